Background: an optimization exercise with open tools, aiming at small area, a short achievable clock period and few clock cycles per item. Do not read the settings as production practice.
At most, simulation tests tie the RTL to the original design; equivalence was not proved.
The runs stand in the order in which they began. Some may have run side by side, so a run need not build on the results above it, and the first need not be the original design.
Some runs may be left out. An edit can pass the tests and still lose a function that they never use.
The RTL of runs 2, 21 and 23 was laid out without a check of its function.

## flow/config.mk

```make
export PLATFORM = sky130hd
export DESIGN_NAME = haze_removal
export DESIGN_NICKNAME = haze_removal
export VERILOG_FILES = /design/flow/design.v
export SDC_FILE = /design/flow/constraint.sdc
export NUM_CORES = 4
export LEC_CHECK = 0
export CAP_MARGIN = 20
export CORE_MARGIN = 2
export CORE_UTILIZATION = 40
export SLEW_MARGIN = 20
```

## flow/constraint.sdc

```tcl
create_clock -name core_clock -period 40.0 [get_ports {clock}]
set_input_delay 8.0000 -clock core_clock [delete_from_list [all_inputs] [get_ports {clock}]]
set_output_delay 8.0000 -clock core_clock [all_outputs]
set_load 0.01 [all_outputs]
```

## flow/design.v

```verilog
`timescale 1ns / 1ps
module MIN9(clock,Enable, pixel_1, pixel_2, pixel_3, pixel_4,x, pixel_6, pixel_7, pixel_8, pixel_9, dataout) ;
input clock;
input Enable;
input [7:0] pixel_1, pixel_2, pixel_3, pixel_4, x, pixel_6, pixel_7, pixel_8, pixel_9;
output [7:0] dataout ;
reg [7:0] pixel_values[1:9];
integer i;
reg [3:0] ADDR, temp;  
always @(posedge clock) begin
if (Enable) begin
pixel_values[1] <= pixel_1;
pixel_values[2] <= pixel_2;
pixel_values[3] <= pixel_3;
pixel_values[4] <= pixel_4;
pixel_values[5] <= x;
pixel_values[6] <= pixel_6;
pixel_values[7] <= pixel_7;
pixel_values[8] <= pixel_8;
pixel_values[9] <= pixel_9;
end
end
always @(*) begin
temp = 1;
for (i = 1; i < 9; i=i+1) begin
if (pixel_values[i] > pixel_values[i+1] )
ADDR = i+1;   
else
ADDR = i;
if (pixel_values[temp] >  pixel_values[ADDR])
temp = ADDR;
end
end
assign dataout = pixel_values[temp];
endmodule 
`timescale 1ns / 1ps
module MIN3(clock,Enable, a, b, c, dataout) ;
input clock;
input Enable;
input [7:0] a, b, c;
output [7:0] dataout ;
reg [7:0] values[1:3];
integer i;
reg [3:0] ADDR, temp;  
always @(posedge clock) begin
if (Enable) begin
values[1] <= a;
values[2] <= b;
values[3] <= c;
end
end
always @(*) begin
temp = 1;
for (i = 1; i < 3; i=i+1) begin
if (values[i] > values[i+1] )
ADDR = i+1;  
else
ADDR = i;
if (values[temp] >  values[ADDR])
temp = ADDR;
end
end
assign dataout = values[temp];
endmodule 
`timescale 1ns / 1ps
module MAX3(clock,Enable, a, b, c, dataout) ;
input clock;
input Enable;
input [7:0] a, b, c;
output [7:0] dataout ;
reg [7:0] values[1:3];
integer i;
reg [3:0] ADDR, temp;  
always @(posedge clock) begin
if (Enable) begin
values[1] <= a;
values[2] <= b;
values[3] <= c;
end
end
always @(*) begin
temp = 1;
for (i = 1; i < 3; i=i+1) begin
if (values[i] < values[i+1] )
ADDR = i+1;  
else
ADDR = i;
if (values[temp] <  values[ADDR])
temp = ADDR;
end
end
assign dataout = values[temp];
endmodule 
`timescale 1ns / 1ps
module alight_est( clock, reset, Enable, valid, start, r1, r2, r3, r4, r5, r6, r7, r8, r9, A );
input clock;
input reset;    
input Enable;   
input valid;    
input start;    
input [7:0] r1, r2, r3, r4, r5, r6, r7, r8, r9;
output [7:0] A;
wire [7:0] min;
reg [7:0] temp, A;
MIN9 channel_min (clock, Enable, r1, r2, r3, r4, r5, r6, r7, r8, r9, min);
always @(posedge clock)
begin
    if (reset)
        A <= 8'd180;
    else if (valid)
    begin
        if (start)
            temp = 8'd180;
        else
            temp = A;
        if(min > temp)
            A <= min;
        else A <= temp;
    end
end
endmodule
`timescale 1ns / 1ps
module transmission_estimation(clock, Enable, r1, r2, r3, r4, r5, r6, r7, r8, r9,
g1, g2, g3, g4, g5, g6, g7, g8, g9, b1, b2, b3, b4, b5, b6, b7, b8, b9, t);
input clock;
input Enable;
input [7:0] r1, r2, r3, r4, r5, r6, r7, r8, r9;
input [7:0] g1, g2, g3, g4, g5, g6, g7, g8, g9; 
input [7:0] b1, b2, b3, b4, b5, b6, b7, b8, b9;
output [7:0] t ;
wire [7:0] r_min;
wire [7:0] g_min;
wire [7:0] b_min; 
wire [7:0] BC; 
wire [7:0] DC;
wire [7:0] DC_neg;
wire [7:0] three_BC;
reg [7:0] BC_d;  
MIN9 r_min9 (clock, Enable, r1, r2, r3, r4, r5, r6, r7, r8, r9, r_min);
MIN9 g_min9 (clock, Enable, g1, g2, g3, g4, g5, g6, g7, g8, g9, g_min);
MIN9 b_min9 (clock, Enable, b1, b2, b3, b4, b5, b6, b7, b8, b9, b_min);
MAX3 max3_x (clock, Enable, r5, g5, b5, BC);
MIN3 min3 (clock, Enable, r_min, g_min, b_min, DC);
always @(posedge clock)
begin
BC_d <= BC;
end
assign DC_neg = ~DC;
assign three_BC = BC_d + {BC_d[6:0],1'b0};
assign t = (DC_neg > three_BC) ? DC_neg : three_BC;
endmodule
`timescale 1ns / 1ps
module scene_recovery( Ar, R, t, Jr );
input [7:0] Ar, R, t;
output [7:0] Jr;
reg Jr_flag;
reg [15:0] Jr_temp;
reg [7:0] Jr;
always @(*)
begin
    if(R > Ar)
    Jr_flag = 1'b1;
    else Jr_flag = 1'b0;
end
always @(*)
begin
    if(R > Ar)
    Jr_temp = ((R-Ar)<<8)/t;
    else Jr_temp = ((Ar-R)<<8)/t;
end
always @(*)
begin
if(Jr_flag == 0)
    begin
    if(Jr_temp > Ar)
        Jr = 8'b0;
    else Jr = Ar - Jr_temp;
    end
else
    begin
    if(Jr_temp + Ar > 255)
        Jr = 8'd255;
    else Jr = Jr_temp + Ar;
    end
end
endmodule
`timescale 1ns / 1ps
module haze_removal( clock, reset, in_valid, frame_start, win_r, win_g, win_b,
                     out_valid, Jr, Jg, Jb );
input clock;
input reset;         
input in_valid;      
input frame_start;   
input [71:0] win_r, win_g, win_b;
output reg out_valid;
output reg [7:0] Jr, Jg, Jb;
wire [7:0] r1 = win_r[7:0],   r2 = win_r[15:8],  r3 = win_r[23:16],
           r4 = win_r[31:24], r5 = win_r[39:32], r6 = win_r[47:40],
           r7 = win_r[55:48], r8 = win_r[63:56], r9 = win_r[71:64];
wire [7:0] g1 = win_g[7:0],   g2 = win_g[15:8],  g3 = win_g[23:16],
           g4 = win_g[31:24], g5 = win_g[39:32], g6 = win_g[47:40],
           g7 = win_g[55:48], g8 = win_g[63:56], g9 = win_g[71:64];
wire [7:0] b1 = win_b[7:0],   b2 = win_b[15:8],  b3 = win_b[23:16],
           b4 = win_b[31:24], b5 = win_b[39:32], b6 = win_b[47:40],
           b7 = win_b[55:48], b8 = win_b[63:56], b9 = win_b[71:64];
reg valid_d1, valid_d2, start_d1;
always @(posedge clock)
begin
    if (reset)
    begin
        valid_d1 <= 1'b0;
        valid_d2 <= 1'b0;
        out_valid <= 1'b0;
    end
    else
    begin
        valid_d1 <= in_valid;
        valid_d2 <= valid_d1;
        out_valid <= valid_d2;
    end
    start_d1 <= frame_start;
end
reg [7:0] R_d1, G_d1, B_d1, R_d2, G_d2, B_d2;
always @(posedge clock)
begin
    R_d1 <= r5; G_d1 <= g5; B_d1 <= b5;
    R_d2 <= R_d1; G_d2 <= G_d1; B_d2 <= B_d1;
end
wire [7:0] t;
transmission_estimation trans_est (clock, 1'b1, r1, r2, r3, r4, r5, r6, r7, r8, r9,
    g1, g2, g3, g4, g5, g6, g7, g8, g9, b1, b2, b3, b4, b5, b6, b7, b8, b9, t);
wire [7:0] Ar, Ag, Ab;
alight_est alight_red   (clock, reset, in_valid, valid_d1, start_d1, r1, r2, r3, r4, r5, r6, r7, r8, r9, Ar);
alight_est alight_green (clock, reset, in_valid, valid_d1, start_d1, g1, g2, g3, g4, g5, g6, g7, g8, g9, Ag);
alight_est alight_blue  (clock, reset, in_valid, valid_d1, start_d1, b1, b2, b3, b4, b5, b6, b7, b8, b9, Ab);
wire [7:0] Jr_c, Jg_c, Jb_c;
scene_recovery recover_red   (Ar, R_d2, t, Jr_c);
scene_recovery recover_green (Ag, G_d2, t, Jg_c);
scene_recovery recover_blue  (Ab, B_d2, t, Jb_c);
always @(posedge clock)
begin
    Jr <= Jr_c;
    Jg <= Jg_c;
    Jb <= Jb_c;
end
endmodule
```

## flow/run.sh

```bash
#!/bin/bash
# synth_recipe.tcl (not shown) runs the flow's synth.tcl, then flattens the netlist and writes it again
# the make line also repeats each setting of config.mk as NAME=value (left out here)
make -C /OpenROAD-flow-scripts/flow DESIGN_CONFIG=/design/flow/config.mk WORK_HOME=/design/flow/orfs CLKGATE_MAP_FILE= SYNTH_SCRIPT=/design/flow/synth_recipe.tcl finish
```

==> impl_metrics.yaml, run 1 <==
global_routing:
  grt_max_degree: 128
  track_usage_pct: 31.3
  grt_pass1_wl_um: 462000
  grt_overflow: 0
  grt_pass1_vias: 73900
  antenna_found_initial: 18
hold_path:
  min_to: "out_valid"
  worstHoldPathCells: 1
  hp-start: "valid_d2"
  worstHoldPathType: "flip-flop to flip-flop"
die:
  num_rows: 158
  die_h_um: 435
  initial_core_util_pct: 40.1
  pin_count: 245
  die_x_um: 435
  core_um2: 185000
  die_area_um2: 189000
clocking:
  clk_latency_ps: 700
  cts_tree: "built"
  cts.reportedPaths.clkPinSlew_ps: 70
  cts_max_path_buffers: 3
  root_buffer: "clkbuf_16"
  cts_htree_levels: 2
  clock_sinks: 540
  cts_buffers: 61
synthesis:
  synth_edf_count: 216
  ys_types: 119
  synth_top_area_share_pct: 21.2
  avgSynthCellArea_um2: 7.45
  ys_ff_latch: 540
  syn_nets: 11500
  yosysSeqAreaShare_pct: 17.5
  yosysWarningCount: 74
  ys.flop_type: "dfxtp_1"
  synthTopCellsByArea: "ha_1 (21%), dfxtp_1 (8.7%), edfxtp_1 (8.7%), a21oi_1 (8.2%), nor2_1 (6.0%)"
  synthCells: 9966
  yosysTopAreaCell: "ha_1"
  synthArstFlopShare_pct: 0
  synth_area_um2: 74300
run:
  max_cap_violations: 0
setup_path:
  crit_arrival_ps: 38460
  reg2reg_depth: 202
  crit_fanout: 16
  end_kind: "flip-flop"
  cp.required_ps: 40570
  cp_common_cell: "ha_1"
  crit_slowest_cell: "or4b_2"
  rr_endpoint: "Jr[1]"
  path_class: "flip-flop to flip-flop"
  r2r_start: "trans_est.min3.values[2][1]"
  cp-start-kind: "flip-flop"
  rrSetupSlack_ps: 2110
  slowest_delay_ps: 600
place:
  place_area_um2: 80300
  gp_congestion: 0.985
  dp_hpwl_um: 238000
  io_buffers: 244
  place_ws_ps: -679
status:
  status: "timing/DRC/antenna clean"
final_layout:
  nNetsFinal: 11700
  final-seq-area_um2: 13000
  areaGrowthSynthToFinish_pct: 12.8
  multiInputGateArea_um2: 58000
  n_fill_cell: 18700
  layout_common_cells: "ha_1 (1253), a21oi_1 (1179), nor2_1 (1175)"
  drive_gt1_share_pct: 8.18
  post-route-util_pct: 45.3
  final_common_cell: "ha_1"
  fin_area_um2: 83800
drt:
  drc: 0
  vias: 79200
  drt_iter0_drc: 8449
  finalWirelength_um: 314000
  ant_nets: 0
  wl_per_cell_um: 24.7
  via_per_inst: 6.23
  dr.pass1.iters: 9
sta:
  max_freq_mhz: 26.4
  setup_tns_ps: 0
  period_share_pct: 94.7
  tightest_slew_ps: 1130
  hold_violations: 0
  setup_viol: 0
  period_minus_slack_ps: 37890
  clock_skew_ps: 33.5
  finalMaxSlewViolations: 0
  maxSlewHeadroom_pct: 24.3
  setup_ws_ps: 2110
==> synth_stat cells, types with 45 or more instances <==
cell type	count
clkbuf_1	387
o221ai_1	61
a221oi_1	118
and2_1	52
a211oi_1	55
a22oi_1	131
a21o_1	229
edfxtp_1	216
inv_1	638
xnor2_1	135
or2_2	45
nand2b_1	188
nand2_1	658
o21bai_1	69
mux2i_1	171
ha_1	1257
dfxtp_1	324
o21ai_1	71
mux2_2	95
or3_1	59
nor2b_1	164
nor2_1	1192
nand4_1	92
o22ai_1	64
o21a_1	229
and3_1	99
a21oi_1	1220
o21ai_0	668
xor2_1	54
a31oi_1	110
a222oi_1	71
nand3_1	270
nor3_1	175
==> stage by stage <==
step,hold slack [ps],instances
after global routing,456,12700
after floorplan,354,9966
after CTS,444,12600
after global placement,429,12500
final,436,12700
after detailed placement,441,12500
==> cell type report <==
class | instances | share of cell area [%]
sequential | 540 | 15.5
timing repair buffer | 581 | 6.07
multi-input combinational | 8320 | 69.2
clock buffer | 73 | 1.96
clock inverter | 43 | 0.539
tap | 2480 | 3.70
inverter | 663 | 3.02
antenna | 16 | 0.0478
==> logic make-up after synthesis <==
family | after synthesis | synth area share, %
AO/OA/AOI/OAI | 3497 | 29.9
flip-flops | 540 | 17.5
buffers and inverters | 1108 | 5.66
XOR/XNOR | 189 | 2.23
multiplexers | 274 | 3.88
adder cells (fa/ha/maj) | 1273 | 21.6
AND/OR/NAND/NOR | 3085 | 19.2
==> registers in the layout (all words and copies together), names as in the netlist, 24 cells and up <==
name,count
trans_est.g_min9.pixel_values,72
trans_est.r_min9.pixel_values,72
trans_est.min3.values,24
alight_red.channel_min.pixel_values,72
alight_blue.channel_min.pixel_values,72
trans_est.b_min9.pixel_values,72
alight_green.channel_min.pixel_values,72
==> repair_timing <==
action / in CTS / in global routing
endpoints found under the setup margin: 10 / 24
hold buffers: 0 / 0
cloned: 0 / 5
pin swaps: 2 / 50
buffers inserted: 3 / 62
gates resized for setup: 11 / 199
==> routing by layer <==
layer / global-route usage [%] / vias up / part of all wire [%] / wire length, um
li1: - / 37200 / - / -
met1: 42.7 / 37600 / 44 / 137000
met2: 48.8 / 3556 / 43 / 136000
met3: 4.65 / 849 / 8.2 / 25800
met4: 13.3 / 4 / 4.8 / 15100
met5: 0 / - / 0.0086 / 27
==> worst max-delay path, delay by kind of cell, from the launching register on <==
kind / cells / cell delay [ps]
AO/OA/AOI/OAI: 98 / 17240
AND/OR/NAND/NOR: 59 / 9770
adder cells (fa/ha/maj): 21 / 6160
buffers and inverters: 19 / 2530
multiplexers: 5 / 1680
flip-flops: 1 / 340
==> worst max-delay path by stage <==
stage | from | end | slack, ps | cells past startpoint
6_report | trans_est.min3.values[2][1] | Jr[1] | 2110 | 202
5_1_grt | trans_est.min3.values[2][1] | Jr[1] | -340 | 210
4_1_cts | trans_est.min3.values[2][1] | Jr[0] | 50 | 203
3_5_place_dp | trans_est.min3.values[2][1] | Jr[1] | -680 | 202
3_3_place_gp | trans_est.min3.values[2][1] | Jr[6] | 410 | 205
2_1_floorplan | trans_est.min3.values[2][1] | Jr[1] | 60 | 218
Testbench counts, summed over its fixed seeds: cycles 16,016, items 16,000.
Power of run 1 is not shown: default switching activity piles up to over one toggle a cycle in this logic, so the estimate is an artifact.
==> run 2, diff against run 1 <==
==> flow/design.v (replaced) <==
`timescale 1ns / 1ps
module MIN9( w, m );
input  [71:0] w;
output [7:0]  m;
wire [7:0] a = (w[7:0]   < w[15:8])  ? w[7:0]   : w[15:8];
wire [7:0] b = (w[23:16] < w[31:24]) ? w[23:16] : w[31:24];
wire [7:0] c = (w[39:32] < w[47:40]) ? w[39:32] : w[47:40];
wire [7:0] d = (w[55:48] < w[63:56]) ? w[55:48] : w[63:56];
wire [7:0] e = (a < b) ? a : b;
wire [7:0] f = (c < d) ? c : d;
wire [7:0] g = (e < f) ? e : f;
assign m = (g < w[71:64]) ? g : w[71:64];
endmodule
`timescale 1ns / 1ps
module MIN3( a, b, c, m );
input  [7:0] a, b, c;
output [7:0] m;
wire [7:0] x = (a < b) ? a : b;
assign m = (x < c) ? x : c;
endmodule
`timescale 1ns / 1ps
module MAX3( a, b, c, m );
input  [7:0] a, b, c;
output [7:0] m;
wire [7:0] x = (a > b) ? a : b;
assign m = (x > c) ? x : c;
endmodule
`timescale 1ns / 1ps
module alight_est( clock, reset, valid, start, min, A );
input clock;
input reset;
input valid;
input start;
input  [7:0] min;
output [7:0] A;
reg [7:0] Areg;
wire [7:0] base = start ? 8'd180 : Areg;
assign A = (min > base) ? min : base;
always @(posedge clock)
begin
    if (reset)      Areg <= 8'd180;
    else if (valid) Areg <= A;
end
endmodule
`timescale 1ns / 1ps
`timescale 1ns / 1ps
module div_step #(parameter K = 7) ( x, t, y );
input  [24:0] x;
input  [7:0]  t;
output [24:0] y;
wire [7:0] r  = x[7:0];
wire [9:0] d  = {1'b0, r, 1'b0} - {2'b0, t};
wire       b  = ~d[9];                       
wire [7:0] rn = b ? d[7:0] : {r[6:0], 1'b0};
wire [7:0] q  = x[15:8] | ({7'd0, b} << K);
assign y = {x[24:16], q, (K == 0) ? 8'd0 : rn};
endmodule
module scene_recovery( A, q, s, J );
input  [7:0] A, q;
input        s;
output [7:0] J;
wire [8:0] sum  = {1'b0, A} + {1'b0, q};
wire [8:0] dif  = {1'b0, A} - {1'b0, q};
assign J = s ? (sum[8] ? 8'd255 : sum[7:0]) : (dif[8] ? 8'd0 : dif[7:0]);
endmodule
`timescale 1ns / 1ps
module haze_removal( clock, reset, in_valid, frame_start, win_r, win_g, win_b,
                     out_valid, Jr, Jg, Jb );
parameter [8:0] DCUT = 9'b000010000;  
parameter OCUT = 1;                   
input clock;
input reset;
input in_valid;
input frame_start;
input [71:0] win_r, win_g, win_b;
output out_valid;
output [7:0] Jr, Jg, Jb;
wire [7:0] mr_c, mg_c, mb_c;
MIN9 min_r (win_r, mr_c);
MIN9 min_g (win_g, mg_c);
MIN9 min_b (win_b, mb_c);
reg        v1, fs1;
reg [7:0]  mr, mg, mb, cr, cg, cb;
always @(posedge clock)
begin
    if (reset) v1 <= 1'b0;
    else       v1 <= in_valid;
    fs1 <= frame_start;
    mr <= mr_c; mg <= mg_c; mb <= mb_c;
    cr <= win_r[39:32]; cg <= win_g[39:32]; cb <= win_b[39:32];
end
wire [7:0] dc, bc;
MIN3 min_dc (mr, mg, mb, dc);
MAX3 max_bc (cr, cg, cb, bc);
wire [7:0] dc_n = ~dc;
wire [7:0] bc3  = bc + {bc[6:0], 1'b0};
wire [7:0] t0   = (dc_n > bc3) ? dc_n : bc3;
wire [7:0] Ar0, Ag0, Ab0;
alight_est al_r (clock, reset, v1, fs1, mr, Ar0);
alight_est al_g (clock, reset, v1, fs1, mg, Ag0);
alight_est al_b (clock, reset, v1, fs1, mb, Ab0);
wire [24:0] br [0:9];
wire [24:0] bg [0:9];
wire [24:0] bb [0:9];
wire [7:0]  tt [0:9];
wire        vv [0:9];
wire [7:0] dr0 = (cr > Ar0) ? cr - Ar0 : Ar0 - cr;
wire [7:0] dg0 = (cg > Ag0) ? cg - Ag0 : Ag0 - cg;
wire [7:0] db0 = (cb > Ab0) ? cb - Ab0 : Ab0 - cb;
assign br[0] = {cr > Ar0, Ar0, 8'd0, dr0};
assign bg[0] = {cg > Ag0, Ag0, 8'd0, dg0};
assign bb[0] = {cb > Ab0, Ab0, 8'd0, db0};
assign tt[0] = t0;
assign vv[0] = v1;
genvar k;
generate
for (k = 0; k < 9; k = k + 1) begin : step
    wire [24:0] xr, xg, xb;
    wire [7:0]  xt;
    wire        xv;
    if (DCUT[k]) begin : cut
        reg [24:0] pr, pg, pb;
        reg [7:0]  pt;
        reg        pv;
        always @(posedge clock)
        begin
            if (reset) pv <= 1'b0;
            else       pv <= vv[k];
            pr <= br[k]; pg <= bg[k]; pb <= bb[k]; pt <= tt[k];
        end
        assign xr = pr; assign xg = pg; assign xb = pb; assign xt = pt; assign xv = pv;
    end else begin : nocut
        assign xr = br[k]; assign xg = bg[k]; assign xb = bb[k]; assign xt = tt[k]; assign xv = vv[k];
    end
    if (k < 8) begin : dstep
        div_step #(.K(7-k)) sr (xr, xt, br[k+1]);
        div_step #(.K(7-k)) sg (xg, xt, bg[k+1]);
        div_step #(.K(7-k)) sb (xb, xt, bb[k+1]);
    end else begin : last
        assign br[9] = xr; assign bg[9] = xg; assign bb[9] = xb;
    end
    assign tt[k+1] = xt;
    assign vv[k+1] = xv;
end
endgenerate
wire [7:0] Jr_c, Jg_c, Jb_c;
scene_recovery rec_r (br[9][23:16], br[9][15:8], br[9][24], Jr_c);
scene_recovery rec_g (bg[9][23:16], bg[9][15:8], bg[9][24], Jg_c);
scene_recovery rec_b (bb[9][23:16], bb[9][15:8], bb[9][24], Jb_c);
generate
if (OCUT) begin : oreg
    reg       ov;
    reg [7:0] oJr, oJg, oJb;
    always @(posedge clock)
    begin
        if (reset) ov <= 1'b0;
        else       ov <= vv[9];
        oJr <= Jr_c; oJg <= Jg_c; oJb <= Jb_c;
    end
    assign out_valid = ov;
    assign Jr = oJr; assign Jg = oJg; assign Jb = oJb;
end else begin : ocomb
    assign out_valid = vv[9];
    assign Jr = Jr_c; assign Jg = Jg_c; assign Jb = Jb_c;
end
endgenerate
endmodule
==> run 2 against run 1 <==
  * Synthesized cell count fell by 67%
  * Critical path depth down 172
  * Wire length fell by 78%
  * Sequential share of layout area down 4.1 points
  * Global-route usage fell by 11 points
  * Final cell count shrank 66%
  * Register-to-register slack better by 22000 ps
  * Highest routed layer unchanged
  * Non-clock buffer count fell by 314
==> impl_metrics.yaml, run 2 <==
status:
  status: "timing/DRC/antenna clean"
drt:
  vias: 23300
  dr.pass1.iters: 7
  wl_per_cell_um: 15.7
  ant_nets: 0
  via_per_inst: 5.33
  drc: 0
  finalWirelength_um: 68700
  drt_iter0_drc: 1093
sta:
  tightest_slew_ps: 1090
  clock_skew_ps: 16.3
  finalMaxSlewViolations: 0
  maxSlewHeadroom_pct: 27.0
  period_share_pct: 41.0
  hold_violations: 0
  rsz0062_at_grt: "false"
  setup_tns_ps: 0
  setup_viol: 0
  period_minus_slack_ps: 16400
  max_freq_mhz: 61.0
synthesis:
  ys.flop_type: "dfxtp_1"
  synthCells: 3286
  synth_top_area_share_pct: 23.8
  ys_ff_latch: 171
  yosysSeqAreaShare_pct: 13.1
  synth_edf_count: 0
  synth_area_um2: 26100
  yosysWarningCount: 2
  synthTopCellsByArea: "ha_1 (24%), dfxtp_1 (13%), mux2i_1 (6.1%), inv_1 (5.6%), mux2_2 (5.0%)"
  synth.most_common_cell: "ha_1"
  ys_types: 99
  avgSynthCellArea_um2: 7.96
  synthArstFlopShare_pct: 0
  yosysTopAreaCell: "ha_1"
  synth_common_cells: "ha_1 (497), inv_1 (392), a21oi_1 (249)"
  syn_nets: 4021
hold_path:
  worstHoldPathType: "flip-flop to flip-flop"
global_routing:
  grt_pass1_vias: 22300
  grt_max_degree: 50
  antenna_found_initial: 2
  grt_pass1_wl_um: 112000
  track_usage_pct: 20.3
  grt_overflow: 0
final_layout:
  areaGrowthSynthToFinish_pct: 15.5
  drive_gt1_share_pct: 6.86
  reg_top3: "step.cut.pb x21, step.cut.pg x21, step.cut.pr x21"
  final_common_cell: "ha_1"
  layout_common_cells: "ha_1 (497), inv_1 (392), a21oi_1 (249)"
  diodes: 0
  nNetsFinal: 4235
die:
  num_rows: 93
  pin_count: 245
  die_h_um: 260
  die_area_um2: 67400
  core_um2: 64600
  initial_core_util_pct: 40.5
  die_x_um: 260
clocking:
  post_cts_resized: 0
  clock_sinks: 171
  cts_htree_levels: 4
  post_cts_buffers: 0
  root_buffer: "clkbuf_16"
  cts.reportedPaths.clkPinSlew_ps: 70
  cts_tree: "built"
  clk_latency_ps: 500
  cts_buffers: 17
  ctsHoldBuffers: 0
  cts_max_path_buffers: 2
setup_path:
  crit_slowest_cell: "a2111oi_0"
  crit_fanout: 8
  end_kind: "flip-flop"
  cp-start-kind: "input pin"
  cp.required_ps: 40380
  slowest_delay_ps: 650
  cp_common_cell: "a21o_1"
  path_class: "input pin to flip-flop"
  crit_arrival_ps: 16780
place:
  gp_congestion: 0.912
  dp_hpwl_um: 57000
  io_buffers: 244
run:
  max_cap_violations: 0
-- run 2: changes by cell type in the layout (fill, tap and decap cells not counted), moves of 232 or more --
| cell | before | now |
|---|---|---|
| nand3_1 | 265 | 33 |
| nor2_1 | 1175 | 226 |
| nand2_1 | 648 | 173 |
| inv_1 | 631 | 392 |
| o21ai_0 | 644 | 188 |
| buf_4 | 325 | 23 |
| a21oi_1 | 1179 | 249 |
| ha_1 | 1253 | 497 |
-- run 2: through the flow --
stage / cell area [um^2] / utilization, % / instances / setup WS [ps] / hold slack [ps]
after global placement: 29500 / 45.7 / 4336 / 23340 / 420
final: 30200 / 46.8 / 4368 / 23600 / 437
after floorplan: 26100 / - / 3286 / 24620 / 414
after global routing: 30200 / 46.8 / 4368 / 22770 / 475
after CTS: 30200 / 46.7 / 4368 / 23710 / 438
after detailed placement: 29500 / 45.7 / 4336 / 23180 / 420
-- run 2: kinds of logic after synthesis --
group,after synthesis,share of synthesized area [%]
AOI/OAI and AO/OA,942,23.8
and+or+nand+nor,765,14.6
adders and majority gates,515,25.2
buffers and inverters,470,6.93
muxes,290,11.9
DFF,171,13.1
xor gates and xnor gates,133,4.48
-- run 2: worst max-delay path: cells and delay by family --
family                     cells  cell delay (ps)
AOI/OAI and AO/OA             15             4370
adders and majority gates      4             1140
buffers and inverters          3              580
muxes                          4             1460
and+or+nand+nor                4             1210
-- run 2: final timing paths --
kind | slack (ps) | startpoint | endpoint | cells after the start
setup reg to reg | 23930 | cg[3] | step[4].cut.pr[1] | 63
setup / recovery | 23600 | win_b[57] | mb[0] | 30
hold / removal | 440 | step[4].cut.pv | oreg.ov | 1
hold reg to reg | 440 | step[4].cut.pv | oreg.ov | 1
-- run 2: per-layer routing --
metal | track usage [%] | part of all wire, % | up-vias
li1 | - | - | 12200
met1 | 26.9 | 49 | 10600
met2 | 33.8 | 45 | 364
met3 | 3.50 | 4.1 | 70
met4 | 5.36 | 1.9 | 2
met5 | 0 | 0.019 | -
-- run 2: cell type report --
class	count	area (um^2)
Inverter	398	1490
Clock inverter	14	220
Tap cell	855	1070
Sequential cell	171	3420
Fill cell	6370	34400
Multi-Input combinational cell	2645	20900
Clock buffer	18	439
Timing Repair Buffer	267	2620
Power of run 2 is left out for the same reason.
==> run 3, diff against run 2 <==
==> flow/design.v (replaced) <==
`timescale 1ns / 1ps
module MINB #(parameter N = 9) ( w, m );
input  [8*N-1:0] w;
output [7:0]     m;
wire [N-1:0] dead [0:8];
assign dead[8] = {N{1'b0}};
genvar k, i;
generate for (k = 7; k >= 0; k = k - 1) begin : gk
    wire [N-1:0] e;
    for (i = 0; i < N; i = i + 1) begin : gi
        assign e[i] = dead[k+1][i] | w[8*i+k];
    end
    assign m[k] = &e;
    assign dead[k] = dead[k+1] | ({N{~m[k]}} & e);
end endgenerate
endmodule
module MIN9( w, m );
input  [71:0] w;
output [7:0]  m;
MINB #(9) mn (w, m);
endmodule
`timescale 1ns / 1ps
module LT8( a, b, lt );
input  [7:0] a, b;
output lt;
wire [8:0] c;
assign c[0] = 1'b0;
genvar i;
generate for (i = 0; i < 8; i = i + 1) begin : gb
    assign c[i+1] = (a[i] ^ b[i]) ? b[i] : c[i];
end endgenerate
assign lt = c[8];
endmodule
`timescale 1ns / 1ps
module MAX3( a, b, c, m );
input  [7:0] a, b, c;
output [7:0] m;
wire [7:0] mn;
MINB #(3) mx ({~c, ~b, ~a}, mn);
assign m = ~mn;
endmodule
`timescale 1ns / 1ps
module alight_est( clock, reset, valid, start, min, A, Aq );
input clock;
input reset;
input valid;
input start;
input  [7:0] min;
output [7:0] A;
output [6:0] Aq;
reg [6:0] Areg;
wire [6:0] base = start ? 7'd52 : Areg;         
wire lt;
LT8 cmp ({1'b1, base}, min, lt);
assign A  = lt ? min : {1'b1, base};
assign Aq = Areg;
always @(posedge clock)
begin
    if (reset)      Areg <= 7'd52;
    else if (valid) Areg <= A[6:0];
end
endmodule
`timescale 1ns / 1ps
module transmission_estimation( r5, g5, b5, bc3 );
input  [7:0] r5, g5, b5;
output [7:0] bc3;
wire [7:0] bc;
MAX3 mx (r5, g5, b5, bc);
wire [7:0] y = {bc[6:0], 1'b0};
wire [8:0] c;
assign c[0] = 1'b0;
genvar i;
generate for (i = 0; i < 8; i = i + 1) begin : gb
    assign bc3[i]  = bc[i] ^ y[i] ^ c[i];
    assign c[i+1] = (bc[i] ^ y[i]) ? c[i] : bc[i];
end endgenerate
endmodule
`timescale 1ns / 1ps
module scene_div( C, A, t, q, s );
input  [7:0] C, A, t;
output [7:0] q;
output       s;
wire [7:0] x, r0;
wire [8:0] bo, nz;
assign bo[0] = 1'b0;
assign nz[0] = 1'b0;
genvar k, i;
generate for (i = 0; i < 8; i = i + 1) begin : gd
    assign x[i]    = C[i] ^ A[i] ^ bo[i];
    assign bo[i+1] = (C[i] ^ A[i]) ? A[i] : bo[i];
    assign r0[i]   = x[i] ^ (bo[8] & nz[i]);
    assign nz[i+1] = nz[i] | x[i];
end endgenerate
assign s = ~bo[8] & nz[8];
wire [7:0] r [0:8];
assign r[0] = r0;
generate for (k = 0; k < 8; k = k + 1) begin : gk
    wire [8:0] a = {r[k], 1'b0};
    wire [8:0] d;
    wire [9:0] bw;
    assign bw[0] = 1'b0;
    for (i = 0; i < 9; i = i + 1) begin : gi
        wire ti = (i < 8) ? t[i] : 1'b0;
        assign d[i]    = a[i] ^ ti ^ bw[i];
        assign bw[i+1] = (a[i] ^ ti) ? ti : bw[i];
    end
    assign q[7-k] = ~bw[9];                     
    assign r[k+1] = bw[9] ? a[7:0] : d[7:0];
end endgenerate
endmodule
module scene_recovery( A, q, s, J );
input  [7:0] A, q;
input        s;
output [7:0] J;
wire [7:0] y = s ? q : ~q;
wire [7:0] u;
wire [8:0] c;
assign c[0] = ~s;
genvar i;
generate for (i = 0; i < 8; i = i + 1) begin : gb
    wire a = (i == 7) ? 1'b1 : A[i];
    assign u[i]   = a ^ y[i] ^ c[i];
    assign c[i+1] = (a ^ y[i]) ? c[i] : a;
end endgenerate
assign J = (c[8] == s) ? {8{s}} : u;
endmodule
`timescale 1ns / 1ps
module haze_removal( clock, reset, in_valid, frame_start, win_r, win_g, win_b,
                     out_valid, Jr, Jg, Jb );
input clock;
input reset;
input in_valid;
input frame_start;
input [71:0] win_r, win_g, win_b;
output out_valid;
output [7:0] Jr, Jg, Jb;
wire [7:0] mr_c, mg_c, mb_c, bc3_c;
MIN9 min_r (win_r, mr_c);
MIN9 min_g (win_g, mg_c);
MIN9 min_b (win_b, mb_c);
transmission_estimation bc_est (win_r[39:32], win_g[39:32], win_b[39:32], bc3_c);
reg        v1, fs1;
reg [7:0]  mr, mg, mb, cr, cg, cb, bc3;
always @(posedge clock)
begin
    if (reset) v1 <= 1'b0;
    else       v1 <= in_valid;
    fs1 <= frame_start;
    mr <= mr_c; mg <= mg_c; mb <= mb_c;
    cr <= win_r[39:32]; cg <= win_g[39:32]; cb <= win_b[39:32];
    bc3 <= bc3_c;
end
wire [7:0] t_n;
MINB #(4) t_max ({~bc3, mr, mg, mb}, t_n);
wire [7:0] t = ~t_n;
wire [7:0] Ar, Ag, Ab;        
wire [6:0] Ar_q, Ag_q, Ab_q;  
alight_est al_r (clock, reset, v1, fs1, mr, Ar, Ar_q);
alight_est al_g (clock, reset, v1, fs1, mg, Ag, Ag_q);
alight_est al_b (clock, reset, v1, fs1, mb, Ab, Ab_q);
wire [7:0] qr_c, qg_c, qb_c;
wire       sr_c, sg_c, sb_c;
scene_div dv_r (cr, Ar, t, qr_c, sr_c);
scene_div dv_g (cg, Ag, t, qg_c, sg_c);
scene_div dv_b (cb, Ab, t, qb_c, sb_c);
reg        v2;
reg [7:0]  qr, qg, qb;
reg        sr, sg, sb;
always @(posedge clock)
begin
    if (reset) v2 <= 1'b0;
    else       v2 <= v1;
    qr <= qr_c; qg <= qg_c; qb <= qb_c;
    sr <= sr_c; sg <= sg_c; sb <= sb_c;
end
assign out_valid = v2;
scene_recovery rc_r ({1'b1, Ar_q}, qr, sr, Jr);
scene_recovery rc_g ({1'b1, Ag_q}, qg, sg, Jg);
scene_recovery rc_b ({1'b1, Ab_q}, qb, sb, Jb);
endmodule
--- a/flow/config.mk
+++ b/flow/config.mk
@@ -6,4 +6,5 @@
 export NUM_CORES = 4
 export LEC_CHECK = 0
+export ABC_AREA = 1
 export CAP_MARGIN = 20
 export CORE_MARGIN = 2
==> run 3 against run 2 <==
  * Via count is 17% lower
  * Final cell count decreased by 12%
  * Clock skew down 5.0 ps
  * Global-route usage is 4.3 points higher
  * Fmax is 8.7% higher
  * Critical path type unchanged
  * Critical endpoint is now mr[0]
==> impl_metrics.yaml, run 3 <==
status:
  status: "timing/DRC/antenna clean"
synthesis:
  synth_edf_count: 0
  ys_ff_latch: 107
  synthArstFlopShare_pct: 0
  yosysWarningCount: 6
  syn_nets: 3287
  synthCells: 3060
  synth_top_area_share_pct: 19.7
  avgSynthCellArea_um2: 5.74
  ys_types: 64
  ys.flop_type: "dfxtp_1"
  synthTopCellsByArea: "nand2_1 (20%), dfxtp_1 (12%), inv_1 (10%), nand3_1 (6.5%), xor2_1 (6.2%)"
  synth.most_common_cell: "nand2_1"
  synth_area_um2: 17600
  yosysTopAreaCell: "nand2_1"
  yosysSeqAreaShare_pct: 12.2
  synth_common_cells: "nand2_1 (920), inv_1 (481), nand3_1 (227)"
die:
  pin_count: 245
  die_h_um: 214
  die_x_um: 214
  die_area_um2: 45600
  core_um2: 43200
  num_rows: 76
  initial_core_util_pct: 40.7
setup_path:
  crit_fanout: 8
  cp-start-kind: "input pin"
  cp_common_cell: "nor2_1"
  rr_endpoint: "qg[0]"
  r2r_start: "mg[7]"
  rrSetupSlack_ps: 25790
  crit_end: "mr[0]"
  crit_arrival_ps: 15350
  cp.required_ps: 40260
  startpoint: "win_r[39]"
  path_class: "input pin to flip-flop"
  slowest_delay_ps: 690
  crit_slowest_cell: "clkdlybuf4s50_1"
  end_kind: "flip-flop"
  reg2reg_depth: 124
sta:
  finalMaxSlewViolations: 0
  maxSlewHeadroom_pct: 34.1
  tightest_slew_ps: 987
  max_freq_mhz: 66.3
  hold_violations: 0
  rsz0062_at_grt: "false"
  setup_tns_ps: 0
  period_share_pct: 37.7
  period_minus_slack_ps: 15090
  clock_skew_ps: 11.3
  setup_viol: 0
clocking:
  cts_buffers: 9
  clock_sinks: 107
  clk_latency_ps: 370
  ctsHoldBuffers: 0
  cts_htree_levels: 3
  post_cts_resized: 0
  cts.reportedPaths.clkPinSlew_ps: 90
  root_buffer: "clkbuf_16"
  cts_tree: "built"
  post_cts_buffers: 0
  cts_max_path_buffers: 2
place:
  dp_hpwl_um: 45800
  io_buffers: 244
  gp_congestion: 0.910
final_layout:
  diodes: 0
  n_fill_cell: 4687
  nNetsFinal: 3486
  areaGrowthSynthToFinish_pct: 15.9
  final_common_cell: "nand2_1"
  drive_gt1_share_pct: 11.8
  layout_common_cells: "nand2_1 (920), inv_1 (481), clkdlybuf4s50_1 (244)"
drt:
  dr.pass1.iters: 5
  drc: 0
  finalWirelength_um: 56100
  vias: 19400
  ant_nets: 0
  wl_per_cell_um: 14.6
  via_per_inst: 5.03
  drt_iter0_drc: 1048
global_routing:
  grt_max_degree: 39
  grt_overflow: 0
  grt_pass1_wl_um: 90000
  antenna_found_initial: 0
  track_usage_pct: 24.5
  grt_pass1_vias: 18200
hold_path:
  worstHoldPathType: "flip-flop to flip-flop"
run:
  max_cap_violations: 0
==> run 3: changes by cell type after synthesis, sizes merged, moves of 113 or more <==
cell,change
a21o,-134
ha,-490
inv,+113
mux2,-128
mux2i,-161
nand2,+885
nand3,+289
==> run 3: cell families (layout without fill, tap and decap cells) <==
logic type | after synthesis | in the layout | synth area share, %
buf+inv | 589 | 793 | 15.6
flops | 107 | 107 | 12.2
mux | 1 | 1 | 0.0855
simple gates | 1649 | 1649 | 45.3
xor+xnor | 148 | 148 | 7.47
compound gates | 547 | 547 | 18.2
fa+ha+maj | 19 | 19 | 1.18
==> run 3: routing by layer <==
| layer | GRT usage [%] | routed length (um) | vias up |
|---|---|---|---|
| li1 | - | - | 10200 |
| met1 | 30.8 | 25300 | 8719 |
| met2 | 45.4 | 27600 | 417 |
| met3 | 2.37 | 2340 | 52 |
| met4 | 4.96 | 841 | 0 |
| met5 | 0 | 0 | - |
==> run 3: worst min-delay path by stage <==
stage                   end  cells past startpoint         start
2_1_floorplan  al_b.Areg[3]                      2  al_b.Areg[3]
3_3_place_gp   al_b.Areg[3]                      2  al_b.Areg[3]
3_5_place_dp   al_b.Areg[3]                      2  al_b.Areg[3]
4_1_cts        al_b.Areg[3]                      2  al_b.Areg[3]
5_1_grt        al_b.Areg[3]                      2  al_b.Areg[3]
6_report       al_b.Areg[3]                      2  al_b.Areg[3]
==> run 3: layout make-up <==
type                            count  area [um^2]  share of cell area (%)
Multi-Input combinational cell   2364        12700                    62.4
Clock inverter                      6         50.0                   0.246
Tap cell                          585          732                    3.59
Sequential cell                   107         2140                    10.5
Timing Repair Buffer              259         2550                    12.5
Inverter                          518         1950                    9.56
Clock buffer                       10          239                    1.17
==> run 3: metrics by stage <==
stage / util, % / hold slack, ps / cell area, um^2 / worst slack [ps] / std cells
finish: 47.2 / 544 / 20400 / 24910 / 3849
global route: 47.2 / 585 / 20400 / 23960 / 3849
CTS: 47.2 / 547 / 20400 / 24840 / 3849
detailed placement: 46.5 / 527 / 20100 / 24440 / 3833
global placement: 46.5 / 514 / 20100 / 24670 / 3833
floorplan: - / 489 / 17600 / 26580 / 3060
==> run 3: critical path, delay by kind of cell <==
family / cells / cell delay (ps)
and+or+nand+nor: 19 / 2440
buffers and inverters: 8 / 1600
AOI/OAI and AO/OA: 17 / 3290
Testbench counts for the RTL of run 3, summed over its fixed seeds: cycles 16,008, items 16,000.
Power of run 3 is left out for the same reason.
==> run 4, diff against run 3 <==
==> flow/flow/run.sh (new file) <==
#!/bin/bash
# The standard layout (bash standard.sh: ORFS synthesis to finish, with
# the standard flow's config.mk and SDC unchanged), with two changes to how the layout is
# made:
#  * the port buffers are plain buffers (buf_2) instead of the delay buffers
#    that buffer_ports otherwise picks;
#  * repair_timing aims for a setup slack margin, so that the resizer works on
#    the critical paths although the 40 ns clock is met with room to spare.
# Each tool's full output goes to standard.log in this folder (ORFS also
# keeps its per-step logs under orfs/logs).
set -euo pipefail
export BUFFER_PORTS_ARGS="-buffer_cell sky130_fd_sc_hd__buf_2"
export SETUP_SLACK_MARGIN=${SETUP_SLACK_MARGIN_OVERRIDE:-27}
bash standard.sh > standard.log 2>&1
==> flow/standard.sh (new file) <==
#!/bin/bash
# synth_recipe.tcl (not shown) runs the flow's synth.tcl, then flattens the netlist and writes it again
# the make line also repeats each setting of config.mk as NAME=value (left out here)
make -C /OpenROAD-flow-scripts/flow DESIGN_CONFIG=/design/flow/config.mk WORK_HOME=/design/flow/orfs CLKGATE_MAP_FILE= SYNTH_SCRIPT=/design/flow/synth_recipe.tcl "${@:-finish}"
removed: flow/run.sh
==> run 4 against run 3 <==
  * Fmax rose by 11%
  * Worst hold slack improved by 13 ps
  * Sequential cell count did not move
  * Critical path depth rose by 4
  * Sequential share of layout area fell by 1.4 points
  * Wire length rose by 11%
  * Non-clock buffer count rose by 224
  * Via count rose by 8.0%
  * Critical path type unchanged
  * Largest cell class unchanged
==> impl_metrics.yaml, run 4 <==
synthesis:
  avgSynthCellArea_um2: 5.74
  yosysTopAreaCell: "nand2_1"
  synth_area_um2: 17600
  synth-xor-area-share_pct: 7.47
  ys_types: 64
  synthCells: 3060
  synth_top_family_by_area: "simple AND/OR/NAND/NOR gates"
  yosysSeqAreaShare_pct: 12.2
  yosysWarningCount: 6
  syn_nets: 3287
  synth_mux_area_share_pct: 0.0855
  yosys.area_share.simple_pct: 45.3
  synth.most_common_cell: "nand2_1"
  synth_edf_count: 0
  ys_ff_latch: 107
  synthTopCellsByArea: "nand2_1 (20%), dfxtp_1 (12%), inv_1 (10%), nand3_1 (6.5%), xor2_1 (6.2%)"
  yosys.area_share.adder_pct: 1.18
  synthArstFlopShare_pct: 0
  synth_compound_area_share_pct: 18.2
  ys.flop_type: "dfxtp_1"
  synth_common_cells: "nand2_1 (920), inv_1 (481), nand3_1 (227)"
  synth_top_area_share_pct: 19.7
sta:
  period_share_pct: 33.9
  clock_skew_ps: 12.7
  setup_ws_ps: 26430
  maxSlewHeadroom_pct: 30.5
  hold_violations: 0
  setup_tns_ps: 0
  rsz0062_at_grt: "true"
  max_freq_mhz: 73.7
  tightest_slew_ps: 1030
  setup_viol: 0
  period_minus_slack_ps: 13570
  finalMaxSlewViolations: 0
final_layout:
  areaGrowthSynthToFinish_pct: 34.2
  nNetsFinal: 3718
  n_fill_cell: 4238
  layout_common_cells: "nand2_1 (850), inv_1 (429), buf_4 (228)"
  final_common_cell: "nand2_1"
  final_cells: 4083
  drive_gt1_share_pct: 36.1
  fin_area_um2: 23600
setup_path:
  r2r_start: "mr[7]"
  cp-start-kind: "input pin"
  slowest_delay_ps: 270
  cp.required_ps: 40270
  rrSetupSlack_ps: 27400
  reg2reg_depth: 117
  crit_slowest_cell: "or2_4"
  path_class: "input pin to flip-flop"
  crit_fanout: 8
  rr_endpoint: "qr[0]"
  crit_end: "mb[0]"
  startpoint: "win_b[55]"
  crit_arrival_ps: 13850
  end_kind: "flip-flop"
clocking:
  cts.reportedPaths.clkPinSlew_ps: 90
  root_buffer: "clkbuf_16"
  cts_htree_levels: 3
  clock_sinks: 107
  clk_latency_ps: 380
  cts_tree: "built"
  cts_buffers: 9
  cts_max_path_buffers: 2
drt:
  via_per_inst: 5.13
  ant_nets: 0
  dr.pass1.iters: 5
  drt_iter0_drc: 1039
  wl_per_cell_um: 15.3
  finalWirelength_um: 62400
  drc: 0
  vias: 20900
die:
  initial_core_util_pct: 40.7
  die_x_um: 214
  num_rows: 76
  die_h_um: 214
  die_area_um2: 45600
  pin_count: 245
  core_um2: 43200
status:
  status: "timing/DRC/antenna clean"
global_routing:
  grt_max_degree: 39
  antenna_found_initial: 1
  grt_pass1_wl_um: 93700
  use_met2_pct: 46.2
  grt_pass1_vias: 19400
  track_usage_pct: 25.3
  grtUsageMet1_pct: 31.4
  grt_busiest_layer: "met2"
  grtUsageMet3_pct: 3.00
  grt_overflow: 0
hold_path:
  worstHoldPathType: "flip-flop to flip-flop"
place:
  io_buffers: 244
  place_ws_ps: 25740
  gp_congestion: 0.905
  post-place-cells: 3833
  dp_hpwl_um: 44200
  place_area_um2: 19000
run:
  max_cap_violations: 0
==> run 4: cell count changes in the layout (fill, tap and decap cells not counted), moves of 25 or more <==
cell             before  now
a21oi_1             151   88
clkdlybuf4s50_1     244    0
o22ai_1              43   18
o21ai_2              22   84
a21oi_2               2   55
o21ai_0             152   76
nand2_2             110  148
nand3_1             227  201
nor2_1              139  108
buf_4                15  228
inv_1               481  429
nand2_1             920  850
buf_2                 0  226
==> run 4: timing repair <==
| item | in CTS | in global routing |
|---|---|---|
| hold buffers | 0 | 0 |
| gates resized for setup | 195 | 435 |
| endpoints found under the setup margin | 11 | 15 |
| cloned | 0 | 11 |
| pin swaps | 83 | 167 |
| buffers inserted | 74 | 146 |
==> run 4: per-stage QoR <==
step / util, % / hold WS (ps)
global placement: 43.9 / 537
finish: 54.6 / 557
CTS: 47.4 / 563
detailed placement: 43.9 / 543
floorplan: - / 489
global route: 54.6 / 600
==> run 4: cell type report <==
cell class / instances / area [um^2] / area share [%]
Clock buffer: 9 / 225 / 0.955
Sequential cell: 107 / 2150 / 9.13
Inverter: 518 / 2070 / 8.78
Timing Repair Buffer: 483 / 3310 / 14.0
Clock inverter: 7 / 68.8 / 0.292
Multi-Input combinational cell: 2372 / 15000 / 63.7
Antenna cell: 2 / 5.00 / 0.0212
Tap cell: 585 / 732 / 3.10
==> run 4: logic make-up after synthesis <==
| family | Yosys count |
|---|---|
| AO/OA/AOI/OAI | 547 |
| XOR/XNOR | 148 |
| adder cells (fa/ha/maj) | 19 |
| buffers and inverters | 589 |
| flip-flops | 107 |
| multiplexers | 1 |
| AND/OR/NAND/NOR | 1649 |
==> run 4: worst min-delay path by stage <==
| stage | start | end | slack (ps) | depth (start not counted) |
|---|---|---|---|---|
| floorplan | al_b.Areg[3] | al_b.Areg[3] | 490 | 2 |
| global route | al_g.Areg[2] | al_g.Areg[2] | 600 | 2 |
| global placement | al_g.Areg[2] | al_g.Areg[2] | 540 | 2 |
| detailed placement | al_g.Areg[2] | al_g.Areg[2] | 540 | 2 |
| finish | al_g.Areg[2] | al_g.Areg[2] | 560 | 2 |
| CTS | al_g.Areg[2] | al_g.Areg[2] | 560 | 2 |
==> run 4: critical path: cells and delay by family <==
kind | cells | cell delay, ps
and+or+nand+nor | 21 | 2430
AOI/OAI and AO/OA | 15 | 2120
buffers and inverters | 12 | 1260
==> run 4: metal layers <==
metal	up-vias	wire, um	part of all wire, %
met2	565	30800	49
li1	10700	-	-
met5	-	0	0
met1	9539	26600	43
met4	0	1720	2.8
met3	137	3240	5.2
Power of run 4 is left out for the same reason.
==> run 5, diff against run 4 <==
--- a/flow/flow/run.sh
+++ b/flow/flow/run.sh
@@ -11,4 +11,4 @@
 set -euo pipefail
 export BUFFER_PORTS_ARGS="-buffer_cell sky130_fd_sc_hd__buf_2"
-export SETUP_SLACK_MARGIN=${SETUP_SLACK_MARGIN_OVERRIDE:-27}
+export SETUP_SLACK_MARGIN=${SETUP_SLACK_MARGIN_OVERRIDE:-0}
 bash standard.sh > standard.log 2>&1
==> run 5 against run 4 <==
  * Sequential cell count unchanged
  * Cell area down 19%
  * Setup slack worse by 920 ps
  * Global-route usage down 1.3 points
  * Largest cell class unchanged
  * Critical path type unchanged
  * Final cell count down 5.8%
  * Sequential share of layout area up 2.1 points
  * Synthesized area unchanged
  * Register-to-register slack worse by 1700 ps
  * Synthesized cell count unchanged
==> impl_metrics.yaml, run 5 <==
setup_path:
  cp_top_family: "compound AO/OA/AOI/OAI gates"
  end_kind: "flip-flop"
  cp-start-kind: "input pin"
  cp_common_cell: "nor2_1"
  rrSetupSlack_ps: 25710
  r2r_start: "mg[7]"
  rr_endpoint: "qr[0]"
  slowest_delay_ps: 290
  crit_fanout: 8
  path_class: "input pin to flip-flop"
  crit_slowest_cell: "or2_2"
  reg2reg_depth: 131
  cp.required_ps: 40270
  path_buf_inv: 8
  crit_arrival_ps: 14760
drt:
  finalWirelength_um: 54100
  drc: 0
  vias: 19300
  via_per_inst: 5.03
  wl_per_cell_um: 14.0
  drt_iter0_drc: 1016
  ant_nets: 0
  dr.pass1.iters: 6
sta:
  maxSlewHeadroom_pct: 32.1
  setup_tns_ps: 0
  hold_violations: 0
  period_minus_slack_ps: 14490
  setup_ws_ps: 25510
  tightest_slew_ps: 1020
  rsz0062_at_grt: "false"
  max_freq_mhz: 69.0
  clock_skew_ps: 10.9
  setup_viol: 0
  period_share_pct: 36.2
  finalMaxSlewViolations: 0
die:
  pin_count: 245
  die_area_um2: 45600
  die_h_um: 214
  initial_core_util_pct: 40.7
  die_x_um: 214
  core_um2: 43200
  num_rows: 76
clocking:
  cts_buffers: 9
  cts.reportedPaths.clkPinSlew_ps: 80
  cts_tree: "built"
  cts_htree_levels: 3
  clock_sinks: 107
  ctsHoldBuffers: 0
  post_cts_buffers: 0
  root_buffer: "clkbuf_16"
  cts_max_path_buffers: 2
  post_cts_resized: 0
  clk_latency_ps: 380
global_routing:
  antenna_found_initial: 0
  track_usage_pct: 24.0
  grt_max_degree: 39
  grt_pass1_vias: 18400
  grt_overflow: 0
  grt_pass1_wl_um: 88800
final_layout:
  drive_gt1_share_pct: 19.2
  diodes: 0
  n_fill_cell: 4688
  areaGrowthSynthToFinish_pct: 9.00
  nNetsFinal: 3485
  post-route-util_pct: 44.3
  layout_common_cells: "nand2_1 (920), inv_1 (480), buf_2 (244)"
  final_common_cell: "nand2_1"
synthesis:
  synth.most_common_cell: "nand2_1"
  ys.flop_type: "dfxtp_1"
  yosysTopAreaCell: "nand2_1"
  synth_top_area_share_pct: 19.7
  synthTopCellsByArea: "nand2_1 (20%), dfxtp_1 (12%), inv_1 (10%), nand3_1 (6.5%), xor2_1 (6.2%)"
  synthArstFlopShare_pct: 0
  synth_edf_count: 0
  yosysSeqAreaShare_pct: 12.2
  avgSynthCellArea_um2: 5.74
  ys_types: 64
  syn_nets: 3287
  synth_area_um2: 17600
  synthCells: 3060
  yosysWarningCount: 6
  synth_common_cells: "nand2_1 (920), inv_1 (481), nand3_1 (227)"
  ys_ff_latch: 107
place:
  gp_congestion: 0.996
  dp_hpwl_um: 43000
  io_buffers: 244
  place_ws_ps: 25200
hold_path:
  worstHoldPathType: "flip-flop to flip-flop"
  min_to: "al_r.Areg[3]"
  worstHoldPathCells: 2
  hp-start: "al_r.Areg[3]"
run:
  max_cap_violations: 0
status:
  status: "timing/DRC/antenna clean"
-- run 5: cell counts after synthesis --
Identical to the previous run, type by type.
-- run 5: cell families after synthesis --
family | count (synthesis) | synth area share, %
fa+ha+maj | 19 | 1.18
compound gates | 547 | 18.2
buf+inv | 589 | 15.6
simple gates | 1649 | 45.3
flops | 107 | 12.2
xor+xnor | 148 | 7.47
mux | 1 | 0.0855
-- run 5: routing by layer --
metal | vias to the layer above | GRT usage, % | share of wire [%] | routed length, um
li1 | 10200 | - | - | -
met1 | 8634 | 30.2 | 46 | 24800
met2 | 477 | 43.2 | 47 | 25700
met3 | 69 | 2.55 | 4.6 | 2500
met4 | 0 | 6.66 | 2.1 | 1140
met5 | - | 0 | 0 | 0
-- run 5: final cells by class --
cell class / count / area (um^2) / share of cell area (%)
Clock buffer: 10 / 229 / 1.20
Clock inverter: 6 / 72.6 / 0.379
Inverter: 518 / 1950 / 10.2
Multi-Input combinational cell: 2364 / 12700 / 66.3
Sequential cell: 107 / 2140 / 11.2
Tap cell: 585 / 732 / 3.82
Timing Repair Buffer: 258 / 1330 / 6.93
-- run 5: worst max-delay path by stage --
stage	endpoint	slack [ps]	cells after the start	from
final	mr[0]	25510	44	win_r[39]
after global routing	qr[0]	23890	132	mg[7]
after CTS	mr[0]	25610	44	win_r[39]
after detailed placement	mr[0]	25200	44	win_r[39]
after global placement	mr[0]	25480	44	win_r[39]
after floorplan	mg[0]	26580	47	win_g[63]
-- run 5: worst min-delay path, delay by kind of cell, from the launching register on --
family | cells | cell delay [ps]
AOI/OAI and AO/OA | 1 | 90
buffers and inverters | 1 | 50
DFF | 1 | 370
-- run 5: stage by stage --
| stage | instances | hold WS, ps | cell area, um^2 |
|---|---|---|---|
| finish | 3848 | 539 | 19100 |
| global route | 3848 | 616 | 19100 |
| CTS | 3848 | 545 | 19100 |
| detailed placement | 3832 | 526 | 18800 |
| global placement | 3832 | 529 | 18800 |
| floorplan | 3060 | 489 | 17600 |
Power of run 5 is left out for the same reason.
==> run 6, diff against run 5 <==
==> flow/design.v (replaced) <==
`timescale 1ns / 1ps
module MINB #(parameter N = 9) ( w, m );
input  [8*N-1:0] w;
output [7:0]     m;
wire [N-1:0] dead [0:8];
assign dead[8] = {N{1'b0}};
genvar k, i;
generate for (k = 7; k >= 0; k = k - 1) begin : gk
    wire [N-1:0] e;
    for (i = 0; i < N; i = i + 1) begin : gi
        assign e[i] = dead[k+1][i] | w[8*i+k];
    end
    assign m[k] = &e;
    assign dead[k] = dead[k+1] | ({N{~m[k]}} & e);
end endgenerate
endmodule
module MIN9( w, m );
input  [71:0] w;
output [7:0]  m;
MINB #(9) mn (w, m);
endmodule
`timescale 1ns / 1ps
module LT8( a, b, lt );
input  [7:0] a, b;
output lt;
wire [8:0] c;
assign c[0] = 1'b0;
genvar i;
generate for (i = 0; i < 8; i = i + 1) begin : gb
    assign c[i+1] = (a[i] ^ b[i]) ? b[i] : c[i];
end endgenerate
assign lt = c[8];
endmodule
`timescale 1ns / 1ps
module MAX3( a, b, c, m );
input  [7:0] a, b, c;
output [7:0] m;
wire [7:0] mn;
MINB #(3) mx ({~c, ~b, ~a}, mn);
assign m = ~mn;
endmodule
`timescale 1ns / 1ps
module alight_est( clock, reset, valid, start, min, A, Aq );
input clock;
input reset;
input valid;
input start;
input  [7:0] min;
output [7:0] A;
output [6:0] Aq;
reg [6:0] Areg;
wire [6:0] base = start ? 7'd52 : Areg;         
wire lt;
LT8 cmp ({1'b1, base}, min, lt);
assign A  = lt ? min : {1'b1, base};
assign Aq = Areg;
always @(posedge clock)
begin
    if (reset)      Areg <= 7'd52;
    else if (valid) Areg <= A[6:0];
end
endmodule
`timescale 1ns / 1ps
module transmission_estimation( r5, g5, b5, bc3 );
input  [7:0] r5, g5, b5;
output [7:0] bc3;
wire [7:0] bc;
MAX3 mx (r5, g5, b5, bc);
wire [7:0] y = {bc[6:0], 1'b0};
wire [8:0] c;
assign c[0] = 1'b0;
genvar i;
generate for (i = 0; i < 8; i = i + 1) begin : gb
    assign bc3[i]  = bc[i] ^ y[i] ^ c[i];
    assign c[i+1] = (bc[i] ^ y[i]) ? c[i] : bc[i];
end endgenerate
endmodule
`timescale 1ns / 1ps
module ABSDIFF( C, A, d, s );
input  [7:0] C, A;
output [7:0] d;
output       s;
wire [7:0] x;
wire [8:0] bo, nz;
assign bo[0] = 1'b0;
assign nz[0] = 1'b0;
genvar i;
generate for (i = 0; i < 8; i = i + 1) begin : gd
    assign x[i]    = C[i] ^ A[i] ^ bo[i];
    assign bo[i+1] = (C[i] ^ A[i]) ? A[i] : bo[i];
    assign d[i]    = x[i] ^ (bo[8] & nz[i]);
    assign nz[i+1] = nz[i] | x[i];
end endgenerate
assign s = ~bo[8] & nz[8];
endmodule
module div_step #(parameter K = 7) ( x, t, y );
input  [23:0] x;
input  [7:0]  t;
output [23:0] y;
wire [8:0] a = {x[7:0], 1'b0};
wire [8:0] d;
wire [9:0] bw;
assign bw[0] = 1'b0;
genvar i;
generate for (i = 0; i < 9; i = i + 1) begin : gi
    wire ti = (i < 8) ? t[i] : 1'b0;
    assign d[i]    = a[i] ^ ti ^ bw[i];
    assign bw[i+1] = (a[i] ^ ti) ? ti : bw[i];
end endgenerate
wire       b  = ~bw[9];                      
wire [7:0] rn = b ? d[7:0] : a[7:0];
wire [7:0] q  = x[15:8] | ({7'd0, b} << K);
assign y = {x[23:16], q, (K == 0) ? 8'd0 : rn};
endmodule
module scene_recovery( A, q, s, J );
input  [7:0] A, q;
input        s;
output [7:0] J;
wire [7:0] y = s ? q : ~q;
wire [7:0] u;
wire [8:0] c;
assign c[0] = ~s;
genvar i;
generate for (i = 0; i < 8; i = i + 1) begin : gb
    wire a = (i == 7) ? 1'b1 : A[i];
    assign u[i]   = a ^ y[i] ^ c[i];
    assign c[i+1] = (a ^ y[i]) ? c[i] : a;
end endgenerate
assign J = (c[8] == s) ? {8{s}} : u;
endmodule
`timescale 1ns / 1ps
module haze_removal( clock, reset, in_valid, frame_start, win_r, win_g, win_b,
                     out_valid, Jr, Jg, Jb );
parameter ICUT = 0;                   
parameter GCUT = 1;                   
parameter MCUT = 0;                   
parameter [7:0] DCUT = 8'b00001000;   
parameter SCUT = 0;                   
parameter OCUT = 1;                   
input clock;
input reset;
input in_valid;
input frame_start;
input [71:0] win_r, win_g, win_b;
output out_valid;
output [7:0] Jr, Jg, Jb;
wire [71:0] wr, wg, wb;
wire        v0, fs0;
PIPE  #(217, ICUT) p_i  (clock, {frame_start, win_r, win_g, win_b}, {fs0, wr, wg, wb});
VPIPE #(ICUT)      p_iv (clock, reset, in_valid, v0);
wire [23:0] gr_c, gg_c, gb_c;
MINB #(3) g_r0 (wr[23:0],  gr_c[7:0]);
MINB #(3) g_r1 (wr[47:24], gr_c[15:8]);
MINB #(3) g_r2 (wr[71:48], gr_c[23:16]);
MINB #(3) g_g0 (wg[23:0],  gg_c[7:0]);
MINB #(3) g_g1 (wg[47:24], gg_c[15:8]);
MINB #(3) g_g2 (wg[71:48], gg_c[23:16]);
MINB #(3) g_b0 (wb[23:0],  gb_c[7:0]);
MINB #(3) g_b1 (wb[47:24], gb_c[15:8]);
MINB #(3) g_b2 (wb[71:48], gb_c[23:16]);
wire [23:0] gr, gg, gb;
wire [7:0]  cr1, cg1, cb1;
wire        v1, fs1;
PIPE  #(97, GCUT) p_g  (clock, {fs0, gr_c, gg_c, gb_c, wr[39:32], wg[39:32], wb[39:32]},
                               {fs1, gr, gg, gb, cr1, cg1, cb1});
VPIPE #(GCUT)      p_gv (clock, reset, v0, v1);
wire [7:0] mr_c, mg_c, mb_c, bc3;
transmission_estimation bc_est (cr1, cg1, cb1, bc3);
MINB #(3) m_r (gr, mr_c);
MINB #(3) m_g (gg, mg_c);
MINB #(3) m_b (gb, mb_c);
wire [7:0] mr, mg, mb, bc3m, cr, cg, cb;
wire       v2, fs2;
PIPE  #(57, MCUT) p_m  (clock, {fs1, mr_c, mg_c, mb_c, bc3, cr1, cg1, cb1},
                               {fs2, mr, mg, mb, bc3m, cr, cg, cb});
VPIPE #(MCUT)     p_mv (clock, reset, v1, v2);
wire [7:0] t_n;
MINB #(4) t_max ({~bc3m, mr, mg, mb}, t_n);
wire [7:0] t = ~t_n;
wire [7:0] Ar, Ag, Ab;        
wire [6:0] Ar_q, Ag_q, Ab_q;  
alight_est al_r (clock, reset, v2, fs2, mr, Ar, Ar_q);
alight_est al_g (clock, reset, v2, fs2, mg, Ag, Ag_q);
alight_est al_b (clock, reset, v2, fs2, mb, Ab, Ab_q);
wire [7:0] dr, dg, db;
wire       sr, sg, sb;
ABSDIFF ad_r (cr, Ar, dr, sr);
ABSDIFF ad_g (cg, Ag, dg, sg);
ABSDIFF ad_b (cb, Ab, db, sb);
wire [23:0] br [0:8];
wire [23:0] bg [0:8];
wire [23:0] bb [0:8];
wire [7:0]  tt [0:8];
wire        vv [0:8];
assign br[0] = {sr, Ar[6:0], 8'd0, dr};
assign bg[0] = {sg, Ag[6:0], 8'd0, dg};
assign bb[0] = {sb, Ab[6:0], 8'd0, db};
assign tt[0] = t;
assign vv[0] = v2;
genvar k;
generate
for (k = 0; k < 8; k = k + 1) begin : step
    wire [23:0] xr, xg, xb;
    wire [7:0]  xt;
    wire        xv;
    DPIPE #(DCUT[k], (DCUT & ((8'd1 << k) - 8'd1)) != 8'd0) p_d (clock, reset, br[k], bg[k], bb[k], tt[k], vv[k],
                                 Ar_q, Ag_q, Ab_q, xr, xg, xb, xt, xv);
    div_step #(.K(7-k)) sr (xr, xt, br[k+1]);
    div_step #(.K(7-k)) sg (xg, xt, bg[k+1]);
    div_step #(.K(7-k)) sb (xb, xt, bb[k+1]);
    assign tt[k+1] = xt;
    assign vv[k+1] = xv;
end
endgenerate
wire [23:0] yr, yg, yb;
wire [7:0]  yt;
wire        yv;
DPIPE #(SCUT, DCUT != 8'd0) p_s (clock, reset, br[8], bg[8], bb[8], tt[8], vv[8],
                          Ar_q, Ag_q, Ab_q, yr, yg, yb, yt, yv);
wire [7:0] Jr_c, Jg_c, Jb_c;
scene_recovery rc_r ({1'b1, yr[22:16]}, yr[15:8], yr[23], Jr_c);
scene_recovery rc_g ({1'b1, yg[22:16]}, yg[15:8], yg[23], Jg_c);
scene_recovery rc_b ({1'b1, yb[22:16]}, yb[15:8], yb[23], Jb_c);
PIPE  #(24, OCUT) p_o  (clock, {Jr_c, Jg_c, Jb_c}, {Jr, Jg, Jb});
VPIPE #(OCUT)     p_ov (clock, reset, yv, out_valid);
endmodule
module PIPE #(parameter W = 1, parameter EN = 1) ( clock, d, q );
input          clock;
input  [W-1:0] d;
output [W-1:0] q;
generate if (EN) begin : r
    reg [W-1:0] x;
    always @(posedge clock) x <= d;
    assign q = x;
end else begin : w
    assign q = d;
end endgenerate
endmodule
module VPIPE #(parameter EN = 1) ( clock, reset, d, q );
input  clock, reset, d;
output q;
generate if (EN) begin : r
    reg x;
    always @(posedge clock)
        if (reset) x <= 1'b0;
        else       x <= d;
    assign q = x;
end else begin : w
    assign q = d;
end endgenerate
endmodule
module DPIPE #(parameter EN = 1, parameter AFTER = 0) ( clock, reset, dr, dg, db, dt, dv,
                                                        Ar, Ag, Ab, qr, qg, qb, qt, qv );
input         clock, reset;
input  [23:0] dr, dg, db;
input  [7:0]  dt;
input         dv;
input  [6:0]  Ar, Ag, Ab;
output [23:0] qr, qg, qb;
output [7:0]  qt;
output        qv;
generate if (EN) begin : r
    reg [23:0] xr, xg, xb;
    reg [7:0]  xt;
    always @(posedge clock)
    begin
        xr <= dr; xg <= dg; xb <= db; xt <= dt;
    end
    if (AFTER) begin : a
        assign qr = xr; assign qg = xg; assign qb = xb;
    end else begin : n
        assign qr = {xr[23], Ar, xr[15:0]};
        assign qg = {xg[23], Ag, xg[15:0]};
        assign qb = {xb[23], Ab, xb[15:0]};
    end
    assign qt = xt;
    VPIPE #(1) v (clock, reset, dv, qv);
end else begin : w
    assign qr = dr; assign qg = dg; assign qb = db; assign qt = dt; assign qv = dv;
end endgenerate
endmodule
==> run 6 against run 5 <==
  * Still clean
  * Fmax up 27%
  * Sequential share of layout area grew 6.1 points
  * Synthesized area is 11% higher
  * Largest cell class unchanged
==> impl_metrics.yaml, run 6 <==
die:
  pin_count: 245
  die_x_um: 225
  initial_core_util_pct: 40.7
  die_h_um: 225
  die_area_um2: 50500
  core_um2: 47900
  num_rows: 80
setup_path:
  crit_arrival_ps: 11720
  cp-start-kind: "flip-flop"
  r2r_start: "p_g.r.x[23]"
  crit_slowest_cell: "dfxtp_1"
  cp_top_family: "simple AND/OR/NAND/NOR gates"
  path_class: "flip-flop to flip-flop"
  slowest_delay_ps: 580
  cp_common_cell: "nand2_1"
  reg2reg_depth: 98
  end_kind: "flip-flop"
  cp.required_ps: 40350
  crit_fanout: 16
  rrSetupSlack_ps: 28630
  rr_endpoint: "step[3].p_d.r.xr[2]"
  path_buf_inv: 6
synthesis:
  ys_types: 62
  synth.most_common_cell: "nand2_1"
  ys.flop_type: "dfxtp_1"
  yosysWarningCount: 8
  syn_nets: 3584
  synth_edf_count: 0
  synth_common_cells: "nand2_1 (958), inv_1 (534), nand3_1 (254)"
  avgSynthCellArea_um2: 5.81
  synth_top_area_share_pct: 19.4
  synthArstFlopShare_pct: 0
  ys_ff_latch: 189
  yosysSeqAreaShare_pct: 19.4
  synth_area_um2: 19500
  synthTopCellsByArea: "dfxtp_1 (19%), nand2_1 (18%), inv_1 (10%), nand3_1 (6.5%), a21oi_1 (5.6%)"
  yosysTopAreaCell: "dfxtp_1"
  synthCells: 3357
final_layout:
  final_common_cell: "nand2_1"
  areaGrowthSynthToFinish_pct: 12.0
  layout_common_cells: "nand2_1 (958), inv_1 (534), nand3_1 (254)"
  multiInputGateArea_um2: 13200
  drive_gt1_share_pct: 16.9
  reg_top3: "p_g.r.x x97, p_o.r.x x24"
  final-seq-area_um2: 3780
  diodes: 0
  n_fill_cell: 5246
  nNetsFinal: 3797
  top_register: "p_g.r.x"
  largest_reg_flops: 97
clocking:
  cts_buffers: 17
  cts_max_path_buffers: 2
  cts.reportedPaths.clkPinSlew_ps: 90
  cts_htree_levels: 4
  root_buffer: "clkbuf_16"
  ctsHoldBuffers: 0
  cts_tree: "built"
  clk_latency_ps: 470
  post_cts_resized: 0
  post_cts_buffers: 0
  clock_sinks: 189
drt:
  wl_per_cell_um: 13.3
  vias: 20400
  ant_nets: 0
  drt_iter0_drc: 1225
  finalWirelength_um: 55700
  via_per_inst: 4.87
  drc: 0
  dr.pass1.iters: 5
global_routing:
  grt_pass1_wl_um: 90500
  grt_pass1_vias: 18500
  track_usage_pct: 22.3
  antenna_found_initial: 0
  grt_max_degree: 33
  grt_overflow: 0
hold_path:
  worstHoldPathType: "flip-flop to flip-flop"
  worstHoldPathCells: 2
  hp-start: "step[3].p_d.r.v.r.x"
  min_to: "p_ov.r.x"
sta:
  maxSlewHeadroom_pct: 33.6
  finalMaxSlewViolations: 0
  period_share_pct: 28.4
  setup_viol: 0
  hold_violations: 0
  max_freq_mhz: 87.9
  rsz0062_at_grt: "false"
  clock_skew_ps: 18.2
  tightest_slew_ps: 995
  setup_tns_ps: 0
  period_minus_slack_ps: 11370
status:
  status: "timing/DRC/antenna clean"
place:
  gp_congestion: 0.893
  io_buffers: 244
  dp_hpwl_um: 45800
run:
  max_cap_violations: 0
-- run 6: cells by family after synthesis --
kind of cell	after synthesis	share of synthesized area, %
adders and majority gates	10	0.610
and+or+nand+nor	1717	41.4
buffers and inverters	648	13.1
AOI/OAI and AO/OA	647	18.7
DFF	189	19.4
muxes	2	0.103
xor gates and xnor gates	144	6.70
-- run 6: layout make-up --
type / instances / area share (%)
Multi-Input combinational cell: 2520 / 60.3
Sequential cell: 189 / 17.3
Inverter: 587 / 10.1
Timing Repair Buffer: 255 / 5.97
Tap cell: 615 / 3.52
Clock buffer: 17 / 1.95
Clock inverter: 15 / 0.865
-- run 6: per-layer routing --
| layer | vias up | part of all wire, % | GRT usage (%) |
|---|---|---|---|
| li1 | 11100 | - | - |
| met5 | - | 0 | 0 |
| met2 | 391 | 44 | 36.9 |
| met3 | 57 | 4.8 | 3.02 |
| met4 | 0 | 1.8 | 6.11 |
| met1 | 8872 | 50 | 30.3 |
-- run 6: how the worst max path moves through the flow --
stage / start / to / slack (ps) / cells past startpoint
after global routing: p_g.r.x[23] / step[3].p_d.r.xr[4] / 27320 / 98
after floorplan: win_r[39] / p_g.r.x[80] / 29030 / 28
after global placement: win_g[63] / p_g.r.x[64] / 28440 / 30
after CTS: p_g.r.x[23] / step[3].p_d.r.xr[2] / 28640 / 96
final: p_g.r.x[23] / step[3].p_d.r.xr[2] / 28630 / 98
after detailed placement: win_r[55] / p_g.r.x[88] / 28380 / 30
-- run 6: worst register-to-register path, delay by kind of cell, from the launching register on --
family | cells | cell delay, ps
flip-flops | 1 | 580
buffers and inverters | 6 | 580
adder cells (fa/ha/maj) | 1 | 230
AND/OR/NAND/NOR | 78 | 8240
AO/OA/AOI/OAI | 13 | 1590
-- run 6: stage by stage --
step | instance area [um^2] | utilization (%) | worst slack, ps | instances | hold slack [ps]
4_1_cts | 21800 | 45.6 | 28640 | 4198 | 445
6_report | 21800 | 45.6 | 28630 | 4198 | 443
5_1_grt | 21800 | 45.6 | 27320 | 4198 | 478
3_5_place_dp | 21200 | 44.3 | 28380 | 4166 | 423
2_1_floorplan | 19500 | - | 29030 | 3357 | 388
3_3_place_gp | 21200 | 44.3 | 28440 | 4166 | 417
Testbench counts for the RTL of run 6, summed over its fixed seeds: cycles 16,016, items 16,000.
Power of run 6 is not shown: the default activity estimate is doubtful for this run.
==> run 7, diff against run 6 <==
==> flow/design.v: back to that of run 3 <==
--- a/flow/flow/run.sh
+++ b/flow/flow/run.sh
@@ -11,4 +11,4 @@
 set -euo pipefail
 export BUFFER_PORTS_ARGS="-buffer_cell sky130_fd_sc_hd__buf_2"
-export SETUP_SLACK_MARGIN=${SETUP_SLACK_MARGIN_OVERRIDE:-0}
+export SETUP_SLACK_MARGIN=${SETUP_SLACK_MARGIN_OVERRIDE:-25}
 bash standard.sh > standard.log 2>&1
==> run 7 against run 6 <==
  * First-iteration DRC count down 20%
  * Non-clock buffer count rose by 6
  * Synthesized area decreased by 9.9%
  * Clock skew decreased by 7.9 ps
  * Wire length fell by 2.7%
  * Register-to-register slack got worse by 2100 ps
==> impl_metrics.yaml, run 7 <==
setup_path:
  startpoint: "win_g[39]"
  r2r_start: "mg[7]"
  crit_arrival_ps: 14510
  cp_common_cell: "inv_1"
  reg2reg_depth: 128
  crit_fanout: 8
  cp.required_ps: 40250
  cp-start-kind: "input pin"
  slowest_delay_ps: 540
  rr_endpoint: "qb[0]"
  path_class: "input pin to flip-flop"
  crit_slowest_cell: "or4_1"
  end_kind: "flip-flop"
  crit_end: "mg[0]"
  rrSetupSlack_ps: 26560
synthesis:
  ys_ff_latch: 107
  synth_common_cells: "nand2_1 (920), inv_1 (481), nand3_1 (227)"
  synth_area_um2: 17600
  ys_types: 64
  syn_nets: 3287
  synth.most_common_cell: "nand2_1"
  synth_edf_count: 0
  avgSynthCellArea_um2: 5.74
  yosysSeqAreaShare_pct: 12.2
  yosysTopAreaCell: "nand2_1"
  synthCells: 3060
  synth_top_area_share_pct: 19.7
  ys.flop_type: "dfxtp_1"
  synthArstFlopShare_pct: 0
  synthTopCellsByArea: "nand2_1 (20%), dfxtp_1 (12%), inv_1 (10%), nand3_1 (6.5%), xor2_1 (6.2%)"
  yosysWarningCount: 6
final_layout:
  final_common_cell: "nand2_1"
  drive_gt1_share_pct: 19.7
  areaGrowthSynthToFinish_pct: 9.69
  layout_common_cells: "nand2_1 (920), inv_1 (478), buf_2 (244)"
  diodes: 0
  nNetsFinal: 3488
clocking:
  cts.reportedPaths.clkPinSlew_ps: 80
  cts_tree: "built"
  cts_max_path_buffers: 2
  cts_buffers: 9
  cts_htree_levels: 3
  root_buffer: "clkbuf_16"
  clock_sinks: 107
  clk_latency_ps: 370
status:
  status: "timing/DRC/antenna clean"
place:
  io_buffers: 244
  dp_hpwl_um: 43000
  gp_congestion: 0.996
sta:
  clock_skew_ps: 10.4
  rsz0062_at_grt: "true"
  hold_violations: 0
  setup_viol: 0
  setup_tns_ps: 0
  period_minus_slack_ps: 14260
  max_freq_mhz: 70.1
  maxSlewHeadroom_pct: 31.4
  tightest_slew_ps: 1030
  period_share_pct: 35.7
  finalMaxSlewViolations: 0
die:
  num_rows: 76
  pin_count: 245
  core_um2: 43200
  die_x_um: 214
  die_h_um: 214
  initial_core_util_pct: 40.7
  die_area_um2: 45600
global_routing:
  grt_pass1_wl_um: 88800
  grt_overflow: 0
  grt_pass1_vias: 18400
  grt_max_degree: 39
  track_usage_pct: 24.0
  antenna_found_initial: 0
drt:
  via_per_inst: 5.05
  drc: 0
  drt_iter0_drc: 985
  vias: 19400
  ant_nets: 0
  dr.pass1.iters: 7
  wl_per_cell_um: 14.1
  finalWirelength_um: 54200
hold_path:
  worstHoldPathType: "flip-flop to flip-flop"
run:
  max_cap_violations: 0
-- run 7: cell types whose count changed after synthesis, sizes merged, moves of 23 or more --
cell	before	now
a21boi	29	0
a21oi	223	154
dfxtp	189	107
inv	578	510
nor2	188	145
o21ai	289	246
or2	98	71
xnor2	45	22
xor2	99	126
-- run 7: layout make-up --
cell class / instances / area (um^2)
clock buffer: 10 / 229
fill: 4677 / 23900
multi-input combinational: 2364 / 12800
sequential: 107 / 2150
clock inverter: 6 / 72.6
tap: 585 / 732
inverter: 518 / 1960
timing repair buffer: 261 / 1370
-- run 7: through the flow --
step / cells / util (%) / cell area (um^2) / hold slack, ps / setup WS (ps)
after floorplan: 3060 / - / 17600 / 489 / 26580
after CTS: 3848 / 44.3 / 19100 / 545 / 25610
after global placement: 3832 / 43.6 / 18800 / 529 / 25480
final: 3851 / 44.6 / 19300 / 541 / 25740
after global routing: 3851 / 44.6 / 19300 / 616 / 24920
after detailed placement: 3832 / 43.6 / 18800 / 526 / 25200
-- run 7: worst min path at each step --
stage                     slack (ps)      endpoint    startpoint  depth (start not counted)
after global placement           530  al_r.Areg[3]  al_r.Areg[3]                          2
after detailed placement         530  al_r.Areg[3]  al_r.Areg[3]                          2
after global routing             620  al_r.Areg[3]  al_r.Areg[3]                          2
after floorplan                  490  al_b.Areg[3]  al_b.Areg[3]                          2
final                            540  al_r.Areg[3]  al_r.Areg[3]                          2
after CTS                        540  al_r.Areg[3]  al_r.Areg[3]                          2
-- run 7: cells by family (layout without fill, tap and decap cells) --
kind of cell,count (synthesis),in the layout,share of synthesized area [%]
compound gates,547,547,18.2
xor+xnor,148,148,7.47
fa+ha+maj,19,19,1.18
buf+inv,589,795,15.6
flops,107,107,12.2
mux,1,1,0.0855
simple gates,1649,1649,45.3
-- run 7: repair_timing --
action	CTS	global route
hold buffers	0	0
setup buffers	0	3
endpoints found under the setup margin	0	9
gates resized for setup	0	42
-- run 7: per-layer routing --
metal | up-vias | track usage (%) | share of wire [%]
li1 | 10200 | - | -
met1 | 8696 | 30.2 | 46
met2 | 490 | 43.2 | 48
met3 | 71 | 2.55 | 4.5
met4 | 0 | 6.66 | 2.0
met5 | - | 0 | 0
-- run 7: critical path: cells and delay by family --
kind | cells | cell delay [ps]
compound gates | 16 | 2490
buf+inv | 10 | 1210
simple gates | 21 | 2800
Testbench counts for the RTL of run 7, summed over its fixed seeds: cycles 16,008, items 16,000.
Power of run 7 is left out: the tool's default activity adds up to more than one toggle a clock period on the data nets, which glitch-free logic cannot reach.
==> run 8, diff against run 7 <==
==> flow/design.v: back to that of run 6 <==
--- a/flow/flow/run.sh
+++ b/flow/flow/run.sh
@@ -11,4 +11,4 @@
 set -euo pipefail
 export BUFFER_PORTS_ARGS="-buffer_cell sky130_fd_sc_hd__buf_2"
-export SETUP_SLACK_MARGIN=${SETUP_SLACK_MARGIN_OVERRIDE:-25}
+export SETUP_SLACK_MARGIN=${SETUP_SLACK_MARGIN_OVERRIDE:-0}
 bash standard.sh > standard.log 2>&1
--- a/flow/config.mk
+++ b/flow/config.mk
@@ -9,4 +9,4 @@
 export CAP_MARGIN = 20
 export CORE_MARGIN = 2
-export CORE_UTILIZATION = 40
+export CORE_UTILIZATION = 60
 export SLEW_MARGIN = 20
==> run 8 against run 7 <==
  * Still clean on timing, DRC and antenna
  * Via count grew 9.7%
  * Register-to-register slack better by 1700 ps
  * Non-clock buffer count fell by 3
  * Worst hold slack lost 130 ps
  * Fmax increased by 21%
  * Critical endpoint is now step[3].p_d.r.xg[4]
  * Largest cell class unchanged
==> impl_metrics.yaml, run 8 <==
synthesis:
  avgSynthCellArea_um2: 5.81
  synthCells: 3357
  yosysTopAreaCell: "dfxtp_1"
  synthTopCellsByArea: "dfxtp_1 (19%), nand2_1 (18%), inv_1 (10%), nand3_1 (6.5%), a21oi_1 (5.6%)"
  yosys.area_share.simple_pct: 41.4
  yosys.area_share.adder_pct: 0.610
  synth_edf_count: 0
  yosysWarningCount: 8
  synth_top_area_share_pct: 19.4
  synth_top_family_by_area: "simple AND/OR/NAND/NOR gates"
  ys.flop_type: "dfxtp_1"
  synth.most_common_cell: "nand2_1"
  synth_compound_area_share_pct: 18.7
  synth-xor-area-share_pct: 6.70
  synth_common_cells: "nand2_1 (958), inv_1 (534), nand3_1 (254)"
  synth_mux_area_share_pct: 0.103
  syn_nets: 3584
  ys_types: 62
  ys_ff_latch: 189
  synth_area_um2: 19500
  yosysSeqAreaShare_pct: 19.4
  synthArstFlopShare_pct: 0
drt:
  finalWirelength_um: 54400
  wl_per_cell_um: 13.5
  via_per_inst: 5.29
  drc: 0
  vias: 21300
  dr.pass1.iters: 5
  drt_iter0_drc: 1027
  ant_nets: 0
final_layout:
  largest_reg_flops: 97
  top_register: "p_g.r.x"
  nNetsFinal: 3800
  fin_area_um2: 21700
  reg_top3: "p_g.r.x x97, p_o.r.x x24"
  layout_common_cells: "nand2_1 (958), inv_1 (534), nand3_1 (254)"
  areaGrowthSynthToFinish_pct: 11.1
  final_common_cell: "nand2_1"
  drive_gt1_share_pct: 17.0
clocking:
  root_buffer: "clkbuf_16"
  ctsHoldBuffers: 0
  cts_tree: "built"
  post_cts_buffers: 0
  cts_htree_levels: 4
  clock_sinks: 189
  post_cts_resized: 0
  clk_latency_ps: 470
  cts_buffers: 17
  cts_max_path_buffers: 2
  cts.reportedPaths.clkPinSlew_ps: 80
setup_path:
  crit_slowest_cell: "dfxtp_1"
  cp.required_ps: 40310
  reg2reg_depth: 98
  crit_cells: 98
  rrSetupSlack_ps: 28230
  rr_endpoint: "step[3].p_d.r.xg[4]"
  crit_fanout: 15
  cp_top_family: "simple AND/OR/NAND/NOR gates"
  path_buf_inv: 7
  crit_end: "step[3].p_d.r.xg[4]"
  cp-start-kind: "flip-flop"
  r2r_start: "p_g.r.x[23]"
  end_kind: "flip-flop"
  path_class: "flip-flop to flip-flop"
  crit_arrival_ps: 12070
  slowest_delay_ps: 600
  startpoint: "p_g.r.x[23]"
  cp_common_cell: "nand2_2"
sta:
  tightest_slew_ps: 944
  finalMaxSlewViolations: 0
  max_freq_mhz: 85.0
  maxSlewHeadroom_pct: 37.0
  setup_tns_ps: 0
  setup_viol: 0
  clock_skew_ps: 17.0
  hold_violations: 0
  setup_ws_ps: 28230
  period_share_pct: 29.4
  fin_hold_ws_ps: 413
  rsz0062_at_grt: "false"
  period_minus_slack_ps: 11770
die:
  die_x_um: 184
  pin_count: 245
  die_area_um2: 34000
  num_rows: 66
  core_um2: 32300
  die_h_um: 184
  initial_core_util_pct: 60.4
hold_path:
  worstHoldPathType: "flip-flop to flip-flop"
  worstHoldPathCells: 2
global_routing:
  grt_overflow: 0
  grt_pass1_vias: 19700
  grt_max_degree: 33
  track_usage_pct: 32.1
  antenna_found_initial: 3
  grt_pass1_wl_um: 89000
run:
  max_cap_violations: 0
place:
  gp_congestion: 0.965
  io_buffers: 244
  place_area_um2: 21000
  dp_hpwl_um: 44600
  place_ws_ps: 28280
status:
  status: "timing/DRC/antenna clean"
run 8: worst min path at each step:
stage | start | endpoint | slack (ps)
finish | step[3].p_d.r.v.r.x | p_ov.r.x | 410
global placement | step[3].p_d.r.v.r.x | p_ov.r.x | 400
floorplan | step[3].p_d.r.v.r.x | p_ov.r.x | 390
global route | step[3].p_d.r.v.r.x | p_ov.r.x | 440
detailed placement | step[3].p_d.r.v.r.x | p_ov.r.x | 400
CTS | step[3].p_d.r.v.r.x | p_ov.r.x | 410
run 8: logic make-up after synthesis:
logic type                 after synthesis
DFF                                    189
muxes                                    2
buffers and inverters                  648
adders and majority gates               10
xor gates and xnor gates               144
AOI/OAI and AO/OA                      647
and+or+nand+nor                       1717
run 8: layer usage:
layer | share of wire (%) | global-route usage, %
met3 | 5.1 | 4.52
met1 | 41 | 36.3
met5 | 0.020 | 0
met2 | 49 | 59.3
met4 | 4.1 | 15.0
run 8: area by class of cell:
type / instances / area (um^2)
inverters: 587 / 2200
clock buffers: 17 / 425
fillers: 3068 / 10600
flip-flops and latches: 189 / 3780
multi-input cells: 2520 / 13200
repair buffers: 258 / 1330
clock inverters: 15 / 196
diodes: 1 / 2.50
well taps: 442 / 553
run 8: through the flow:
step,cells,util (%)
2_1_floorplan,3357,-
3_3_place_gp,3996,65.2
3_5_place_dp,3996,65.2
4_1_cts,4028,67.1
5_1_grt,4029,67.1
6_report,4029,67.1
run 8: tightest hold or removal path, delay by kind of cell (launching register included):
family	cells	cell delay [ps]
buf+inv	1	40
simple gates	1	30
flops	1	300
Testbench counts for the RTL of run 8, summed over its fixed seeds: cycles 16,016, items 16,000.
Power of run 8 is not shown: the default activity estimate is doubtful for this run.
==> run 9, diff against run 8 <==
--- a/flow/flow/run.sh
+++ b/flow/flow/run.sh
@@ -3,5 +3,5 @@
 # the standard flow's config.mk and SDC unchanged), with two changes to how the layout is
 # made:
-#  * the port buffers are plain buffers (buf_2) instead of the delay buffers
+#  * the port buffers are plain buffers (buf_1) instead of the delay buffers
 #    that buffer_ports otherwise picks;
 #  * repair_timing aims for a setup slack margin, so that the resizer works on
@@ -10,5 +10,5 @@
 # keeps its per-step logs under orfs/logs).
 set -euo pipefail
-export BUFFER_PORTS_ARGS="-buffer_cell sky130_fd_sc_hd__buf_2"
+export BUFFER_PORTS_ARGS="-buffer_cell sky130_fd_sc_hd__buf_1"
 export SETUP_SLACK_MARGIN=${SETUP_SLACK_MARGIN_OVERRIDE:-0}
 bash standard.sh > standard.log 2>&1
--- a/flow/config.mk
+++ b/flow/config.mk
@@ -9,4 +9,4 @@
 export CAP_MARGIN = 20
 export CORE_MARGIN = 2
-export CORE_UTILIZATION = 60
+export CORE_UTILIZATION = 40
 export SLEW_MARGIN = 20
==> run 9 against run 8 <==
  * Via count decreased by 3.9%
  * Final cell count increased by 4.3%
  * Clock-buffer cell count unchanged
  * Core utilization decreased by 22 points
  * Sequential share of layout area about the same
  * Setup slack improved by 340 ps
  * Register-to-register slack improved by 340 ps
  * Fmax increased by 2.9%
  * Global-route usage decreased by 9.7 points
  * Clock skew decreased by 0.79 ps
  * Critical path type unchanged
==> impl_metrics.yaml, run 9 <==
synthesis:
  synth_area_um2: 19500
  synth_edf_count: 0
  ys_types: 62
  avgSynthCellArea_um2: 5.81
  synthCells: 3357
  yosysWarningCount: 8
  syn_nets: 3584
  synth_common_cells: "nand2_1 (958), inv_1 (534), nand3_1 (254)"
  synthArstFlopShare_pct: 0
  ys.flop_type: "dfxtp_1"
  synth_top_area_share_pct: 19.4
  yosysSeqAreaShare_pct: 19.4
  yosysTopAreaCell: "dfxtp_1"
  ys_ff_latch: 189
  synthTopCellsByArea: "dfxtp_1 (19%), nand2_1 (18%), inv_1 (10%), nand3_1 (6.5%), a21oi_1 (5.6%)"
  synth.most_common_cell: "nand2_1"
final_layout:
  top_register: "p_g.r.x"
  reg_top3: "p_g.r.x x97, p_o.r.x x24"
  post-route-util_pct: 45.1
  layout_common_cells: "nand2_1 (958), inv_1 (534), nand3_1 (254)"
  diodes: 0
  final_common_cell: "nand2_1"
  nNetsFinal: 3801
  largest_reg_flops: 97
  areaGrowthSynthToFinish_pct: 10.8
  drive_gt1_share_pct: 10.3
status:
  status: "timing/DRC/antenna clean"
drt:
  finalWirelength_um: 55700
  vias: 20500
  via_per_inst: 4.88
  dr.pass1.iters: 5
  wl_per_cell_um: 13.3
  drt_iter0_drc: 1194
  drc: 0
  ant_nets: 0
sta:
  period_share_pct: 28.6
  setup_ws_ps: 28570
  setup_viol: 0
  setup_tns_ps: 0
  tightest_slew_ps: 875
  rsz0062_at_grt: "false"
  maxSlewHeadroom_pct: 41.6
  clock_skew_ps: 16.3
  max_freq_mhz: 87.5
  finalMaxSlewViolations: 0
  period_minus_slack_ps: 11430
  hold_violations: 0
setup_path:
  cp_top_family: "simple AND/OR/NAND/NOR gates"
  slowest_delay_ps: 580
  path_class: "flip-flop to flip-flop"
  crit_fanout: 16
  cp.required_ps: 40350
  crit_arrival_ps: 11780
  rrSetupSlack_ps: 28570
  path_buf_inv: 7
  crit_slowest_cell: "dfxtp_1"
  cp-start-kind: "flip-flop"
  end_kind: "flip-flop"
hold_path:
  worstHoldPathType: "flip-flop to flip-flop"
place:
  io_buffers: 244
  gp_congestion: 0.900
  dp_hpwl_um: 45600
  place_ws_ps: 28280
die:
  initial_core_util_pct: 40.7
  die_area_um2: 50500
  die_x_um: 225
  die_h_um: 225
  core_um2: 47900
  num_rows: 80
  pin_count: 245
global_routing:
  antenna_found_initial: 2
  track_usage_pct: 22.4
  grt_pass1_vias: 18500
  grt_overflow: 0
  grt_pass1_wl_um: 90900
  grt_max_degree: 27
clocking:
  clock_sinks: 189
  root_buffer: "clkbuf_16"
  cts_htree_levels: 4
  ctsHoldBuffers: 0
  clk_latency_ps: 480
  cts_max_path_buffers: 2
  post_cts_resized: 0
  post_cts_buffers: 0
  cts_buffers: 17
  cts.reportedPaths.clkPinSlew_ps: 90
  cts_tree: "built"
run:
  max_cap_violations: 0
## run 9: cell types whose count changed in the layout (fill, tap and decap cells not counted), moves of 2 or more
cell	before	now
buf_1	0	244
inv_6	4	1
inv_12	0	2
buf_2	244	0
clkinvlp_4	2	0
clkinv_8	2	6
## run 9: final timing paths
| check | startpoint | to | cells after the start |
|---|---|---|---|
| max reg2reg | p_g.r.x[23] | step[3].p_d.r.xr[2] | 98 |
| min reg2reg | step[3].p_d.r.v.r.x | p_ov.r.x | 2 |
| min | step[3].p_d.r.v.r.x | p_ov.r.x | 2 |
| max | p_g.r.x[23] | step[3].p_d.r.xr[2] | 98 |
## run 9: through the flow
step                      instance area, um^2  hold WS (ps)  cells
after floorplan                         19500           388   3357
after global placement                  21000           416   4170
after detailed placement                21000           416   4170
after CTS                               21600           434   4202
after global routing                    21600           465   4202
final                                   21600           431   4202
## run 9: kinds of logic after synthesis
logic type / share of synthesized area [%]
AND/OR/NAND/NOR: 41.4
adder cells (fa/ha/maj): 0.610
XOR/XNOR: 6.70
buffers and inverters: 13.1
flip-flops: 19.4
AO/OA/AOI/OAI: 18.7
multiplexers: 0.103
## run 9: area by class of cell
class                   count  area [um^2]
fillers                  5225        26300
inverters                 587         2200
multi-input cells        2520        13200
well taps                 615          769
clock inverters            15          220
repair buffers            259         1030
clock buffers              17          425
flip-flops and latches    189         3780
## run 9: per-layer routing
metal / track usage [%] / share of wire [%]
met1: 30.7 / 49
met2: 37.4 / 45
met3: 2.74 / 5.1
met4: 5.58 / 1.5
met5: 0 / 0.022
## run 9: worst register-to-register path, delay by kind of cell (launching register included)
family | cells | cell delay, ps
AND/OR/NAND/NOR | 77 | 8130
buffers and inverters | 7 | 660
flip-flops | 1 | 580
adder cells (fa/ha/maj) | 1 | 240
AO/OA/AOI/OAI | 13 | 1700
Power of run 9 is not shown: the default activity estimate is doubtful for this run.
==> run 10, diff against run 9 <==
--- a/flow/flow/run.sh
+++ b/flow/flow/run.sh
@@ -11,4 +11,4 @@
 set -euo pipefail
 export BUFFER_PORTS_ARGS="-buffer_cell sky130_fd_sc_hd__buf_1"
-export SETUP_SLACK_MARGIN=${SETUP_SLACK_MARGIN_OVERRIDE:-0}
+export SETUP_SLACK_MARGIN=${SETUP_SLACK_MARGIN_OVERRIDE:-28.5}
 bash standard.sh > standard.log 2>&1
==> run 10 against run 9 <==
  * Still clean on timing, DRC and antenna
  * Synthesized cell count unchanged
  * Core utilization increased by 1.5 points
  * Final cell count increased by 0.79%
  * Cell area increased by 3.3%
  * Via count increased by 1.1%
  * Non-clock buffer count increased by 31
  * Clock-buffer cell count unchanged
  * Critical endpoint is now p_g.r.x[40]
  * Highest routed layer is now met4
==> impl_metrics.yaml, run 10 <==
synthesis:
  yosysSeqAreaShare_pct: 19.4
  synthTopCellsByArea: "dfxtp_1 (19%), nand2_1 (18%), inv_1 (10%), nand3_1 (6.5%), a21oi_1 (5.6%)"
  ys_types: 62
  yosys.area_share.simple_pct: 41.4
  synth_compound_area_share_pct: 18.7
  synth.most_common_cell: "nand2_1"
  yosysTopAreaCell: "dfxtp_1"
  synth_edf_count: 0
  synth_mux_area_share_pct: 0.103
  synth_top_family_by_area: "simple AND/OR/NAND/NOR gates"
  avgSynthCellArea_um2: 5.81
  synth-xor-area-share_pct: 6.70
  synth_common_cells: "nand2_1 (958), inv_1 (534), nand3_1 (254)"
  synth_area_um2: 19500
  ys_ff_latch: 189
  synthArstFlopShare_pct: 0
  yosys.area_share.adder_pct: 0.610
  yosysWarningCount: 8
  synthCells: 3357
  syn_nets: 3584
  ys.flop_type: "dfxtp_1"
  synth_top_area_share_pct: 19.4
place:
  dp_hpwl_um: 45600
  place_ws_ps: 28280
  gp_congestion: 0.900
  io_buffers: 244
final_layout:
  largest_reg_flops: 97
  areaGrowthSynthToFinish_pct: 14.4
  final_common_cell: "nand2_1"
  n_fill_cell: 5180
  nNetsFinal: 3833
  layout_common_cells: "nand2_1 (952), inv_1 (529), nand3_1 (251)"
  post-route-util_pct: 46.5
  reg_top3: "p_g.r.x x97, p_o.r.x x24"
  drive_gt1_share_pct: 13.1
  top_register: "p_g.r.x"
global_routing:
  grt_max_degree: 27
  grt_pass1_wl_um: 90900
  grt_overflow: 0
  track_usage_pct: 22.4
  grt_pass1_vias: 18500
  antenna_found_initial: 2
drt:
  dr.pass1.iters: 5
  wl_per_cell_um: 13.3
  finalWirelength_um: 56500
  drt_iter0_drc: 1170
  ant_nets: 0
  via_per_inst: 4.89
  vias: 20700
  drc: 0
sta:
  setup_tns_ps: 0
  period_share_pct: 27.8
  setup_viol: 0
  rsz0062_at_grt: "true"
  max_freq_mhz: 90.0
  tightest_slew_ps: 863
  hold_violations: 0
  clock_skew_ps: 16.5
  period_minus_slack_ps: 11110
  finalMaxSlewViolations: 0
  setup_ws_ps: 28890
  maxSlewHeadroom_pct: 42.4
die:
  initial_core_util_pct: 40.7
  core_um2: 47900
  num_rows: 80
  die_h_um: 225
  die_x_um: 225
  pin_count: 245
  die_area_um2: 50500
status:
  status: "timing/DRC/antenna clean"
clocking:
  clk_latency_ps: 480
  ctsHoldBuffers: 0
  cts_max_path_buffers: 2
  cts_buffers: 17
  cts_htree_levels: 4
  root_buffer: "clkbuf_16"
  cts.reportedPaths.clkPinSlew_ps: 90
  cts_tree: "built"
  clock_sinks: 189
setup_path:
  cp-start-kind: "input pin"
  end_kind: "flip-flop"
  path_class: "input pin to flip-flop"
  cp.required_ps: 40370
  slowest_delay_ps: 280
  crit_arrival_ps: 11470
  cp_common_cell: "nand2_1"
  crit_fanout: 3
  crit_slowest_cell: "a21oi_1"
run:
  max_cap_violations: 0
hold_path:
  worstHoldPathType: "flip-flop to flip-flop"
-- run 10: cell counts after synthesis --
Identical to the previous run, type by type.
-- run 10: per-stage QoR --
step / instance area, um^2 / cells / hold slack, ps
after floorplan: 19500 / 3357 / 388
after global placement: 21000 / 4170 / 416
after detailed placement: 21000 / 4170 / 416
after CTS: 21600 / 4202 / 434
after global routing: 22300 / 4234 / 464
final: 22300 / 4235 / 429
-- run 10: cell type report --
cell class	count	area, um^2	share of cell area, %
repair buffers	290	1280	5.73
well taps	615	769	3.45
inverters	587	2220	9.96
clock buffers	17	425	1.91
flip-flops and latches	189	3800	17.0
multi-input cells	2521	13600	60.9
diodes	1	2.50	0.0112
clock inverters	15	220	0.987
-- run 10: what timing repair did --
action	in CTS	in global routing
setup buffers	0	31
gates resized for setup	0	156
setup endpoints to repair	0	60
-- run 10: final timing paths --
path | cells after the start | to | slack [ps] | start
min reg2reg | 2 | p_ov.r.x | 430 | step[3].p_d.r.v.r.x
min | 2 | p_ov.r.x | 430 | step[3].p_d.r.v.r.x
max reg2reg | 98 | step[3].p_d.r.xb[3] | 29550 | p_g.r.x[15]
max | 30 | p_g.r.x[40] | 28890 | win_b[63]
-- run 10: metal layers --
metal	global-route usage (%)	share of wire, %
met5	0	0
met4	5.58	1.4
met2	37.4	45
met3	2.74	4.4
met1	30.7	49
-- run 10: critical path, delay by kind of cell --
family,cells,cell delay [ps]
compound gates,17,2340
buf+inv,5,450
simple gates,8,710
-- run 10: kinds of logic after synthesis --
kind of cell / count (synthesis)
fa+ha+maj: 10
simple gates: 1717
mux: 2
compound gates: 647
xor+xnor: 144
flops: 189
buf+inv: 648
Power of run 10 is not shown: the default activity estimate is doubtful for this run.
==> run 11, diff against run 10 <==
--- a/flow/flow/run.sh
+++ b/flow/flow/run.sh
@@ -11,4 +11,4 @@
 set -euo pipefail
 export BUFFER_PORTS_ARGS="-buffer_cell sky130_fd_sc_hd__buf_1"
-export SETUP_SLACK_MARGIN=${SETUP_SLACK_MARGIN_OVERRIDE:-28.5}
+export SETUP_SLACK_MARGIN=${SETUP_SLACK_MARGIN_OVERRIDE:-29.5}
 bash standard.sh > standard.log 2>&1
==> run 11 against run 10 <==
  * Sequential share of layout area shrank 3.8 points
  * Via count rose by 13%
  * First-iteration DRC count grew 1.1%
  * Largest cell class unchanged
  * Final cell count is 9.5% higher
  * Fmax increased by 0.33%
  * Non-clock buffer count grew 396
  * Still clean on timing, DRC and antenna
  * Clock skew is 2.5 ps higher
==> impl_metrics.yaml, run 11 <==
global_routing:
  grt_pass1_wl_um: 95100
  grt_overflow: 0
  grt_pass1_vias: 19900
  antenna_found_initial: 0
  grt_max_degree: 33
  track_usage_pct: 23.2
final_layout:
  largest_reg_flops: 97
  reg_top3: "p_g.r.x x97, p_o.r.x x24"
  layout_common_cells: "nand2_1 (801), inv_1 (466), buf_4 (357)"
  top_register: "p_g.r.x"
  areaGrowthSynthToFinish_pct: 47.8
  final_cells: 4637
  nNetsFinal: 4236
  final_common_cell: "nand2_1"
  diodes: 0
  drive_gt1_share_pct: 35.2
synthesis:
  synth.most_common_cell: "nand2_1"
  yosysTopAreaCell: "dfxtp_1"
  yosysSeqAreaShare_pct: 19.4
  synth_common_cells: "nand2_1 (958), inv_1 (534), nand3_1 (254)"
  avgSynthCellArea_um2: 5.81
  ys_ff_latch: 189
  ys.flop_type: "dfxtp_1"
  synthTopCellsByArea: "dfxtp_1 (19%), nand2_1 (18%), inv_1 (10%), nand3_1 (6.5%), a21oi_1 (5.6%)"
  syn_nets: 3584
  synthArstFlopShare_pct: 0
  synth_edf_count: 0
  synth_top_area_share_pct: 19.4
  synthCells: 3357
  ys_types: 62
  yosysWarningCount: 8
  synth_area_um2: 19500
setup_path:
  crit_fanout: 3
  cp.required_ps: 40400
  slowest_delay_ps: 200
  path_class: "input pin to flip-flop"
  cp-start-kind: "input pin"
  reg2reg_depth: 97
  crit_slowest_cell: "o21ai_2"
  end_kind: "flip-flop"
  cp_common_cell: "a21oi_2"
  crit_arrival_ps: 11470
hold_path:
  worstHoldPathCells: 2
  worstHoldPathType: "flip-flop to flip-flop"
drt:
  wl_met2_um: 33600
  wl_per_cell_um: 14.6
  drc: 0
  drt_iter0_drc: 1183
  finalWirelength_um: 67800
  vias: 23400
  met1_length_um: 28700
  dr.pass1.iters: 5
  via_per_inst: 5.05
  ant_nets: 0
  highest_layer: "met4"
  wl_met3_um: 3450
place:
  gp_congestion: 0.877
  post-place-cells: 4164
  io_buffers: 244
  dp_hpwl_um: 44600
die:
  initial_core_util_pct: 40.7
  core_um2: 47900
  die_h_um: 225
  die_area_um2: 50500
  pin_count: 245
  die_x_um: 225
  num_rows: 80
sta:
  hold_violations: 0
  rsz0062_at_grt: "true"
  maxSlewHeadroom_pct: 21.4
  setup_tns_ps: 0
  period_share_pct: 27.7
  tightest_slew_ps: 1180
  fin_hold_ws_ps: 439
  clock_skew_ps: 18.9
  period_minus_slack_ps: 11070
  setup_viol: 0
  max_freq_mhz: 90.3
  finalMaxSlewViolations: 0
status:
  status: "timing/DRC/antenna clean"
clocking:
  cts.reportedPaths.clkPinSlew_ps: 80
  cts_buffers: 17
  clock_sinks: 189
  cts_max_path_buffers: 2
  ctsHoldBuffers: 0
  cts_tree: "built"
  cts_htree_levels: 4
  root_buffer: "clkbuf_16"
  clk_latency_ps: 480
run:
  max_cap_violations: 0
## run 11: cell counts after synthesis
Identical to the previous run, type by type.
## run 11: repair_timing
action | 4_1_cts | 5_1_grt
pin swaps | 105 | 368
hold endpoints to repair | 0 | 0
gates cloned | 0 | 10
resized for setup | 185 | 794
buffers inserted | 174 | 257
setup endpoints to repair | 69 | 75
## run 11: per-layer routing
layer / track usage [%] / vias up
li1: - / 12000
met1: 29.7 / 10600
met2: 41.3 / 636
met3: 2.76 / 144
met4: 6.02 / 0
met5: 0 / -
## run 11: kinds of logic (layout without fill, tap and decap cells)
kind of cell             after synthesis  in the layout  synth area share [%]
buffers and inverters                648           1305                  13.1
adder cells (fa/ha/maj)               10             10                 0.610
AO/OA/AOI/OAI                        647            647                  18.7
multiplexers                           2              2                 0.103
XOR/XNOR                             144            144                  6.70
flip-flops                           189            189                  19.4
AND/OR/NAND/NOR                     1717           1725                  41.4
## run 11: path summary, 6_finish.rpt
| path | slack (ps) | start | to |
|---|---|---|---|
| max | 28930 | win_r[23] | p_g.r.x[72] |
| min reg2reg | 440 | step[3].p_d.r.v.r.x | p_ov.r.x |
| min | 440 | step[3].p_d.r.v.r.x | p_ov.r.x |
| max reg2reg | 29590 | p_g.r.x[23] | step[3].p_d.r.xr[6] |
## run 11: layout make-up
cell class / count / area, um^2
Fill cell: 4332 / 19100
Multi-Input combinational cell: 2528 / 16400
Timing Repair Buffer: 686 / 4830
Sequential cell: 189 / 3810
Inverter: 587 / 2380
Tap cell: 615 / 769
Clock buffer: 18 / 439
Clock inverter: 14 / 175
## run 11: critical path, delay by kind of cell
kind,cells,cell delay (ps)
simple gates,11,1090
compound gates,13,1800
buf+inv,7,590
## run 11: through the flow
stage	instance area [um^2]	setup WS [ps]	util (%)
after CTS	23600	29210	49.3
final	28800	28930	60.1
after floorplan	19700	29180	-
after detailed placement	21100	28490	44.1
after global placement	21100	28580	44.1
after global routing	28800	28680	60.1
Power of run 11 is not shown: the default activity estimate is doubtful for this run.
==> run 12, diff against run 11 <==
--- a/flow/flow/run.sh
+++ b/flow/flow/run.sh
@@ -5,4 +5,6 @@
 #  * the port buffers are plain buffers (buf_1) instead of the delay buffers
 #    that buffer_ports otherwise picks;
+#  * after floorplan, upsized combinational cells go back to drive
+#    strength 1 (flow/downsize.tcl), for the repair steps to size again;
 #  * repair_timing aims for a setup slack margin, so that the resizer works on
 #    the critical paths although the 40 ns clock is met with room to spare.
@@ -11,4 +13,5 @@
 set -euo pipefail
 export BUFFER_PORTS_ARGS="-buffer_cell sky130_fd_sc_hd__buf_1"
-export SETUP_SLACK_MARGIN=${SETUP_SLACK_MARGIN_OVERRIDE:-29.5}
+export SETUP_SLACK_MARGIN=${SETUP_SLACK_MARGIN_OVERRIDE:-28.5}
+export POST_FLOORPLAN_TCL=$(pwd)/flow/downsize.tcl
 bash standard.sh > standard.log 2>&1
==> flow/flow/downsize.tcl (new file) <==
# Area recovery before placement: every combinational cell that synthesis
# upsized goes back to drive strength 1 of the same function (same pins);
# the later repair steps (repair_design, repair_timing) size up again where
# slew, capacitance or timing need it. Registers, clock cells and the port
# buffers are left as they are.
set db [ord::get_db]
set n 0
foreach inst [[ord::get_db_block] getInsts] {
  set m [$inst getMaster]
  set name [$m getName]
  if {![regexp {^sky130_fd_sc_hd__([a-z0-9]+)_([0-9]+)$} $name -> base size]} { continue }
  if {$size <= 1} { continue }
  if {[regexp {^(df|sdf|edf|dl|clk|tap|fill|decap|conb|diode|buf$)} $base]} { continue }
  set new [$db findMaster sky130_fd_sc_hd__${base}_1]
  if {$new == "NULL"} { continue }
  $inst swapMaster $new
  incr n
}
puts "downsize: $n cells set to drive strength 1"
==> run 12 against run 11 <==
  * Highest routed layer unchanged
  * Via count shrank 11%
  * Core utilization shrank 13 points
  * First-iteration DRC count shrank 1.4%
  * Sequential cell count is the same
  * Critical path type unchanged
  * Final cell count shrank 7.7%
  * Largest cell class unchanged
  * Wire length shrank 18%
  * Clock-buffer cell count shrank 1
  * Cell area shrank 22%
==> impl_metrics.yaml, run 12 <==
global_routing:
  grt_max_degree: 33
  grt_pass1_vias: 17700
  grt_pass1_wl_um: 86600
  grt_overflow: 0
  antenna_found_initial: 0
  track_usage_pct: 21.4
sta:
  period_share_pct: 27.7
  setup_tns_ps: 0
  hold_violations: 0
  clock_skew_ps: 14.6
  setup_viol: 0
  maxSlewHeadroom_pct: 34.8
  tightest_slew_ps: 977
  max_freq_mhz: 90.2
  fin_hold_ws_ps: 412
  rsz0062_at_grt: "true"
  period_minus_slack_ps: 11090
  finalMaxSlewViolations: 0
drt:
  vias: 20800
  finalWirelength_um: 55600
  ant_nets: 0
  via_per_inst: 4.86
  wl_met3_um: 2730
  drc: 0
  highest_layer: "met4"
  met1_length_um: 26100
  wl_per_cell_um: 13.0
  dr.pass1.iters: 5
  drt_iter0_drc: 1167
  wl_met2_um: 25900
setup_path:
  crit_fanout: 3
  end_kind: "flip-flop"
  cp_common_cell: "a21oi_1"
  path_class: "input pin to flip-flop"
  slowest_delay_ps: 260
  cp-start-kind: "input pin"
  crit_arrival_ps: 11470
  cp.required_ps: 40380
  crit_slowest_cell: "a21oi_1"
final_layout:
  final_cells: 4282
  final-seq-area_um2: 3800
  n_fill_cell: 5158
  multiInputGateArea_um2: 13600
  nNetsFinal: 3881
  drive_gt1_share_pct: 11.1
  reg_top3: "p_g.r.x x97, p_o.r.x x24"
  top_register: "p_g.r.x"
  areaGrowthSynthToFinish_pct: 16.0
  largest_reg_flops: 97
  layout_common_cells: "nand2_1 (980), inv_1 (559), nand3_1 (244)"
  diodes: 0
  final_common_cell: "nand2_1"
synthesis:
  synthTopCellsByArea: "dfxtp_1 (19%), nand2_1 (18%), inv_1 (10%), nand3_1 (6.5%), a21oi_1 (5.6%)"
  synth_area_um2: 19500
  synthArstFlopShare_pct: 0
  ys_types: 62
  synth.most_common_cell: "nand2_1"
  yosysSeqAreaShare_pct: 19.4
  synth_edf_count: 0
  synth_top_area_share_pct: 19.4
  yosysWarningCount: 8
  ys.flop_type: "dfxtp_1"
  avgSynthCellArea_um2: 5.81
  yosysTopAreaCell: "dfxtp_1"
  syn_nets: 3584
  synth_common_cells: "nand2_1 (958), inv_1 (534), nand3_1 (254)"
  ys_ff_latch: 189
  synthCells: 3357
clocking:
  clk_latency_ps: 500
  ctsHoldBuffers: 0
  cts_htree_levels: 4
  root_buffer: "clkbuf_16"
  cts_max_path_buffers: 2
  clock_sinks: 189
  cts_buffers: 17
  cts_tree: "built"
  cts.reportedPaths.clkPinSlew_ps: 70
status:
  status: "timing/DRC/antenna clean"
run:
  max_cap_violations: 0
place:
  post-place-cells: 4175
  io_buffers: 244
  dp_hpwl_um: 44500
  gp_congestion: 0.902
die:
  pin_count: 245
  core_um2: 47900
  num_rows: 80
  die_area_um2: 50500
  initial_core_util_pct: 40.7
  die_h_um: 225
  die_x_um: 225
hold_path:
  worstHoldPathType: "flip-flop to flip-flop"
-- run 12: cell counts after synthesis --
No cell type changed its count.
-- run 12: worst max-delay path, delay by kind of cell --
kind            cells  cell delay, ps
simple gates       10             960
buf+inv             6             450
compound gates     14            2040
-- run 12: final cells by class --
type                            count  area share, %
Multi-Input combinational cell   2523           60.2
Sequential cell                   189           16.8
Inverter                          587           9.81
Timing Repair Buffer              336           7.16
Tap cell                          615           3.40
Clock buffer                       17           1.88
Clock inverter                     15          0.769
-- run 12: repair_timing --
item                                    in CTS  in global routing
setup buffers                                5                 66
gates cloned                                 0                  4
resized for setup                           63                334
pin swaps                                    5                 71
endpoints found under the setup margin      46                 62
hold endpoints to repair                     0                  0
-- run 12: per-layer routing --
| layer | track usage [%] | vias up |
|---|---|---|
| met1 | 27.7 | 9039 |
| met2 | 36.7 | 408 |
| li1 | - | 11300 |
| met3 | 3.70 | 48 |
| met4 | 5.62 | 0 |
| met5 | 0 | - |
-- run 12: kinds of logic (layout without fill, tap and decap cells) --
kind of cell | after synthesis | count (layout) | share of synthesized area [%]
compound gates | 647 | 647 | 18.7
xor+xnor | 144 | 144 | 6.70
fa+ha+maj | 10 | 10 | 0.610
buf+inv | 648 | 955 | 13.1
flops | 189 | 189 | 19.4
mux | 2 | 2 | 0.103
simple gates | 1717 | 1720 | 41.4
-- run 12: path summary, 6_finish.rpt --
| check | start | endpoint | slack [ps] | cells after the start |
|---|---|---|---|---|
| setup / recovery | win_r[63] | p_g.r.x[88] | 28910 | 30 |
| setup reg to reg | p_g.r.x[7] | step[3].p_d.r.xg[3] | 29280 | 98 |
| hold reg to reg | step[3].p_d.r.v.r.x | p_ov.r.x | 410 | 2 |
| hold / removal | step[3].p_d.r.v.r.x | p_ov.r.x | 410 | 2 |
-- run 12: metrics by stage --
step | area [um^2] | utilization [%] | setup slack [ps]
3_3_place_gp | 20000 | 41.8 | 25860
6_report | 22600 | 47.2 | 28910
5_1_grt | 22600 | 47.2 | 28250
3_5_place_dp | 20000 | 41.8 | 25980
4_1_cts | 20900 | 43.6 | 28500
2_1_floorplan | 19500 | - | 29030
Power of run 12 is not shown: the default activity estimate is doubtful for this run.
==> run 13, diff against run 12 <==
--- a/flow/flow/run.sh
+++ b/flow/flow/run.sh
@@ -13,5 +13,5 @@
 set -euo pipefail
 export BUFFER_PORTS_ARGS="-buffer_cell sky130_fd_sc_hd__buf_1"
-export SETUP_SLACK_MARGIN=${SETUP_SLACK_MARGIN_OVERRIDE:-28.5}
+export SETUP_SLACK_MARGIN=${SETUP_SLACK_MARGIN_OVERRIDE:-0}
 export POST_FLOORPLAN_TCL=$(pwd)/flow/downsize.tcl
 bash standard.sh > standard.log 2>&1
==> run 13 against run 12 <==
  * Still clean on timing, DRC and antenna
  * Synthesized cell count unchanged
  * Global-route usage is essentially flat
  * First-iteration DRC count rose by 0.34%
  * Die area unchanged
  * Largest cell class unchanged
  * Highest routed layer unchanged
==> impl_metrics.yaml, run 13 <==
global_routing:
  antenna_found_initial: 0
  grt_pass1_vias: 17600
  grt_overflow: 0
  track_usage_pct: 21.4
  grt_max_degree: 33
  grt_pass1_wl_um: 86300
synthesis:
  synth_common_cells: "nand2_1 (958), inv_1 (534), nand3_1 (254)"
  synthArstFlopShare_pct: 0
  synth_edf_count: 0
  ys.flop_type: "dfxtp_1"
  synth_area_um2: 19500
  yosysTopAreaCell: "dfxtp_1"
  avgSynthCellArea_um2: 5.81
  yosysWarningCount: 8
  syn_nets: 3584
  synthTopCellsByArea: "dfxtp_1 (19%), nand2_1 (18%), inv_1 (10%), nand3_1 (6.5%), a21oi_1 (5.6%)"
  yosysSeqAreaShare_pct: 19.4
  synthCells: 3357
  ys_ff_latch: 189
  synth.most_common_cell: "nand2_1"
  synth_top_area_share_pct: 19.4
  ys_types: 62
setup_path:
  cp_top_family: "simple AND/OR/NAND/NOR gates"
  cp.required_ps: 40380
  path_buf_inv: 8
  crit_slowest_cell: "nand3_1"
  slowest_delay_ps: 650
  rrSetupSlack_ps: 25930
  end_kind: "flip-flop"
  cp-start-kind: "flip-flop"
  crit_arrival_ps: 14450
  reg2reg_depth: 93
  cp_common_cell: "nand2_1"
  crit_cells: 93
  crit_fanout: 15
  path_class: "flip-flop to flip-flop"
final_layout:
  areaGrowthSynthToFinish_pct: 5.89
  nNetsFinal: 3806
  largest_reg_flops: 97
  top_register: "p_g.r.x"
  drive_gt1_share_pct: 1.50
  reg_top3: "p_g.r.x x97, p_o.r.x x24"
  final_common_cell: "nand2_1"
  layout_common_cells: "nand2_1 (1050), inv_1 (578), nand3_1 (304)"
run:
  max_cap_violations: 0
hold_path:
  worstHoldPathType: "flip-flop to flip-flop"
  worstHoldPathCells: 2
sta:
  clock_skew_ps: 14.8
  max_freq_mhz: 71.1
  maxSlewHeadroom_pct: 33.7
  period_share_pct: 35.2
  finalMaxSlewViolations: 0
  hold_violations: 0
  rsz0062_at_grt: "false"
  tightest_slew_ps: 993
  setup_viol: 0
  period_minus_slack_ps: 14070
  setup_ws_ps: 25930
  setup_tns_ps: 0
place:
  place_ws_ps: 25980
  gp_congestion: 0.902
  dp_hpwl_um: 44500
  io_buffers: 244
die:
  die_x_um: 225
  die_h_um: 225
  core_um2: 47900
  num_rows: 80
  initial_core_util_pct: 40.7
  die_area_um2: 50500
  pin_count: 245
drt:
  dr.pass1.iters: 6
  drc: 0
  vias: 20200
  wl_per_cell_um: 12.6
  drt_iter0_drc: 1171
  via_per_inst: 4.80
  finalWirelength_um: 53200
  ant_nets: 0
clocking:
  post_cts_buffers: 0
  cts.reportedPaths.clkPinSlew_ps: 70
  clock_sinks: 189
  clk_latency_ps: 490
  cts_htree_levels: 4
  cts_tree: "built"
  post_cts_resized: 0
  cts_max_path_buffers: 2
  ctsHoldBuffers: 0
  root_buffer: "clkbuf_16"
  cts_buffers: 17
status:
  status: "timing/DRC/antenna clean"
## run 13: changes by cell type in the layout (fill, tap and decap cells not counted), moves of 15 or more
| cell | delta |
|---|---|
| a21oi_1 | +38 |
| a21oi_2 | -36 |
| buf_4 | -68 |
| inv_1 | +19 |
| inv_2 | -15 |
| nand2_1 | +70 |
| nand2_2 | -48 |
| nand2_4 | -22 |
| nand3_1 | +60 |
| nand3_2 | -53 |
| nor2_1 | +21 |
| o21ai_0 | +41 |
| o21ai_2 | -31 |
## run 13: cell type report
| type | instances | area, um^2 |
|---|---|---|
| antenna | 1 | 2.50 |
| clock buffer | 17 | 425 |
| clock inverter | 15 | 174 |
| fill | 5311 | 27300 |
| inverter | 587 | 2200 |
| multi-input combinational | 2520 | 12200 |
| sequential | 189 | 3780 |
| tap | 615 | 769 |
| timing repair buffer | 264 | 1070 |
## run 13: kinds of logic (layout without fill, tap and decap cells)
kind of cell | after synthesis | count (layout) | synth area share [%]
buf+inv | 648 | 883 | 13.1
flops | 189 | 189 | 19.4
other cells | 0 | 1 | 0
compound gates | 647 | 647 | 18.7
fa+ha+maj | 10 | 10 | 0.610
mux | 2 | 2 | 0.103
simple gates | 1717 | 1717 | 41.4
xor+xnor | 144 | 144 | 6.70
## run 13: per-stage QoR
step                      area [um^2]  instances  util, %  hold WS [ps]
final                           20600       4208     43.1           415
after global routing            20600       4207     43.1           456
after CTS                       20600       4207     43.1           413
after detailed placement        20000       4175     41.8           402
after global placement          20000       4175     41.8           405
after floorplan                 19500       3357        -           388
## run 13: routing by layer
layer	global-route usage [%]	wire length [um]
met1	27.7	25700
met2	36.4	24100
met3	3.57	2570
met4	5.96	844
met5	0	0
## run 13: worst paths after layout
kind / from / end
worst max-delay path: p_g.r.x[7] / step[3].p_d.r.xg[3]
worst min-delay path: step[3].p_d.r.v.r.x / p_ov.r.x
worst max register to register: p_g.r.x[7] / step[3].p_d.r.xg[3]
worst min register to register: step[3].p_d.r.v.r.x / p_ov.r.x
## run 13: worst reg2reg max path, delay by kind of cell, from the launching register on
family          cells  cell delay (ps)
compound gates     16             3090
simple gates       68             9200
buf+inv             8              970
flops               1              450
fa+ha+maj           1              250
Power of run 13 is not shown: the default activity estimate is doubtful for this run.
==> run 14, diff against run 13 <==
==> flow/flow/run.sh (replaced) <==
#!/bin/bash
# The standard layout (bash standard.sh: ORFS synthesis to finish, with
# the standard flow's config.mk and SDC unchanged), with two changes to how the layout is
# made:
#  * the port buffers are plain buffers (buf_1) instead of the delay buffers
#    that buffer_ports otherwise picks;
#  * repair_timing aims for a setup slack margin, so that the resizer works on
#    the critical paths although the 40 ns clock is met with room to spare.
# Each tool's full output goes to standard.log in this folder (ORFS also
# keeps its per-step logs under orfs/logs).
set -euo pipefail
export BUFFER_PORTS_ARGS="-buffer_cell sky130_fd_sc_hd__buf_1"
export SETUP_SLACK_MARGIN=${SETUP_SLACK_MARGIN_OVERRIDE:-28.5}
bash standard.sh > standard.log 2>&1
--- a/flow/config.mk
+++ b/flow/config.mk
@@ -10,3 +10,4 @@
 export CORE_MARGIN = 2
 export CORE_UTILIZATION = 40
+export GPL_TIMING_DRIVEN = 1
 export SLEW_MARGIN = 20
removed: flow/flow/downsize.tcl
==> run 14 against run 13 <==
  * Critical path type is now input pin to flip-flop
  * Synthesized cell count stayed put
  * Largest cell class unchanged
  * First-iteration DRC count about the same
  * Fmax grew 27%
  * Via count is 2.6% higher
  * Global-route usage is 1.1 points higher
  * Still clean
  * Critical path depth shrank 63
  * Clock-buffer cell count unchanged
  * Final cell count rose by 0.64%
==> impl_metrics.yaml, run 14 <==
final_layout:
  final_common_cell: "nand2_1"
  nNetsFinal: 3833
  layout_common_cells: "nand2_1 (952), inv_1 (529), nand3_1 (251)"
  drive_gt1_share_pct: 13.1
  final_cells: 4235
  top_register: "p_g.r.x"
  fin_area_um2: 22300
  areaGrowthSynthToFinish_pct: 14.4
  reg_top3: "p_g.r.x x97, p_o.r.x x24"
  largest_reg_flops: 97
clocking:
  cts_tree: "built"
  cts.reportedPaths.clkPinSlew_ps: 90
  clock_sinks: 189
  cts_htree_levels: 4
  clk_latency_ps: 480
  cts_buffers: 17
  cts_max_path_buffers: 2
  root_buffer: "clkbuf_16"
synthesis:
  synth_compound_area_share_pct: 18.7
  synth_area_um2: 19500
  yosys.area_share.adder_pct: 0.610
  synth_top_family_by_area: "simple AND/OR/NAND/NOR gates"
  synth_top_area_share_pct: 19.4
  synth-xor-area-share_pct: 6.70
  synthArstFlopShare_pct: 0
  synth_mux_area_share_pct: 0.103
  synth_edf_count: 0
  synth.most_common_cell: "nand2_1"
  avgSynthCellArea_um2: 5.81
  yosys.area_share.simple_pct: 41.4
  ys.flop_type: "dfxtp_1"
  synthTopCellsByArea: "dfxtp_1 (19%), nand2_1 (18%), inv_1 (10%), nand3_1 (6.5%), a21oi_1 (5.6%)"
  synth_common_cells: "nand2_1 (958), inv_1 (534), nand3_1 (254)"
  yosysSeqAreaShare_pct: 19.4
  ys_ff_latch: 189
  yosysTopAreaCell: "dfxtp_1"
  ys_types: 62
  syn_nets: 3584
  yosysWarningCount: 8
  synthCells: 3357
setup_path:
  cp.required_ps: 40370
  cp_common_cell: "nand2_1"
  rr_endpoint: "step[3].p_d.r.xb[3]"
  path_class: "input pin to flip-flop"
  end_kind: "flip-flop"
  cp-start-kind: "input pin"
  crit_arrival_ps: 11470
  rrSetupSlack_ps: 29550
  reg2reg_depth: 98
  crit_slowest_cell: "a21oi_1"
  r2r_start: "p_g.r.x[15]"
  crit_fanout: 3
  slowest_delay_ps: 280
  startpoint: "win_b[63]"
die:
  num_rows: 80
  die_x_um: 225
  core_um2: 47900
  pin_count: 245
  initial_core_util_pct: 40.7
  die_area_um2: 50500
  die_h_um: 225
sta:
  setup_tns_ps: 0
  max_freq_mhz: 90.0
  clock_skew_ps: 16.5
  rsz0062_at_grt: "true"
  period_share_pct: 27.8
  finalMaxSlewViolations: 0
  hold_violations: 0
  setup_ws_ps: 28890
  setup_viol: 0
  period_minus_slack_ps: 11110
  tightest_slew_ps: 863
  maxSlewHeadroom_pct: 42.4
drt:
  wl_per_cell_um: 13.3
  dr.pass1.iters: 5
  via_per_inst: 4.89
  vias: 20700
  finalWirelength_um: 56500
  ant_nets: 0
  drt_iter0_drc: 1170
  drc: 0
hold_path:
  worstHoldPathCells: 2
  min_to: "p_ov.r.x"
  worstHoldPathType: "flip-flop to flip-flop"
  hp-start: "step[3].p_d.r.v.r.x"
global_routing:
  grt_pass1_vias: 18500
  grt_pass1_wl_um: 90900
  grt_overflow: 0
  track_usage_pct: 22.4
  antenna_found_initial: 2
  grt_max_degree: 27
place:
  dp_hpwl_um: 45600
  io_buffers: 244
  gp_congestion: 0.900
  post-place-cells: 4170
  place_ws_ps: 28280
  place_area_um2: 21000
run:
  max_cap_violations: 0
status:
  status: "timing/DRC/antenna clean"
[run 14: cell counts after synthesis]
Identical to the previous run, type by type.
[run 14: cell families (layout without fill, tap and decap cells)]
logic type                 after synthesis  count (layout)
and+or+nand+nor                       1717            1718
buffers and inverters                  648             909
AOI/OAI and AO/OA                      647             647
DFF                                    189             189
xor gates and xnor gates               144             144
muxes                                    2               2
adders and majority gates               10              10
other                                    0               1
[run 14: per-stage QoR]
step,hold slack (ps),util (%)
finish,429,46.5
global route,464,46.5
CTS,434,45.1
detailed placement,416,43.7
global placement,416,43.7
floorplan,388,-
[run 14: area by class of cell]
class                      count  area, um^2
clock buffer                  17         425
antenna                        1        2.50
fill                        5180       25600
multi-input combinational   2521       13600
sequential                   189        3800
inverter                     587        2220
tap                          615         769
clock inverter                15         220
timing repair buffer         290        1280
[run 14: routing by layer]
layer	part of all wire, %	global-route usage, %	vias to the layer above
met4	1.4	5.58	0
met5	0	0	-
met1	49	30.7	9074
met2	45	37.4	392
met3	4.4	2.74	46
li1	-	-	11200
[run 14: worst max-delay path by stage]
stage                     cells past startpoint  slack, ps                   to
after floorplan                              28      29030          p_g.r.x[80]
after global placement                       30      28380          p_g.r.x[64]
after detailed placement                     29      28280          p_g.r.x[80]
after CTS                                    96      28660  step[3].p_d.r.xr[2]
after global routing                         98      28390  step[3].p_d.r.xr[2]
final                                        30      28890          p_g.r.x[40]
[run 14: repair_timing]
item | in CTS | in global routing
endpoints found under the setup margin | 0 | 60
setup buffers | 0 | 31
hold buffers | 0 | 0
resized for setup | 0 | 156
[run 14: critical path, delay by kind of cell]
kind | cells | cell delay (ps)
buf+inv | 5 | 450
compound gates | 17 | 2340
simple gates | 8 | 710
Power of run 14 is not shown: the default activity estimate is doubtful for this run.
==> run 15, diff against run 14 <==
--- a/flow/design.v
+++ b/flow/design.v
@@ -51,7 +51,7 @@
 reg [6:0] Areg;
 wire [6:0] base = start ? 7'd52 : Areg;         
-wire lt;
-LT8 cmp ({1'b1, base}, min, lt);
-assign A  = lt ? min : {1'b1, base};
+wire [7:0] mx_n;
+MINB #(2) mx ({~min, 1'b0, ~base}, mx_n);
+assign A  = ~mx_n;
 assign Aq = Areg;
 always @(posedge clock)
--- a/flow/config.mk
+++ b/flow/config.mk
@@ -10,4 +10,3 @@
 export CORE_MARGIN = 2
 export CORE_UTILIZATION = 40
-export GPL_TIMING_DRIVEN = 1
 export SLEW_MARGIN = 20
==> run 15 against run 14 <==
  * Largest cell class unchanged
  * Cell area down 0.70%
  * Sequential share of layout area up 0.10 points
  * Highest routed layer unchanged
  * Via count down 0.31%
  * Register-to-register slack worse by 250 ps
  * Critical path type unchanged
==> impl_metrics.yaml, run 15 <==
status:
  status: "timing/DRC/antenna clean"
final_layout:
  top_register: "p_g.r.x"
  final_common_cell: "nand2_1"
  reg_top3: "p_g.r.x x97, p_o.r.x x24"
  layout_common_cells: "nand2_1 (933), inv_1 (578), nand3_1 (251)"
  areaGrowthSynthToFinish_pct: 15.0
  n_fill_cell: 5221
  final_cells: 4253
  nNetsFinal: 3855
  largest_reg_flops: 97
  diodes: 0
  drive_gt1_share_pct: 13.6
synthesis:
  syn_nets: 3608
  synth_top_area_share_pct: 19.6
  synthTopCellsByArea: "dfxtp_1 (20%), nand2_1 (18%), inv_1 (11%), nand3_1 (6.8%), a21oi_1 (6.5%)"
  synth_area_um2: 19300
  yosysTopAreaCell: "dfxtp_1"
  synth_edf_count: 0
  synthArstFlopShare_pct: 0
  avgSynthCellArea_um2: 5.70
  ys.flop_type: "dfxtp_1"
  synthCells: 3378
  yosysWarningCount: 9
  synth_common_cells: "nand2_1 (945), inv_1 (583), nand3_1 (260)"
  yosysSeqAreaShare_pct: 19.6
  ys_ff_latch: 189
  synth.most_common_cell: "nand2_1"
  ys_types: 58
die:
  die_x_um: 223
  pin_count: 245
  num_rows: 80
  die_h_um: 223
  core_um2: 47600
  die_area_um2: 49900
  initial_core_util_pct: 40.4
global_routing:
  grt_max_degree: 31
  antenna_found_initial: 0
  grt_overflow: 0
  grt_pass1_vias: 18200
  grt_pass1_wl_um: 89500
  track_usage_pct: 22.2
sta:
  hold_violations: 0
  period_minus_slack_ps: 11090
  maxSlewHeadroom_pct: 41.9
  max_freq_mhz: 90.1
  rsz0062_at_grt: "true"
  setup_viol: 0
  finalMaxSlewViolations: 0
  setup_tns_ps: 0
  period_share_pct: 27.7
  setup_ws_ps: 28910
  tightest_slew_ps: 871
  clock_skew_ps: 13.2
setup_path:
  cp.required_ps: 40400
  path_class: "input pin to flip-flop"
  crit_slowest_cell: "o21ai_1"
  crit_fanout: 3
  slowest_delay_ps: 190
  crit_arrival_ps: 11490
  cp-start-kind: "input pin"
  end_kind: "flip-flop"
drt:
  wl_per_cell_um: 13.1
  drt_iter0_drc: 1082
  vias: 20700
  ant_nets: 0
  drc: 0
  finalWirelength_um: 55800
  via_per_inst: 4.86
  dr.pass1.iters: 6
clocking:
  clock_sinks: 189
  cts_htree_levels: 4
  ctsHoldBuffers: 0
  root_buffer: "clkbuf_16"
  clk_latency_ps: 480
  cts.reportedPaths.clkPinSlew_ps: 80
  cts_max_path_buffers: 2
  cts_buffers: 17
  cts_tree: "built"
place:
  gp_congestion: 0.875
  io_buffers: 244
  post-place-cells: 4191
  place_ws_ps: 27790
  dp_hpwl_um: 45800
hold_path:
  worstHoldPathType: "flip-flop to flip-flop"
run:
  max_cap_violations: 0
## run 15: cell families (layout without fill, tap and decap cells)
kind of cell               after synthesis  count (layout)  share of synthesized area, %
muxes                                    1               1                        0.0520
adders and majority gates               13              13                         0.805
buffers and inverters                  666             925                          13.5
and+or+nand+nor                       1738            1739                          42.1
AOI/OAI and AO/OA                      662             662                          18.9
DFF                                    189             189                          19.6
xor gates and xnor gates               109             109                          4.96
## run 15: final timing paths
path,from,end,slack (ps),cells past startpoint
worst min-delay path,step[3].p_d.r.v.r.x,p_ov.r.x,400,2
worst max-delay path,win_b[7],p_g.r.x[24],28910,30
worst min register to register,step[3].p_d.r.v.r.x,p_ov.r.x,400,2
worst max register to register,p_g.r.x[23],step[3].p_d.r.xg[6],29300,101
## run 15: critical path: cells and delay by family
kind	cells	cell delay (ps)
buffers and inverters	6	520
AOI/OAI and AO/OA	17	2270
and+or+nand+nor	7	720
## run 15: what timing repair did
item	in CTS	in global routing
setup endpoints to repair	28	62
resized for setup	4	196
buffers inserted	4	25
gates cloned	0	1
pin swaps	1	28
## run 15: per-stage QoR
stage / cell area [um^2] / util (%) / hold slack (ps)
floorplan: 19300 / - / 388
CTS: 21400 / 44.8 / 408
finish: 22200 / 46.5 / 405
detailed placement: 20700 / 43.5 / 396
global route: 22200 / 46.5 / 443
global placement: 20700 / 43.5 / 400
## run 15: routing by layer
metal	vias up	routed length, um	share of wire, %	GRT usage (%)
met5	-	0	0	0
met4	0	742	1.3	4.43
met3	44	2520	4.5	3.41
met2	387	25800	46	38.0
met1	8975	26800	48	29.4
li1	11300	-	-	-
## run 15: final cells by class
cell class	instances	area [um^2]	area share [%]
Clock inverter	14	148	0.666
Tap cell	615	769	3.47
Inverter	609	2290	10.3
Multi-Input combinational cell	2524	13500	60.8
Clock buffer	18	429	1.94
Timing Repair Buffer	284	1240	5.62
Sequential cell	189	3790	17.1
Testbench counts for the RTL of run 15, summed over its fixed seeds: cycles 16,016, items 16,000.
Power of run 15 is not shown: the default activity estimate is doubtful for this run.
==> run 16, diff against run 15 <==
--- a/flow/flow/run.sh
+++ b/flow/flow/run.sh
@@ -11,4 +11,4 @@
 set -euo pipefail
 export BUFFER_PORTS_ARGS="-buffer_cell sky130_fd_sc_hd__buf_1"
-export SETUP_SLACK_MARGIN=${SETUP_SLACK_MARGIN_OVERRIDE:-28.5}
+export SETUP_SLACK_MARGIN=${SETUP_SLACK_MARGIN_OVERRIDE:-29.0}
 bash standard.sh > standard.log 2>&1
==> run 16 against run 15 <==
  * First-iteration DRC count increased by 3.9%
  * Register-to-register slack improved by 320 ps
  * Critical path depth unchanged
  * Cell area increased by 14%
  * Still clean on timing, DRC and antenna
  * Worst hold slack improved by 4.9 ps
  * Largest cell class unchanged
  * Synthesized area unchanged
  * Clock-buffer cell count unchanged
  * Core utilization increased by 6.3 points
  * Sequential share of layout area decreased by 2.0 points
==> impl_metrics.yaml, run 16 <==
status:
  status: "timing/DRC/antenna clean"
setup_path:
  cp_top_family: "compound AO/OA/AOI/OAI gates"
  crit_slowest_cell: "o21ai_2"
  crit_arrival_ps: 11450
  crit_fanout: 3
  slowest_delay_ps: 210
  path_buf_inv: 6
  cp_common_cell: "a21oi_2"
  path_class: "input pin to flip-flop"
  end_kind: "flip-flop"
  cp-start-kind: "input pin"
  cp.required_ps: 40420
place:
  dp_hpwl_um: 45800
  place_area_um2: 20700
  io_buffers: 244
  gp_congestion: 0.875
synthesis:
  yosys.area_share.adder_pct: 0.805
  ys_ff_latch: 189
  yosysTopAreaCell: "dfxtp_1"
  synthCells: 3378
  synth_top_area_share_pct: 19.6
  yosysSeqAreaShare_pct: 19.6
  synthArstFlopShare_pct: 0
  yosys.area_share.simple_pct: 42.1
  synth_edf_count: 0
  synth-xor-area-share_pct: 4.96
  synthTopCellsByArea: "dfxtp_1 (20%), nand2_1 (18%), inv_1 (11%), nand3_1 (6.8%), a21oi_1 (6.5%)"
  yosysWarningCount: 9
  synth_compound_area_share_pct: 18.9
  ys.flop_type: "dfxtp_1"
  ys_types: 58
  synth_top_family_by_area: "simple AND/OR/NAND/NOR gates"
  synth.most_common_cell: "nand2_1"
  synth_mux_area_share_pct: 0.0520
  avgSynthCellArea_um2: 5.70
  synth_common_cells: "nand2_1 (945), inv_1 (583), nand3_1 (260)"
  syn_nets: 3608
  synth_area_um2: 19300
clocking:
  cts_htree_levels: 4
  cts_max_path_buffers: 2
  root_buffer: "clkbuf_16"
  cts.reportedPaths.clkPinSlew_ps: 80
  clock_sinks: 189
  clk_latency_ps: 490
  cts_tree: "built"
  cts_buffers: 17
final_layout:
  multiInputGateArea_um2: 15000
  final-seq-area_um2: 3800
  areaGrowthSynthToFinish_pct: 30.6
  reg_top3: "p_g.r.x x97, p_o.r.x x24"
  diodes: 0
  final_common_cell: "nand2_1"
  nNetsFinal: 4028
  largest_reg_flops: 97
  drive_gt1_share_pct: 25.9
  layout_common_cells: "nand2_1 (889), inv_1 (518), nand3_1 (242)"
  n_fill_cell: 4876
  fin_area_um2: 25200
  top_register: "p_g.r.x"
global_routing:
  grt_max_degree: 31
  antenna_found_initial: 0
  grt_pass1_wl_um: 90200
  track_usage_pct: 22.3
  grt_pass1_vias: 18400
  grt_overflow: 0
sta:
  period_minus_slack_ps: 11030
  rsz0062_at_grt: "true"
  setup_tns_ps: 0
  period_share_pct: 27.6
  max_freq_mhz: 90.6
  maxSlewHeadroom_pct: 39.2
  hold_violations: 0
  clock_skew_ps: 21.5
  setup_viol: 0
  finalMaxSlewViolations: 0
  tightest_slew_ps: 911
drt:
  vias: 21800
  drt_iter0_drc: 1124
  via_per_inst: 4.93
  dr.pass1.iters: 6
  finalWirelength_um: 60100
  ant_nets: 0
  wl_per_cell_um: 13.6
  drc: 0
hold_path:
  worstHoldPathType: "flip-flop to flip-flop"
die:
  die_area_um2: 49900
  pin_count: 245
  core_um2: 47600
  num_rows: 80
  initial_core_util_pct: 40.4
  die_h_um: 223
  die_x_um: 223
run:
  max_cap_violations: 0
-- run 16: cell counts after synthesis --
No cell type changed its count.
-- run 16: kinds of logic after synthesis --
group                      Yosys count
AOI/OAI and AO/OA                  662
xor gates and xnor gates           109
adders and majority gates           13
buffers and inverters              666
DFF                                189
muxes                                1
and+or+nand+nor                   1738
-- run 16: cell type report --
cell class	count	share of cell area, %
Multi-Input combinational cell	2527	59.7
Sequential cell	189	15.1
Timing Repair Buffer	454	10.5
Inverter	609	9.32
Tap cell	615	3.06
Clock buffer	18	1.71
Clock inverter	14	0.587
-- run 16: what timing repair did --
item	4_1_cts	5_1_grt
setup buffers	20	179
setup endpoints to repair	52	69
resized for setup	89	592
hold buffers	0	0
pin swaps	14	277
cloned	0	4
-- run 16: metal layers --
layer,global-route usage (%),vias up,part of all wire (%)
li1,-,11600,-
met1,29.5,9723,46
met2,38.5,427,48
met3,3.35,61,4.3
met4,4.45,0,1.5
met5,0,-,0
-- run 16: final timing paths --
check / start / end / slack, ps / cells after the start
worst max-delay path: win_b[7] / p_g.r.x[24] / 28970 / 30
worst min-delay path: step[3].p_d.r.v.r.x / p_ov.r.x / 410 / 2
worst max register to register: p_g.r.x[15] / step[3].p_d.r.xr[5] / 29620 / 96
worst min register to register: step[3].p_d.r.v.r.x / p_ov.r.x / 410 / 2
-- run 16: metrics by stage --
stage	setup WS (ps)	hold WS, ps	instances	utilization (%)
floorplan	29030	388	3378	-
global placement	27860	400	4191	43.5
detailed placement	27790	396	4191	43.5
CTS	29000	408	4243	45.5
global route	28680	443	4426	52.8
finish	28970	409	4426	52.8
-- run 16: worst min-delay path: cells and delay by family (launching register included) --
| kind | cells | cell delay [ps] |
|---|---|---|
| and+or+nand+nor | 1 | 30 |
| DFF | 1 | 300 |
| buffers and inverters | 1 | 40 |
Power of run 16 is not shown: the default activity estimate is doubtful for this run.
==> run 17, diff against run 16 <==
--- a/flow/flow/run.sh
+++ b/flow/flow/run.sh
@@ -12,3 +12,4 @@
 export BUFFER_PORTS_ARGS="-buffer_cell sky130_fd_sc_hd__buf_1"
 export SETUP_SLACK_MARGIN=${SETUP_SLACK_MARGIN_OVERRIDE:-29.0}
+export SETUP_MOVE_SEQUENCE=${SETUP_MOVE_SEQUENCE_OVERRIDE:-sizeup,swap}
 bash standard.sh > standard.log 2>&1
==> run 17 against run 16 <==
  * Still clean on timing, DRC and antenna
  * First-iteration DRC count down 12%
  * Critical path depth is 1 lower
  * Global-route usage grew 0.051 points
  * Setup slack got worse by 100 ps
  * Fmax decreased by 0.91%
  * Synthesized cell count stayed put
  * Via count fell by 3.8%
  * Clock-buffer cell count stayed put
  * Final cell count fell by 4.6%
  * Sequential share of layout area grew 0.54 points
  * Die area is the same
  * Worst hold slack got worse by 3.2 ps
  * Highest routed layer unchanged
==> impl_metrics.yaml, run 17 <==
synthesis:
  synth_edf_count: 0
  synthTopCellsByArea: "dfxtp_1 (20%), nand2_1 (18%), inv_1 (11%), nand3_1 (6.8%), a21oi_1 (6.5%)"
  yosysWarningCount: 9
  yosysSeqAreaShare_pct: 19.6
  ys_types: 58
  synthCells: 3378
  synth_area_um2: 19300
  synthArstFlopShare_pct: 0
  syn_nets: 3608
  synth_top_area_share_pct: 19.6
  avgSynthCellArea_um2: 5.70
  ys_ff_latch: 189
  ys.flop_type: "dfxtp_1"
  yosysTopAreaCell: "dfxtp_1"
  synth.most_common_cell: "nand2_1"
  synth_common_cells: "nand2_1 (945), inv_1 (583), nand3_1 (260)"
drt:
  dr.pass1.iters: 5
  drc: 0
  via_per_inst: 4.97
  finalWirelength_um: 58400
  vias: 21000
  ant_nets: 0
  wl_per_cell_um: 13.8
  drt_iter0_drc: 990
global_routing:
  antenna_found_initial: 0
  grt_max_degree: 31
  grt_pass1_vias: 18400
  grt_pass1_wl_um: 90600
  track_usage_pct: 22.4
  grt_overflow: 0
place:
  dp_hpwl_um: 45800
  place_area_um2: 20700
  io_buffers: 244
  gp_congestion: 0.875
setup_path:
  crit_arrival_ps: 11550
  crit_fanout: 3
  cp-start-kind: "input pin"
  end_kind: "flip-flop"
  rrSetupSlack_ps: 28990
  path_buf_inv: 5
  r2r_start: "p_g.r.x[23]"
  slowest_delay_ps: 210
  cp.required_ps: 40410
  crit_slowest_cell: "o21ai_4"
  cp_top_family: "compound AO/OA/AOI/OAI gates"
  startpoint: "win_r[39]"
  path_class: "input pin to flip-flop"
clocking:
  cts_buffers: 17
  clock_sinks: 189
  cts_max_path_buffers: 2
  cts_htree_levels: 4
  cts.reportedPaths.clkPinSlew_ps: 80
  clk_latency_ps: 480
  cts_tree: "built"
  post_cts_buffers: 0
  root_buffer: "clkbuf_16"
final_layout:
  fin_area_um2: 24300
  diodes: 0
  drive_gt1_share_pct: 22.9
  final_common_cell: "nand2_1"
  areaGrowthSynthToFinish_pct: 26.1
  reg_top3: "p_g.r.x x97, p_o.r.x x24"
  top_register: "p_g.r.x"
  largest_reg_flops: 97
  post-route-util_pct: 51.0
  nNetsFinal: 3825
  layout_common_cells: "nand2_1 (851), inv_1 (519), nand3_1 (231)"
die:
  die_area_um2: 49900
  core_um2: 47600
  initial_core_util_pct: 40.4
  num_rows: 80
  die_h_um: 223
  pin_count: 245
  die_x_um: 223
sta:
  period_share_pct: 27.8
  clock_skew_ps: 14.5
  rsz0062_at_grt: "true"
  finalMaxSlewViolations: 0
  setup_viol: 0
  period_minus_slack_ps: 11140
  maxSlewHeadroom_pct: 38.2
  setup_tns_ps: 0
  max_freq_mhz: 89.8
  tightest_slew_ps: 925
  hold_violations: 0
run:
  max_cap_violations: 0
hold_path:
  worstHoldPathType: "flip-flop to flip-flop"
  hp-start: "step[3].p_d.r.v.r.x"
status:
  status: "timing/DRC/antenna clean"
==> run 17: cell counts after synthesis <==
No cell type changed its count.
==> run 17: worst paths after layout <==
| check | cells after the start | end |
|---|---|---|
| max | 29 | p_g.r.x[80] |
| min | 2 | p_ov.r.x |
| max reg2reg | 102 | step[3].p_d.r.xg[6] |
| min reg2reg | 2 | p_ov.r.x |
==> run 17: through the flow <==
step	setup slack (ps)	std cells	hold WS [ps]
final	28860	4223	406
after global routing	28200	4223	443
after CTS	28970	4223	408
after detailed placement	27790	4191	396
after floorplan	29030	3378	388
after global placement	27860	4191	400
==> run 17: cells by family (layout without fill, tap and decap cells) <==
family | count (synthesis) | after routing | synth area share [%]
buffers and inverters | 666 | 896 | 13.5
AO/OA/AOI/OAI | 662 | 662 | 18.9
AND/OR/NAND/NOR | 1738 | 1738 | 42.1
XOR/XNOR | 109 | 109 | 4.96
multiplexers | 1 | 1 | 0.0520
adder cells (fa/ha/maj) | 13 | 13 | 0.805
flip-flops | 189 | 189 | 19.6
==> run 17: worst register-to-register path, delay by kind of cell, from the launching register on <==
family / cells / cell delay, ps
flip-flops: 1 / 400
AND/OR/NAND/NOR: 82 / 7990
adder cells (fa/ha/maj): 1 / 250
buffers and inverters: 6 / 370
AO/OA/AOI/OAI: 13 / 1900
==> run 17: metal layers <==
| layer | global-route usage, % | share of wire [%] | up-vias |
|---|---|---|---|
| li1 | - | - | 11200 |
| met1 | 29.6 | 47 | 9352 |
| met2 | 38.6 | 48 | 390 |
| met3 | 3.42 | 4.4 | 52 |
| met4 | 4.26 | 1.1 | 0 |
| met5 | 0 | 0 | - |
==> run 17: cell type report <==
| type | instances | area [um^2] |
|---|---|---|
| fill | 4952 | 23300 |
| clock buffer | 18 | 429 |
| tap | 615 | 769 |
| timing repair buffer | 255 | 1180 |
| inverter | 609 | 2400 |
| clock inverter | 14 | 148 |
| multi-input combinational | 2523 | 15600 |
| sequential | 189 | 3800 |
==> run 17: what timing repair did <==
item / CTS / global route
gates resized for setup: 179 / 644
hold buffers: 0 / 0
pin swaps: 66 / 306
setup endpoints to repair: 52 / 69
Power of run 17 is not shown: the default activity estimate is doubtful for this run.
==> run 18, diff against run 17 <==
--- a/flow/design.v
+++ b/flow/design.v
@@ -105,9 +105,16 @@
 generate for (i = 0; i < 9; i = i + 1) begin : gi
     wire ti = (i < 8) ? t[i] : 1'b0;
-    assign d[i]    = a[i] ^ ti ^ bw[i];
+    assign d[i]    = 1'b0;
     assign bw[i+1] = (a[i] ^ ti) ? ti : bw[i];
 end endgenerate
 wire       b  = ~bw[9];                      
-wire [7:0] rn = b ? d[7:0] : a[7:0];
+wire [7:0] ts = t & {8{b}};
+wire [8:0] b2;
+wire [7:0] rn;
+assign b2[0] = 1'b0;
+for (i = 0; i < 8; i = i + 1) begin : gs
+    assign rn[i]   = a[i] ^ ts[i] ^ b2[i];
+    assign b2[i+1] = (a[i] ^ ts[i]) ? ts[i] : b2[i];
+end
 wire [7:0] q  = x[15:8] | ({7'd0, b} << K);
 assign y = {x[23:16], q, (K == 0) ? 8'd0 : rn};
--- a/flow/flow/run.sh
+++ b/flow/flow/run.sh
@@ -11,5 +11,4 @@
 set -euo pipefail
 export BUFFER_PORTS_ARGS="-buffer_cell sky130_fd_sc_hd__buf_1"
-export SETUP_SLACK_MARGIN=${SETUP_SLACK_MARGIN_OVERRIDE:-29.0}
-export SETUP_MOVE_SEQUENCE=${SETUP_MOVE_SEQUENCE_OVERRIDE:-sizeup,swap}
+export SETUP_SLACK_MARGIN=${SETUP_SLACK_MARGIN_OVERRIDE:-28.5}
 bash standard.sh > standard.log 2>&1
==> run 18 against run 17 <==
  * Highest routed layer unchanged
  * Die area down 1.4%
  * Critical endpoint is now p_g.r.x[88]
  * Critical path type unchanged
  * Synthesized cell count down 3.7%
  * Wire length down 5.6%
==> impl_metrics.yaml, run 18 <==
setup_path:
  cp-start-kind: "input pin"
  path_class: "input pin to flip-flop"
  end_kind: "flip-flop"
  r2r_start: "p_g.r.x[23]"
  cp_common_cell: "a21oi_2"
  path_buf_inv: 5
  slowest_delay_ps: 240
  crit_fanout: 3
  crit_slowest_cell: "nor3_4"
  cp.required_ps: 40360
  startpoint: "win_r[63]"
  crit_arrival_ps: 11400
  cp_top_family: "compound AO/OA/AOI/OAI gates"
drt:
  drt_iter0_drc: 1144
  vias: 20000
  dr.pass1.iters: 6
  drc: 0
  wl_per_cell_um: 13.4
  finalWirelength_um: 55200
  via_per_inst: 4.85
  ant_nets: 0
final_layout:
  top_register: "p_g.r.x"
  n_fill_cell: 5182
  final_common_cell: "nand2_1"
  drive_gt1_share_pct: 11.9
  layout_common_cells: "nand2_1 (893), inv_1 (557), buf_1 (244)"
  nNetsFinal: 3726
  largest_reg_flops: 97
  areaGrowthSynthToFinish_pct: 13.4
  reg_top3: "p_g.r.x x97, p_o.r.x x24"
place:
  gp_congestion: 0.892
  dp_hpwl_um: 44300
  io_buffers: 244
sta:
  finalMaxSlewViolations: 0
  max_freq_mhz: 90.6
  fin_hold_ws_ps: 421
  rsz0062_at_grt: "false"
  period_share_pct: 27.6
  hold_violations: 0
  setup_tns_ps: 0
  clock_skew_ps: 15.6
  maxSlewHeadroom_pct: 10.2
  setup_viol: 0
  tightest_slew_ps: 1340
  period_minus_slack_ps: 11040
run:
  max_cap_violations: 0
die:
  core_um2: 46800
  die_x_um: 222
  die_h_um: 222
  num_rows: 79
  die_area_um2: 49200
  initial_core_util_pct: 40.6
  pin_count: 245
synthesis:
  synth.most_common_cell: "nand2_1"
  yosysSeqAreaShare_pct: 19.9
  synthTopCellsByArea: "dfxtp_1 (20%), nand2_1 (18%), inv_1 (11%), xor2_1 (6.8%), a21oi_1 (6.6%)"
  synthCells: 3252
  synth_area_um2: 19000
  synth_top_area_share_pct: 19.9
  yosysWarningCount: 9
  ys_types: 59
  avgSynthCellArea_um2: 5.84
  synth_common_cells: "nand2_1 (893), inv_1 (562), a21oi_1 (252)"
  yosysTopAreaCell: "dfxtp_1"
  ys_ff_latch: 189
  ys.flop_type: "dfxtp_1"
  syn_nets: 3482
  synth_edf_count: 0
  synthArstFlopShare_pct: 0
clocking:
  clk_latency_ps: 480
  cts_htree_levels: 4
  cts_tree: "built"
  root_buffer: "clkbuf_16"
  clock_sinks: 189
  cts_max_path_buffers: 2
  cts.reportedPaths.clkPinSlew_ps: 70
  cts_buffers: 17
global_routing:
  track_usage_pct: 22.1
  grt_max_degree: 42
  grt_overflow: 0
  grt_pass1_wl_um: 88000
  grt_pass1_vias: 17900
  antenna_found_initial: 2
hold_path:
  worstHoldPathType: "flip-flop to flip-flop"
  hp-start: "step[3].p_d.r.v.r.x"
status:
  status: "timing/DRC/antenna clean"
[run 18: changes by cell type in the layout (fill, tap and decap cells not counted), sizes merged, moves of 22 or more]
cell and change:
or2 -28, nand3 -40, inv -22, nand2 -80
o21ai -79, buf +31, xor2 +73
[run 18: routing by layer]
layer	wire (um)	track usage, %	vias up
met3	3100	3.90	66
li1	-	-	10800
met5	0	0	-
met2	24600	37.1	428
met1	26000	28.9	8695
met4	1390	6.41	0
[run 18: final cells by class]
class	count	area [um^2]	share of cell area, %
inverter	590	2220	10.3
tap	607	759	3.53
sequential	189	3790	17.6
multi-input combinational	2412	12900	60.0
clock buffer	21	470	2.18
timing repair buffer	286	1230	5.72
antenna	1	2.50	0.0116
clock inverter	11	129	0.598
[run 18: kinds of logic (layout without fill, tap and decap cells)]
kind of cell	Yosys count	in the layout	synth area share [%]
XOR/XNOR	187	187	8.74
adder cells (fa/ha/maj)	14	14	0.870
flip-flops	189	189	19.9
AND/OR/NAND/NOR	1583	1584	37.7
buffers and inverters	652	908	13.6
AO/OA/AOI/OAI	627	627	19.1
other	0	1	0
[run 18: final timing paths]
check | depth (start not counted) | slack (ps) | to
worst max register to register | 96 | 29650 | step[3].p_d.r.xb[5]
worst min register to register | 2 | 420 | p_ov.r.x
worst max-delay path | 30 | 28960 | p_g.r.x[88]
worst min-delay path | 2 | 420 | p_ov.r.x
[run 18: worst register-to-register path: cells and delay by family (launching register included)]
| family | cells | cell delay (ps) |
|---|---|---|
| and+or+nand+nor | 78 | 7530 |
| adders and majority gates | 1 | 260 |
| AOI/OAI and AO/OA | 11 | 1310 |
| DFF | 1 | 460 |
| buffers and inverters | 6 | 690 |
[run 18: timing repair]
action	in CTS	in global routing
gates resized for setup	0	125
hold endpoints to repair	0	0
endpoints found under the setup margin	0	54
hold buffers	0	0
setup buffers	0	23
[run 18: per-stage QoR]
stage | instance area [um^2] | setup WS, ps | instances | utilization [%]
2_1_floorplan | 19000 | 29050 | 3252 | -
4_1_cts | 21000 | 28660 | 4092 | 45.0
3_5_place_dp | 20400 | 28170 | 4060 | 43.7
6_report | 21500 | 28960 | 4117 | 46.1
3_3_place_gp | 20400 | 28280 | 4060 | 43.7
5_1_grt | 21500 | 28430 | 4116 | 46.1
Testbench counts for the RTL of run 18, summed over its fixed seeds: cycles 16,016, items 16,000.
Power of run 18 is left out: the tool's default activity adds up to more than one toggle a clock period on the data nets, which glitch-free logic cannot reach.
==> run 19, diff against run 18 <==
--- a/flow/flow/run.sh
+++ b/flow/flow/run.sh
@@ -11,4 +11,5 @@
 set -euo pipefail
 export BUFFER_PORTS_ARGS="-buffer_cell sky130_fd_sc_hd__buf_1"
-export SETUP_SLACK_MARGIN=${SETUP_SLACK_MARGIN_OVERRIDE:-28.5}
+export SETUP_SLACK_MARGIN=${SETUP_SLACK_MARGIN_OVERRIDE:-28.8}
+export RECOVER_POWER=${RECOVER_POWER_OVERRIDE:-100}
 bash standard.sh > standard.log 2>&1
==> run 19 against run 18 <==
  * The layout now fails its checks (max-capacitance violations, max-slew violations)
  * Setup slack lost 2500 ps
  * First-iteration DRC count is 5.7% higher
  * Synthesized cell count did not move
  * Sequential share of layout area decreased by 0.39 points
  * Clock-buffer cell count did not move
  * Synthesized area did not move
  * Global-route usage unchanged
  * Register-to-register slack worse by 3100 ps
  * Clock skew grew 1.1 ps
  * Via count grew 2.3%
  * Largest cell class unchanged
  * Critical path type is now flip-flop to flip-flop
==> impl_metrics.yaml, run 19 <==
synthesis:
  ys_types: 59
  syn_nets: 3482
  synth_common_cells: "nand2_1 (893), inv_1 (562), a21oi_1 (252)"
  synth_edf_count: 0
  synth.most_common_cell: "nand2_1"
  synth_area_um2: 19000
  synthArstFlopShare_pct: 0
  ys_ff_latch: 189
  yosysSeqAreaShare_pct: 19.9
  ys.flop_type: "dfxtp_1"
  synthTopCellsByArea: "dfxtp_1 (20%), nand2_1 (18%), inv_1 (11%), xor2_1 (6.8%), a21oi_1 (6.6%)"
  synth_top_area_share_pct: 19.9
  synthCells: 3252
  yosysWarningCount: 9
  yosysTopAreaCell: "dfxtp_1"
  avgSynthCellArea_um2: 5.84
final_layout:
  drive_gt1_share_pct: 14.3
  fin_area_um2: 22000
  layout_common_cells: "nand2_1 (905), inv_1 (545), buf_1 (244)"
  areaGrowthSynthToFinish_pct: 16.0
  n_fill_cell: 5211
  reg_top3: "p_g.r.x x97, p_o.r.x x24"
  largest_reg_flops: 97
  final_common_cell: "nand2_1"
  nNetsFinal: 3782
  top_register: "p_g.r.x"
place:
  gp_congestion: 0.892
  dp_hpwl_um: 44300
  io_buffers: 244
  place_area_um2: 20400
setup_path:
  path_class: "flip-flop to flip-flop"
  crit_fanout: 16
  cp.required_ps: 40350
  crit_arrival_ps: 13840
  rrSetupSlack_ps: 26500
  crit_slowest_cell: "clkinvlp_2"
  slowest_delay_ps: 810
  rr_endpoint: "step[3].p_d.r.xb[1]"
  r2r_start: "p_g.r.x[23]"
  reg2reg_depth: 89
  end_kind: "flip-flop"
  cp-start-kind: "flip-flop"
  cp_common_cell: "nand2_1"
sta:
  period_share_pct: 33.7
  period_minus_slack_ps: 13500
  finalMaxSlewViolations: 25
  maxSlewHeadroom_pct: -2.25
  rsz0062_at_grt: "true"
  setup_tns_ps: 0
  tightest_slew_ps: 1530
  max_freq_mhz: 74.1
  setup_viol: 0
  hold_violations: 0
  clock_skew_ps: 16.7
drt:
  vias: 20400
  ant_nets: 0
  wl_per_cell_um: 13.7
  finalWirelength_um: 57100
  drc: 0
  via_per_inst: 4.89
  drt_iter0_drc: 1209
  dr.pass1.iters: 5
hold_path:
  worstHoldPathCells: 2
  worstHoldPathType: "flip-flop to flip-flop"
  hp-start: "step[3].p_d.r.v.r.x"
  min_to: "p_ov.r.x"
die:
  die_area_um2: 49200
  die_h_um: 222
  pin_count: 245
  initial_core_util_pct: 40.6
  die_x_um: 222
  core_um2: 46800
  num_rows: 79
status:
  violations: "max-capacitance violations, max-slew violations"
  status: "finished with violations"
global_routing:
  grt_overflow: 0
  grtUsageMet3_pct: 3.90
  grtUsageMet1_pct: 28.9
  grt_max_degree: 42
  grt_busiest_layer: "met2"
  grt_pass1_wl_um: 88000
  antenna_found_initial: 2
  track_usage_pct: 22.1
  use_met2_pct: 37.1
  grt_pass1_vias: 17900
run:
  max_cap_violations: 1
clocking:
  cts_buffers: 17
  cts_max_path_buffers: 2
  ctsHoldBuffers: 0
  clock_sinks: 189
  cts.reportedPaths.clkPinSlew_ps: 80
  cts_tree: "built"
  root_buffer: "clkbuf_16"
  cts_htree_levels: 4
  clk_latency_ps: 480
[run 19: worst max path at each step]
stage	start	end	slack (ps)	cells after the start
after floorplan	win_b[15]	p_g.r.x[24]	29050	29
after global placement	win_r[63]	p_g.r.x[88]	28280	30
after detailed placement	win_r[63]	p_g.r.x[88]	28170	30
after CTS	win_g[15]	p_g.r.x[48]	28820	29
after global routing	p_g.r.x[23]	step[3].p_d.r.xb[1]	25040	89
final	p_g.r.x[23]	step[3].p_d.r.xb[1]	26500	89
[run 19: layer usage]
layer / wire (um) / share of wire, %
met3: 2910 / 5.1
met1: 26900 / 47
met2: 25900 / 45
met5: 0 / 0
met4: 1380 / 2.4
[run 19: cell families (layout without fill, tap and decap cells)]
| kind of cell | Yosys count | in the layout | share of synthesized area (%) |
|---|---|---|---|
| flops | 189 | 189 | 19.9 |
| fa+ha+maj | 14 | 14 | 0.870 |
| compound gates | 627 | 627 | 19.1 |
| xor+xnor | 187 | 187 | 8.74 |
| other cells | 0 | 1 | 0 |
| simple gates | 1583 | 1586 | 37.7 |
| buf+inv | 652 | 962 | 13.6 |
[run 19: worst max-delay path: cells and delay by family (launching register included)]
kind,cells,cell delay [ps]
and+or+nand+nor,67,8690
AOI/OAI and AO/OA,13,2080
buffers and inverters,8,1670
DFF,1,610
adders and majority gates,1,250
[run 19: layout make-up]
class	count	area, um^2	share of cell area [%]
Antenna cell	1	2.50	0.0114
Clock buffer	21	470	2.14
Clock inverter	11	129	0.585
Inverter	590	2220	10.1
Multi-Input combinational cell	2414	13000	59.2
Sequential cell	189	3790	17.2
Tap cell	607	759	3.45
Timing Repair Buffer	340	1610	7.33
[run 19: what timing repair did]
action                     4_1_cts  5_1_grt
resized for setup                4      328
cloned                           0        3
buffers inserted                 0       77
pin swaps                        0       82
setup endpoints to repair        1       68
[run 19: metrics by stage]
step           hold slack [ps]  worst slack (ps)  std cells  util (%)
3_5_place_dp               408             28170       4060      43.7
6_report                   426             26500       4173      47.1
4_1_cts                    430             28820       4092      45.0
5_1_grt                    448             25040       4172      47.1
2_1_floorplan              388             29050       3252         -
3_3_place_gp               409             28280       4060      43.7
Power of run 19 is left out for the same reason.
==> run 20, diff against run 19 <==
--- a/flow/design.v
+++ b/flow/design.v
@@ -139,8 +139,8 @@
 module haze_removal( clock, reset, in_valid, frame_start, win_r, win_g, win_b,
                      out_valid, Jr, Jg, Jb );
-parameter ICUT = 0;                   
-parameter GCUT = 1;                   
+parameter ICUT = 1;                   
+parameter GCUT = 0;                   
 parameter MCUT = 0;                   
-parameter [7:0] DCUT = 8'b00001000;   
+parameter [7:0] DCUT = 8'b01000001;   
 parameter SCUT = 0;                   
 parameter OCUT = 1;                   
--- a/flow/flow/run.sh
+++ b/flow/flow/run.sh
@@ -11,5 +11,4 @@
 set -euo pipefail
 export BUFFER_PORTS_ARGS="-buffer_cell sky130_fd_sc_hd__buf_1"
-export SETUP_SLACK_MARGIN=${SETUP_SLACK_MARGIN_OVERRIDE:-28.8}
-export RECOVER_POWER=${RECOVER_POWER_OVERRIDE:-100}
+export SETUP_SLACK_MARGIN=${SETUP_SLACK_MARGIN_OVERRIDE:-28.5}
 bash standard.sh > standard.log 2>&1
==> run 20 against run 19 <==
  * Wire length grew 5.8%
  * Clock-buffer cell count is 32 higher
  * Non-clock buffer count shrank 83
  * Largest cell class unchanged
  * Setup slack better by 4500 ps
  * Critical path depth is 88 lower
  * Synthesized cell count is 8.3% higher
  * Cell area grew 18%
  * Sequential cell count rose by 186
  * Register-to-register slack improved by 4900 ps
  * Sequential share of layout area increased by 12 points
  * Core utilization decreased by 1.2 points
  * Highest routed layer is now met5
  * The run now finishes clean
==> impl_metrics.yaml, run 20 <==
sta:
  maxSlewHeadroom_pct: 34.4
  finalMaxSlewViolations: 0
  setup_ws_ps: 30960
  setup_viol: 0
  tightest_slew_ps: 983
  period_share_pct: 22.6
  clock_skew_ps: 32.5
  max_freq_mhz: 111
  hold_violations: 0
  setup_tns_ps: 0
  period_minus_slack_ps: 9040
  rsz0062_at_grt: "false"
  fin_hold_ws_ps: 330
clocking:
  ctsHoldBuffers: 0
  cts_tree: "built"
  post_cts_resized: 0
  root_buffer: "clkbuf_16"
  post_cts_buffers: 0
  cts.reportedPaths.clkPinSlew_ps: 60
  clock_sinks: 375
  cts_htree_levels: 2
  cts_max_path_buffers: 3
  clk_latency_ps: 590
  cts_buffers: 43
drt:
  finalWirelength_um: 60400
  vias: 21400
  wl_per_cell_um: 13.3
  dr.pass1.iters: 5
  drc: 0
  via_per_inst: 4.72
  ant_nets: 0
  drt_iter0_drc: 1073
synthesis:
  synth_top_area_share_pct: 32.6
  ys_ff_latch: 375
  avgSynthCellArea_um2: 6.54
  yosysSeqAreaShare_pct: 32.6
  ys.flop_type: "dfxtp_1"
  syn_nets: 3754
  ys_types: 68
  synthTopCellsByArea: "dfxtp_1 (33%), nand2_1 (17%), inv_1 (9.5%), xor2_1 (6.1%), nand3_1 (5.3%)"
  synth_edf_count: 0
  yosysWarningCount: 10
  synth_area_um2: 23000
  yosysTopAreaCell: "dfxtp_1"
  synth_common_cells: "nand2_1 (1036), inv_1 (583), dfxtp_1 (375)"
  synthCells: 3522
  synthArstFlopShare_pct: 0
  synth.most_common_cell: "nand2_1"
hold_path:
  worstHoldPathCells: 0
  worstHoldPathType: "flip-flop to flip-flop"
status:
  status: "timing/DRC/antenna clean"
final_layout:
  final_common_cell: "nand2_1"
  fin_area_um2: 26000
  n_fill_cell: 5921
  largest_reg_flops: 217
  drive_gt1_share_pct: 8.36
  top_register: "p_i.r.x"
  areaGrowthSynthToFinish_pct: 12.9
  layout_common_cells: "nand2_1 (1036), inv_1 (583), dfxtp_1 (375)"
  nNetsFinal: 3980
setup_path:
  reg2reg_depth: 71
  cp.required_ps: 32000
  crit_slowest_cell: "dfxtp_1"
  path_buf_inv: 1
  path_class: "flip-flop to output pin"
  crit_fanout: 1
  path_cells: "buf_1"
  cp-start-kind: "flip-flop"
  cp_top_family: "flip-flops"
  end_kind: "output pin"
  crit_cells: 1
  crit_arrival_ps: 1040
  slowest_delay_ps: 310
global_routing:
  track_usage_pct: 20.3
  grt_overflow: 0
  grtUsageMet1_pct: 26.8
  antenna_found_initial: 5
  grt_busiest_layer: "met2"
  use_met2_pct: 34.8
  grt_max_degree: 44
  grtUsageMet3_pct: 3.05
  grt_pass1_wl_um: 98600
  grt_pass1_vias: 19900
place:
  place_area_um2: 24500
  place_ws_ps: 31220
  io_buffers: 244
  gp_congestion: 0.886
  dp_hpwl_um: 47600
die:
  core_um2: 56600
  num_rows: 87
  initial_core_util_pct: 40.7
  pin_count: 245
  die_x_um: 244
  die_h_um: 244
  die_area_um2: 59500
run:
  max_cap_violations: 0
-- run 20: cell families after synthesis --
kind of cell / after synthesis / synth area share (%)
flip-flops: 375 / 32.6
buffers and inverters: 692 / 12.3
XOR/XNOR: 200 / 7.84
AND/OR/NAND/NOR: 1679 / 32.3
AO/OA/AOI/OAI: 542 / 13.3
adder cells (fa/ha/maj): 33 / 1.63
multiplexers: 1 / 0.0435
-- run 20: path summary, 6_finish.rpt --
path / startpoint / to / slack, ps
max: p_o.r.x[1] / Jb[1] / 30960
min: step[0].p_d.r.xr[23] / step[6].p_d.r.xr[23] / 330
max reg2reg: p_i.r.x[111] / step[0].p_d.r.xt[0] / 31420
min reg2reg: step[0].p_d.r.xr[23] / step[6].p_d.r.xr[23] / 330
-- run 20: metal layers --
metal	vias up	routed length [um]
met4	4	1150
met2	445	27500
met1	9366	28600
li1	11500	-
met5	-	23
met3	81	3180
-- run 20: area by class of cell --
type / count / area, um^2 / share of cell area [%]
Multi-Input combinational cell: 2455 / 12700 / 48.8
Sequential cell: 375 / 7510 / 28.9
Inverter: 616 / 2320 / 8.94
Clock buffer: 53 / 1170 / 4.52
Timing Repair Buffer: 257 / 1010 / 3.90
Tap cell: 756 / 946 / 3.64
Clock inverter: 25 / 333 / 1.28
Antenna cell: 2 / 5.00 / 0.0193
-- run 20: through the flow --
step	util (%)	cells
2_1_floorplan	-	3522
3_3_place_gp	43.2	4459
3_5_place_dp	43.2	4459
4_1_cts	45.9	4537
5_1_grt	45.9	4537
6_report	45.9	4539
Testbench counts for the RTL of run 20, summed over its fixed seeds: cycles 16,024, items 16,000.
Power of run 20 is left out for the same reason.
==> run 21, diff against run 20 <==
--- a/flow/design.v
+++ b/flow/design.v
@@ -142,5 +142,5 @@
 parameter GCUT = 0;                   
 parameter MCUT = 0;                   
-parameter [7:0] DCUT = 8'b01000001;   
+parameter [7:0] DCUT = 8'b00100001;   
 parameter SCUT = 0;                   
 parameter OCUT = 1;                   
==> run 21 against run 20 <==
  * Still clean on timing, DRC and antenna
  * Die area up 0.96%
  * Worst hold slack better by 13 ps
  * Clock skew down 14 ps
  * Core utilization down 0.67 points
  * Wire length up 0.68%
  * Non-clock buffer count up 2
  * Synthesized area up 0.97%
  * Synthesized cell count up 0.37%
  * First-iteration DRC count up 4.2%
  * Setup slack worse by 3.0 ps
  * Via count up 0.85%
  * Fmax about the same
  * Critical endpoint is now out_valid
==> impl_metrics.yaml, run 21 <==
setup_path:
  r2r_start: "p_i.r.x[39]"
  end_kind: "output pin"
  cp.required_ps: 32000
  reg2reg_depth: 51
  path_cells: "buf_1"
  crit_fanout: 1
  crit_slowest_cell: "dfxtp_1"
  crit_cells: 1
  path_class: "flip-flop to output pin"
  rr_endpoint: "step[0].p_d.r.xb[2]"
  slowest_delay_ps: 310
  crit_arrival_ps: 1040
  rrSetupSlack_ps: 31680
  path_buf_inv: 1
  cp-start-kind: "flip-flop"
  cp_top_family: "flip-flops"
synthesis:
  yosysWarningCount: 10
  synth_top_area_share_pct: 32.0
  yosysSeqAreaShare_pct: 32.0
  avgSynthCellArea_um2: 6.57
  ys_ff_latch: 372
  synthArstFlopShare_pct: 0
  synthCells: 3535
  synth_edf_count: 0
  ys.flop_type: "dfxtp_1"
  synth_common_cells: "nand2_1 (950), inv_1 (600), dfxtp_1 (372)"
  syn_nets: 3767
  ys_types: 65
  synthTopCellsByArea: "dfxtp_1 (32%), nand2_1 (15%), inv_1 (9.7%), xor2_1 (5.7%), nand3_1 (5.6%)"
  synth.most_common_cell: "nand2_1"
  synth_area_um2: 23200
  yosysTopAreaCell: "dfxtp_1"
sta:
  fin_hold_ws_ps: 343
  finalMaxSlewViolations: 0
  hold_violations: 0
  tightest_slew_ps: 968
  clock_skew_ps: 19.0
  period_minus_slack_ps: 9040
  maxSlewHeadroom_pct: 35.1
  max_freq_mhz: 111
  rsz0062_at_grt: "false"
  setup_tns_ps: 0
  setup_viol: 0
  period_share_pct: 22.6
global_routing:
  antenna_found_initial: 0
  grt_pass1_vias: 19600
  grt_pass1_wl_um: 97300
  grt_overflow: 0
  track_usage_pct: 20.1
  grt_max_degree: 38
clocking:
  ctsHoldBuffers: 0
  cts_htree_levels: 2
  cts_tree: "built"
  clock_sinks: 372
  post_cts_resized: 0
  cts_buffers: 44
  clk_latency_ps: 580
  post_cts_buffers: 0
  root_buffer: "clkbuf_16"
  cts.reportedPaths.clkPinSlew_ps: 60
  cts_max_path_buffers: 3
die:
  core_um2: 57600
  die_x_um: 245
  initial_core_util_pct: 40.4
  die_h_um: 245
  die_area_um2: 60000
  num_rows: 88
  pin_count: 245
drt:
  ant_nets: 0
  vias: 21600
  via_per_inst: 4.73
  dr.pass1.iters: 5
  wl_per_cell_um: 13.3
  drc: 0
  drt_iter0_drc: 1118
  finalWirelength_um: 60800
final_layout:
  final_common_cell: "nand2_1"
  nNetsFinal: 4000
  diodes: 0
  layout_common_cells: "nand2_1 (950), inv_1 (600), dfxtp_1 (372)"
  final_cells: 4568
  fin_area_um2: 26100
  final-seq-area_um2: 7450
  largest_reg_flops: 217
  top_register: "p_i.r.x"
  drive_gt1_share_pct: 9.57
  multiInputGateArea_um2: 12800
  n_fill_cell: 6080
  areaGrowthSynthToFinish_pct: 12.1
place:
  io_buffers: 244
  place_area_um2: 24600
  post-place-cells: 4487
  gp_congestion: 0.885
  dp_hpwl_um: 48900
hold_path:
  worstHoldPathType: "flip-flop to flip-flop"
  hp-start: "step[0].p_d.r.xr[23]"
  worstHoldPathCells: 0
  min_to: "step[5].p_d.r.xr[23]"
status:
  status: "timing/DRC/antenna clean"
run:
  max_cap_violations: 0
run 21: cell types whose count changed after synthesis, moves of 11 or more:
cell,previous run,this run
a21oi_1,228,239
buf_2,18,4
buf_4,14,3
clkbuf_8,0,24
inv_1,583,600
maj3_1,21,1
nand2_1,1036,950
nand2_2,115,137
nand3_1,246,259
o21ai_0,155,171
o21ai_1,25,41
or2_2,23,42
run 21: worst reg2reg max path, delay by kind of cell (launching register included):
kind | cells | cell delay (ps)
DFF | 1 | 380
xor gates and xnor gates | 1 | 150
buffers and inverters | 8 | 920
and+or+nand+nor | 19 | 2010
AOI/OAI and AO/OA | 21 | 4250
adders and majority gates | 2 | 500
run 21: logic make-up after synthesis:
group	after synthesis	synth area share (%)
flip-flops	372	32.0
AND/OR/NAND/NOR	1658	32.3
adder cells (fa/ha/maj)	13	0.754
XOR/XNOR	189	7.28
multiplexers	1	0.0431
buffers and inverters	701	13.0
AO/OA/AOI/OAI	601	14.6
run 21: layout make-up:
cell class              count  area share (%)
multi-input cells        2462            49.0
clock buffers              61            4.82
flip-flops and latches    372            28.6
clock inverters            20           0.816
well taps                 765            3.67
repair buffers            259            3.95
inverters                 629            9.11
run 21: worst max-delay path by stage:
stage,startpoint,end
final,p_ov.r.x,out_valid
after global routing,p_o.r.x[4],Jb[4]
after global placement,reset,al_b.Areg[6]
after floorplan,reset,al_g.Areg[3]
after detailed placement,reset,al_b.Areg[6]
after CTS,p_ov.r.x,out_valid
run 21: through the flow:
step                setup slack, ps  util (%)
finish                        30960      45.2
global placement              31200      42.7
CTS                           30910      45.2
detailed placement            31190      42.7
floorplan                     31470         -
global route                  30900      45.2
run 21: layer usage:
| layer | global-route usage [%] | wire length, um |
|---|---|---|
| met2 | 35.0 | 28400 |
| met4 | 6.26 | 1780 |
| met3 | 3.04 | 2920 |
| met1 | 25.5 | 27700 |
| met5 | 0 | 0 |
Power of run 21 is left out for the same reason.
==> run 22, diff against run 21 <==
--- a/flow/design.v
+++ b/flow/design.v
@@ -142,5 +142,5 @@
 parameter GCUT = 0;                   
 parameter MCUT = 0;                   
-parameter [7:0] DCUT = 8'b00100001;   
+parameter [7:0] DCUT = 8'b01000001;   
 parameter SCUT = 0;                   
 parameter OCUT = 1;                   
--- a/flow/config.mk
+++ b/flow/config.mk
@@ -9,4 +9,4 @@
 export CAP_MARGIN = 20
 export CORE_MARGIN = 2
-export CORE_UTILIZATION = 40
+export CORE_UTILIZATION = 60
 export SLEW_MARGIN = 20
==> run 22 against run 21 <==
  * Still clean on timing, DRC and antenna
  * Sequential cell count grew 3
  * Final cell count shrank 6.2%
  * Die area shrank 33%
  * Clock skew grew 2.1 ps
  * Synthesized area shrank 0.96%
  * Clock-buffer cell count shrank 4
  * Synthesized cell count shrank 0.37%
  * Critical path depth is the same
  * Setup slack lost 51 ps
==> impl_metrics.yaml, run 22 <==
sta:
  tightest_slew_ps: 1070
  rsz0062_at_grt: "false"
  max_freq_mhz: 110
  hold_violations: 0
  period_share_pct: 22.7
  maxSlewHeadroom_pct: 28.9
  setup_viol: 0
  setup_tns_ps: 0
  setup_ws_ps: 30900
  clock_skew_ps: 21.0
  period_minus_slack_ps: 9100
  finalMaxSlewViolations: 0
drt:
  dr.pass1.iters: 6
  wl_per_cell_um: 14.0
  drt_iter0_drc: 1184
  drc: 0
  vias: 22300
  via_per_inst: 5.21
  finalWirelength_um: 60000
  ant_nets: 0
setup_path:
  startpoint: "p_ov.r.x"
  rrSetupSlack_ps: 31270
  slowest_delay_ps: 350
  crit_slowest_cell: "dfxtp_1"
  crit_arrival_ps: 1100
  path_cells: "buf_1"
  cp_top_family: "flip-flops"
  cp-start-kind: "flip-flop"
  r2r_start: "p_i.r.x[39]"
  end_kind: "output pin"
  path_buf_inv: 1
  path_class: "flip-flop to output pin"
  crit_fanout: 1
  cp.required_ps: 32000
clocking:
  clock_sinks: 375
  ctsHoldBuffers: 0
  cts_htree_levels: 2
  cts.reportedPaths.clkPinSlew_ps: 60
  root_buffer: "clkbuf_16"
  clk_latency_ps: 570
  cts_max_path_buffers: 3
  cts_tree: "built"
  post_cts_buffers: 0
  post_cts_resized: 0
  cts_buffers: 40
synthesis:
  ys_types: 68
  synth_common_cells: "nand2_1 (1036), inv_1 (583), dfxtp_1 (375)"
  ys.flop_type: "dfxtp_1"
  synth.most_common_cell: "nand2_1"
  synth_area_um2: 23000
  yosysSeqAreaShare_pct: 32.6
  synthTopCellsByArea: "dfxtp_1 (33%), nand2_1 (17%), inv_1 (9.5%), xor2_1 (6.1%), nand3_1 (5.3%)"
  yosysWarningCount: 10
  synth_top_area_share_pct: 32.6
  yosysTopAreaCell: "dfxtp_1"
  ys_ff_latch: 375
  synth_edf_count: 0
  synthArstFlopShare_pct: 0
  syn_nets: 3754
  avgSynthCellArea_um2: 6.54
  synthCells: 3522
die:
  die_h_um: 200
  die_area_um2: 39900
  num_rows: 71
  core_um2: 37800
  die_x_um: 200
  initial_core_util_pct: 61.0
  pin_count: 245
final_layout:
  areaGrowthSynthToFinish_pct: 10.7
  layout_common_cells: "nand2_1 (1036), inv_1 (583), dfxtp_1 (373)"
  largest_reg_flops: 217
  final_common_cell: "nand2_1"
  top_register: "p_i.r.x"
  drive_gt1_share_pct: 8.03
  nNetsFinal: 3977
run:
  max_cap_violations: 0
place:
  io_buffers: 244
  gp_congestion: 0.922
  dp_hpwl_um: 46500
  place_ws_ps: 31200
global_routing:
  grt_overflow: 0
  antenna_found_initial: 0
  grt_pass1_vias: 20800
  track_usage_pct: 30.5
  grt_max_degree: 44
  grt_pass1_wl_um: 98000
hold_path:
  worstHoldPathType: "flip-flop to flip-flop"
  hp-start: "step[0].p_d.r.xg[23]"
status:
  status: "timing/DRC/antenna clean"
run 22: cell count changes after synthesis, moves of 17 or more:
cell / previous run / this run
or2_2: 42 / 23
nand2_2: 137 / 115
maj3_1: 1 / 21
nand2_1: 950 / 1036
clkbuf_8: 24 / 0
inv_1: 600 / 583
run 22: final cells by class:
type,instances,area (um^2)
tap,511,639
inverter,616,2320
timing repair buffer,257,1010
fill,3347,12300
antenna,1,2.50
clock inverter,14,166
sequential,375,7510
multi-input combinational,2455,12700
clock buffer,57,1140
run 22: per-layer routing:
| metal | vias to the layer above | routed length, um | track usage [%] |
|---|---|---|---|
| met5 | - | 0 | 0 |
| met2 | 632 | 27800 | 52.7 |
| met4 | 0 | 2180 | 12.2 |
| met3 | 143 | 3410 | 4.13 |
| li1 | 11500 | - | - |
| met1 | 10100 | 26600 | 38.3 |
run 22: stage by stage:
step | std cells | utilization [%] | hold slack [ps] | instance area [um^2]
CTS | 4285 | 67.5 | 331 | 25500
detailed placement | 4214 | 64.0 | 313 | 24200
global route | 4285 | 67.5 | 333 | 25500
global placement | 4214 | 64.0 | 311 | 24200
floorplan | 3522 | - | 310 | 23000
finish | 4286 | 67.5 | 332 | 25500
run 22: path summary, 6_finish.rpt:
check                                             to  depth (start not counted)
worst max-delay path                       out_valid                          1
worst min-delay path            step[6].p_d.r.xg[23]                          0
worst max register to register   step[0].p_d.r.xb[4]                         54
worst min register to register  step[6].p_d.r.xg[23]                          0
run 22: logic make-up (layout without fill, tap and decap cells):
group / after synthesis / count (layout) / share of synthesized area [%]
fa+ha+maj: 33 / 33 / 1.63
simple gates: 1679 / 1679 / 32.3
xor+xnor: 200 / 200 / 7.84
other cells: 0 / 1 / 0
compound gates: 542 / 542 / 13.3
mux: 1 / 1 / 0.0435
buf+inv: 692 / 944 / 12.3
flops: 375 / 375 / 32.6
Testbench counts for the RTL of run 22, summed over its fixed seeds: cycles 16,024, items 16,000.
Power of run 22 is left out for the same reason.
==> run 23, diff against run 22 <==
--- a/flow/design.v
+++ b/flow/design.v
@@ -174,7 +174,7 @@
 wire [7:0] mr_c, mg_c, mb_c, bc3;
 transmission_estimation bc_est (cr1, cg1, cb1, bc3);
-MINB #(3) m_r (gr, mr_c);
-MINB #(3) m_g (gg, mg_c);
-MINB #(3) m_b (gb, mb_c);
+MIN9 m_r (wr, mr_c);
+MIN9 m_g (wg, mg_c);
+MIN9 m_b (wb, mb_c);
 wire [7:0] mr, mg, mb, bc3m, cr, cg, cb;
 wire       v2, fs2;
--- a/flow/config.mk
+++ b/flow/config.mk
@@ -9,4 +9,4 @@
 export CAP_MARGIN = 20
 export CORE_MARGIN = 2
-export CORE_UTILIZATION = 60
+export CORE_UTILIZATION = 40
 export SLEW_MARGIN = 20
==> run 23 against run 22 <==
  * First-iteration DRC count decreased by 5.0%
  * Setup slack got worse by 270 ps
  * Register-to-register slack got worse by 640 ps
  * Worst hold slack got worse by 3.2 ps
  * Wire length increased by 0.44%
  * Cell area decreased by 0.44%
  * Global-route usage decreased by 9.7 points
  * Non-clock buffer count increased by 1
  * Sequential cell count unchanged
  * Critical path type is now flip-flop to flip-flop
  * Largest cell class unchanged
  * Highest routed layer unchanged
==> impl_metrics.yaml, run 23 <==
setup_path:
  path_class: "flip-flop to flip-flop"
  crit_arrival_ps: 9840
  slowest_delay_ps: 420
  cp-start-kind: "flip-flop"
  crit_slowest_cell: "o211ai_1"
  cp.required_ps: 40470
  end_kind: "flip-flop"
  cp_common_cell: "nand2_1"
  crit_fanout: 12
global_routing:
  grt_pass1_vias: 19000
  grt_overflow: 0
  track_usage_pct: 20.8
  antenna_found_initial: 1
  grt_pass1_wl_um: 96900
  grt_max_degree: 46
die:
  core_um2: 55300
  initial_core_util_pct: 40.6
  die_h_um: 241
  num_rows: 86
  die_area_um2: 58100
  pin_count: 245
  die_x_um: 241
final_layout:
  top_register: "p_i.r.x"
  areaGrowthSynthToFinish_pct: 12.9
  drive_gt1_share_pct: 8.27
  layout_common_cells: "nand2_1 (1063), inv_1 (504), dfxtp_1 (375)"
  largest_reg_flops: 217
  nNetsFinal: 3872
  final_common_cell: "nand2_1"
place:
  gp_congestion: 0.980
  dp_hpwl_um: 47500
  io_buffers: 244
clocking:
  cts_buffers: 42
  cts.reportedPaths.clkPinSlew_ps: 60
  cts_tree: "built"
  post_cts_buffers: 0
  cts_htree_levels: 2
  root_buffer: "clkbuf_16"
  clock_sinks: 375
  clk_latency_ps: 600
  post_cts_resized: 0
  cts_max_path_buffers: 3
  ctsHoldBuffers: 0
drt:
  drt_iter0_drc: 1125
  dr.pass1.iters: 5
  wl_per_cell_um: 13.6
  via_per_inst: 4.69
  vias: 20800
  ant_nets: 0
  finalWirelength_um: 60300
  drc: 0
sta:
  finalMaxSlewViolations: 0
  period_share_pct: 23.4
  clock_skew_ps: 48.1
  period_minus_slack_ps: 9370
  setup_viol: 0
  rsz0062_at_grt: "false"
  tightest_slew_ps: 884
  maxSlewHeadroom_pct: 40.8
  hold_violations: 0
  max_freq_mhz: 107
  setup_tns_ps: 0
synthesis:
  synth_top_area_share_pct: 33.4
  yosysWarningCount: 11
  synthArstFlopShare_pct: 0
  synth_common_cells: "nand2_1 (1063), inv_1 (505), dfxtp_1 (375)"
  ys_types: 64
  synthTopCellsByArea: "dfxtp_1 (33%), nand2_1 (18%), inv_1 (8.4%), nand3_1 (5.9%), xor2_1 (5.6%)"
  synth_edf_count: 0
  synth.most_common_cell: "nand2_1"
  ys_ff_latch: 375
  yosysSeqAreaShare_pct: 33.4
  yosysTopAreaCell: "dfxtp_1"
  synth_area_um2: 22500
  avgSynthCellArea_um2: 6.57
  synthCells: 3420
  ys.flop_type: "dfxtp_1"
  syn_nets: 3650
hold_path:
  worstHoldPathType: "flip-flop to flip-flop"
status:
  status: "timing/DRC/antenna clean"
run:
  max_cap_violations: 0
[run 23: cell count changes in the layout (fill, tap and decap cells not counted), moves of 13 or more]
cell / before / now
nand3_1: 246 / 265
inv_1: 583 / 504
a21oi_1: 228 / 138
nand2_1: 1036 / 1063
o21a_1: 7 / 24
o22ai_1: 49 / 33
nor2_1: 150 / 183
xor2_1: 160 / 144
a21o_1: 3 / 16
[run 23: area by class of cell]
cell class                 count  area [um^2]
sequential                   375         7510
clock inverter                24          353
inverter                     536         2010
fill                        5823        29900
antenna                        1         2.50
timing repair buffer         258         1040
tap                          748          936
multi-input combinational   2429        12300
clock buffer                  54         1180
[run 23: cell families (layout without fill, tap and decap cells)]
family	after synthesis	after routing	synth area share, %
multiplexers	1	1	0.0446
AND/OR/NAND/NOR	1758	1758	34.6
other	0	1	0
adder cells (fa/ha/maj)	27	27	1.31
XOR/XNOR	179	179	7.08
AO/OA/AOI/OAI	464	464	11.9
buffers and inverters	616	872	11.7
flip-flops	375	375	33.4
[run 23: worst paths after layout]
kind,start,slack (ps),cells past startpoint,to
worst max-delay path,p_i.r.x[111],30630,63,step[0].p_d.r.xg[2]
worst min-delay path,step[0].p_d.r.xr[23],330,0,step[6].p_d.r.xr[23]
worst max register to register,p_i.r.x[111],30630,63,step[0].p_d.r.xg[2]
worst min register to register,step[0].p_d.r.xr[23],330,0,step[6].p_d.r.xr[23]
[run 23: per-stage QoR]
stage | util [%] | hold WS, ps | std cells | setup slack (ps) | area, um^2
detailed placement | 43.0 | 320 | 4345 | 30710 | 23800
global route | 45.9 | 340 | 4425 | 29360 | 25400
floorplan | - | 310 | 3420 | 31230 | 22500
finish | 45.9 | 328 | 4425 | 30630 | 25400
global placement | 43.0 | 323 | 4345 | 30800 | 23800
CTS | 45.8 | 333 | 4423 | 30650 | 25300
[run 23: worst max-delay path, delay by kind of cell (launching register included)]
kind | cells | cell delay [ps]
AOI/OAI and AO/OA | 17 | 2930
buffers and inverters | 7 | 1090
adders and majority gates | 2 | 440
and+or+nand+nor | 36 | 4230
xor gates and xnor gates | 1 | 140
DFF | 1 | 400
[run 23: routing by layer]
metal	wire (um)	global-route usage, %
met1	28800	27.6
met4	1700	5.87
met2	26900	34.9
met5	0	0
met3	2900	3.12
Power of run 23 is left out for the same reason.
==> run 24, diff against run 23 <==
--- a/flow/design.v
+++ b/flow/design.v
@@ -174,7 +174,7 @@
 wire [7:0] mr_c, mg_c, mb_c, bc3;
 transmission_estimation bc_est (cr1, cg1, cb1, bc3);
-MIN9 m_r (wr, mr_c);
-MIN9 m_g (wg, mg_c);
-MIN9 m_b (wb, mb_c);
+MINB #(3) m_r (gr, mr_c);
+MINB #(3) m_g (gg, mg_c);
+MINB #(3) m_b (gb, mb_c);
 wire [7:0] mr, mg, mb, bc3m, cr, cg, cb;
 wire       v2, fs2;
--- a/flow/config.mk
+++ b/flow/config.mk
@@ -9,4 +9,4 @@
 export CAP_MARGIN = 20
 export CORE_MARGIN = 2
-export CORE_UTILIZATION = 40
+export CORE_UTILIZATION = 75
 export SLEW_MARGIN = 20
==> run 24 against run 23 <==
  * Wire length up 6.8%
  * Non-clock buffer count down 2
  * Sequential share of layout area up 0.13 points
  * Critical path depth down 62
  * Synthesized area up 2.4%
  * Die area down 45%
  * Global-route usage up 19 points
  * Setup slack better by 290 ps
  * Critical path type is now flip-flop to output pin
  * Still clean
  * Final cell count down 5.9%
  * Critical endpoint is now out_valid
  * Via count up 15%
  * Largest cell class unchanged
==> impl_metrics.yaml, run 24 <==
status:
  status: "timing/DRC/antenna clean"
drt:
  drc: 0
  drt_iter0_drc: 1924
  ant_nets: 0
  finalWirelength_um: 64400
  highest_layer: "met4"
  met1_length_um: 23900
  wl_met2_um: 31100
  wl_met3_um: 6010
  dr.pass1.iters: 8
  wl_per_cell_um: 15.5
  via_per_inst: 5.72
  vias: 23800
sta:
  setup_tns_ps: 0
  hold_violations: 0
  period_share_pct: 22.7
  tightest_slew_ps: 1030
  period_minus_slack_ps: 9080
  max_freq_mhz: 110
  maxSlewHeadroom_pct: 31.6
  rsz0062_at_grt: "false"
  setup_viol: 0
  finalMaxSlewViolations: 0
  clock_skew_ps: 30.4
synthesis:
  synth_common_cells: "nand2_1 (1036), inv_1 (583), dfxtp_1 (375)"
  synth_mux_area_share_pct: 0.0435
  synth-xor-area-share_pct: 7.84
  yosysSeqAreaShare_pct: 32.6
  yosys.area_share.adder_pct: 1.63
  ys_ff_latch: 375
  yosys.area_share.simple_pct: 32.3
  ys_types: 68
  synth.most_common_cell: "nand2_1"
  synthTopCellsByArea: "dfxtp_1 (33%), nand2_1 (17%), inv_1 (9.5%), xor2_1 (6.1%), nand3_1 (5.3%)"
  ys.flop_type: "dfxtp_1"
  synth_top_family_by_area: "simple AND/OR/NAND/NOR gates"
  avgSynthCellArea_um2: 6.54
  synth_top_area_share_pct: 32.6
  synth_compound_area_share_pct: 13.3
  yosysWarningCount: 10
  synth_area_um2: 23000
  synth_edf_count: 0
  synthCells: 3522
  synthArstFlopShare_pct: 0
  yosysTopAreaCell: "dfxtp_1"
  syn_nets: 3754
die:
  initial_core_util_pct: 75.6
  num_rows: 64
  pin_count: 245
  core_um2: 30400
  die_x_um: 179
  die_h_um: 179
  die_area_um2: 32100
final_layout:
  nNetsFinal: 3973
  final_common_cell: "nand2_1"
  post-route-util_pct: 83.0
  final_cells: 4163
  areaGrowthSynthToFinish_pct: 9.75
  top_register: "p_i.r.x"
  largest_reg_flops: 217
  diodes: 0
  layout_common_cells: "nand2_1 (1036), inv_1 (583), dfxtp_1 (373)"
  n_fill_cell: 2009
  fin_area_um2: 25300
  drive_gt1_share_pct: 8.02
place:
  io_buffers: 244
  gp_congestion: 0.955
  dp_hpwl_um: 46500
  place_area_um2: 24000
  post-place-cells: 4098
setup_path:
  crit_slowest_cell: "dfxtp_1"
  end_kind: "output pin"
  path_cells: "buf_1"
  cp.required_ps: 32000
  slowest_delay_ps: 370
  cp_top_family: "flip-flops"
  cp-start-kind: "flip-flop"
  path_class: "flip-flop to output pin"
  crit_arrival_ps: 1080
  crit_fanout: 1
  path_buf_inv: 1
  rrSetupSlack_ps: 31260
clocking:
  root_buffer: "clkbuf_16"
  ctsHoldBuffers: 0
  cts_max_path_buffers: 3
  cts_buffers: 37
  cts.reportedPaths.clkPinSlew_ps: 60
  post_cts_buffers: 0
  cts_tree: "built"
  cts_htree_levels: 2
  clock_sinks: 375
  clk_latency_ps: 550
  post_cts_resized: 0
global_routing:
  antenna_found_initial: 0
  grt_pass1_wl_um: 103000
  grt_overflow: 0
  grt_max_degree: 44
  track_usage_pct: 39.5
  grt_pass1_vias: 22600
hold_path:
  worstHoldPathType: "flip-flop to flip-flop"
run:
  max_cap_violations: 0
run 24: path summary, 6_finish.rpt:
kind | start | end | depth (start not counted)
worst min register to register | step[0].p_d.r.xb[23] | step[6].p_d.r.xb[23] | 0
worst max register to register | p_i.r.x[39] | step[0].p_d.r.xb[2] | 53
worst max-delay path | p_ov.r.x | out_valid | 1
worst min-delay path | step[0].p_d.r.xb[23] | step[6].p_d.r.xb[23] | 0
run 24: per-stage QoR:
stage          setup WS (ps)  hold slack, ps
6_report               30920             326
5_1_grt                30440             345
4_1_cts                30940             326
3_5_place_dp           31250             312
3_3_place_gp           31270             312
2_1_floorplan          31460             310
run 24: layout make-up:
cell class                      count  area [um^2]  area share (%)
Multi-Input combinational cell   2455        12700            50.2
Tap cell                          396          495            1.96
Inverter                          616         2320            9.19
Clock buffer                       50         1060            4.18
Timing Repair Buffer              256         1010            3.98
Sequential cell                   375         7510            29.7
Clock inverter                     15          186           0.738
run 24: kinds of logic after synthesis:
logic type      after synthesis
simple gates               1679
xor+xnor                    200
buf+inv                     692
compound gates              542
mux                           1
flops                       375
fa+ha+maj                    33
run 24: worst register-to-register path, delay by kind of cell, from the launching register on:
family | cells | cell delay [ps]
AO/OA/AOI/OAI | 19 | 2910
XOR/XNOR | 1 | 150
flip-flops | 1 | 440
AND/OR/NAND/NOR | 22 | 3200
buffers and inverters | 9 | 1470
adder cells (fa/ha/maj) | 2 | 480
run 24: routing by layer:
metal,vias up,track usage [%]
met5,-,0
met4,0,20.9
met3,302,6.85
met2,1319,70.7
met1,10700,44.9
li1,11500,-
Testbench counts for the RTL of run 24, summed over its fixed seeds: cycles 16,024, items 16,000.
Power of run 24 is left out for the same reason.
==> run 25, diff against run 24 <==
--- a/flow/flow/run.sh
+++ b/flow/flow/run.sh
@@ -11,4 +11,4 @@
 set -euo pipefail
 export BUFFER_PORTS_ARGS="-buffer_cell sky130_fd_sc_hd__buf_1"
-export SETUP_SLACK_MARGIN=${SETUP_SLACK_MARGIN_OVERRIDE:-28.5}
+export SETUP_SLACK_MARGIN=${SETUP_SLACK_MARGIN_OVERRIDE:-31.0}
 bash standard.sh > standard.log 2>&1
==> run 25 against run 24 <==
  * Worst hold slack improved by 1.0 ps
  * Wire length increased by 2.6%
  * Clock-buffer cell count unchanged
  * Via count increased by 0.92%
  * Critical path depth unchanged
  * Largest cell class unchanged
  * Critical endpoint is now Jb[7]
  * Synthesized area unchanged
==> impl_metrics.yaml, run 25 <==
status:
  status: "timing/DRC/antenna clean"
run:
  max_cap_violations: 0
setup_path:
  crit_cells: 1
  rr_endpoint: "step[0].p_d.r.xg[23]"
  crit_slowest_cell: "dfxtp_1"
  cp.required_ps: 32000
  slowest_delay_ps: 330
  startpoint: "p_o.r.x[7]"
  path_cells: "clkbuf_2"
  crit_fanout: 1
  crit_end: "Jb[7]"
  path_class: "flip-flop to output pin"
  crit_arrival_ps: 1000
  rrSetupSlack_ps: 31720
  r2r_start: "p_i.r.x[111]"
  path_buf_inv: 1
  cp_top_family: "flip-flops"
  reg2reg_depth: 48
  end_kind: "output pin"
  cp-start-kind: "flip-flop"
clocking:
  cts_max_path_buffers: 3
  cts_buffers: 37
  cts_htree_levels: 2
  clk_latency_ps: 550
  cts_tree: "built"
  ctsHoldBuffers: 0
  cts.reportedPaths.clkPinSlew_ps: 60
  root_buffer: "clkbuf_16"
  clock_sinks: 375
final_layout:
  layout_common_cells: "nand2_1 (1036), inv_1 (581), dfxtp_1 (358)"
  largest_reg_flops: 217
  final-seq-area_um2: 7530
  final_common_cell: "nand2_1"
  multiInputGateArea_um2: 12800
  top_register: "p_i.r.x"
  n_fill_cell: 1947
  diodes: 0
  final_cells: 4167
  areaGrowthSynthToFinish_pct: 10.7
  drive_gt1_share_pct: 9.63
  nNetsFinal: 3977
drt:
  drc: 0
  dr.pass1.iters: 7
  drt_iter0_drc: 2108
  met1_length_um: 24500
  highest_layer: "met4"
  wl_met3_um: 5840
  via_per_inst: 5.77
  wl_per_cell_um: 15.8
  ant_nets: 0
  vias: 24000
  wl_met2_um: 32400
  finalWirelength_um: 66000
global_routing:
  grt_pass1_vias: 22600
  grt_pass1_wl_um: 103000
  track_usage_pct: 39.5
  grt_overflow: 0
  antenna_found_initial: 0
  grt_max_degree: 44
sta:
  finalMaxSlewViolations: 0
  max_freq_mhz: 111
  period_minus_slack_ps: 9000
  period_share_pct: 22.5
  maxSlewHeadroom_pct: 34.2
  clock_skew_ps: 31.8
  setup_tns_ps: 0
  tightest_slew_ps: 985
  rsz0062_at_grt: "true"
  hold_violations: 0
  setup_viol: 0
place:
  post-place-cells: 4098
  io_buffers: 244
  gp_congestion: 0.955
  dp_hpwl_um: 46500
synthesis:
  synthArstFlopShare_pct: 0
  ys.flop_type: "dfxtp_1"
  synthTopCellsByArea: "dfxtp_1 (33%), nand2_1 (17%), inv_1 (9.5%), xor2_1 (6.1%), nand3_1 (5.3%)"
  avgSynthCellArea_um2: 6.54
  synth_common_cells: "nand2_1 (1036), inv_1 (583), dfxtp_1 (375)"
  ys_types: 68
  syn_nets: 3754
  yosysWarningCount: 10
  synth_edf_count: 0
  synth_top_area_share_pct: 32.6
  yosysSeqAreaShare_pct: 32.6
  ys_ff_latch: 375
  yosysTopAreaCell: "dfxtp_1"
  synthCells: 3522
  synth.most_common_cell: "nand2_1"
  synth_area_um2: 23000
die:
  die_h_um: 179
  core_um2: 30400
  die_x_um: 179
  die_area_um2: 32100
  num_rows: 64
  pin_count: 245
  initial_core_util_pct: 75.6
hold_path:
  worstHoldPathType: "flip-flop to flip-flop"
run 25: cell families after synthesis:
group | synth area share, %
mux | 0.0435
buf+inv | 12.3
compound gates | 13.3
simple gates | 32.3
flops | 32.6
fa+ha+maj | 1.63
xor+xnor | 7.84
run 25: per-stage QoR:
stage / hold WS [ps] / instance area [um^2] / setup slack, ps / utilization (%)
after global routing: 345 / 25500 / 30960 / 83.8
after floorplan: 310 / 23000 / 31460 / -
after CTS: 326 / 25300 / 30990 / 83.1
after global placement: 312 / 24000 / 31270 / 78.9
final: 327 / 25500 / 31000 / 83.8
after detailed placement: 312 / 24000 / 31250 / 78.9
run 25: per-layer routing:
| metal | up-vias | global-route usage (%) |
|---|---|---|
| met4 | 0 | 20.9 |
| li1 | 11500 | - |
| met1 | 10900 | 44.9 |
| met2 | 1321 | 70.7 |
| met3 | 291 | 6.85 |
| met5 | - | 0 |
run 25: what timing repair did:
action	4_1_cts	5_1_grt
gates cloned	0	1
gates resized for setup	8	75
buffers inserted	0	3
setup endpoints to repair	7	70
run 25: worst min path at each step:
stage	start	end	slack (ps)	depth (start not counted)
2_1_floorplan	step[0].p_d.r.xb[23]	step[6].p_d.r.xb[23]	310	0
4_1_cts	step[0].p_d.r.xb[23]	step[6].p_d.r.xb[23]	330	0
3_3_place_gp	step[0].p_d.r.xr[23]	step[6].p_d.r.xr[23]	310	0
5_1_grt	step[0].p_d.r.xr[23]	step[6].p_d.r.xr[23]	340	0
3_5_place_dp	step[0].p_d.r.xb[23]	step[6].p_d.r.xb[23]	310	0
6_report	step[0].p_d.r.xb[23]	step[6].p_d.r.xb[23]	330	0
run 25: layout make-up:
class / count / share of cell area (%)
repair buffers: 259 / 4.38
repair inverters: 1 / 0.0196
multi-input cells: 2455 / 50.1
clock inverters: 15 / 0.731
flip-flops and latches: 375 / 29.5
well taps: 396 / 1.94
inverters: 616 / 9.15
clock buffers: 50 / 4.14
Power of run 25 is left out for the same reason.

[port drivers added, routing unchanged]
The flow's constraints put no driver on any port. The routed layouts listed below were extracted and timed again, unchanged, in two steps. Step 1 (the two cells are an assumption about what drives the block):
set clk [get_ports {clock}]
set_driving_cell -lib_cell sky130_fd_sc_hd__clkbuf_16 $clk
set_driving_cell -lib_cell sky130_fd_sc_hd__buf_2 [delete_from_list [all_inputs] $clk]
Step 2 also shifts input and output timing later by t, the mid clock arrival at the registers, as if the neighbouring blocks saw the same clock. Three values: ideal ports, drivers, drivers and shift; two values: the first two.
run	shift t [ns]	setup WS [ns]	clock arrival spread, ns	slew at the worst register clock pin (ns)	worst data-port slew with drivers (ns)
run 1	0.778	2.114 / 2.114 / 2.114	0.041 / 0.041	0.08 / 0.08	0.12
run 2	0.546	23.604 / 23.637 / 23.090	0.017 / 0.017	0.08 / 0.08	0.07
run 3	0.419	24.910 / 24.936 / 24.517	0.013 / 0.013	0.09 / 0.09	0.06
run 4	0.426	26.428 / 26.435 / 26.009	0.016 / 0.015	0.09 / 0.09	0.07
run 5	0.421	25.512 / 25.543 / 25.122	0.011 / 0.011	0.08 / 0.08	0.05
run 6	0.524	28.630 / 28.630 / 28.364	0.018 / 0.019	0.09 / 0.09	0.05
run 7	0.418	25.738 / 25.761 / 25.343	0.011 / 0.010	0.08 / 0.08	0.05
run 8	0.512	28.233 / 28.233 / 28.201	0.017 / 0.017	0.08 / 0.08	0.06
run 9	0.529	28.569 / 28.569 / 28.216	0.016 / 0.016	0.09 / 0.09	0.05
run 10	0.532	28.893 / 28.929 / 28.396	0.017 / 0.017	0.09 / 0.09	0.05
run 11	0.534	28.929 / 28.955 / 28.421	0.020 / 0.021	0.08 / 0.08	0.08
run 12	0.546	28.908 / 28.944 / 28.397	0.015 / 0.015	0.08 / 0.08	0.05
run 13	0.544	25.926 / 25.926 / 25.926	0.015 / 0.015	0.08 / 0.08	0.05
run 14	0.532	28.893 / 28.929 / 28.396	0.017 / 0.017	0.09 / 0.09	0.05
run 15	0.532	28.906 / 28.943 / 28.412	0.014 / 0.015	0.08 / 0.08	0.06
run 16	0.534	28.966 / 28.980 / 28.446	0.023 / 0.023	0.08 / 0.08	0.06
run 17	0.534	28.865 / 28.883 / 28.349	0.015 / 0.014	0.08 / 0.08	0.06
run 18	0.525	28.957 / 28.990 / 28.465	0.016 / 0.016	0.07 / 0.07	0.07
run 19	0.528	26.504 / 26.504 / 26.504	0.017 / 0.016	0.08 / 0.08	0.08
run 20	0.629	30.959 / 30.908 / 31.233	0.032 / 0.032	0.06 / 0.06	0.07
run 21	0.632	30.956 / 30.899 / 31.200	0.020 / 0.020	0.07 / 0.07	0.07
run 22	0.622	30.905 / 30.847 / 31.154	0.022 / 0.022	0.07 / 0.07	0.05
run 23	0.621	30.632 / 30.632 / 30.632	0.049 / 0.048	0.07 / 0.07	0.08
run 24	0.587	30.922 / 30.868 / 31.199	0.031 / 0.031	0.07 / 0.07	0.06
run 25	0.584	31.000 / 30.946 / 31.200	0.032 / 0.032	0.07 / 0.07	0.05
For run 16, which loses most, drivers alone change the setup slack by +0.014 ns; drivers and shift together by -0.520 ns.
